From an optimization exercise on the open Yosys and OpenROAD flow, aimed at small area, a short achievable clock period and few clock cycles per item; shortcuts taken in it are not production practice. At most, simulation tests tie the RTL to the original design; equivalence was not proved. The runs stand in the order in which they began. Some may have run side by side, so a run need not build on the results above it, and the first need not be the original design. Not every run is shown, and edits may drop behaviour that the tests do not exercise. The RTL of runs 2, 3 and 7 was laid out without a check of its function. No activity file was given, so power comes from the tool's default toggle rates.

==> flow/design.v <==
module sum_stationary #(
  parameter int DATA_WIDTH = 8,    
  parameter int N = 4,             
  parameter int C_DATA_WIDTH = (2 * DATA_WIDTH) + $clog2(N),   
  parameter int COUNTER_BITS = 16  
) (
  input                             clk,             
  input                             reset,           
  input                             a_input_valid,     
  input                             b_input_valid,     
  input                             output_ready,    
  output                            input_ready,     
  output logic                      output_valid,    
  input                             output_by_row,   
  input        [COUNTER_BITS-1:0]   len_input,       
  input        [N*DATA_WIDTH-1:0]   a_data,          
  input        [N*DATA_WIDTH-1:0]   b_data,          
  output logic [N*C_DATA_WIDTH-1:0] c_data_streaming  
);
  logic [COUNTER_BITS-1:0] counter;   
  logic is_first_input;   
  logic result_valid;
  assign result_valid = counter == 0;   
  logic enable;
  logic clear;
  assign clear = reset || (result_valid && !output_valid);
  always_ff @(posedge clk) begin
    if (clear) begin
      counter <= 3 * N - 1;   
      is_first_input <= 1;
    end else if (enable && is_first_input) begin   
      counter <= 2*N-1 + len_input-1;   
      is_first_input <= 0;
    end else if (enable) begin   
      counter <= counter - 1;
    end
  end
  assign enable = ((a_input_valid && b_input_valid) || (counter <= 2 * N - 1)) && !result_valid;   
  assign input_ready = (counter > 2 * N - 1) && (a_input_valid && b_input_valid);  
  logic [N*DATA_WIDTH-1:0] north_inputs;   
  logic [N*DATA_WIDTH-1:0] west_inputs;    
  input_delay_register #(
    .DATA_WIDTH(DATA_WIDTH),
    .N(N)
  ) west_delay_register (
    .clk(clk),
    .reset(clear),
    .input_valid(input_ready),   
    .enable(enable),
    .data_i(a_data),
    .data_o(west_inputs)
  );
  input_delay_register #(
    .DATA_WIDTH(DATA_WIDTH),
    .N(N)
  ) north_delay_register(
    .clk(clk),
    .reset(clear),
    .input_valid(input_ready),
    .enable(enable),
    .data_i(b_data),
    .data_o(north_inputs)
  );
  logic [DATA_WIDTH-1:0] horizontal_interconnect[N][N+1];  
  logic [DATA_WIDTH-1:0] vertical_interconnect[N+1][N];  
  logic [N*N*C_DATA_WIDTH-1:0] c_data;  
  generate
    genvar i, j;
    for (i = 0; i < N; i++) begin : row
      assign horizontal_interconnect[i][0] = west_inputs[i*DATA_WIDTH +: DATA_WIDTH];
      for (j = 0; j < N; j++) begin : col
        if (i == 0) begin : top_edge
          assign vertical_interconnect[0][j] = north_inputs[j*DATA_WIDTH +: DATA_WIDTH];
        end
        processing_unit #(
          .DATA_WIDTH(DATA_WIDTH),
          .N(N),
          .C_DATA_WIDTH(C_DATA_WIDTH)
        ) u_processing_unit (
          .clk(clk),
          .enable(enable),
          .reset(clear),
          .west_i(horizontal_interconnect[i][j]),
          .north_i(vertical_interconnect[i][j]),
          .south_o(vertical_interconnect[i+1][j]),
          .east_o(horizontal_interconnect[i][j+1]),
          .result_o(c_data[(i*N+j)*C_DATA_WIDTH +: C_DATA_WIDTH])
        );
      end
    end
  endgenerate
  output_streaming_registers #(
    .C_DATA_WIDTH(C_DATA_WIDTH),
    .N(N)
  ) u_output_streaming_registers (
    .clk(clk),
    .reset(reset),
    .result_valid(result_valid),   
    .output_by_row(output_by_row),  
    .output_ready(output_ready),   
    .output_valid(output_valid),   
    .c_data(c_data),   
    .output_data(c_data_streaming)
  );
endmodule
module processing_unit #(
  parameter int DATA_WIDTH = 8,
  parameter int N = 4,
  parameter int C_DATA_WIDTH = (2 * DATA_WIDTH) + $clog2(N),
  parameter int PRODUCT_WIDTH = (2 * DATA_WIDTH)
) (
  input                           clk,       
  input                           enable,    
  input                           reset,     
  input        [DATA_WIDTH-1:0]   west_i,    
  input        [DATA_WIDTH-1:0]   north_i,   
  output       [DATA_WIDTH-1:0]   south_o,   
  output       [DATA_WIDTH-1:0]   east_o,    
  output logic [C_DATA_WIDTH-1:0] result_o   
);
  logic [C_DATA_WIDTH-1:0] result_calc;
  logic [C_DATA_WIDTH-1:0] result_reg;
  logic [PRODUCT_WIDTH-1:0] product_calc;
  logic [PRODUCT_WIDTH-1:0] product_reg;
  logic product_calculated;
  assign result_calc = product_reg + result_reg;
  assign product_calc = north_i * west_i;
  assign result_o = result_reg;
  logic [DATA_WIDTH-1:0] north_i_reg;
  logic [DATA_WIDTH-1:0] west_i_reg;
  assign south_o = north_i_reg;
  assign east_o = west_i_reg;
  always_ff @(posedge clk) begin
    if (reset) begin
      north_i_reg <= '0;
      west_i_reg <= '0;
      result_reg <= '0;
      product_reg <= '0;
      product_calculated <= '0;
    end else begin
      if (enable) begin
        product_reg <= product_calc;
        product_calculated <= '1;
        north_i_reg <= north_i;
        west_i_reg <= west_i;
      end else begin
        product_calculated <= '0;
      end
      if (product_calculated) begin
        result_reg <= result_calc;
      end
    end
  end
endmodule
module input_delay_register #(
  parameter int DATA_WIDTH = 8,    
  parameter int N = 4              
) (
  input                           clk,             
  input                           reset,           
  input                           input_valid,     
  input                           enable,          
  input        [N*DATA_WIDTH-1:0] data_i,          
  output logic [N*DATA_WIDTH-1:0] data_o           
);
  assign data_o[0 +: DATA_WIDTH] = input_valid ? data_i[0 +: DATA_WIDTH] : '0;
  generate
    genvar i;
    for (i = 1; i < N; i++) begin : shift_reg_gen
      logic [i*DATA_WIDTH-1:0] shift_reg_i;  
      always_ff @(posedge clk) begin
        if (reset) begin
          shift_reg_i <= '0;
        end else if (enable) begin
          for (int j = i-1; j > 0; j--) begin
            shift_reg_i[j*DATA_WIDTH +: DATA_WIDTH] <= shift_reg_i[(j-1)*DATA_WIDTH +: DATA_WIDTH];
          end
          shift_reg_i[0 +: DATA_WIDTH] <= input_valid ? data_i[i*DATA_WIDTH +: DATA_WIDTH] : '0;  
        end
      end
      assign data_o[i*DATA_WIDTH +: DATA_WIDTH] = shift_reg_i[(i-1)*DATA_WIDTH +: DATA_WIDTH];  
    end
  endgenerate
endmodule
module output_streaming_registers #(
  parameter int N = 4,  
  parameter int C_DATA_WIDTH = 18
) (
  input                               clk, 
  input                               reset,
  input                               result_valid,    
  input                               output_by_row,   
  input                               output_ready,    
  output logic                        output_valid,    
  input        [N*N*C_DATA_WIDTH-1:0] c_data,          
  output logic [N*C_DATA_WIDTH-1:0]   output_data      
);
  logic [$clog2(N+1)-1:0] counter;   
  always_ff @(posedge clk) begin
    if (reset) begin
      counter <= 0;   
    end else if (result_valid && !output_valid) begin   
      counter <= N;
    end else if (output_valid && output_ready) begin   
      counter <= counter - 1; 
    end
  end
  assign output_valid = counter != 0;   
  logic output_by_row_register;
  logic output_by_row_wire;
  assign output_by_row_wire = counter == N ? output_by_row : output_by_row_register;   
  always_ff @(posedge clk) begin
    if (reset) begin
      output_by_row_register <= 0;
    end else if (output_valid && output_ready && counter == N) begin   
      output_by_row_register <= output_by_row;
    end
  end
  logic [C_DATA_WIDTH-1:0] output_registers [N][N];  
  generate
    genvar i, j;
    for (i = 0; i < N; i++) begin : output_buffer_i
      for (j = 0; j < N; j++) begin : output_buffer_j
        always_ff @(posedge clk) begin
          if (reset) begin
            output_registers[i][j] <= 0;
          end else if (result_valid && !output_valid) begin
            output_registers[i][j] <= c_data[(i*N+j)*C_DATA_WIDTH +: C_DATA_WIDTH];
          end else if (output_valid && output_ready) begin
            output_registers[i][j] <= output_by_row_wire ? (i < N-1 ? output_registers[(i+1)%N][j] : 0) : (j < N-1 ? output_registers[i][(j+1)%N] : 0);
          end
        end
      end
    end
  endgenerate
  always_comb begin
    if (output_by_row_wire) begin
      for (int j = 0; j < N; j++) begin
        output_data[j*C_DATA_WIDTH +: C_DATA_WIDTH] = output_registers[0][j];
      end
    end else begin
      for (int i = 0; i < N; i++) begin
        output_data[i*C_DATA_WIDTH +: C_DATA_WIDTH] = output_registers[i][0];
      end
    end
  end
endmodule
==> flow/run.sh <==
#!/bin/bash
# synth_recipe.tcl (not shown) runs the flow's synth.tcl, then flattens the netlist and writes it again
# the make line also repeats each setting of config.mk as NAME=value (left out here)
make -C /OpenROAD-flow-scripts/flow DESIGN_CONFIG=/design/flow/config.mk WORK_HOME=/design/flow/orfs CLKGATE_MAP_FILE= SYNTH_SCRIPT=/design/flow/synth_recipe.tcl finish
==> flow/config.mk <==
export PLATFORM = sky130hd
export DESIGN_NAME = sum_stationary
export DESIGN_NICKNAME = sum_stationary
export VERILOG_FILES = /design/flow/design.v
export SDC_FILE = /design/flow/constraint.sdc
export NUM_CORES = 4
export LEC_CHECK = 0
export CAP_MARGIN = 20
export CORE_MARGIN = 2
export CORE_UTILIZATION = 40
export PLACE_DENSITY = 0.6
export SLEW_MARGIN = 20
==> flow/constraint.sdc <==
create_clock -name core_clock -period 6.0 [get_ports {clk}]
set_input_delay 1.2000 -clock core_clock [delete_from_list [all_inputs] [get_ports {clk}]]
set_output_delay 1.2000 -clock core_clock [all_outputs]
set_load 0.01 [all_outputs]
==> flow_metrics.py, run 1 <==
metrics = {
    "power": {
        "internal_power_mw": 13.91,
        "powerDensity_nw_per_um2": 210.6,
        "switching_share_pct": 30.50,
        "combPwrFrac_pct": 14.7,
        "vdd_drop_max_mv": 0.2912,
        "leakage_nw": 40.73,
        "switching_power_mw": 6.101,
        "p_total_mw": 20.01,
        "p_clk_share_pct": 44.2,
        "pwr-share-seq_pct": 41.1,
    },
    "finish": {
        "synthToLayoutAreaGrowth_pct": 10.15,
        "fillers": 21160,
        "final_common_cell": "nand2_1",
        "num-nets-final": 11930,
        "final_util_pct": 44.30,
        "final_cell_mix": "nand2_1, dfxtp_1, a21oi_1",
        "drive_above_1_share_pct": 4.019,
    },
    "route": {
        "via_per_inst": 5.524,
        "met1Wirelength_um": 131300,
        "postRouteWirelength_um": 278800,
        "firstDrtPassIters": 8,
        "route.met3.wl_um": 20920,
        "detail_route.wl_per_cell_um": 20.87,
        "vias": 73820,
        "top_layer_used": "met5",
        "wl_met2_um": 118300,
        "drt_first_iter_violations": 6427,
        "route.detailed.drc": 0,
        "antenna_left": 0,
    },
    "global_routing": {
        "antenna_found_initial": 15,
        "globalRoute.totalOverflow": 0,
        "grt_pass1_wl_um": 426700,
        "grt_pass1_vias": 70010,
        "grtUsageTotal_pct": 25.02,
        "grt_start_max_net_pins": 170,
    },
    "synth": {
        "synth_cell_types": 72,
        "synth_adder_area_share_pct": 25.89,
        "synth_top_cell_by_area": "dfxtp_1",
        "synth_xor_area_share_pct": 3.768,
        "synthCells": 10610,
        "synth_warnings": 9,
        "synth_edf_count": 0,
        "synth_top_family_by_area": "adder cells",
        "muxShareOfSynthArea_pct": 1.210,
        "netlist_top_cells_area": "dfxtp_1, fa_1, ha_1",
        "synth_compound_area_share_pct": 16.67,
        "synth_nets": 12130,
        "async_flop_share_pct": 0,
        "netlist.area_leader.share_pct": 26.51,
        "seq_area_frac_synth_pct": 26.51,
        "ys.flop_type": "dfxtp_1",
        "synth.cell_area_um2": 86240,
        "synth-simple-area-share_pct": 19.21,
        "synth-seq-cells": 1142,
        "synth_area_per_cell_um2": 8.126,
    },
    "die": {
        "die_w_um": 468.3,
        "rows": 170,
        "io_pins": 160,
        "start_util_pct": 40.22,
        "die_height_um": 468.3,
        "coreArea_um2": 214400,
        "die_area_um2": 219300,
    },
    "worst_setup_path": {
        "startpoint_type": "flip-flop",
        "worstSetupPathType": "flip-flop to flip-flop",
        "worstPathRequired_ns": 6.74,
        "cp_max_fo": 19,
        "endpoint_kind": "flip-flop",
        "arrival_ns": 6.47,
        "rr_worst_depth": 22,
    },
    "timing": {
        "skew_ns": 0.02982,
        "slew_viol_final": 0,
        "fin_ws_ns": 0.2638,
        "fin_crit_ns": 5.736,
        "setup_viol": 0,
        "worst_pin_slew_ns": 1.117,
        "rsz0062_at_grt": "false",
        "relSlewSlack_pct": 24.93,
        "hold_viol_final": 0,
        "fin_setup_tns_ns": 0,
        "max_freq_ghz": 0.1743,
        "period_share_pct": 95.60,
    },
    "clock_network": {
        "cts_made_buffers": 139,
        "clkTransAtPathRegs_ns": 0.06,
        "cts_tree": "yes",
        "clk_path_buf_depth": 3,
        "clk_latency_ns": 0.82,
        "cts_sinks": 1142,
        "cts_root_buf": "clkbuf_16",
        "ctsHtreeMaxLevel": 4,
    },
    "hold_path": {
        "worstHoldPathCells": 2,
        "min_path_type": "flip-flop to flip-flop",
    },
    "placed_design": {
        "dp_slack_ns": -0.3465,
        "place.gp.congestion": 0.9336,
        "place_hpwl_um": 210300,
        "port_buffers": 159,
    },
    "run_status": {
        "status": "complete, no violations",
    },
    "job": {
        "drv_cap": 0,
    },
}
-- area by class of cell --
cell class	count	area, um^2	area share (%)
Inverter	846	3178	3.346
Sequential cell	1142	22870	24.07
Multi-Input combinational cell	7981	57690	60.73
Timing Repair Buffer	301	2983	3.140
Antenna cell	1	2.502	0.002634
Clock inverter	53	684.4	0.7205
Tap cell	2838	3551	3.738
Clock buffer	201	4034	4.247
-- cell families after synthesis --
group | after synthesis
mux | 104
fa+ha+maj | 1429
compound gates | 2322
buf+inv | 1490
flops | 1142
xor+xnor | 371
simple gates | 3755
-- power by group through the flow --
stage / registers [mW] / logic [mW] / clock network, mW
floorplan: 8.15 / 1.88 / 0
global placement: 8.38 / 2.89 / 0
detailed placement: 8.38 / 2.91 / 0
CTS: 8.22 / 2.92 / 8.99
global route: 8.25 / 3.17 / 9.29
finish: 8.23 / 2.94 / 8.84
-- worst paths after layout --
path / start / end / slack (ns)
setup reg to reg: counter[7]$_SDFFE_PP0P_ / row[0].col[0].u_processing_unit.product_reg[13]$_SDFFE_PP0P_ / 0.26
setup / recovery: counter[7]$_SDFFE_PP0P_ / row[0].col[0].u_processing_unit.product_reg[13]$_SDFFE_PP0P_ / 0.26
hold reg to reg: flip-flop / flip-flop / 0.45
hold / removal: flip-flop / flip-flop / 0.45
-- cell usage after synthesis (105+ instances only) --
library cell,instances
a21o_1,113
dfxtp_1,1142
fa_1,592
xnor2_1,239
a21oi_1,1074
nor2b_1,105
nand3_1,168
xor2_1,132
a22oi_1,125
ha_1,837
o21a_1,111
a221oi_1,117
clkbuf_1,452
and2_1,532
buf_2,164
nand2_1,2098
o21ai_0,296
inv_1,845
nor2_1,564
-- what timing repair did --
action | 4_1_cts | 5_1_grt
buffers inserted | 0 | 0
hold buffers | 0 | 0
resized for setup | 0 | 1
setup endpoints to repair | 0 | 2
-- critical path: stages, from the launching register on --
cell and delay [ns]:
dfxtp_1 0.31, or4_1 0.59, nor4_4 0.17, buf_4 0.20
a21oi_4 0.10, buf_4 0.22, and3_1 0.21, fa_1 0.50
fa_1 0.52, inv_1 0.06, fa_1 0.44, fa_1 0.52
inv_1 0.04, ha_1 0.28, a21oi_1 0.15, nor2b_1 0.07
a311o_1 0.34, a21o_1 0.23, a41oi_2 0.23, buf_4 0.14
xnor2_1 0.10, nand2_1 0.07, a21oi_1 0.16
-- through the flow --
| stage | instance area [um^2] | hold WS (ns) | std cells |
|---|---|---|---|
| 3_3_place_gp | 90230 | 0.4391 | 13110 |
| 5_1_grt | 94990 | 0.4662 | 13360 |
| 6_report | 94990 | 0.4514 | 13360 |
| 4_1_cts | 94950 | 0.4513 | 13360 |
| 3_5_place_dp | 90230 | 0.4432 | 13110 |
| 2_1_floorplan | 86240 | 0.4291 | 10610 |
-- metal layers --
metal | track usage (%) | vias up
li1 | - | 35010
met1 | 36.91 | 36090
met2 | 37.38 | 2357
met3 | 3.927 | 353
met4 | 7.337 | 8
met5 | 0 | -
Testbench counts, summed over its fixed seeds: cycles 5,747, tiles 128.
==> inputs of run 2 (changes only) <==
==> flow/design.v (replaced) <==
module sum_stationary #(
  parameter int DATA_WIDTH = 8,
  parameter int N = 4,
  parameter int C_DATA_WIDTH = (2 * DATA_WIDTH) + $clog2(N),
  parameter int COUNTER_BITS = 16,
  parameter int LEN_BITS = 12      
) (
  input                             clk,
  input                             reset,
  input                             a_input_valid,
  input                             b_input_valid,
  input                             output_ready,
  output                            input_ready,
  output logic                      output_valid,
  input                             output_by_row,
  input        [COUNTER_BITS-1:0]   len_input,
  input        [N*DATA_WIDTH-1:0]   a_data,
  input        [N*DATA_WIDTH-1:0]   b_data,
  output logic [N*C_DATA_WIDTH-1:0] c_data_streaming
);
  localparam int DW = DATA_WIDTH;
  localparam int CW = C_DATA_WIDTH;
  logic               in_first;    
  logic [LEN_BITS-1:0] rem;        
  logic               rem_is1;     
  logic               v_r, f_r, l_r;    
  logic [N*DW-1:0]    a_r, b_r;
  logic               full;        
  logic [1:0]         beat;        
  logic               by_row_r;
  logic out_xfer;
  assign out_xfer = full && output_ready && !reset;
  assign input_ready = !in_first ||
                       (!(v_r && l_r) && (!full || (beat == 2'd3 && output_ready)));
  logic hs;
  assign hs = a_input_valid && b_input_valid && input_ready && !reset;
  logic len_is1;
  assign len_is1 = len_input[LEN_BITS-1:0] == 1;
  always_ff @(posedge clk) begin
    if (reset) begin
      in_first <= 1'b1;
      rem      <= '0;
      rem_is1  <= 1'b0;
      v_r      <= 1'b0;
      f_r      <= 1'b0;
      l_r      <= 1'b0;
    end else begin
      v_r <= hs;
      f_r <= hs && in_first;
      l_r <= hs && (in_first ? len_is1 : rem_is1);
      if (hs) begin
        if (in_first) begin
          rem      <= len_input[LEN_BITS-1:0] - 1'b1;
          rem_is1  <= len_input[LEN_BITS-1:0] == 2;
          in_first <= len_is1;
        end else begin
          rem      <= rem - 1'b1;
          rem_is1  <= rem == 2;
          in_first <= rem_is1;
        end
      end
    end
  end
  always_ff @(posedge clk) begin
    a_r <= hs ? a_data : '0;
    b_r <= b_data;
  end
  logic [CW-1:0] acc [N][N];
  generate
    genvar i, j;
    for (i = 0; i < N; i++) begin : row
      for (j = 0; j < N; j++) begin : col
        always_ff @(posedge clk) begin
          acc[i][j] <= (f_r ? {CW{1'b0}} : acc[i][j])
                       + a_r[i*DW +: DW] * b_r[j*DW +: DW];
        end
      end
    end
  endgenerate
  always_ff @(posedge clk) begin
    if (reset) begin
      full     <= 1'b0;
      beat     <= 2'd0;
      by_row_r <= 1'b0;
    end else begin
      if (out_xfer) beat <= beat + 1'b1;
      if (out_xfer && beat == 2'd0) by_row_r <= output_by_row;
      if (v_r && l_r) full <= 1'b1;
      else if (out_xfer && beat == 2'd3) full <= 1'b0;
    end
  end
  assign output_valid = full;
  always_comb begin
    for (int e = 0; e < N; e++) begin
      logic [CW-1:0] x_row, x_col, x_sel;
      x_row = acc[beat][e];
      x_col = acc[e][beat];
      x_sel = by_row_r ? x_row : x_col;
      if (beat == 2'd0)
        c_data_streaming[e*CW +: CW] = output_by_row ? acc[0][e] : acc[e][0];
      else
        c_data_streaming[e*CW +: CW] = x_sel;
    end
  end
endmodule
==> flow_metrics.py, run 2 <==
metrics = {
    "power": {
        "leakage_nw": 31.71,
        "p_total_mw": 17.67,
        "powerDensity_nw_per_um2": 286.4,
        "vdd_drop_max_mv": 0.2705,
    },
    "route": {
        "antenna_left": 0,
        "via_per_inst": 5.193,
        "vias": 43450,
        "route.detailed.drc": 0,
        "drt_first_iter_violations": 3218,
        "detail_route.wl_per_cell_um": 20.27,
        "postRouteWirelength_um": 169600,
        "firstDrtPassIters": 8,
    },
    "finish": {
        "num-nets-final": 7977,
        "fillers": 13760,
        "synthToLayoutAreaGrowth_pct": 10.57,
        "regMostFlops": "acc",
        "largest_reg_flops": 288,
        "drive_above_1_share_pct": 4.592,
        "final_common_cell": "inv_1",
        "final_util_pct": 44.37,
        "final_cell_mix": "inv_1, fa_1, and2_1",
    },
    "worst_setup_path": {
        "endpoint_kind": "flip-flop",
        "critPathBufInv": 4,
        "worstPathRequired_ns": 6.54,
        "crit_path_frequent_cell": "fa_1",
        "ff2ff_setup_slack_ns": 0.58,
        "path_cells": "buf_4, nand2_1, fa_1, inv_1, fa_1, inv_1, fa_1, fa_1, inv_1, ha_1, o21ai_0, o21bai_1, o2111ai_1, a21boi_0, o21ai_0, a31oi_1",
        "worstSetupPathType": "flip-flop to flip-flop",
        "cpPeakStageDelay_ns": 0.81,
        "arrival_ns": 5.95,
        "critPathTopFamily": "adder cells",
        "slowest_stage": "dfxtp_1",
        "cp_max_fo": 17,
        "startpoint_type": "flip-flop",
    },
    "global_routing": {
        "globalRoute.totalOverflow": 0,
        "grt_pass1_vias": 44320,
        "grtUsageTotal_pct": 24.33,
        "grt_pass1_wl_um": 264000,
        "antenna_found_initial": 13,
        "grt_start_max_net_pins": 106,
    },
    "hold_path": {
        "min_path_type": "flip-flop to flip-flop",
    },
    "timing": {
        "relSlewSlack_pct": 21.98,
        "slew_viol_final": 0,
        "skew_ns": 0.02257,
        "rsz0062_at_grt": "false",
        "max_freq_ghz": 0.1846,
        "worst_pin_slew_ns": 1.169,
        "setup_viol": 0,
        "fin_crit_ns": 5.416,
        "period_share_pct": 90.26,
        "hold_viol_final": 0,
        "fin_setup_tns_ns": 0,
    },
    "die": {
        "die_w_um": 377.4,
        "die_area_um2": 142500,
        "io_pins": 160,
        "start_util_pct": 40.13,
        "die_height_um": 377.4,
        "rows": 137,
        "coreArea_um2": 139000,
    },
    "synth": {
        "synthCells": 6406,
        "netlist_top_cells_area": "fa_1, ha_1, dfxtp_1",
        "synth_warnings": 2,
        "synth.most_common_cell": "inv_1",
        "ys.flop_type": "dfxtp_1",
        "synth_cell_types": 79,
        "synth-seq-cells": 373,
        "synth_nets": 7939,
        "synth_commonest_cells": "inv_1, fa_1, and2_1",
        "synth_top_cell_by_area": "fa_1",
        "synth_edf_count": 0,
        "netlist.area_leader.share_pct": 28.71,
        "async_flop_share_pct": 0,
        "seq_area_frac_synth_pct": 13.39,
        "synth_area_per_cell_um2": 8.708,
        "synth.cell_area_um2": 55780,
    },
    "job": {
        "drv_cap": 0,
    },
    "placed_design": {
        "place.gp.congestion": 0.9614,
        "port_buffers": 155,
        "place_hpwl_um": 136600,
    },
    "clock_network": {
        "ctsResizeCount": 0,
        "cts_setup_buffers": 0,
        "cts_root_buf": "clkbuf_16",
        "clk_latency_ns": 0.67,
        "cts_tree": "yes",
        "clkTransAtPathRegs_ns": 0.06,
        "cts_sinks": 373,
        "holdBufCountCts": 0,
        "ctsHtreeMaxLevel": 2,
        "clk_path_buf_depth": 3,
        "cts_made_buffers": 56,
    },
    "run_status": {
        "status": "complete, no violations",
    },
}
[run 2: cell types whose count changed after synthesis, moves of 140 or more]
cell      delta
nand2_1   -1616
a21oi_1    -813
dfxtp_1    -769
inv_1      +516
nor2_1     -449
fa_1       +208
ha_1       -190
o21ai_0    -185
buf_2      -160
clkbuf_1   -156
and2_1     +153
nand3_1    -140
[run 2: worst reg2reg max path, stage by stage (launching register included)]
cell,delay [ns]
dfxtp_1,0.81
buf_4,0.44
nand2_1,0.11
fa_1,0.50
inv_1,0.05
fa_1,0.49
inv_1,0.05
fa_1,0.51
fa_1,0.51
inv_1,0.05
ha_1,0.33
o21ai_0,0.23
o21bai_1,0.14
o2111ai_1,0.49
a21boi_0,0.22
o21ai_0,0.22
a31oi_1,0.13
[run 2: final timing paths]
kind,startpoint,endpoint,cells past startpoint
max reg2reg,a_r[29]$_SDFF_PN0_,acc[13][15]$_DFF_P_,16
min reg2reg,rem[6]$_SDFFE_PP0P_,rem[6]$_SDFFE_PP0P_,2
max,a_r[29]$_SDFF_PN0_,acc[13][15]$_DFF_P_,16
min,rem[6]$_SDFFE_PP0P_,rem[6]$_SDFFE_PP0P_,2
[run 2: final cells by class]
class                   instances  area [um^2]  share of cell area, %
diodes                          1        2.502               0.004057
clock buffers                  73         1577                  2.556
clock inverters                31        384.1                 0.6228
inverters                    1361         5109                  8.283
multi-input cells            4354        42070                  68.20
flip-flops and latches        373         7482                  12.13
well taps                    1876         2347                  3.806
repair buffers                298         2710                  4.394
[run 2: metrics by stage]
stage / area [um^2] / worst slack [ns] / instances / hold slack [ns]
after global placement: 59710 / 0.6704 / 8262 / 0.4644
after floorplan: 55780 / 1.065 / 6406 / 0.4568
final: 61680 / 0.5842 / 8367 / 0.4912
after CTS: 61670 / 0.6132 / 8366 / 0.4896
after global routing: 61680 / 0.3019 / 8366 / 0.5089
after detailed placement: 59710 / 0.6846 / 8262 / 0.4834
[run 2: routing by layer]
layer  vias up  global-route usage (%)  wire length, um
met3       240                   3.820            12020
li1      20110                       -                -
met5         -                       0               35
met4         6                   7.864             5679
met1     21780                   33.76            75690
met2      1314                   38.67            76160
[run 2: cells by family after synthesis]
| family | share of synthesized area [%] |
|---|---|
| buffers and inverters | 11.31 |
| AO/OA/AOI/OAI | 10.46 |
| adder cells (fa/ha/maj) | 43.22 |
| XOR/XNOR | 3.172 |
| multiplexers | 1.422 |
| AND/OR/NAND/NOR | 17.03 |
| flip-flops | 13.39 |
[run 2: where the power goes]
| part | switching [mW] | total [mW] | internal [mW] |
|---|---|---|---|
| sequential | 1.42 | 4.85 | 3.43 |
| combinational | 5.24 | 9.19 | 3.95 |
| clock | 1.44 | 3.63 | 2.19 |
==> inputs of run 3 (changes only) <==
--- a/flow/config.mk
+++ b/flow/config.mk
@@ -5,8 +5,10 @@
 export SDC_FILE = /design/flow/constraint.sdc
 export NUM_CORES = 4
 export LEC_CHECK = 0
+export ABC_CLOCK_PERIOD_IN_PS = 3000
 export CAP_MARGIN = 20
 export CORE_MARGIN = 2
 export CORE_UTILIZATION = 40
 export PLACE_DENSITY = 0.6
+export SETUP_SLACK_MARGIN = 2.6
 export SLEW_MARGIN = 20
==> flow_metrics.py, run 3 <==
metrics = {
    "timing": {
        "slew_viol_final": 0,
        "period_share_pct": 78.42,
        "skew_ns": 0.03019,
        "max_freq_ghz": 0.2125,
        "worst_pin_slew_ns": 0.8847,
        "setup_viol": 0,
        "hold_viol_final": 0,
        "relSlewSlack_pct": 40.83,
        "rsz0062_at_grt": "true",
        "fin_setup_tns_ns": 0,
        "fin_crit_ns": 4.705,
    },
    "global_routing": {
        "globalRoute.totalOverflow": 0,
        "grt_pass1_wl_um": 294500,
        "grt_pass1_vias": 48340,
        "grtUsageTotal_pct": 27.46,
        "grt_start_max_net_pins": 51,
        "antenna_found_initial": 17,
    },
    "route": {
        "detail_route.wl_per_cell_um": 23.06,
        "postRouteWirelength_um": 203800,
        "vias": 47610,
        "antenna_left": 0,
        "drt_first_iter_violations": 3794,
        "firstDrtPassIters": 8,
        "route.detailed.drc": 0,
        "via_per_inst": 5.388,
    },
    "synth": {
        "async_flop_share_pct": 0,
        "synth-seq-cells": 373,
        "synth.most_common_cell": "inv_1",
        "synth_compound_area_share_pct": 10.46,
        "synth_area_per_cell_um2": 8.708,
        "synth_nets": 7939,
        "synthCells": 6406,
        "netlist_top_cells_area": "fa_1, ha_1, dfxtp_1",
        "synth-simple-area-share_pct": 17.03,
        "synth_top_family_by_area": "adder cells",
        "synth_top_cell_by_area": "fa_1",
        "synth.cell_area_um2": 55780,
        "seq_area_frac_synth_pct": 13.39,
        "ys.flop_type": "dfxtp_1",
        "synth_xor_area_share_pct": 3.172,
        "synth_cell_types": 79,
        "synth_warnings": 2,
        "muxShareOfSynthArea_pct": 1.422,
        "synth_commonest_cells": "inv_1, fa_1, and2_1",
        "netlist.area_leader.share_pct": 28.71,
        "synth_edf_count": 0,
        "synth_adder_area_share_pct": 43.22,
    },
    "finish": {
        "drive_above_1_share_pct": 26.14,
        "final_cell_mix": "inv_1, fa_1, and2_1",
        "final_util_pct": 53.24,
        "largest_reg_flops": 288,
        "num-nets-final": 8447,
        "synthToLayoutAreaGrowth_pct": 32.67,
        "fillers": 12130,
        "final_common_cell": "inv_1",
        "regMostFlops": "acc",
    },
    "power": {
        "powerDensity_nw_per_um2": 283.4,
        "vdd_drop_max_mv": 0.2648,
        "leakage_nw": 35.77,
    },
    "hold_path": {
        "min_path_type": "flip-flop to flip-flop",
    },
    "worst_setup_path": {
        "slowest_stage": "fa_1",
        "cp_max_fo": 14,
        "critPathTopFamily": "adder cells",
        "critPathBufInv": 7,
        "ff2ff_setup_slack_ns": 1.30,
        "arrival_ns": 5.33,
        "worstSetupPathType": "flip-flop to flip-flop",
        "crit_path_frequent_cell": "fa_1",
        "worstPathRequired_ns": 6.62,
        "path_cells": "buf_12, buf_12, buf_6, nand2b_4, fa_1, inv_1, fa_1, fa_1, inv_1, fa_1, inv_1, ha_4, o21a_1, o31a_1, or2_1, buf_4, nand3_2, nand3b_1, xor2_1",
        "startpoint_type": "flip-flop",
        "cpPeakStageDelay_ns": 0.53,
        "endpoint_kind": "flip-flop",
    },
    "placed_design": {
        "port_buffers": 155,
        "place_hpwl_um": 136700,
        "place.gp.congestion": 0.9139,
    },
    "die": {
        "coreArea_um2": 139000,
        "die_height_um": 377.4,
        "rows": 137,
        "io_pins": 160,
        "die_w_um": 377.4,
        "start_util_pct": 40.13,
        "die_area_um2": 142500,
    },
    "clock_network": {
        "cts_sinks": 373,
        "clkTransAtPathRegs_ns": 0.07,
        "clk_latency_ns": 0.70,
        "cts_tree": "yes",
        "cts_root_buf": "clkbuf_16",
        "ctsHtreeMaxLevel": 2,
        "holdBufCountCts": 0,
        "cts_made_buffers": 53,
        "clk_path_buf_depth": 3,
    },
    "job": {
        "drv_cap": 0,
    },
    "run_status": {
        "status": "complete, no violations",
    },
}
## run 3: cells by family after synthesis
| group | Yosys count |
|---|---|
| adder cells (fa/ha/maj) | 1447 |
| flip-flops | 373 |
| AO/OA/AOI/OAI | 869 |
| XOR/XNOR | 202 |
| AND/OR/NAND/NOR | 1759 |
| multiplexers | 77 |
| buffers and inverters | 1679 |
## run 3: path summary, 6_finish.rpt
kind | from | to | cells past startpoint
setup / recovery | f_r$_SDFF_PP0_ | acc[9][13]$_DFF_P_ | 19
setup reg to reg | f_r$_SDFF_PP0_ | acc[9][13]$_DFF_P_ | 19
hold reg to reg | rem_is1$_SDFFE_PP0P_ | rem_is1$_SDFFE_PP0P_ | 2
hold / removal | rem_is1$_SDFFE_PP0P_ | rem_is1$_SDFFE_PP0P_ | 2
## run 3: per-layer routing
| layer | global-route usage [%] | up-vias | wire, um |
|---|---|---|---|
| li1 | - | 21050 | - |
| met1 | 36.64 | 23970 | 81210 |
| met2 | 42.88 | 2002 | 88650 |
| met3 | 5.249 | 586 | 20340 |
| met4 | 12.82 | 8 | 13530 |
| met5 | 0 | - | 54 |
## run 3: worst reg2reg max path: stages, from the launching register on
cell and delay [ns]:
dfxtp_4 0.36, buf_12 0.17, buf_12 0.18, buf_6 0.16, nand2b_4 0.15, fa_1 0.53, inv_1 0.05, fa_1 0.46
fa_1 0.52, inv_1 0.06, fa_1 0.49, inv_1 0.07, ha_4 0.30, o21a_1 0.14, o31a_1 0.24, or2_1 0.18
buf_4 0.12, nand3_2 0.11, nand3b_1 0.17, xor2_1 0.18
## run 3: stage by stage
stage / power, mW / std cells / instance area (um^2) / worst slack, ns / hold WS [ns]
2_1_floorplan: 11.23 / 6406 / 56970 / 1.457 / 0.4568
3_3_place_gp: 14.18 / 8253 / 60680 / 0.7816 / 0.4800
3_5_place_dp: 14.42 / 8253 / 60680 / 0.7857 / 0.4904
4_1_cts: 19.56 / 8659 / 70120 / 1.359 / 0.4979
5_1_grt: 22.49 / 8836 / 74010 / 1.198 / 0.5296
6_report: 20.97 / 8836 / 74010 / 1.295 / 0.5008
## run 3: timing repair
action,in CTS,in global routing
gates resized for setup,1288,508
pin swaps,429,472
setup endpoints to repair,339,297
gates cloned,25,12
buffers inserted,281,163
endpoints found under the hold margin,0,0
## run 3: cell type report
cell class | instances | area (um^2) | share of cell area, %
Clock inverter | 32 | 467.9 | 0.6323
Clock buffer | 68 | 1483 | 2.003
Inverter | 1361 | 5114 | 6.910
Multi-Input combinational cell | 4354 | 48320 | 65.28
Timing Repair Buffer | 771 | 8625 | 11.65
Tap cell | 1876 | 2347 | 3.172
Sequential cell | 373 | 7655 | 10.34
Antenna cell | 1 | 2.502 | 0.003381
## run 3: where the power goes
group	switching, mW	internal [mW]	leakage, nW
combinational	6.51	5.60	31.7
clock	1.47	2.22	0.972
sequential	1.75	3.42	3.14
==> inputs of run 4 (changes only) <==
--- a/flow/design.v
+++ b/flow/design.v
@@ -20,18 +20,20 @@
 );
   localparam int DW = DATA_WIDTH;
   localparam int CW = C_DATA_WIDTH;
-  logic               in_first;    
+  logic                in_first;   
   logic [LEN_BITS-1:0] rem;        
-  logic               rem_is1;     
-  logic               v_r, f_r, l_r;    
-  logic [N*DW-1:0]    a_r, b_r;
-  logic               full;        
-  logic [1:0]         beat;        
-  logic               by_row_r;
+  logic                rem_is1;    
+  logic                v_r, f_r, l_r;    
+  logic [N*DW-1:0]     a_r, b_r;
+  logic                full;       
+  logic                b0;         
+  logic [N-1:1]        rs, cs;     
+  logic                last_beat;
+  assign last_beat = rs[N-1] || cs[N-1];
   logic out_xfer;
   assign out_xfer = full && output_ready && !reset;
   assign input_ready = !in_first ||
-                       (!(v_r && l_r) && (!full || (beat == 2'd3 && output_ready)));
+                       (!(v_r && l_r) && (!full || (last_beat && output_ready)));
   logic hs;
   assign hs = a_input_valid && b_input_valid && input_ready && !reset;
   logic len_is1;
@@ -70,36 +72,161 @@
     genvar i, j;
     for (i = 0; i < N; i++) begin : row
       for (j = 0; j < N; j++) begin : col
-        always_ff @(posedge clk) begin
-          acc[i][j] <= (f_r ? {CW{1'b0}} : acc[i][j])
-                       + a_r[i*DW +: DW] * b_r[j*DW +: DW];
-        end
+        logic [CW-1:0] acc_in, acc_nx;
+        assign acc_in = f_r ? {CW{1'b0}} : acc[i][j];
+        ss_mac18 u_mac (
+          .a(a_r[i*DW +: DW]),
+          .b(b_r[j*DW +: DW]),
+          .c(acc_in),
+          .y(acc_nx)
+        );
+        always_ff @(posedge clk) acc[i][j] <= acc_nx;
       end
     end
   endgenerate
   always_ff @(posedge clk) begin
     if (reset) begin
-      full     <= 1'b0;
-      beat     <= 2'd0;
-      by_row_r <= 1'b0;
+      full <= 1'b0;
+      b0   <= 1'b1;
+      rs   <= '0;
+      cs   <= '0;
     end else begin
-      if (out_xfer) beat <= beat + 1'b1;
-      if (out_xfer && beat == 2'd0) by_row_r <= output_by_row;
+      if (out_xfer) begin
+        b0 <= last_beat;
+        rs <= {rs[N-2:1], b0 && output_by_row};
+        cs <= {cs[N-2:1], b0 && !output_by_row};
+      end
       if (v_r && l_r) full <= 1'b1;
-      else if (out_xfer && beat == 2'd3) full <= 1'b0;
+      else if (out_xfer && last_beat) full <= 1'b0;
     end
   end
   assign output_valid = full;
   always_comb begin
     for (int e = 0; e < N; e++) begin
-      logic [CW-1:0] x_row, x_col, x_sel;
-      x_row = acc[beat][e];
-      x_col = acc[e][beat];
-      x_sel = by_row_r ? x_row : x_col;
-      if (beat == 2'd0)
-        c_data_streaming[e*CW +: CW] = output_by_row ? acc[0][e] : acc[e][0];
-      else
-        c_data_streaming[e*CW +: CW] = x_sel;
+      c_data_streaming[e*CW +: CW] = b0 ? (output_by_row ? acc[0][e] : acc[e][0]) : '0;
+      for (int r = 1; r < N; r++) begin
+        c_data_streaming[e*CW +: CW] = c_data_streaming[e*CW +: CW]
+                                      | ({CW{rs[r]}} & acc[r][e])
+                                      | ({CW{cs[r]}} & acc[e][r]);
+      end
     end
   end
 endmodule
+module ss_mac18 (input [7:0] a, input [7:0] b, input [17:0] c, output [17:0] y);
+  wire t1, t2, t3, t4, t5, t6, t7, t8, t9, t10, t11, t12, t13, t14, t15, t16, t17, t18, t19, t20, t21, t22, t23, t24, t25, t26, t27, t28, t29, t30, t31, t32, t33, t34, t35, t36, t37, t38, t39, t40, t41, t42, t43, t44, t45, t46, t47, t48, t49, t50, t51, t52, t53, t54, t55, t56, t57, t58, t59, t60, t61, t62, t63, t64, t65, t66, t67, t68, t69, t70, t71, t72, t73, t74, t75, t76, t77, t78, t79, t80, t81, t82, t83, t84, t85, t86, t87, t88, t89, t90, t91, t92, t93, t94, t95, t96, t97, t98, t99, t100, t101, t102, t103, t104, t105, t106, t107, t108, t109, t110, t111, t112;
+  assign t1 = (a[0] & b[5]) ^ (a[1] & b[4]);
+  assign t2 = (a[0] & b[5]) & (a[1] & b[4]);
+  assign t3 = (a[0] & b[6]) ^ (a[1] & b[5]) ^ (a[2] & b[4]);
+  assign t4 = ((a[0] & b[6]) & (a[1] & b[5])) | ((a[0] & b[6]) & (a[2] & b[4])) | ((a[1] & b[5]) & (a[2] & b[4]));
+  assign t5 = (a[3] & b[3]) ^ (a[4] & b[2]);
+  assign t6 = (a[3] & b[3]) & (a[4] & b[2]);
+  assign t7 = (a[0] & b[7]) ^ (a[1] & b[6]) ^ (a[2] & b[5]);
+  assign t8 = ((a[0] & b[7]) & (a[1] & b[6])) | ((a[0] & b[7]) & (a[2] & b[5])) | ((a[1] & b[6]) & (a[2] & b[5]));
+  assign t9 = (a[3] & b[4]) ^ (a[4] & b[3]) ^ (a[5] & b[2]);
+  assign t10 = ((a[3] & b[4]) & (a[4] & b[3])) | ((a[3] & b[4]) & (a[5] & b[2])) | ((a[4] & b[3]) & (a[5] & b[2]));
+  assign t11 = (a[6] & b[1]) ^ (a[7] & b[0]);
+  assign t12 = (a[6] & b[1]) & (a[7] & b[0]);
+  assign t13 = (a[1] & b[7]) ^ (a[2] & b[6]) ^ (a[3] & b[5]);
+  assign t14 = ((a[1] & b[7]) & (a[2] & b[6])) | ((a[1] & b[7]) & (a[3] & b[5])) | ((a[2] & b[6]) & (a[3] & b[5]));
+  assign t15 = (a[4] & b[4]) ^ (a[5] & b[3]) ^ (a[6] & b[2]);
+  assign t16 = ((a[4] & b[4]) & (a[5] & b[3])) | ((a[4] & b[4]) & (a[6] & b[2])) | ((a[5] & b[3]) & (a[6] & b[2]));
+  assign t17 = (a[7] & b[1]) ^ c[8];
+  assign t18 = (a[7] & b[1]) & c[8];
+  assign t19 = (a[2] & b[7]) ^ (a[3] & b[6]) ^ (a[4] & b[5]);
+  assign t20 = ((a[2] & b[7]) & (a[3] & b[6])) | ((a[2] & b[7]) & (a[4] & b[5])) | ((a[3] & b[6]) & (a[4] & b[5]));
+  assign t21 = (a[5] & b[4]) ^ (a[6] & b[3]) ^ (a[7] & b[2]);
+  assign t22 = ((a[5] & b[4]) & (a[6] & b[3])) | ((a[5] & b[4]) & (a[7] & b[2])) | ((a[6] & b[3]) & (a[7] & b[2]));
+  assign t23 = (a[3] & b[7]) ^ (a[4] & b[6]) ^ (a[5] & b[5]);
+  assign t24 = ((a[3] & b[7]) & (a[4] & b[6])) | ((a[3] & b[7]) & (a[5] & b[5])) | ((a[4] & b[6]) & (a[5] & b[5]));
+  assign t25 = (a[0] & b[3]) ^ (a[1] & b[2]);
+  assign t26 = (a[0] & b[3]) & (a[1] & b[2]);
+  assign t27 = (a[0] & b[4]) ^ (a[1] & b[3]) ^ (a[2] & b[2]);
+  assign t28 = ((a[0] & b[4]) & (a[1] & b[3])) | ((a[0] & b[4]) & (a[2] & b[2])) | ((a[1] & b[3]) & (a[2] & b[2]));
+  assign t29 = (a[3] & b[1]) ^ (a[4] & b[0]);
+  assign t30 = (a[3] & b[1]) & (a[4] & b[0]);
+  assign t31 = (a[2] & b[3]) ^ (a[3] & b[2]) ^ (a[4] & b[1]);
+  assign t32 = ((a[2] & b[3]) & (a[3] & b[2])) | ((a[2] & b[3]) & (a[4] & b[1])) | ((a[3] & b[2]) & (a[4] & b[1]));
+  assign t33 = (a[5] & b[0]) ^ c[5] ^ t1;
+  assign t34 = ((a[5] & b[0]) & c[5]) | ((a[5] & b[0]) & t1) | (c[5] & t1);
+  assign t35 = (a[5] & b[1]) ^ (a[6] & b[0]) ^ c[6];
+  assign t36 = ((a[5] & b[1]) & (a[6] & b[0])) | ((a[5] & b[1]) & c[6]) | ((a[6] & b[0]) & c[6]);
+  assign t37 = t3 ^ t5 ^ t2;
+  assign t38 = (t3 & t5) | (t3 & t2) | (t5 & t2);
+  assign t39 = c[7] ^ t7 ^ t9;
+  assign t40 = (c[7] & t7) | (c[7] & t9) | (t7 & t9);
+  assign t41 = t11 ^ t4 ^ t6;
+  assign t42 = (t11 & t4) | (t11 & t6) | (t4 & t6);
+  assign t43 = t13 ^ t15 ^ t17;
+  assign t44 = (t13 & t15) | (t13 & t17) | (t15 & t17);
+  assign t45 = t8 ^ t10 ^ t12;
+  assign t46 = (t8 & t10) | (t8 & t12) | (t10 & t12);
+  assign t47 = c[9] ^ t19 ^ t21;
+  assign t48 = (c[9] & t19) | (c[9] & t21) | (t19 & t21);
+  assign t49 = t14 ^ t16 ^ t18;
+  assign t50 = (t14 & t16) | (t14 & t18) | (t16 & t18);
+  assign t51 = (a[6] & b[4]) ^ (a[7] & b[3]) ^ c[10];
+  assign t52 = ((a[6] & b[4]) & (a[7] & b[3])) | ((a[6] & b[4]) & c[10]) | ((a[7] & b[3]) & c[10]);
+  assign t53 = t23 ^ t20 ^ t22;
+  assign t54 = (t23 & t20) | (t23 & t22) | (t20 & t22);
+  assign t55 = (a[4] & b[7]) ^ (a[5] & b[6]) ^ (a[6] & b[5]);
+  assign t56 = ((a[4] & b[7]) & (a[5] & b[6])) | ((a[4] & b[7]) & (a[6] & b[5])) | ((a[5] & b[6]) & (a[6] & b[5]));
+  assign t57 = (a[7] & b[4]) ^ c[11] ^ t24;
+  assign t58 = ((a[7] & b[4]) & c[11]) | ((a[7] & b[4]) & t24) | (c[11] & t24);
+  assign t59 = (a[5] & b[7]) ^ (a[6] & b[6]) ^ (a[7] & b[5]);
+  assign t60 = ((a[5] & b[7]) & (a[6] & b[6])) | ((a[5] & b[7]) & (a[7] & b[5])) | ((a[6] & b[6]) & (a[7] & b[5]));
+  assign t61 = (a[0] & b[2]) ^ (a[1] & b[1]);
+  assign t62 = (a[0] & b[2]) & (a[1] & b[1]);
+  assign t63 = (a[2] & b[1]) ^ (a[3] & b[0]) ^ c[3];
+  assign t64 = ((a[2] & b[1]) & (a[3] & b[0])) | ((a[2] & b[1]) & c[3]) | ((a[3] & b[0]) & c[3]);
+  assign t65 = c[4] ^ t27 ^ t29;
+  assign t66 = (c[4] & t27) | (c[4] & t29) | (t27 & t29);
+  assign t67 = t31 ^ t33 ^ t28;
+  assign t68 = (t31 & t33) | (t31 & t28) | (t33 & t28);
+  assign t69 = t35 ^ t37 ^ t32;
+  assign t70 = (t35 & t37) | (t35 & t32) | (t37 & t32);
+  assign t71 = t39 ^ t41 ^ t36;
+  assign t72 = (t39 & t41) | (t39 & t36) | (t41 & t36);
+  assign t73 = t43 ^ t45 ^ t40;
+  assign t74 = (t43 & t45) | (t43 & t40) | (t45 & t40);
+  assign t75 = t47 ^ t49 ^ t44;
+  assign t76 = (t47 & t49) | (t47 & t44) | (t49 & t44);
+  assign t77 = t51 ^ t53 ^ t48;
+  assign t78 = (t51 & t53) | (t51 & t48) | (t53 & t48);
+  assign t79 = t55 ^ t57 ^ t52;
+  assign t80 = (t55 & t57) | (t55 & t52) | (t57 & t52);
+  assign t81 = c[12] ^ t59 ^ t56;
+  assign t82 = (c[12] & t59) | (c[12] & t56) | (t59 & t56);
+  assign t83 = (a[6] & b[7]) ^ (a[7] & b[6]) ^ c[13];
+  assign t84 = ((a[6] & b[7]) & (a[7] & b[6])) | ((a[6] & b[7]) & c[13]) | ((a[7] & b[6]) & c[13]);
+  assign t85 = (a[0] & b[1]) ^ (a[1] & b[0]);
+  assign t86 = (a[0] & b[1]) & (a[1] & b[0]);
+  assign t87 = (a[2] & b[0]) ^ c[2] ^ t61;
+  assign t88 = ((a[2] & b[0]) & c[2]) | ((a[2] & b[0]) & t61) | (c[2] & t61);
+  assign t89 = t25 ^ t63 ^ t62;
+  assign t90 = (t25 & t63) | (t25 & t62) | (t63 & t62);
+  assign t91 = t26 ^ t65 ^ t64;
+  assign t92 = (t26 & t65) | (t26 & t64) | (t65 & t64);
+  assign t93 = t30 ^ t67 ^ t66;
+  assign t94 = (t30 & t67) | (t30 & t66) | (t67 & t66);
+  assign t95 = t34 ^ t69 ^ t68;
+  assign t96 = (t34 & t69) | (t34 & t68) | (t69 & t68);
+  assign t97 = t38 ^ t71 ^ t70;
+  assign t98 = (t38 & t71) | (t38 & t70) | (t71 & t70);
+  assign t99 = t42 ^ t73 ^ t72;
+  assign t100 = (t42 & t73) | (t42 & t72) | (t73 & t72);
+  assign t101 = t46 ^ t75 ^ t74;
+  assign t102 = (t46 & t75) | (t46 & t74) | (t75 & t74);
+  assign t103 = t50 ^ t77 ^ t76;
+  assign t104 = (t50 & t77) | (t50 & t76) | (t77 & t76);
+  assign t105 = t54 ^ t79 ^ t78;
+  assign t106 = (t54 & t79) | (t54 & t78) | (t79 & t78);
+  assign t107 = t58 ^ t81 ^ t80;
+  assign t108 = (t58 & t81) | (t58 & t80) | (t81 & t80);
+  assign t109 = t60 ^ t83 ^ t82;
+  assign t110 = (t60 & t83) | (t60 & t82) | (t83 & t82);
+  assign t111 = (a[7] & b[7]) ^ c[14] ^ t84;
+  assign t112 = ((a[7] & b[7]) & c[14]) | ((a[7] & b[7]) & t84) | (c[14] & t84);
+  wire [17:0] r0 = {c[17], c[16], c[15], t111, t109, t107, t105, t103, t101, t99, t97, t95, t93, t91, t89, t87, c[1], (a[0] & b[0])};
+  wire [17:0] r1 = {1'b0, 1'b0, t112, t110, t108, t106, t104, t102, t100, t98, t96, t94, t92, t90, t88, t86, t85, c[0]};
+  assign y = r0 + r1;
+endmodule
--- a/flow/config.mk
+++ b/flow/config.mk
@@ -5,10 +5,9 @@
 export SDC_FILE = /design/flow/constraint.sdc
 export NUM_CORES = 4
 export LEC_CHECK = 0
-export ABC_CLOCK_PERIOD_IN_PS = 3000
 export CAP_MARGIN = 20
 export CORE_MARGIN = 2
 export CORE_UTILIZATION = 40
 export PLACE_DENSITY = 0.6
-export SETUP_SLACK_MARGIN = 2.6
+export SETUP_SLACK_MARGIN = 0.6
 export SLEW_MARGIN = 20
==> flow_metrics.py, run 4 <==
metrics = {
    "die": {
        "die_w_um": 361.9,
        "rows": 131,
        "die_area_um2": 130900,
        "io_pins": 160,
        "coreArea_um2": 127400,
        "die_height_um": 361.9,
        "start_util_pct": 40.22,
    },
    "clock_network": {
        "ctsResizeCount": 0,
        "cts_made_buffers": 55,
        "ctsHtreeMaxLevel": 2,
        "clk_path_buf_depth": 3,
        "holdBufCountCts": 0,
        "cts_sinks": 377,
        "cts_setup_buffers": 0,
        "cts_tree": "yes",
        "clk_latency_ns": 0.70,
        "cts_root_buf": "clkbuf_16",
        "clkTransAtPathRegs_ns": 0.06,
    },
    "worst_setup_path": {
        "ff2ff_setup_slack_ns": 0.82,
        "critPathTopFamily": "adder cells",
        "slowest_stage": "dfxtp_1",
        "reg2reg_to": "acc[14][17]$_DFF_P_",
        "critPathBufInv": 3,
        "endpoint_kind": "flip-flop",
        "arrival_ns": 5.74,
        "rr_worst_depth": 14,
        "cp_max_fo": 14,
        "path_cells": "nand2_1, fa_1, inv_1, fa_1, inv_1, fa_1, fa_1, inv_1, ha_1, and3_1, a221oi_1, o22ai_1, xnor2_1, nor2_1",
        "crit_path_frequent_cell": "fa_1",
        "cpPeakStageDelay_ns": 0.96,
        "worstPathRequired_ns": 6.56,
        "worstSetupPathType": "flip-flop to flip-flop",
        "r2r_start": "a_r[29]$_SDFF_PN0_",
        "startpoint_type": "flip-flop",
    },
    "route": {
        "antenna_left": 0,
        "detail_route.wl_per_cell_um": 23.15,
        "firstDrtPassIters": 6,
        "top_layer_used": "met5",
        "postRouteWirelength_um": 174700,
        "drt_first_iter_violations": 3517,
        "via_per_inst": 5.524,
        "route.detailed.drc": 0,
        "vias": 41670,
        "wl_met2_um": 78440,
        "met1Wirelength_um": 72610,
        "route.met3.wl_um": 13810,
    },
    "synth": {
        "synth_top_cell_by_area": "fa_1",
        "async_flop_share_pct": 0,
        "synth_area_per_cell_um2": 8.857,
        "synth_edf_count": 0,
        "netlist_top_cells_area": "fa_1, dfxtp_1, ha_1",
        "netlist.area_leader.share_pct": 30.64,
        "seq_area_frac_synth_pct": 14.73,
        "synth-seq-cells": 377,
        "synthCells": 5784,
        "synth_nets": 7041,
        "synth.cell_area_um2": 51230,
        "ys.flop_type": "dfxtp_1",
        "synth.most_common_cell": "fa_1",
        "synth_warnings": 2,
        "synth_commonest_cells": "fa_1, inv_1, nand2_1",
        "synth_cell_types": 85,
    },
    "global_routing": {
        "antenna_found_initial": 12,
        "grtUsageTotal_pct": 26.95,
        "grt_start_max_net_pins": 70,
        "grt_pass1_vias": 42760,
        "globalRoute.totalOverflow": 0,
        "grt_pass1_wl_um": 266300,
    },
    "hold_path": {
        "min_to": "rem[10]$_SDFFE_PP0P_",
        "worstHoldPathCells": 2,
        "min_from": "rem[10]$_SDFFE_PP0P_",
        "min_path_type": "flip-flop to flip-flop",
    },
    "timing": {
        "worst_pin_slew_ns": 1.058,
        "period_share_pct": 86.42,
        "fin_ws_ns": 0.8151,
        "slew_viol_final": 0,
        "fin_setup_tns_ns": 0,
        "relSlewSlack_pct": 29.45,
        "fin_crit_ns": 5.185,
        "max_freq_ghz": 0.1929,
        "skew_ns": 0.03711,
        "hold_viol_final": 0,
        "setup_viol": 0,
        "rsz0062_at_grt": "false",
    },
    "finish": {
        "fillers": 12330,
        "multi_input_area_um2": 39670,
        "largest_reg_flops": 288,
        "final_cell_mix": "fa_1, inv_1, nand2_1",
        "final_common_cell": "fa_1",
        "synthToLayoutAreaGrowth_pct": 11.36,
        "regMostFlops": "acc",
        "drive_above_1_share_pct": 5.837,
        "regArea_um2": 7564,
        "num-nets-final": 7088,
    },
    "placed_design": {
        "place_hpwl_um": 133600,
        "port_buffers": 155,
        "place.gp.congestion": 0.9726,
        "dp_slack_ns": 0.8282,
    },
    "power": {
        "leakage_nw": 27.77,
        "powerDensity_nw_per_um2": 320.1,
        "vdd_drop_max_mv": 0.2565,
    },
    "run_status": {
        "status": "complete, no violations",
    },
    "job": {
        "drv_cap": 0,
    },
}
-- run 4: cell count changes after synthesis, moves of 65 or more --
cell / previous run / this run
inv_1: 1361 / 759
ha_1: 647 / 387
nand2_1: 482 / 664
and2_1: 685 / 563
a22oi_1: 58 / 150
a211oi_1: 88 / 23
nor2_1: 115 / 180
-- run 4: worst max-delay path by stage --
stage                                   from                  end  slack (ns)  depth (start not counted)
after floorplan               f_r$_SDFF_PP0_  acc[10][15]$_DFF_P_        1.23                         18
after global placement       b_r[20]$_DFF_P_  acc[14][17]$_DFF_P_        0.81                         15
after detailed placement     b_r[20]$_DFF_P_   acc[6][16]$_DFF_P_        0.83                         17
after CTS                    b_r[20]$_DFF_P_   acc[6][16]$_DFF_P_        0.76                         17
after global routing         b_r[27]$_DFF_P_   acc[7][16]$_DFF_P_        0.62                         16
final                     a_r[29]$_SDFF_PN0_  acc[14][17]$_DFF_P_        0.82                         14
-- run 4: worst register-to-register path, cell delays in order, from the launching register on --
cell and delay, ns:
dfxtp_1 0.96, nand2_1 0.19, fa_1 0.54, inv_1 0.05, fa_1 0.49, inv_1 0.05
fa_1 0.48, fa_1 0.53, inv_1 0.04, ha_1 0.38, and3_1 0.18, a221oi_1 0.59
o22ai_1 0.33, xnor2_1 0.21, nor2_1 0.05
-- run 4: metal layers --
layer / GRT usage [%] / vias up
met2: 42.44 / 1519
met1: 35.01 / 21060
li1: - / 18720
met3: 5.750 / 368
met4: 13.46 / 10
met5: 0 / -
-- run 4: logic make-up after synthesis --
| family | after synthesis | synth area share (%) |
|---|---|---|
| and+or+nand+nor | 1966 | 19.74 |
| buffers and inverters | 1068 | 7.831 |
| muxes | 65 | 1.424 |
| AOI/OAI and AO/OA | 907 | 12.25 |
| xor gates and xnor gates | 230 | 3.932 |
| adders and majority gates | 1171 | 40.09 |
| DFF | 377 | 14.73 |
-- run 4: power by group --
part           internal (mW)  switching (mW)
sequential              3.46            1.37
combinational           4.19            5.45
clock                   2.29            1.50
total                   9.94            8.32
-- run 4: area by class of cell --
class | count | area share [%]
Antenna cell | 6 | 0.02632
Clock buffer | 70 | 2.709
Clock inverter | 32 | 0.8334
Inverter | 759 | 4.994
Multi-Input combinational cell | 4339 | 69.53
Sequential cell | 377 | 13.26
Tap cell | 1662 | 3.645
Timing Repair Buffer | 299 | 5.001
-- run 4: per-stage QoR --
stage	hold slack [ns]	total power [mW]	std cells	util [%]	area, um^2
finish	0.4941	18.26	7544	44.79	57050
global route	0.5210	19.61	7539	44.78	57040
CTS	0.4938	18.25	7538	44.78	57030
detailed placement	0.4802	14.35	7436	43.20	55010
global placement	0.4686	14.22	7436	43.19	55010
floorplan	0.4520	10.93	5784	-	51230
Testbench counts for the RTL of run 4, summed over its fixed seeds: cycles 5,211, tiles 128.
==> inputs of run 5 (changes only) <==
--- a/flow/config.mk
+++ b/flow/config.mk
@@ -9,5 +9,4 @@
 export CORE_MARGIN = 2
 export CORE_UTILIZATION = 40
 export PLACE_DENSITY = 0.6
-export SETUP_SLACK_MARGIN = 0.6
 export SLEW_MARGIN = 20
==> flow_metrics.py, run 5 <==
metrics = {
    "run_status": {
        "status": "complete, no violations",
    },
    "timing": {
        "relSlewSlack_pct": 24.24,
        "fin_crit_ns": 5.256,
        "hold_viol_final": 0,
        "whs_ns": 0.4941,
        "fin_setup_tns_ns": 0,
        "period_share_pct": 87.60,
        "worst_pin_slew_ns": 1.136,
        "setup_viol": 0,
        "rsz0062_at_grt": "false",
        "max_freq_ghz": 0.1903,
        "slew_viol_final": 0,
        "skew_ns": 0.03588,
        "fin_ws_ns": 0.7443,
    },
    "placed_design": {
        "port_buffers": 155,
        "place.gp.congestion": 0.9726,
        "place_hpwl_um": 133600,
        "dp_slack_ns": 0.8282,
    },
    "global_routing": {
        "globalRoute.totalOverflow": 0,
        "grt_pass1_wl_um": 266300,
        "grt_pass1_vias": 42760,
        "grt_start_max_net_pins": 70,
        "antenna_found_initial": 12,
        "grtUsageTotal_pct": 26.95,
    },
    "synth": {
        "synth.cell_area_um2": 51230,
        "async_flop_share_pct": 0,
        "synth_commonest_cells": "fa_1, inv_1, nand2_1",
        "synth-seq-cells": 377,
        "synth_edf_count": 0,
        "ys.flop_type": "dfxtp_1",
        "synth_nets": 7041,
        "synth_top_cell_by_area": "fa_1",
        "synth_warnings": 2,
        "seq_area_frac_synth_pct": 14.73,
        "synthCells": 5784,
        "netlist_top_cells_area": "fa_1, dfxtp_1, ha_1",
        "netlist.area_leader.share_pct": 30.64,
        "synth.most_common_cell": "fa_1",
        "synth_cell_types": 85,
        "synth_area_per_cell_um2": 8.857,
    },
    "worst_setup_path": {
        "crit_path_frequent_cell": "fa_1",
        "endpoint_kind": "flip-flop",
        "startpoint_type": "flip-flop",
        "critPathBufInv": 4,
        "cp_max_fo": 18,
        "worstSetupPathType": "flip-flop to flip-flop",
        "path_cells": "buf_4, nand2_1, fa_1, inv_1, fa_1, inv_1, fa_1, fa_1, inv_1, ha_1, and2_1, a31o_2, o21ai_0, a21oi_1, nor3_2, nor3_1, a311o_1",
        "cpPeakStageDelay_ns": 0.68,
        "worstPathRequired_ns": 6.56,
        "slowest_stage": "dfxtp_1",
        "arrival_ns": 5.82,
        "critPathTopFamily": "adder cells",
    },
    "finish": {
        "num-nets-final": 7088,
        "largest_reg_flops": 288,
        "final_common_cell": "fa_1",
        "synthToLayoutAreaGrowth_pct": 11.37,
        "multi_input_area_um2": 39670,
        "final_cell_mix": "fa_1, inv_1, nand2_1",
        "drive_above_1_share_pct": 5.820,
        "regMostFlops": "acc",
        "fillers": 12330,
        "regArea_um2": 7562,
    },
    "route": {
        "via_per_inst": 5.532,
        "route.detailed.drc": 0,
        "antenna_left": 0,
        "firstDrtPassIters": 6,
        "postRouteWirelength_um": 174800,
        "drt_first_iter_violations": 3580,
        "vias": 41740,
        "detail_route.wl_per_cell_um": 23.17,
    },
    "die": {
        "start_util_pct": 40.22,
        "io_pins": 160,
        "rows": 131,
        "die_area_um2": 130900,
        "coreArea_um2": 127400,
        "die_height_um": 361.9,
        "die_w_um": 361.9,
    },
    "clock_network": {
        "clk_latency_ns": 0.69,
        "cts_root_buf": "clkbuf_16",
        "ctsResizeCount": 0,
        "clkTransAtPathRegs_ns": 0.06,
        "clk_path_buf_depth": 3,
        "cts_made_buffers": 55,
        "cts_setup_buffers": 0,
        "cts_sinks": 377,
        "cts_tree": "yes",
        "holdBufCountCts": 0,
        "ctsHtreeMaxLevel": 2,
    },
    "power": {
        "vdd_drop_max_mv": 0.2569,
        "powerDensity_nw_per_um2": 320.0,
        "switching_share_pct": 45.54,
        "combPwrFrac_pct": 52.8,
        "p_clk_share_pct": 20.8,
        "switching_power_mw": 8.314,
        "leakage_nw": 27.77,
        "pwr-share-seq_pct": 26.4,
        "internal_power_mw": 9.943,
    },
    "hold_path": {
        "min_path_type": "flip-flop to flip-flop",
    },
    "job": {
        "drv_cap": 0,
    },
}
run 5: cell types whose count changed in the layout (fill, tap and decap cells not counted), sizes merged:
cell and change:
diode +1
run 5: per-stage QoR:
stage	total power [mW]	std cells	util, %	area [um^2]
after floorplan	10.93	5784	-	51230
after global placement	14.22	7436	43.19	55010
after detailed placement	14.35	7436	43.20	55010
after CTS	18.25	7538	44.78	57030
after global routing	19.61	7539	44.78	57030
final	18.26	7545	44.80	57050
run 5: worst min-delay path: stages, from the launching register on:
cell and delay, ns:
dfxtp_1 0.33, nand2_1 0.06, a21oi_1 0.05
run 5: power by group through the flow:
stage	Clock (mW)	Sequential, mW	Combinational (mW)
floorplan	0	3.93	7.01
global placement	0	4.81	9.41
detailed placement	0	4.80	9.55
CTS	3.84	4.76	9.65
global route	3.93	4.85	10.8
finish	3.79	4.82	9.64
run 5: cells by family after synthesis:
kind of cell	share of synthesized area, %
fa+ha+maj	40.09
mux	1.424
xor+xnor	3.932
flops	14.73
simple gates	19.74
compound gates	12.25
buf+inv	7.831
run 5: final cells by class:
cell class                 instances  area share (%)
inverter                         759           4.994
timing repair buffer             299           5.000
clock inverter                    32          0.8334
antenna                            7         0.03070
sequential                       377           13.26
tap                             1662           3.645
clock buffer                      70           2.709
multi-input combinational       4339           69.53
run 5: final timing paths:
| check | depth (start not counted) | slack, ns | endpoint | startpoint |
|---|---|---|---|---|
| max reg2reg | 17 | 0.74 | acc[6][16]$_DFF_P_ | b_r[20]$_DFF_P_ |
| min reg2reg | 2 | 0.49 | rem[10]$_SDFFE_PP0P_ | rem[10]$_SDFFE_PP0P_ |
| min | 2 | 0.49 | rem[10]$_SDFFE_PP0P_ | rem[10]$_SDFFE_PP0P_ |
| max | 17 | 0.74 | acc[6][16]$_DFF_P_ | b_r[20]$_DFF_P_ |
run 5: layer usage:
metal	part of all wire [%]	GRT usage (%)
met5	0.029	0
met4	5.5	13.46
met3	8.1	5.750
met2	45	42.44
met1	41	35.01
==> inputs of run 6 (changes only) <==
--- a/flow/config.mk
+++ b/flow/config.mk
@@ -9,4 +9,5 @@
 export CORE_MARGIN = 2
 export CORE_UTILIZATION = 40
 export PLACE_DENSITY = 0.6
+export SETUP_SLACK_MARGIN = 1.2
 export SLEW_MARGIN = 20
==> flow_metrics.py, run 6 <==
metrics = {
    "route": {
        "antenna_left": 0,
        "via_per_inst": 5.621,
        "postRouteWirelength_um": 192000,
        "drt_first_iter_violations": 4006,
        "detail_route.wl_per_cell_um": 25.10,
        "firstDrtPassIters": 6,
        "route.detailed.drc": 0,
        "vias": 42990,
    },
    "synth": {
        "synth_commonest_cells": "fa_1, inv_1, nand2_1",
        "synth_nets": 7041,
        "synth.most_common_cell": "fa_1",
        "netlist.area_leader.share_pct": 30.64,
        "synth_edf_count": 0,
        "seq_area_frac_synth_pct": 14.73,
        "synth.cell_area_um2": 51230,
        "synth_cell_types": 85,
        "async_flop_share_pct": 0,
        "synth_area_per_cell_um2": 8.857,
        "synth-seq-cells": 377,
        "netlist_top_cells_area": "fa_1, dfxtp_1, ha_1",
        "synthCells": 5784,
        "synth_warnings": 2,
        "synth_top_cell_by_area": "fa_1",
        "ys.flop_type": "dfxtp_1",
    },
    "worst_setup_path": {
        "endpoint_kind": "flip-flop",
        "worstSetupPathType": "flip-flop to flip-flop",
        "cp_max_fo": 8,
        "startpoint_type": "flip-flop",
        "worstPathRequired_ns": 6.59,
        "crit_start": "b_r[21]$_DFF_P_",
        "r2r_start": "b_r[21]$_DFF_P_",
        "arrival_ns": 5.33,
    },
    "finish": {
        "fin_area_um2": 59360,
        "drive_above_1_share_pct": 9.176,
        "final_cell_mix": "fa_1, inv_1, nand2_1",
        "stdcell_count": 7648,
        "synthToLayoutAreaGrowth_pct": 15.88,
        "final_common_cell": "fa_1",
        "largest_reg_flops": 288,
        "num-nets-final": 7184,
        "regMostFlops": "acc",
    },
    "clock_network": {
        "cts_root_buf": "clkbuf_16",
        "holdBufCountCts": 0,
        "cts_tree": "yes",
        "clk_path_buf_depth": 3,
        "cts_sinks": 377,
        "clkTransAtPathRegs_ns": 0.06,
        "ctsHtreeMaxLevel": 2,
        "clk_latency_ns": 0.70,
        "cts_made_buffers": 55,
    },
    "die": {
        "die_area_um2": 130900,
        "coreArea_um2": 127400,
        "rows": 131,
        "die_w_um": 361.9,
        "start_util_pct": 40.22,
        "io_pins": 160,
        "die_height_um": 361.9,
    },
    "placed_design": {
        "placed_area_um2": 55010,
        "place_hpwl_um": 133600,
        "place.gp.congestion": 0.9726,
        "place_inst": 7436,
        "port_buffers": 155,
    },
    "global_routing": {
        "grt_pass1_vias": 42860,
        "grt_start_max_net_pins": 70,
        "grt_util_met2_pct": 42.41,
        "use_met1_pct": 35.20,
        "antenna_found_initial": 16,
        "grtUsageTotal_pct": 27.15,
        "grt_pass1_wl_um": 267800,
        "met3_usage_pct": 5.878,
        "grt_busiest_layer": "met2",
        "globalRoute.totalOverflow": 0,
    },
    "power": {
        "vdd_drop_max_mv": 0.2580,
        "powerDensity_nw_per_um2": 317.1,
        "leakage_nw": 28.64,
    },
    "timing": {
        "setup_viol": 0,
        "relSlewSlack_pct": 28.69,
        "slew_viol_final": 0,
        "fin_crit_ns": 4.747,
        "hold_viol_final": 0,
        "worst_pin_slew_ns": 1.070,
        "fin_setup_tns_ns": 0,
        "skew_ns": 0.03160,
        "rsz0062_at_grt": "true",
        "max_freq_ghz": 0.2107,
        "period_share_pct": 79.12,
        "whs_ns": 0.4964,
    },
    "hold_path": {
        "min_path_type": "flip-flop to flip-flop",
        "min_from": "rem[11]$_SDFFE_PP0P_",
    },
    "run_status": {
        "status": "complete, no violations",
    },
    "job": {
        "drv_cap": 0,
    },
}
==> run 6: cell types whose count changed in the layout (fill, tap and decap cells not counted), sizes merged <==
| cell | change |
|---|---|
| bufbuf | +1 |
| clkbuf | +21 |
| buf | +74 |
| diode | +7 |
==> run 6: path summary, 6_finish.rpt <==
kind | endpoint | depth (start not counted) | slack, ns
worst max register to register | acc[2][17]$_DFF_P_ | 14 | 1.25
worst min register to register | rem[11]$_SDFFE_PP0P_ | 2 | 0.50
worst max-delay path | acc[2][17]$_DFF_P_ | 14 | 1.25
worst min-delay path | rem[11]$_SDFFE_PP0P_ | 2 | 0.50
==> run 6: timing repair <==
action / 4_1_cts / 5_1_grt
resized for setup: 65 / 190
gates cloned: 2 / 21
setup buffers: 6 / 67
pin swaps: 3 / 26
setup endpoints to repair: 89 / 70
==> run 6: cell families (layout without fill, tap and decap cells) <==
family | count (synthesis) | after routing | synth area share [%]
fa+ha+maj | 1171 | 1171 | 40.09
flops | 377 | 377 | 14.73
xor+xnor | 230 | 230 | 3.932
buf+inv | 1068 | 1256 | 7.831
compound gates | 907 | 907 | 12.25
other cells | 0 | 14 | 0
simple gates | 1966 | 1966 | 19.74
mux | 65 | 65 | 1.424
==> run 6: critical path, cell delays in order, from the launching register on <==
cell and delay, ns:
dfxtp_4 0.42, buf_12 0.21, and2_4 0.17, fa_1 0.44, fa_1 0.53, fa_1 0.60, fa_1 0.48, ha_4 0.31
nand3_2 0.08, or4b_1 0.47, o211ai_1 0.19, o31ai_4 0.13, nor3b_2 0.17, o31a_1 0.15, mux2_4 0.29
==> run 6: metal layers <==
layer  up-vias  part of all wire, %
li1      18950                    -
met2      1787                   44
met1     21800                   40
met3       447                  9.4
met5         -                0.022
met4         6                  6.6
==> run 6: stage by stage <==
stage	worst slack, ns	utilization, %	power [mW]
floorplan	1.231	-	10.93
global placement	0.8110	43.19	14.22
detailed placement	0.8282	43.20	14.35
CTS	1.151	45.02	18.30
global route	1.128	46.59	20.08
finish	1.253	46.61	18.82
==> run 6: final cells by class <==
class                      instances  area (um^2)
multi-input combinational       4339        40090
sequential                       377         7714
tap                             1662         2079
clock inverter                    32        475.5
fill                           12110        67990
antenna                           14        35.03
inverter                         759         2849
clock buffer                      70         1545
timing repair buffer             395         4573
==> run 6: power by group <==
| part | switching, mW | internal, mW | total [mW] |
|---|---|---|---|
| clock network | 1.51 | 2.29 | 3.80 |
| registers | 1.40 | 3.45 | 4.85 |
| logic | 5.72 | 4.45 | 10.2 |
==> inputs of run 7 (changes only) <==
==> flow/design.v (replaced) <==
module sum_stationary #(
  parameter int DATA_WIDTH = 8,
  parameter int N = 4,
  parameter int C_DATA_WIDTH = (2 * DATA_WIDTH) + $clog2(N),
  parameter int COUNTER_BITS = 16,
  parameter int LEN_BITS = 12      
) (
  input                             clk,
  input                             reset,
  input                             a_input_valid,
  input                             b_input_valid,
  input                             output_ready,
  output                            input_ready,
  output logic                      output_valid,
  input                             output_by_row,
  input        [COUNTER_BITS-1:0]   len_input,
  input        [N*DATA_WIDTH-1:0]   a_data,
  input        [N*DATA_WIDTH-1:0]   b_data,
  output logic [N*C_DATA_WIDTH-1:0] c_data_streaming
);
  localparam int DW = DATA_WIDTH;
  localparam int CW = C_DATA_WIDTH;
  logic                in_first;   
  logic [LEN_BITS-1:0] rem;        
  logic                rem_is1;    
  logic                v_r, f_r, l_r;    
  logic [N*DW-1:0]     a_r;              
  logic [N*10-1:0]     t_r;              
  logic [N*4-1:0]      s1_r, s2_r, s3_r;  
  logic                full;       
  logic                b0;         
  logic [N-1:1]        rs, cs;     
  logic                last_beat;
  assign last_beat = rs[N-1] || cs[N-1];
  logic out_xfer;
  assign out_xfer = full && output_ready && !reset;
  assign input_ready = !in_first ||
                       (!(v_r && l_r) && (!full || (last_beat && output_ready)));
  logic hs;
  assign hs = a_input_valid && b_input_valid && input_ready && !reset;
  logic len_is1;
  assign len_is1 = len_input[LEN_BITS-1:0] == 1;
  always_ff @(posedge clk) begin
    if (reset) begin
      in_first <= 1'b1;
      rem      <= '0;
      rem_is1  <= 1'b0;
      v_r      <= 1'b0;
      f_r      <= 1'b0;
      l_r      <= 1'b0;
    end else begin
      v_r <= hs;
      f_r <= hs && in_first;
      l_r <= hs && (in_first ? len_is1 : rem_is1);
      if (hs) begin
        if (in_first) begin
          rem      <= len_input[LEN_BITS-1:0] - 1'b1;
          rem_is1  <= len_input[LEN_BITS-1:0] == 2;
          in_first <= len_is1;
        end else begin
          rem      <= rem - 1'b1;
          rem_is1  <= rem == 2;
          in_first <= rem_is1;
        end
      end
    end
  end
  always_ff @(posedge clk) begin
    a_r <= a_data;
    for (int r = 0; r < N; r++)
      t_r[r*10 +: 10] <= {2'b00, a_data[r*DW +: DW]} + {1'b0, a_data[r*DW +: DW], 1'b0};
    for (int c = 0; c < N; c++)
      for (int k = 0; k < 4; k++) begin
        s1_r[4*c+k] <= hs && b_data[c*DW + 2*k +: 2] == 2'd1;
        s2_r[4*c+k] <= hs && b_data[c*DW + 2*k +: 2] == 2'd2;
        s3_r[4*c+k] <= hs && b_data[c*DW + 2*k +: 2] == 2'd3;
      end
  end
  logic [CW-1:0] acc [N][N];
  generate
    genvar i, j;
    for (i = 0; i < N; i++) begin : row
      for (j = 0; j < N; j++) begin : col
        logic [CW-1:0] acc_in, acc_nx;
        assign acc_in = f_r ? {CW{1'b0}} : acc[i][j];
        ss_mac18 u_mac (
          .a(a_r[i*DW +: DW]),
          .t(t_r[i*10 +: 10]),
          .s1(s1_r[4*j +: 4]),
          .s2(s2_r[4*j +: 4]),
          .s3(s3_r[4*j +: 4]),
          .c(acc_in),
          .y(acc_nx)
        );
        always_ff @(posedge clk) acc[i][j] <= acc_nx;
      end
    end
  endgenerate
  always_ff @(posedge clk) begin
    if (reset) begin
      full <= 1'b0;
      b0   <= 1'b1;
      rs   <= '0;
      cs   <= '0;
    end else begin
      if (out_xfer) begin
        b0 <= last_beat;
        rs <= {rs[N-2:1], b0 && output_by_row};
        cs <= {cs[N-2:1], b0 && !output_by_row};
      end
      if (v_r && l_r) full <= 1'b1;
      else if (out_xfer && last_beat) full <= 1'b0;
    end
  end
  assign output_valid = full;
  always_comb begin
    for (int e = 0; e < N; e++) begin
      c_data_streaming[e*CW +: CW] = b0 ? (output_by_row ? acc[0][e] : acc[e][0]) : '0;
      for (int r = 1; r < N; r++) begin
        c_data_streaming[e*CW +: CW] = c_data_streaming[e*CW +: CW]
                                      | ({CW{rs[r]}} & acc[r][e])
                                      | ({CW{cs[r]}} & acc[e][r]);
      end
    end
  end
endmodule
module ss_mac18 (input [7:0] a, input [9:0] t, input [3:0] s1, input [3:0] s2, input [3:0] s3, input [17:0] c, output [17:0] y);
  wire t1, t2, t3, t4, t5, t6, t7, t8, t9, t10, t11, t12, t13, t14, t15, t16, t17, t18, t19, t20, t21, t22, t23, t24, t25, t26, t27, t28, t29, t30, t31, t32, t33, t34, t35, t36, t37, t38, t39, t40, t41, t42, t43, t44, t45, t46, t47, t48, t49, t50, t51, t52, t53, t54, t55, t56, t57, t58, t59, t60;
  assign t1 = ((s1[0] & a[6]) | (s2[0] & a[5]) | (s3[0] & t[6])) ^ ((s1[1] & a[4]) | (s2[1] & a[3]) | (s3[1] & t[4]));
  assign t2 = ((s1[0] & a[6]) | (s2[0] & a[5]) | (s3[0] & t[6])) & ((s1[1] & a[4]) | (s2[1] & a[3]) | (s3[1] & t[4]));
  assign t3 = ((s1[0] & a[7]) | (s2[0] & a[6]) | (s3[0] & t[7])) ^ ((s1[1] & a[5]) | (s2[1] & a[4]) | (s3[1] & t[5])) ^ ((s1[2] & a[3]) | (s2[2] & a[2]) | (s3[2] & t[3]));
  assign t4 = (((s1[0] & a[7]) | (s2[0] & a[6]) | (s3[0] & t[7])) & ((s1[1] & a[5]) | (s2[1] & a[4]) | (s3[1] & t[5]))) | (((s1[0] & a[7]) | (s2[0] & a[6]) | (s3[0] & t[7])) & ((s1[2] & a[3]) | (s2[2] & a[2]) | (s3[2] & t[3]))) | (((s1[1] & a[5]) | (s2[1] & a[4]) | (s3[1] & t[5])) & ((s1[2] & a[3]) | (s2[2] & a[2]) | (s3[2] & t[3])));
  assign t5 = ((s2[0] & a[7]) | (s3[0] & t[8])) ^ ((s1[1] & a[6]) | (s2[1] & a[5]) | (s3[1] & t[6])) ^ ((s1[2] & a[4]) | (s2[2] & a[3]) | (s3[2] & t[4]));
  assign t6 = (((s2[0] & a[7]) | (s3[0] & t[8])) & ((s1[1] & a[6]) | (s2[1] & a[5]) | (s3[1] & t[6]))) | (((s2[0] & a[7]) | (s3[0] & t[8])) & ((s1[2] & a[4]) | (s2[2] & a[3]) | (s3[2] & t[4]))) | (((s1[1] & a[6]) | (s2[1] & a[5]) | (s3[1] & t[6])) & ((s1[2] & a[4]) | (s2[2] & a[3]) | (s3[2] & t[4])));
  assign t7 = ((s3[0] & t[9])) ^ ((s1[1] & a[7]) | (s2[1] & a[6]) | (s3[1] & t[7])) ^ ((s1[2] & a[5]) | (s2[2] & a[4]) | (s3[2] & t[5]));
  assign t8 = (((s3[0] & t[9])) & ((s1[1] & a[7]) | (s2[1] & a[6]) | (s3[1] & t[7]))) | (((s3[0] & t[9])) & ((s1[2] & a[5]) | (s2[2] & a[4]) | (s3[2] & t[5]))) | (((s1[1] & a[7]) | (s2[1] & a[6]) | (s3[1] & t[7])) & ((s1[2] & a[5]) | (s2[2] & a[4]) | (s3[2] & t[5])));
  assign t9 = ((s2[1] & a[7]) | (s3[1] & t[8])) ^ ((s1[2] & a[6]) | (s2[2] & a[5]) | (s3[2] & t[6]));
  assign t10 = ((s2[1] & a[7]) | (s3[1] & t[8])) & ((s1[2] & a[6]) | (s2[2] & a[5]) | (s3[2] & t[6]));
  assign t11 = ((s3[1] & t[9])) ^ ((s1[2] & a[7]) | (s2[2] & a[6]) | (s3[2] & t[7]));
  assign t12 = ((s3[1] & t[9])) & ((s1[2] & a[7]) | (s2[2] & a[6]) | (s3[2] & t[7]));
  assign t13 = ((s1[0] & a[4]) | (s2[0] & a[3]) | (s3[0] & t[4])) ^ ((s1[1] & a[2]) | (s2[1] & a[1]) | (s3[1] & t[2]));
  assign t14 = ((s1[0] & a[4]) | (s2[0] & a[3]) | (s3[0] & t[4])) & ((s1[1] & a[2]) | (s2[1] & a[1]) | (s3[1] & t[2]));
  assign t15 = ((s1[0] & a[5]) | (s2[0] & a[4]) | (s3[0] & t[5])) ^ ((s1[1] & a[3]) | (s2[1] & a[2]) | (s3[1] & t[3])) ^ ((s1[2] & a[1]) | (s2[2] & a[0]) | (s3[2] & t[1]));
  assign t16 = (((s1[0] & a[5]) | (s2[0] & a[4]) | (s3[0] & t[5])) & ((s1[1] & a[3]) | (s2[1] & a[2]) | (s3[1] & t[3]))) | (((s1[0] & a[5]) | (s2[0] & a[4]) | (s3[0] & t[5])) & ((s1[2] & a[1]) | (s2[2] & a[0]) | (s3[2] & t[1]))) | (((s1[1] & a[3]) | (s2[1] & a[2]) | (s3[1] & t[3])) & ((s1[2] & a[1]) | (s2[2] & a[0]) | (s3[2] & t[1])));
  assign t17 = ((s1[2] & a[2]) | (s2[2] & a[1]) | (s3[2] & t[2])) ^ ((s1[3] & a[0]) | (s3[3] & t[0])) ^ c[6];
  assign t18 = (((s1[2] & a[2]) | (s2[2] & a[1]) | (s3[2] & t[2])) & ((s1[3] & a[0]) | (s3[3] & t[0]))) | (((s1[2] & a[2]) | (s2[2] & a[1]) | (s3[2] & t[2])) & c[6]) | (((s1[3] & a[0]) | (s3[3] & t[0])) & c[6]);
  assign t19 = ((s1[3] & a[1]) | (s2[3] & a[0]) | (s3[3] & t[1])) ^ c[7] ^ t3;
  assign t20 = (((s1[3] & a[1]) | (s2[3] & a[0]) | (s3[3] & t[1])) & c[7]) | (((s1[3] & a[1]) | (s2[3] & a[0]) | (s3[3] & t[1])) & t3) | (c[7] & t3);
  assign t21 = ((s1[3] & a[2]) | (s2[3] & a[1]) | (s3[3] & t[2])) ^ c[8] ^ t5;
  assign t22 = (((s1[3] & a[2]) | (s2[3] & a[1]) | (s3[3] & t[2])) & c[8]) | (((s1[3] & a[2]) | (s2[3] & a[1]) | (s3[3] & t[2])) & t5) | (c[8] & t5);
  assign t23 = ((s1[3] & a[3]) | (s2[3] & a[2]) | (s3[3] & t[3])) ^ c[9] ^ t7;
  assign t24 = (((s1[3] & a[3]) | (s2[3] & a[2]) | (s3[3] & t[3])) & c[9]) | (((s1[3] & a[3]) | (s2[3] & a[2]) | (s3[3] & t[3])) & t7) | (c[9] & t7);
  assign t25 = ((s1[3] & a[4]) | (s2[3] & a[3]) | (s3[3] & t[4])) ^ c[10] ^ t9;
  assign t26 = (((s1[3] & a[4]) | (s2[3] & a[3]) | (s3[3] & t[4])) & c[10]) | (((s1[3] & a[4]) | (s2[3] & a[3]) | (s3[3] & t[4])) & t9) | (c[10] & t9);
  assign t27 = ((s1[3] & a[5]) | (s2[3] & a[4]) | (s3[3] & t[5])) ^ c[11] ^ t11;
  assign t28 = (((s1[3] & a[5]) | (s2[3] & a[4]) | (s3[3] & t[5])) & c[11]) | (((s1[3] & a[5]) | (s2[3] & a[4]) | (s3[3] & t[5])) & t11) | (c[11] & t11);
  assign t29 = ((s2[2] & a[7]) | (s3[2] & t[8])) ^ ((s1[3] & a[6]) | (s2[3] & a[5]) | (s3[3] & t[6])) ^ c[12];
  assign t30 = (((s2[2] & a[7]) | (s3[2] & t[8])) & ((s1[3] & a[6]) | (s2[3] & a[5]) | (s3[3] & t[6]))) | (((s2[2] & a[7]) | (s3[2] & t[8])) & c[12]) | (((s1[3] & a[6]) | (s2[3] & a[5]) | (s3[3] & t[6])) & c[12]);
  assign t31 = ((s3[2] & t[9])) ^ ((s1[3] & a[7]) | (s2[3] & a[6]) | (s3[3] & t[7]));
  assign t32 = ((s3[2] & t[9])) & ((s1[3] & a[7]) | (s2[3] & a[6]) | (s3[3] & t[7]));
  assign t33 = ((s1[0] & a[2]) | (s2[0] & a[1]) | (s3[0] & t[2])) ^ ((s1[1] & a[0]) | (s3[1] & t[0]));
  assign t34 = ((s1[0] & a[2]) | (s2[0] & a[1]) | (s3[0] & t[2])) & ((s1[1] & a[0]) | (s3[1] & t[0]));
  assign t35 = ((s1[0] & a[3]) | (s2[0] & a[2]) | (s3[0] & t[3])) ^ ((s1[1] & a[1]) | (s2[1] & a[0]) | (s3[1] & t[1])) ^ c[3];
  assign t36 = (((s1[0] & a[3]) | (s2[0] & a[2]) | (s3[0] & t[3])) & ((s1[1] & a[1]) | (s2[1] & a[0]) | (s3[1] & t[1]))) | (((s1[0] & a[3]) | (s2[0] & a[2]) | (s3[0] & t[3])) & c[3]) | (((s1[1] & a[1]) | (s2[1] & a[0]) | (s3[1] & t[1])) & c[3]);
  assign t37 = ((s1[2] & a[0]) | (s3[2] & t[0])) ^ c[4] ^ t13;
  assign t38 = (((s1[2] & a[0]) | (s3[2] & t[0])) & c[4]) | (((s1[2] & a[0]) | (s3[2] & t[0])) & t13) | (c[4] & t13);
  assign t39 = c[5] ^ t15 ^ t14;
  assign t40 = (c[5] & t15) | (c[5] & t14) | (t15 & t14);
  assign t41 = t1 ^ t17 ^ t16;
  assign t42 = (t1 & t17) | (t1 & t16) | (t17 & t16);
  assign t43 = t2 ^ t19 ^ t18;
  assign t44 = (t2 & t19) | (t2 & t18) | (t19 & t18);
  assign t45 = t4 ^ t21 ^ t20;
  assign t46 = (t4 & t21) | (t4 & t20) | (t21 & t20);
  assign t47 = t6 ^ t23 ^ t22;
  assign t48 = (t6 & t23) | (t6 & t22) | (t23 & t22);
  assign t49 = t8 ^ t25 ^ t24;
  assign t50 = (t8 & t25) | (t8 & t24) | (t25 & t24);
  assign t51 = t10 ^ t27 ^ t26;
  assign t52 = (t10 & t27) | (t10 & t26) | (t27 & t26);
  assign t53 = t12 ^ t29 ^ t28;
  assign t54 = (t12 & t29) | (t12 & t28) | (t29 & t28);
  assign t55 = c[13] ^ t31 ^ t30;
  assign t56 = (c[13] & t31) | (c[13] & t30) | (t31 & t30);
  assign t57 = ((s2[3] & a[7]) | (s3[3] & t[8])) ^ c[14] ^ t32;
  assign t58 = (((s2[3] & a[7]) | (s3[3] & t[8])) & c[14]) | (((s2[3] & a[7]) | (s3[3] & t[8])) & t32) | (c[14] & t32);
  assign t59 = ((s3[3] & t[9])) ^ c[15];
  assign t60 = ((s3[3] & t[9])) & c[15];
  wire [17:0] r0 = {c[17], c[16], t59, t57, t55, t53, t51, t49, t47, t45, t43, t41, t39, t37, t35, c[2], ((s1[0] & a[1]) | (s2[0] & a[0]) | (s3[0] & t[1])), ((s1[0] & a[0]) | (s3[0] & t[0]))};
  wire [17:0] r1 = {1'b0, t60, t58, t56, t54, t52, t50, t48, t46, t44, t42, t40, t38, t36, t34, t33, c[1], c[0]};
  assign y = r0 + r1;
endmodule
--- a/flow/config.mk
+++ b/flow/config.mk
@@ -9,5 +9,4 @@
 export CORE_MARGIN = 2
 export CORE_UTILIZATION = 40
 export PLACE_DENSITY = 0.6
-export SETUP_SLACK_MARGIN = 1.2
 export SLEW_MARGIN = 20
==> flow_metrics.py, run 7 <==
metrics = {
    "timing": {
        "max_freq_ghz": 0.1942,
        "setup_viol": 0,
        "fin_crit_ns": 5.149,
        "skew_ns": 0.03640,
        "worst_pin_slew_ns": 1.193,
        "period_share_pct": 85.82,
        "slew_viol_final": 0,
        "hold_viol_final": 0,
        "relSlewSlack_pct": 20.38,
        "rsz0062_at_grt": "false",
        "fin_setup_tns_ns": 0,
    },
    "synth": {
        "synthCells": 5253,
        "ys.flop_type": "dfxtp_1",
        "seq_area_frac_synth_pct": 18.54,
        "async_flop_share_pct": 0,
        "netlist.area_leader.share_pct": 18.54,
        "synth_commonest_cells": "inv_1, a222oi_1, dfxtp_1",
        "synth_cell_types": 83,
        "synth.cell_area_um2": 46320,
        "synth_area_per_cell_um2": 8.817,
        "netlist_top_cells_area": "dfxtp_1, fa_1, ha_1",
        "synth_nets": 6150,
        "synth_top_cell_by_area": "dfxtp_1",
        "synth.most_common_cell": "inv_1",
        "synth_edf_count": 0,
        "synth_warnings": 2,
        "synth-seq-cells": 429,
    },
    "route": {
        "vias": 43590,
        "route.met3.wl_um": 26580,
        "met1Wirelength_um": 71700,
        "postRouteWirelength_um": 190000,
        "wl_met2_um": 75630,
        "via_per_inst": 6.413,
        "antenna_left": 0,
        "route.detailed.drc": 0,
        "drt_first_iter_violations": 9039,
        "top_layer_used": "met5",
        "firstDrtPassIters": 22,
        "detail_route.wl_per_cell_um": 27.95,
    },
    "worst_setup_path": {
        "critPathTopFamily": "adder cells",
        "slowest_stage": "dfxtp_1",
        "path_cells": "buf_4, a222oi_1, fa_1, inv_1, fa_1, inv_1, fa_1, inv_1, ha_1, a21o_1, a21oi_1, nor2b_1, o311ai_0, a21oi_1, nor3_1, xnor2_1",
        "crit_cells": 16,
        "endpoint_kind": "flip-flop",
        "worstPathRequired_ns": 6.62,
        "startpoint_type": "flip-flop",
        "arrival_ns": 5.77,
        "cp_max_fo": 17,
        "cpPeakStageDelay_ns": 1.10,
        "crit_start": "a_r[14]$_DFF_P_",
        "worstSetupPathType": "flip-flop to flip-flop",
        "rr_worst_depth": 16,
        "critPathBufInv": 4,
        "r2r_start": "a_r[14]$_DFF_P_",
    },
    "die": {
        "die_height_um": 344.3,
        "start_util_pct": 40.40,
        "io_pins": 160,
        "coreArea_um2": 114700,
        "die_w_um": 344.3,
        "die_area_um2": 118500,
        "rows": 124,
    },
    "run_status": {
        "status": "complete, no violations",
    },
    "finish": {
        "final_util_pct": 45.20,
        "largest_reg_flops": 288,
        "regMostFlops": "acc",
        "synthToLayoutAreaGrowth_pct": 11.89,
        "n_antenna_cell": 0,
        "num-nets-final": 6136,
        "drive_above_1_share_pct": 7.550,
        "final_cell_mix": "inv_1, a222oi_1, ha_1",
        "final_common_cell": "inv_1",
    },
    "clock_network": {
        "cts_made_buffers": 57,
        "clk_path_buf_depth": 3,
        "clk_latency_ns": 0.71,
        "holdBufCountCts": 0,
        "cts_setup_buffers": 0,
        "ctsHtreeMaxLevel": 2,
        "cts_sinks": 429,
        "cts_tree": "yes",
        "cts_root_buf": "clkbuf_16",
        "clkTransAtPathRegs_ns": 0.06,
        "ctsResizeCount": 0,
    },
    "power": {
        "p_clk_share_pct": 21.5,
        "combPwrFrac_pct": 48.6,
        "internal_power_mw": 9.788,
        "pwr-share-seq_pct": 29.9,
        "vdd_drop_max_mv": 0.2108,
        "switching_share_pct": 44.60,
        "switching_power_mw": 7.881,
        "powerDensity_nw_per_um2": 340.9,
        "leakage_nw": 25.04,
    },
    "placed_design": {
        "port_buffers": 155,
        "place_hpwl_um": 143400,
        "place.gp.congestion": 1.003,
    },
    "global_routing": {
        "grt_pass1_wl_um": 279100,
        "grt_start_max_net_pins": 57,
        "antenna_found_initial": 9,
        "grt_pass1_vias": 42100,
        "grtUsageTotal_pct": 31.56,
        "globalRoute.totalOverflow": 0,
    },
    "job": {
        "drv_cap": 0,
    },
    "hold_path": {
        "min_path_type": "flip-flop to flip-flop",
        "worstHoldPathCells": 2,
        "min_from": "rem[9]$_SDFFE_PP0P_",
    },
}
-- run 7: final timing paths --
kind | endpoint | slack [ns]
worst max-delay path | acc[4][16]$_DFF_P_ | 0.85
worst min-delay path | rem[9]$_SDFFE_PP0P_ | 0.48
worst max register to register | acc[4][16]$_DFF_P_ | 0.85
worst min register to register | rem[9]$_SDFFE_PP0P_ | 0.48
-- run 7: routing by layer --
layer	vias up	GRT usage (%)
met5	-	0
li1	19000	-
met2	3007	44.86
met3	625	10.81
met4	14	21.14
met1	20940	40.30
-- run 7: area by class of cell --
cell class              instances  area, um^2
flip-flops and latches        429        8613
clock buffers                  71        1549
well taps                    1512        1892
inverters                     715        2684
clock inverters                34       460.4
fillers                     11120       62830
multi-input cells            3686       33450
repair buffers                350        3173
-- run 7: kinds of logic (layout without fill, tap and decap cells) --
family          after synthesis  count (layout)  share of synthesized area [%]
compound gates             1458            1458                          25.03
xor+xnor                    253             253                          4.784
fa+ha+maj                   811             811                          28.20
buf+inv                    1138            1170                          9.234
flops                       429             429                          18.54
mux                          63              63                          1.510
simple gates               1101            1101                          12.70
-- run 7: metrics by stage --
| stage | area, um^2 | power (mW) | hold slack (ns) | cells | setup WS [ns] |
|---|---|---|---|---|---|
| global placement | 49810 | 13.56 | 0.4597 | 6692 | 1.111 |
| CTS | 51820 | 17.54 | 0.4778 | 6797 | 1.073 |
| detailed placement | 49810 | 13.70 | 0.4667 | 6692 | 1.104 |
| floorplan | 46320 | 10.51 | 0.4436 | 5253 | 1.614 |
| finish | 51820 | 17.67 | 0.4818 | 6797 | 0.8508 |
| global route | 51820 | 18.77 | 0.5087 | 6797 | 0.7169 |
-- run 7: power groups by stage --
stage	Clock [mW]	Combinational (mW)	Sequential, mW
6_report	3.79	8.59	5.29
4_1_cts	3.83	8.50	5.21
5_1_grt	3.93	9.54	5.30
3_3_place_gp	0	8.30	5.27
3_5_place_dp	0	8.44	5.25
2_1_floorplan	0	6.18	4.33
-- run 7: tightest hold or removal path, stage by stage, from the launching register on --
cell     delay, ns
dfxtp_1       0.31
o21ai_0       0.07
a21oi_1       0.06
==> inputs of run 8 (changes only) <==
--- a/flow/design.v
+++ b/flow/design.v
@@ -3,7 +3,8 @@
   parameter int N = 4,
   parameter int C_DATA_WIDTH = (2 * DATA_WIDTH) + $clog2(N),
   parameter int COUNTER_BITS = 16,
-  parameter int LEN_BITS = 12      
+  parameter int LEN_BITS = 12,     
+  parameter int SPLIT = 13         
 ) (
   input                             clk,
   input                             reset,
@@ -77,13 +78,19 @@
       end
   end
   logic [CW-1:0] acc [N][N];
+  logic          cp [N][N];
+  logic [CW-1:0] res [N][N];      
   generate
     genvar i, j;
     for (i = 0; i < N; i++) begin : row
       for (j = 0; j < N; j++) begin : col
         logic [CW-1:0] acc_in, acc_nx;
+        logic cp_nx;
         assign acc_in = f_r ? {CW{1'b0}} : acc[i][j];
+        assign res[i][j] = {acc[i][j][CW-1:SPLIT] + cp[i][j], acc[i][j][SPLIT-1:0]};
         ss_mac18 u_mac (
+          .cp(!f_r && cp[i][j]),
+          .co(cp_nx),
           .a(a_r[i*DW +: DW]),
           .t(t_r[i*10 +: 10]),
           .s1(s1_r[4*j +: 4]),
@@ -92,7 +99,10 @@
           .c(acc_in),
           .y(acc_nx)
         );
-        always_ff @(posedge clk) acc[i][j] <= acc_nx;
+        always_ff @(posedge clk) begin
+          acc[i][j] <= acc_nx;
+          cp[i][j]  <= cp_nx;
+        end
       end
     end
   endgenerate
@@ -115,7 +125,7 @@
   assign output_valid = full;
   always_comb begin
     for (int e = 0; e < N; e++) begin
-      c_data_streaming[e*CW +: CW] = b0 ? (output_by_row ? acc[0][e] : acc[e][0]) : '0;
+      c_data_streaming[e*CW +: CW] = b0 ? (output_by_row ? res[0][e] : res[e][0]) : '0;
       for (int r = 1; r < N; r++) begin
         c_data_streaming[e*CW +: CW] = c_data_streaming[e*CW +: CW]
                                       | ({CW{rs[r]}} & acc[r][e])
@@ -124,7 +134,7 @@
     end
   end
 endmodule
-module ss_mac18 (input [7:0] a, input [9:0] t, input [3:0] s1, input [3:0] s2, input [3:0] s3, input [17:0] c, output [17:0] y);
+module ss_mac18 (input [7:0] a, input [9:0] t, input [3:0] s1, input [3:0] s2, input [3:0] s3, input [17:0] c, input cp, output co, output [17:0] y);
   wire t1, t2, t3, t4, t5, t6, t7, t8, t9, t10, t11, t12, t13, t14, t15, t16, t17, t18, t19, t20, t21, t22, t23, t24, t25, t26, t27, t28, t29, t30, t31, t32, t33, t34, t35, t36, t37, t38, t39, t40, t41, t42, t43, t44, t45, t46, t47, t48, t49, t50, t51, t52, t53, t54, t55, t56, t57, t58, t59, t60;
   assign t1 = ((s1[0] & a[6]) | (s2[0] & a[5]) | (s3[0] & t[6])) ^ ((s1[1] & a[4]) | (s2[1] & a[3]) | (s3[1] & t[4]));
   assign t2 = ((s1[0] & a[6]) | (s2[0] & a[5]) | (s3[0] & t[6])) & ((s1[1] & a[4]) | (s2[1] & a[3]) | (s3[1] & t[4]));
@@ -156,8 +166,8 @@
   assign t28 = (((s1[3] & a[5]) | (s2[3] & a[4]) | (s3[3] & t[5])) & c[11]) | (((s1[3] & a[5]) | (s2[3] & a[4]) | (s3[3] & t[5])) & t11) | (c[11] & t11);
   assign t29 = ((s2[2] & a[7]) | (s3[2] & t[8])) ^ ((s1[3] & a[6]) | (s2[3] & a[5]) | (s3[3] & t[6])) ^ c[12];
   assign t30 = (((s2[2] & a[7]) | (s3[2] & t[8])) & ((s1[3] & a[6]) | (s2[3] & a[5]) | (s3[3] & t[6]))) | (((s2[2] & a[7]) | (s3[2] & t[8])) & c[12]) | (((s1[3] & a[6]) | (s2[3] & a[5]) | (s3[3] & t[6])) & c[12]);
-  assign t31 = ((s3[2] & t[9])) ^ ((s1[3] & a[7]) | (s2[3] & a[6]) | (s3[3] & t[7]));
-  assign t32 = ((s3[2] & t[9])) & ((s1[3] & a[7]) | (s2[3] & a[6]) | (s3[3] & t[7]));
+  assign t31 = ((s3[2] & t[9])) ^ ((s1[3] & a[7]) | (s2[3] & a[6]) | (s3[3] & t[7])) ^ c[13];
+  assign t32 = (((s3[2] & t[9])) & ((s1[3] & a[7]) | (s2[3] & a[6]) | (s3[3] & t[7]))) | (((s3[2] & t[9])) & c[13]) | (((s1[3] & a[7]) | (s2[3] & a[6]) | (s3[3] & t[7])) & c[13]);
   assign t33 = ((s1[0] & a[2]) | (s2[0] & a[1]) | (s3[0] & t[2])) ^ ((s1[1] & a[0]) | (s3[1] & t[0]));
   assign t34 = ((s1[0] & a[2]) | (s2[0] & a[1]) | (s3[0] & t[2])) & ((s1[1] & a[0]) | (s3[1] & t[0]));
   assign t35 = ((s1[0] & a[3]) | (s2[0] & a[2]) | (s3[0] & t[3])) ^ ((s1[1] & a[1]) | (s2[1] & a[0]) | (s3[1] & t[1])) ^ c[3];
@@ -180,13 +190,16 @@
   assign t52 = (t10 & t27) | (t10 & t26) | (t27 & t26);
   assign t53 = t12 ^ t29 ^ t28;
   assign t54 = (t12 & t29) | (t12 & t28) | (t29 & t28);
-  assign t55 = c[13] ^ t31 ^ t30;
-  assign t56 = (c[13] & t31) | (c[13] & t30) | (t31 & t30);
+  assign t55 = cp ^ t31 ^ t30;
+  assign t56 = (cp & t31) | (cp & t30) | (t31 & t30);
   assign t57 = ((s2[3] & a[7]) | (s3[3] & t[8])) ^ c[14] ^ t32;
   assign t58 = (((s2[3] & a[7]) | (s3[3] & t[8])) & c[14]) | (((s2[3] & a[7]) | (s3[3] & t[8])) & t32) | (c[14] & t32);
   assign t59 = ((s3[3] & t[9])) ^ c[15];
   assign t60 = ((s3[3] & t[9])) & c[15];
   wire [17:0] r0 = {c[17], c[16], t59, t57, t55, t53, t51, t49, t47, t45, t43, t41, t39, t37, t35, c[2], ((s1[0] & a[1]) | (s2[0] & a[0]) | (s3[0] & t[1])), ((s1[0] & a[0]) | (s3[0] & t[0]))};
   wire [17:0] r1 = {1'b0, t60, t58, t56, t54, t52, t50, t48, t46, t44, t42, t40, t38, t36, t34, t33, c[1], c[0]};
-  assign y = r0 + r1;
+  wire [13:0] ylo = r0[12:0] + r1[12:0];
+  assign y[12:0] = ylo[12:0];
+  assign co = ylo[13];
+  assign y[17:13] = r0[17:13] + r1[17:13];
 endmodule
--- a/flow/config.mk
+++ b/flow/config.mk
@@ -5,6 +5,7 @@
 export SDC_FILE = /design/flow/constraint.sdc
 export NUM_CORES = 4
 export LEC_CHECK = 0
+export ABC_AREA = 1
 export CAP_MARGIN = 20
 export CORE_MARGIN = 2
 export CORE_UTILIZATION = 40
==> flow_metrics.py, run 8 <==
metrics = {
    "timing": {
        "relSlewSlack_pct": 12.87,
        "rsz0062_at_grt": "false",
        "hold_viol_final": 0,
        "fin_setup_tns_ns": 0,
        "fin_ws_ns": 0.8933,
        "max_freq_ghz": 0.1958,
        "period_share_pct": 85.11,
        "fin_crit_ns": 5.107,
        "slew_viol_final": 0,
        "setup_viol": 0,
        "skew_ns": 0.05880,
        "worst_pin_slew_ns": 1.305,
        "whs_ns": 0.4770,
    },
    "global_routing": {
        "grt_pass1_vias": 47730,
        "antenna_found_initial": 11,
        "grt_pass1_wl_um": 341700,
        "grtUsageTotal_pct": 38.77,
        "globalRoute.totalOverflow": 0,
        "grt_start_max_net_pins": 79,
    },
    "finish": {
        "num-nets-final": 7555,
        "final_cell_mix": "nand2_1, inv_1, nand3_1",
        "drive_above_1_share_pct": 5.078,
        "fillers": 12240,
        "final_common_cell": "nand2_1",
        "multi_input_area_um2": 33970,
        "synthToLayoutAreaGrowth_pct": 11.69,
        "regMostFlops": "acc",
        "fin_area_um2": 53520,
        "largest_reg_flops": 288,
        "regArea_um2": 8945,
    },
    "power": {
        "leakage_nw": 26.95,
        "vdd_drop_max_mv": 0.2592,
        "p_total_mw": 18.58,
        "combPwrFrac_pct": 48.5,
        "internal_power_mw": 9.498,
        "p_clk_share_pct": 21.5,
        "switching_power_mw": 9.084,
        "pwr-share-seq_pct": 30.0,
        "powerDensity_nw_per_um2": 347.2,
        "switching_share_pct": 48.89,
    },
    "synth": {
        "synth_adder_area_share_pct": 28.54,
        "synth_compound_area_share_pct": 15.80,
        "seq_area_frac_synth_pct": 18.59,
        "netlist.area_leader.share_pct": 18.59,
        "synth-seq-cells": 445,
        "synth_top_cell_by_area": "dfxtp_1",
        "synth_nets": 7567,
        "ys.flop_type": "dfxtp_1",
        "synthCells": 6640,
        "synth_area_per_cell_um2": 7.217,
        "synth_xor_area_share_pct": 4.423,
        "synth_warnings": 4,
        "muxShareOfSynthArea_pct": 0.02089,
        "netlist_top_cells_area": "dfxtp_1, fa_1, nand2_1",
        "synth_top_family_by_area": "adder cells",
        "async_flop_share_pct": 0,
        "synth_edf_count": 0,
        "synth_commonest_cells": "nand2_1, inv_1, nand3_1",
        "synth-simple-area-share_pct": 22.09,
        "synth.cell_area_um2": 47920,
        "synth.most_common_cell": "nand2_1",
        "synth_cell_types": 44,
    },
    "clock_network": {
        "clk_path_buf_depth": 3,
        "clk_latency_ns": 0.75,
        "cts_setup_buffers": 0,
        "ctsResizeCount": 0,
        "cts_root_buf": "clkbuf_16",
        "clkTransAtPathRegs_ns": 0.06,
        "ctsHtreeMaxLevel": 2,
        "cts_made_buffers": 59,
        "holdBufCountCts": 0,
        "cts_sinks": 445,
        "cts_tree": "yes",
    },
    "route": {
        "detail_route.wl_per_cell_um": 29.00,
        "route.detailed.drc": 0,
        "vias": 49590,
        "postRouteWirelength_um": 240400,
        "drt_first_iter_violations": 6547,
        "via_per_inst": 5.982,
        "antenna_left": 0,
        "firstDrtPassIters": 8,
    },
    "die": {
        "rows": 126,
        "io_pins": 160,
        "die_height_um": 350.1,
        "coreArea_um2": 118400,
        "die_w_um": 350.1,
        "start_util_pct": 40.47,
        "die_area_um2": 122600,
    },
    "worst_setup_path": {
        "reg2reg_to": "acc[11][8]$_DFF_P_",
        "worstSetupPathType": "flip-flop to output pin",
        "ff2ff_setup_slack_ns": 1.38,
        "cp_max_fo": 15,
        "rr_worst_depth": 14,
        "endpoint_kind": "output pin",
        "startpoint_type": "flip-flop",
        "r2r_start": "a_r[18]$_DFF_P_",
        "worstPathRequired_ns": 4.80,
        "arrival_ns": 3.91,
    },
    "run_status": {
        "status": "complete, no violations",
    },
    "placed_design": {
        "place_hpwl_um": 179400,
        "dp_slack_ns": 1.031,
        "placed_area_um2": 51350,
        "port_buffers": 155,
        "place.gp.congestion": 1.060,
    },
    "hold_path": {
        "min_to": "rem_is1$_SDFFE_PP0P_",
        "worstHoldPathCells": 2,
        "min_from": "rem_is1$_SDFFE_PP0P_",
        "min_path_type": "flip-flop to flip-flop",
    },
    "job": {
        "drv_cap": 0,
    },
}
## run 8: changes by cell type in the layout (fill, tap and decap cells not counted), moves of 102 or more
cell	delta
nand2b_1	-132
nor2_1	+291
a22oi_1	-175
nand3_1	+430
a22o_1	+175
o22ai_1	+102
nand2_1	+1291
a21oi_1	+277
a222oi_1	-466
inv_1	+189
nor2b_1	-262
## run 8: area by class of cell
type                    instances  area share (%)
flip-flops and latches        445           16.71
well taps                    1600           3.740
repair buffers                346           5.695
diodes                         14         0.06546
clock buffers                  79           3.048
clock inverters                30          0.9047
multi-input cells            4867           63.46
inverters                     909           6.375
## run 8: stage by stage
stage / util [%] / std cells
after floorplan: - / 6640
after global placement: 43.37 / 8165
after detailed placement: 43.37 / 8165
after CTS: 45.16 / 8274
after global routing: 45.18 / 8276
final: 45.21 / 8290
## run 8: logic make-up after synthesis
kind of cell    Yosys count
mux                       1
simple gates           2579
fa+ha+maj               841
compound gates         1204
buf+inv                1328
flops                   445
xor+xnor                242
## run 8: how the worst max path moves through the flow
stage | start | to
3_5_place_dp | output_by_row | c_data_streaming[29]
2_1_floorplan | a_r[21]$_DFF_P_ | acc[9][12]$_DFF_P_
3_3_place_gp | output_by_row | c_data_streaming[29]
4_1_cts | output_by_row | c_data_streaming[29]
6_report | cs[3]$_SDFFE_PP0P_ | c_data_streaming[45]
5_1_grt | output_by_row | c_data_streaming[64]
## run 8: power groups by stage
stage / logic, mW / registers, mW / clock network, mW
2_1_floorplan: 5.89 / 4.42 / 0
3_3_place_gp: 8.67 / 5.49 / 0
3_5_place_dp: 8.74 / 5.47 / 0
4_1_cts: 8.81 / 5.42 / 4.03
5_1_grt: 9.91 / 5.52 / 4.14
6_report: 9.01 / 5.58 / 3.99
## run 8: metal layers
metal / GRT usage [%] / vias up / wire (um)
met5: 1.217 / - / 250
met4: 26.42 / 10 / 19290
met3: 15.23 / 814 / 34030
met2: 53.80 / 3563 / 94420
met1: 49.00 / 23580 / 92450
li1: - / 21620 / -
## run 8: critical path, stage by stage (launching register included)
cell and delay, ns:
dfxtp_2 0.32, inv_1 0.68, o22ai_1 0.43, a221oi_1 0.92, nand3_1 0.24, clkdlybuf4s50_1 0.56
Testbench counts for the RTL of run 8, summed over its fixed seeds: cycles 5,211, tiles 128.
==> inputs of run 9 (changes only) <==
--- a/flow/config.mk
+++ b/flow/config.mk
@@ -10,4 +10,5 @@
 export CORE_MARGIN = 2
 export CORE_UTILIZATION = 40
 export PLACE_DENSITY = 0.6
+export SETUP_SLACK_MARGIN = 1.5
 export SLEW_MARGIN = 20
==> flow_metrics.py, run 9 <==
metrics = {
    "global_routing": {
        "grt_busiest_layer": "met2",
        "grtUsageTotal_pct": 38.86,
        "use_met1_pct": 49.53,
        "globalRoute.totalOverflow": 0,
        "met3_usage_pct": 14.69,
        "grt_pass1_wl_um": 342600,
        "antenna_found_initial": 16,
        "grt_start_max_net_pins": 79,
        "grt_pass1_vias": 47840,
        "grt_util_met2_pct": 54.09,
    },
    "placed_design": {
        "place.gp.congestion": 1.060,
        "place_hpwl_um": 179400,
        "place_inst": 8165,
        "dp_slack_ns": 1.031,
        "port_buffers": 155,
        "placed_area_um2": 51350,
    },
    "run_status": {
        "status": "complete, no violations",
    },
    "worst_setup_path": {
        "critPathBufInv": 3,
        "arrival_ns": 3.36,
        "endpoint_kind": "output pin",
        "startpoint_type": "flip-flop",
        "path_cells": "inv_1, buf_6, o22ai_1, a21oi_1, o2111ai_1, clkdlybuf4s50_1",
        "cp_max_fo": 21,
        "worstSetupPathType": "flip-flop to output pin",
        "slowest_stage": "clkdlybuf4s50_1",
        "worstPathRequired_ns": 4.80,
        "cpPeakStageDelay_ns": 0.57,
        "critPathTopFamily": "buffers and inverters",
    },
    "route": {
        "vias": 49480,
        "via_per_inst": 5.962,
        "route.detailed.drc": 0,
        "detail_route.wl_per_cell_um": 29.00,
        "antenna_left": 0,
        "postRouteWirelength_um": 240700,
        "drt_first_iter_violations": 6456,
        "firstDrtPassIters": 9,
    },
    "die": {
        "start_util_pct": 40.47,
        "coreArea_um2": 118400,
        "rows": 126,
        "die_area_um2": 122600,
        "io_pins": 160,
        "die_height_um": 350.1,
        "die_w_um": 350.1,
    },
    "finish": {
        "final_common_cell": "nand2_1",
        "fin_area_um2": 53820,
        "fillers": 12230,
        "synthToLayoutAreaGrowth_pct": 12.32,
        "drive_above_1_share_pct": 5.976,
        "largest_reg_flops": 288,
        "regMostFlops": "acc",
        "num-nets-final": 7572,
        "final_cell_mix": "nand2_1, inv_1, nand3_1",
        "final_util_pct": 45.46,
        "stdcell_count": 8299,
    },
    "synth": {
        "synth_nets": 7567,
        "netlist_top_cells_area": "dfxtp_1, fa_1, nand2_1",
        "netlist.area_leader.share_pct": 18.59,
        "synth-seq-cells": 445,
        "synth_top_cell_by_area": "dfxtp_1",
        "synth_warnings": 4,
        "synth_commonest_cells": "nand2_1, inv_1, nand3_1",
        "synth.most_common_cell": "nand2_1",
        "seq_area_frac_synth_pct": 18.59,
        "synth_edf_count": 0,
        "synthCells": 6640,
        "synth_cell_types": 44,
        "ys.flop_type": "dfxtp_1",
        "synth.cell_area_um2": 47920,
        "async_flop_share_pct": 0,
        "synth_area_per_cell_um2": 7.217,
    },
    "timing": {
        "hold_viol_final": 0,
        "worst_pin_slew_ns": 1.188,
        "fin_crit_ns": 4.556,
        "relSlewSlack_pct": 20.54,
        "fin_ws_ns": 1.444,
        "whs_ns": 0.4763,
        "skew_ns": 0.05038,
        "rsz0062_at_grt": "true",
        "fin_setup_tns_ns": 0,
        "max_freq_ghz": 0.2195,
        "setup_viol": 0,
        "period_share_pct": 75.93,
        "slew_viol_final": 0,
    },
    "clock_network": {
        "clk_latency_ns": 0.74,
        "cts_sinks": 445,
        "cts_tree": "yes",
        "holdBufCountCts": 0,
        "clkTransAtPathRegs_ns": 0.06,
        "ctsHtreeMaxLevel": 2,
        "cts_made_buffers": 59,
        "clk_path_buf_depth": 3,
        "cts_root_buf": "clkbuf_16",
    },
    "power": {
        "p_total_mw": 18.58,
        "leakage_nw": 27.05,
        "vdd_drop_max_mv": 0.2538,
        "powerDensity_nw_per_um2": 345.2,
    },
    "hold_path": {
        "min_path_type": "flip-flop to flip-flop",
    },
    "job": {
        "drv_cap": 0,
    },
}
-- run 9: cell types whose count changed in the layout (fill, tap and decap cells not counted), moves of 8 or more --
cell and delta:
dfxtp_2 +12, inv_1 -9, clkinvlp_4 +9, a221oi_2 +13, diode_2 -8, buf_4 +13, a221oi_1 -13, dfxtp_1 -13
-- run 9: final timing paths --
path	from	endpoint	slack, ns	depth (start not counted)
worst max register to register	s2_r[9]$_DFF_P_	acc[6][9]$_DFF_P_	1.56	12
worst max-delay path	cs[2]$_SDFFE_PP0P_	c_data_streaming[55]	1.44	6
worst min-delay path	rem_is1$_SDFFE_PP0P_	rem_is1$_SDFFE_PP0P_	0.48	2
worst min register to register	rem_is1$_SDFFE_PP0P_	rem_is1$_SDFFE_PP0P_	0.48	2
-- run 9: what timing repair did --
item | CTS | global route
resized for setup | 31 | 24
setup endpoints to repair | 58 | 43
buffers inserted | 10 | 9
pin swaps | 2 | 1
cloned | 0 | 0
-- run 9: cell families after synthesis --
group                      synth area share, %
muxes                                  0.02089
AOI/OAI and AO/OA                        15.80
and+or+nand+nor                          22.09
DFF                                      18.59
adders and majority gates                28.54
xor gates and xnor gates                 4.423
buffers and inverters                    10.53
-- run 9: report_power, final --
group | switching [mW] | leakage (nW) | total, mW | internal [mW]
sequential | 1.61 | 3.71 | 5.58 | 3.96
combinational | 5.79 | 22.3 | 9.01 | 3.22
clock | 1.67 | 1.02 | 3.99 | 2.32
total | 9.08 | 27.1 | 18.6 | 9.50
-- run 9: area by class of cell --
cell class	instances	area (um^2)	area share [%]
tap	1600	2002	3.719
sequential	445	8964	16.65
multi-input combinational	4867	34070	63.30
inverter	909	3451	6.411
antenna	6	15.01	0.02790
clock inverter	30	484.2	0.8996
clock buffer	79	1632	3.031
timing repair buffer	363	3204	5.953
-- run 9: worst min-delay path, cell delays in order (launching register included) --
cell	delay (ns)
dfxtp_1	0.31
nand2_1	0.06
a21oi_1	0.05
-- run 9: per-layer routing --
layer | vias to the layer above | routed length (um)
li1 | 21640 | -
met1 | 23510 | 91960
met2 | 3474 | 94540
met3 | 838 | 34710
met4 | 18 | 19080
met5 | - | 378
==> inputs of run 10 (changes only) <==
--- a/flow/config.mk
+++ b/flow/config.mk
@@ -5,10 +5,9 @@
 export SDC_FILE = /design/flow/constraint.sdc
 export NUM_CORES = 4
 export LEC_CHECK = 0
-export ABC_AREA = 1
 export CAP_MARGIN = 20
 export CORE_MARGIN = 2
 export CORE_UTILIZATION = 40
 export PLACE_DENSITY = 0.6
-export SETUP_SLACK_MARGIN = 1.5
+export SETUP_SLACK_MARGIN = 2.0
 export SLEW_MARGIN = 20
==> flow_metrics.py, run 10 <==
metrics = {
    "worst_setup_path": {
        "cp_max_fo": 22,
        "crit_cells": 14,
        "startpoint_type": "flip-flop",
        "slowest_stage": "fa_1",
        "ff2ff_setup_slack_ns": 1.95,
        "r2r_start": "a_r[22]$_DFF_P_",
        "critPathBufInv": 3,
        "cpPeakStageDelay_ns": 0.58,
        "path_cells": "a222oi_1, fa_1, inv_1, fa_1, inv_1, fa_1, inv_1, ha_2, nand3_1, nor3_1, a211o_1, a31o_4, a21oi_2, xnor2_1",
        "endpoint_kind": "flip-flop",
        "worstPathRequired_ns": 6.60,
        "arrival_ns": 4.65,
        "worstSetupPathType": "flip-flop to flip-flop",
        "setup.worst_path.end": "acc[9][12]$_DFF_P_",
        "rr_worst_depth": 14,
        "critPathTopFamily": "adder cells",
        "reg2reg_to": "acc[9][12]$_DFF_P_",
        "crit_start": "a_r[22]$_DFF_P_",
    },
    "clock_network": {
        "cts_made_buffers": 56,
        "cts_tree": "yes",
        "cts_root_buf": "clkbuf_16",
        "clk_path_buf_depth": 3,
        "clk_latency_ns": 0.71,
        "ctsHtreeMaxLevel": 2,
        "holdBufCountCts": 0,
        "cts_sinks": 445,
        "clkTransAtPathRegs_ns": 0.07,
    },
    "synth": {
        "netlist.area_leader.share_pct": 19.68,
        "async_flop_share_pct": 0,
        "seq_area_frac_synth_pct": 19.68,
        "synth_nets": 5896,
        "netlist_top_cells_area": "dfxtp_1, fa_1, ha_1",
        "ys.flop_type": "dfxtp_1",
        "synth_commonest_cells": "inv_1, a222oi_1, dfxtp_1",
        "synth_warnings": 4,
        "synthCells": 4969,
        "synth.cell_area_um2": 45260,
        "synth-seq-cells": 445,
        "synth_edf_count": 0,
        "synth_cell_types": 68,
        "synth_area_per_cell_um2": 9.109,
        "synth_top_cell_by_area": "dfxtp_1",
        "synth.most_common_cell": "inv_1",
    },
    "route": {
        "vias": 43020,
        "postRouteWirelength_um": 196400,
        "drt_first_iter_violations": 8522,
        "route.detailed.drc": 0,
        "firstDrtPassIters": 13,
        "antenna_left": 0,
        "detail_route.wl_per_cell_um": 29.39,
        "via_per_inst": 6.437,
    },
    "finish": {
        "final_cell_mix": "inv_1, a222oi_1, fa_1",
        "final_common_cell": "inv_1",
        "fillers": 10590,
        "final_util_pct": 48.35,
        "drive_above_1_share_pct": 15.50,
        "stdcell_count": 6682,
        "regMostFlops": "acc",
        "largest_reg_flops": 288,
        "num-nets-final": 6061,
        "synthToLayoutAreaGrowth_pct": 20.01,
    },
    "die": {
        "die_w_um": 340.4,
        "die_area_um2": 115900,
        "rows": 123,
        "die_height_um": 340.4,
        "coreArea_um2": 112300,
        "io_pins": 160,
        "start_util_pct": 40.29,
    },
    "global_routing": {
        "grt_start_max_net_pins": 76,
        "grt_pass1_wl_um": 277400,
        "grtUsageTotal_pct": 32.13,
        "antenna_found_initial": 3,
        "globalRoute.totalOverflow": 0,
        "grt_pass1_vias": 42660,
    },
    "power": {
        "leakage_nw": 26.92,
        "p_total_mw": 17.80,
        "powerDensity_nw_per_um2": 327.7,
        "vdd_drop_max_mv": 0.2630,
    },
    "timing": {
        "hold_viol_final": 0,
        "relSlewSlack_pct": 20.40,
        "fin_setup_tns_ns": 0,
        "max_freq_ghz": 0.2470,
        "setup_viol": 0,
        "worst_pin_slew_ns": 1.190,
        "fin_crit_ns": 4.048,
        "slew_viol_final": 0,
        "skew_ns": 0.03732,
        "period_share_pct": 67.47,
        "rsz0062_at_grt": "true",
    },
    "placed_design": {
        "place_hpwl_um": 137500,
        "place_inst": 6400,
        "port_buffers": 155,
        "place.gp.congestion": 1.006,
    },
    "hold_path": {
        "min_path_type": "flip-flop to flip-flop",
    },
    "job": {
        "drv_cap": 0,
    },
    "run_status": {
        "status": "complete, no violations",
    },
}
-- run 10: changes by cell type after synthesis, sizes merged, moves of 99 or more --
cell    delta
nand3    -414
a22oi    +161
a222oi   +463
nor2     -336
a21o      +99
nand2   -1267
a22o     -158
nor2b    +321
o22ai    -103
o21ai    -101
a21oi    -293
xnor2    +100
inv      -261
-- run 10: worst min-delay path by stage --
stage	startpoint	endpoint	slack (ns)	depth (start not counted)
2_1_floorplan	rem[11]$_SDFFE_PP0P_	rem[11]$_SDFFE_PP0P_	0.44	2
3_3_place_gp	rem[11]$_SDFFE_PP0P_	rem[11]$_SDFFE_PP0P_	0.45	2
3_5_place_dp	rem[11]$_SDFFE_PP0P_	rem[11]$_SDFFE_PP0P_	0.46	2
4_1_cts	rem[11]$_SDFFE_PP0P_	rem[11]$_SDFFE_PP0P_	0.47	2
5_1_grt	rem[11]$_SDFFE_PP0P_	rem[11]$_SDFFE_PP0P_	0.48	2
6_report	rem[11]$_SDFFE_PP0P_	rem[11]$_SDFFE_PP0P_	0.46	2
-- run 10: worst register-to-register path: stages (launching register included) --
cell	delay [ns]
dfxtp_4	0.56
a222oi_1	0.18
fa_1	0.58
inv_1	0.06
fa_1	0.56
inv_1	0.06
fa_1	0.51
inv_1	0.04
ha_2	0.39
nand3_1	0.10
nor3_1	0.30
a211o_1	0.20
a31o_4	0.20
a21oi_2	0.07
xnor2_1	0.12
-- run 10: cells by family after synthesis --
kind of cell,share of synthesized area (%)
buffers and inverters,8.812
adder cells (fa/ha/maj),30.21
AND/OR/NAND/NOR,12.05
AO/OA/AOI/OAI,23.07
XOR/XNOR,4.992
flip-flops,19.68
multiplexers,1.186
-- run 10: through the flow --
step	area, um^2	setup slack [ns]	hold slack [ns]
after floorplan	45290	2.002	0.4406
after global placement	48590	1.242	0.4526
after detailed placement	48600	1.259	0.4574
after CTS	52030	1.864	0.4679
after global routing	54320	1.818	0.4839
final	54320	1.952	0.4650
-- run 10: metal layers --
layer  vias up  wire (um)  global-route usage, %  share of wire (%)
met1     20840      70430                  39.72                 36
met2      3128      82530                  48.63                 42
met4         0      16620                  21.81                8.5
met3       791      26810                  9.015                 14
li1      18260          -                      -                  -
met5         -          0                      0                  0
-- run 10: final cells by class --
cell class / instances / area, um^2 / share of cell area, %
clock buffers: 64 / 1491 / 2.746
flip-flops and latches: 445 / 9228 / 16.99
clock inverters: 41 / 594.3 / 1.094
diodes: 1 / 2.502 / 0.004607
inverters: 645 / 2421 / 4.457
multi-input cells: 3471 / 33140 / 61.02
repair buffers: 515 / 5562 / 10.24
well taps: 1500 / 1877 / 3.455
-- run 10: repair_timing --
item                                    4_1_cts  5_1_grt
setup buffers                                45      120
endpoints found under the setup margin      169       76
gates resized for setup                     304      268
pin swaps                                    40      211
gates cloned                                  2        9
-- run 10: power breakdown --
part           switching, mW  internal (mW)
logic                   4.66           3.81
clock network           1.60           2.35
registers               1.46           3.91
==> inputs of run 11 (changes only) <==
--- a/flow/config.mk
+++ b/flow/config.mk
@@ -5,6 +5,7 @@
 export SDC_FILE = /design/flow/constraint.sdc
 export NUM_CORES = 4
 export LEC_CHECK = 0
+export ABC_AREA = 1
 export CAP_MARGIN = 20
 export CORE_MARGIN = 2
 export CORE_UTILIZATION = 40
==> flow_metrics.py, run 11 <==
metrics = {
    "run_status": {
        "status": "complete, no violations",
    },
    "synth": {
        "synth_cell_types": 44,
        "synth_warnings": 4,
        "synth_compound_area_share_pct": 15.80,
        "netlist.area_leader.share_pct": 18.59,
        "synth_xor_area_share_pct": 4.423,
        "synth_top_cell_by_area": "dfxtp_1",
        "muxShareOfSynthArea_pct": 0.02089,
        "async_flop_share_pct": 0,
        "synth_area_per_cell_um2": 7.217,
        "synth_edf_count": 0,
        "synth_commonest_cells": "nand2_1, inv_1, nand3_1",
        "netlist_top_cells_area": "dfxtp_1, fa_1, nand2_1",
        "synth_top_family_by_area": "adder cells",
        "synth-seq-cells": 445,
        "ys.flop_type": "dfxtp_1",
        "synthCells": 6640,
        "synth_adder_area_share_pct": 28.54,
        "seq_area_frac_synth_pct": 18.59,
        "synth-simple-area-share_pct": 22.09,
        "synth.most_common_cell": "nand2_1",
        "synth_nets": 7567,
        "synth.cell_area_um2": 47920,
    },
    "job": {
        "drv_cap": 0,
    },
    "route": {
        "vias": 50870,
        "firstDrtPassIters": 10,
        "drt_first_iter_violations": 6987,
        "postRouteWirelength_um": 252300,
        "via_per_inst": 6.044,
        "route.detailed.drc": 0,
        "antenna_left": 0,
        "detail_route.wl_per_cell_um": 29.98,
    },
    "global_routing": {
        "globalRoute.totalOverflow": 0,
        "grtUsageTotal_pct": 39.28,
        "grt_pass1_wl_um": 345800,
        "antenna_found_initial": 18,
        "grt_pass1_vias": 48210,
        "grt_start_max_net_pins": 79,
    },
    "clock_network": {
        "ctsHtreeMaxLevel": 2,
        "cts_tree": "yes",
        "holdBufCountCts": 0,
        "clk_path_buf_depth": 3,
        "clk_latency_ns": 0.75,
        "cts_made_buffers": 59,
        "clkTransAtPathRegs_ns": 0.06,
        "cts_root_buf": "clkbuf_16",
        "cts_sinks": 445,
    },
    "placed_design": {
        "place.gp.congestion": 1.060,
        "port_buffers": 155,
        "place_hpwl_um": 179400,
        "dp_slack_ns": 1.031,
    },
    "worst_setup_path": {
        "crit_path_frequent_cell": "buf_4",
        "arrival_ns": 2.91,
        "ff2ff_setup_slack_ns": 2.08,
        "setup.worst_path.end": "c_data_streaming[65]",
        "crit_start": "b0$_SDFFE_PP1P_",
        "cpPeakStageDelay_ns": 0.52,
        "worstSetupPathType": "flip-flop to output pin",
        "path_cells": "buf_12, buf_4, nand2_4, clkinv_8, buf_4, a22oi_1, o211ai_1, clkdlybuf4s50_1",
        "endpoint_kind": "output pin",
        "cp_max_fo": 11,
        "reg2reg_to": "acc[8][9]$_DFF_P_",
        "r2r_start": "t_r[26]$_DFF_P_",
        "slowest_stage": "clkdlybuf4s50_1",
        "startpoint_type": "flip-flop",
        "worstPathRequired_ns": 4.80,
        "rr_worst_depth": 12,
    },
    "hold_path": {
        "min_from": "rem_is1$_SDFFE_PP0P_",
        "min_path_type": "flip-flop to flip-flop",
    },
    "finish": {
        "regMostFlops": "acc",
        "synthToLayoutAreaGrowth_pct": 17.71,
        "final_cell_mix": "nand2_1, inv_1, nand3_1",
        "largest_reg_flops": 288,
        "fillers": 12000,
        "final_util_pct": 47.64,
        "final_common_cell": "nand2_1",
        "drive_above_1_share_pct": 9.410,
        "num-nets-final": 7680,
    },
    "die": {
        "start_util_pct": 40.47,
        "die_height_um": 350.1,
        "rows": 126,
        "coreArea_um2": 118400,
        "io_pins": 160,
        "die_area_um2": 122600,
        "die_w_um": 350.1,
    },
    "timing": {
        "slew_viol_final": 0,
        "worst_pin_slew_ns": 1.151,
        "period_share_pct": 68.54,
        "fin_setup_tns_ns": 0,
        "fin_crit_ns": 4.112,
        "hold_viol_final": 0,
        "relSlewSlack_pct": 22.99,
        "fin_ws_ns": 1.888,
        "setup_viol": 0,
        "rsz0062_at_grt": "true",
        "skew_ns": 0.05316,
        "max_freq_ghz": 0.2432,
    },
    "power": {
        "powerDensity_nw_per_um2": 336.2,
        "leakage_nw": 28.27,
        "vdd_drop_max_mv": 0.2582,
    },
}
## run 11: cell types whose count changed after synthesis, moves of 103 or more
| cell | change |
|---|---|
| o22ai_1 | +103 |
| inv_1 | +260 |
| nor2_1 | +332 |
| a22o_1 | +158 |
| nor2b_1 | -321 |
| a21oi_1 | +293 |
| nand3_1 | +414 |
| a22oi_1 | -161 |
| nand2_1 | +1264 |
| a222oi_1 | -463 |
## run 11: worst min-delay path by stage
stage / end / slack (ns) / cells after the start
after floorplan: rem_is1$_SDFFE_PP0P_ / 0.44 / 2
after global placement: rem_is1$_SDFFE_PP0P_ / 0.46 / 2
after detailed placement: rem_is1$_SDFFE_PP0P_ / 0.47 / 2
after CTS: rem_is1$_SDFFE_PP0P_ / 0.48 / 2
after global routing: rem_is1$_SDFFE_PP0P_ / 0.50 / 2
final: rem_is1$_SDFFE_PP0P_ / 0.48 / 2
## run 11: worst max-delay path: cells and delay by family, from the launching register on
kind / cells / cell delay, ns
buffers and inverters: 5 / 1.23
flip-flops: 1 / 0.32
AND/OR/NAND/NOR: 1 / 0.20
AO/OA/AOI/OAI: 2 / 0.40
## run 11: area by class of cell
| type | instances | area [um^2] | area share, % |
|---|---|---|---|
| diodes | 16 | 40.04 | 0.07098 |
| repair buffers | 471 | 4888 | 8.667 |
| inverters | 909 | 3510 | 6.222 |
| clock inverters | 30 | 484.2 | 0.8585 |
| well taps | 1600 | 2002 | 3.549 |
| flip-flops and latches | 445 | 9130 | 16.19 |
| clock buffers | 79 | 1632 | 2.893 |
| multi-input cells | 4867 | 34720 | 61.55 |
## run 11: power breakdown
group          switching [mW]  total (mW)  internal [mW]
registers                1.68        5.64           3.96
logic                    5.99        9.32           3.32
clock network            1.69        4.01           2.32
## run 11: what timing repair did
item                       4_1_cts  5_1_grt
pin swaps                       11       13
buffers inserted                44       76
gates resized for setup        215      213
setup endpoints to repair      171      136
cloned                           1        6
## run 11: routing by layer
layer / global-route usage [%] / part of all wire [%] / vias up
met5: 1.570 / 0.23 / -
met4: 25.56 / 8.6 / 24
met3: 15.75 / 15 / 1051
met2: 54.94 / 39 / 3846
met1: 49.54 / 37 / 24070
li1: - / - / 21880
## run 11: metrics by stage
step	instance area [um^2]	hold WS, ns	instances	total power, mW
after floorplan	47920	0.4437	6640	10.31
after global placement	51350	0.4574	8165	14.16
after detailed placement	51350	0.4662	8165	14.21
after CTS	54640	0.4759	8319	18.35
after global routing	56360	0.4973	8401	19.89
final	56400	0.4758	8417	18.96
## run 11: logic make-up after synthesis
| group | count (synthesis) |
|---|---|
| AND/OR/NAND/NOR | 2579 |
| multiplexers | 1 |
| flip-flops | 445 |
| buffers and inverters | 1328 |
| AO/OA/AOI/OAI | 1204 |
| adder cells (fa/ha/maj) | 841 |
| XOR/XNOR | 242 |
==> inputs of run 12 (changes only) <==
==> flow/flow/run.sh (new file) <==
#!/bin/bash
# The standard layout (standard synthesis, floorplan, placement, CTS,
# routing), with one change: the input and output port buffers that
# global placement inserts are plain buf_2 cells, which the resizer may
# upsize, instead of the clkdlybuf4s50 delay cells buffer_ports picks on
# its own. Every port still gets its buffer.
set -euo pipefail
export BUFFER_PORTS_ARGS="-buffer_cell sky130_fd_sc_hd__buf_2"
bash standard.sh finish > run_standard.log 2>&1
==> flow/standard.sh (new file) <==
#!/bin/bash
# synth_recipe.tcl (not shown) runs the flow's synth.tcl, then flattens the netlist and writes it again
# the make line also repeats each setting of config.mk as NAME=value (left out here)
make -C /OpenROAD-flow-scripts/flow DESIGN_CONFIG=/design/flow/config.mk WORK_HOME=/design/flow/orfs CLKGATE_MAP_FILE= SYNTH_SCRIPT=/design/flow/synth_recipe.tcl "${@:-finish}"
removed: flow/run.sh
==> flow_metrics.py, run 12 <==
metrics = {
    "run_status": {
        "status": "complete, no violations",
    },
    "die": {
        "die_area_um2": 122600,
        "coreArea_um2": 118400,
        "die_w_um": 350.1,
        "start_util_pct": 40.47,
        "rows": 126,
        "die_height_um": 350.1,
        "io_pins": 160,
    },
    "power": {
        "p_total_mw": 18.40,
        "switching_power_mw": 9.200,
        "vdd_drop_max_mv": 0.2753,
        "p_clk_share_pct": 20.9,
        "leakage_nw": 27.48,
        "internal_power_mw": 9.199,
        "powerDensity_nw_per_um2": 339.0,
        "pwr-share-seq_pct": 30.0,
        "switching_share_pct": 50.00,
        "combPwrFrac_pct": 49.0,
    },
    "route": {
        "firstDrtPassIters": 7,
        "drt_first_iter_violations": 6746,
        "vias": 50190,
        "route.detailed.drc": 0,
        "postRouteWirelength_um": 238900,
        "antenna_left": 0,
        "detail_route.wl_per_cell_um": 28.57,
        "via_per_inst": 6.003,
    },
    "timing": {
        "skew_ns": 0.06640,
        "fin_setup_tns_ns": 0,
        "worst_pin_slew_ns": 1.368,
        "period_share_pct": 68.49,
        "slew_viol_final": 0,
        "setup_viol": 0,
        "rsz0062_at_grt": "true",
        "fin_ws_ns": 1.891,
        "relSlewSlack_pct": 8.473,
        "fin_crit_ns": 4.109,
        "hold_viol_final": 0,
        "max_freq_ghz": 0.2434,
    },
    "job": {
        "drv_cap": 0,
    },
    "clock_network": {
        "cts_sinks": 445,
        "ctsHtreeMaxLevel": 2,
        "cts_root_buf": "clkbuf_16",
        "cts_tree": "yes",
        "clkTransAtPathRegs_ns": 0.06,
        "cts_made_buffers": 60,
        "clk_path_buf_depth": 3,
        "clk_latency_ns": 0.75,
    },
    "synth": {
        "synth_top_cell_by_area": "dfxtp_1",
        "synth_cell_types": 44,
        "synth-seq-cells": 445,
        "synth_area_per_cell_um2": 7.217,
        "seq_area_frac_synth_pct": 18.59,
        "synth_nets": 7567,
        "synth.most_common_cell": "nand2_1",
        "synthCells": 6640,
        "synth_commonest_cells": "nand2_1, inv_1, nand3_1",
        "synth_edf_count": 0,
        "netlist.area_leader.share_pct": 18.59,
        "async_flop_share_pct": 0,
        "netlist_top_cells_area": "dfxtp_1, fa_1, nand2_1",
        "synth_warnings": 4,
        "ys.flop_type": "dfxtp_1",
        "synth.cell_area_um2": 47920,
    },
    "global_routing": {
        "antenna_found_initial": 21,
        "grt_start_max_net_pins": 160,
        "globalRoute.totalOverflow": 0,
        "grt_pass1_wl_um": 335300,
        "grt_pass1_vias": 47960,
        "grtUsageTotal_pct": 37.98,
    },
    "worst_setup_path": {
        "endpoint_kind": "output pin",
        "startpoint_type": "flip-flop",
        "arrival_ns": 2.91,
        "critPathTopFamily": "compound AO/OA/AOI/OAI gates",
        "worstPathRequired_ns": 4.80,
        "cp_max_fo": 18,
        "critPathBufInv": 3,
        "path_cells": "clkinvlp_4, buf_12, o21ai_0, a221oi_2, o211ai_1, buf_2",
        "cpPeakStageDelay_ns": 0.64,
        "slowest_stage": "a221oi_2",
        "worstSetupPathType": "flip-flop to output pin",
    },
    "finish": {
        "regMostFlops": "acc",
        "final_common_cell": "nand2_1",
        "drive_above_1_share_pct": 10.31,
        "num-nets-final": 7628,
        "stdcell_count": 8361,
        "final_cell_mix": "nand2_1, inv_1, nand3_1",
        "synthToLayoutAreaGrowth_pct": 13.26,
        "largest_reg_flops": 288,
    },
    "placed_design": {
        "place_inst": 8175,
        "dp_slack_ns": 1.661,
        "port_buffers": 155,
        "place_hpwl_um": 174900,
        "place.gp.congestion": 1.075,
    },
    "hold_path": {
        "min_path_type": "flip-flop to flip-flop",
    },
}
run 12: cells by family (layout without fill, tap and decap cells):
logic type                 Yosys count  in the layout  share of synthesized area, %
muxes                                1              1                       0.02089
AOI/OAI and AO/OA                 1204           1204                         15.80
adders and majority gates          841            841                         28.54
xor gates and xnor gates           242            242                         4.423
DFF                                445            445                         18.59
buffers and inverters             1328           1436                         10.53
other                                0             13                             0
and+or+nand+nor                   2579           2579                         22.09
run 12: worst register-to-register path: cells and delay by family (launching register included):
family / cells / cell delay (ns)
adder cells (fa/ha/maj): 3 / 1.41
buffers and inverters: 1 / 0.31
XOR/XNOR: 1 / 0.19
AND/OR/NAND/NOR: 5 / 1.42
AO/OA/AOI/OAI: 1 / 0.26
flip-flops: 1 / 0.30
run 12: final timing paths:
path                              from                   end  slack, ns  cells after the start
hold reg to reg   rem_is1$_SDFFE_PP0P_  rem_is1$_SDFFE_PP0P_       0.47                      2
setup / recovery    rs[1]$_SDFFE_PP0P_  c_data_streaming[56]       1.89                      6
setup reg to reg       s3_r[7]$_DFF_P_    acc[1][11]$_DFF_P_       1.99                     11
hold / removal    rem_is1$_SDFFE_PP0P_  rem_is1$_SDFFE_PP0P_       0.47                      2
run 12: per-layer routing:
layer	wire length (um)	global-route usage, %
met1	89380	47.31
met2	91840	52.04
met3	36880	16.93
met4	20560	26.21
met5	211	0
run 12: power by group through the flow:
stage	registers [mW]	clock network (mW)	logic (mW)
2_1_floorplan	4.42	0	5.89
3_3_place_gp	5.42	0	8.44
3_5_place_dp	5.41	0	8.53
4_1_cts	5.38	3.89	8.63
5_1_grt	5.47	4.00	9.87
6_report	5.52	3.85	9.02
run 12: final cells by class:
cell class	instances	area (um^2)
Fill cell	12050	64120
Antenna cell	13	32.53
Sequential cell	445	9120
Multi-Input combinational cell	4867	34330
Tap cell	1600	2002
Clock inverter	31	404.1
Timing Repair inverter	1	5.005
Clock buffer	78	1629
Inverter	909	3491
Timing Repair Buffer	417	3257
run 12: timing repair:
action,CTS,global route
hold buffers,0,0
gates cloned,0,3
setup buffers,35,26
resized for setup,120,175
endpoints found under the setup margin,159,128
pin swaps,3,7
run 12: stage by stage:
| step | hold slack (ns) | util, % | cell area, um^2 |
|---|---|---|---|
| after floorplan | 0.4437 | - | 47920 |
| after global placement | 0.4610 | 42.75 | 50620 |
| after detailed placement | 0.4574 | 42.75 | 50620 |
| after CTS | 0.4665 | 45.03 | 53310 |
| after global routing | 0.4826 | 45.82 | 54240 |
| final | 0.4657 | 45.84 | 54270 |
==> inputs of run 13 (changes only) <==
--- a/flow/config.mk
+++ b/flow/config.mk
@@ -5,7 +5,6 @@
 export SDC_FILE = /design/flow/constraint.sdc
 export NUM_CORES = 4
 export LEC_CHECK = 0
-export ABC_AREA = 1
 export CAP_MARGIN = 20
 export CORE_MARGIN = 2
 export CORE_UTILIZATION = 40
==> flow_metrics.py, run 13 <==
metrics = {
    "run_status": {
        "status": "complete, no violations",
    },
    "synth": {
        "synth_warnings": 4,
        "synth_area_per_cell_um2": 9.109,
        "netlist.area_leader.share_pct": 19.68,
        "synth_top_family_by_area": "adder cells",
        "synthCells": 4969,
        "synth_top_cell_by_area": "dfxtp_1",
        "synth_commonest_cells": "inv_1, a222oi_1, dfxtp_1",
        "synth_xor_area_share_pct": 4.992,
        "muxShareOfSynthArea_pct": 1.186,
        "synth_adder_area_share_pct": 30.21,
        "synth-simple-area-share_pct": 12.05,
        "synth.most_common_cell": "inv_1",
        "synth_compound_area_share_pct": 23.07,
        "netlist_top_cells_area": "dfxtp_1, fa_1, ha_1",
        "synth_nets": 5896,
        "synth_edf_count": 0,
        "synth_cell_types": 68,
        "synth-seq-cells": 445,
        "ys.flop_type": "dfxtp_1",
        "seq_area_frac_synth_pct": 19.68,
        "async_flop_share_pct": 0,
        "synth.cell_area_um2": 45260,
    },
    "route": {
        "vias": 42870,
        "detail_route.wl_per_cell_um": 29.55,
        "via_per_inst": 6.451,
        "route.detailed.drc": 0,
        "firstDrtPassIters": 15,
        "postRouteWirelength_um": 196400,
        "drt_first_iter_violations": 8525,
        "antenna_left": 0,
    },
    "placed_design": {
        "place_inst": 6399,
        "place.gp.congestion": 1.010,
        "dp_slack_ns": 1.312,
        "place_hpwl_um": 136500,
        "port_buffers": 155,
    },
    "worst_setup_path": {
        "rr_worst_depth": 13,
        "arrival_ns": 4.64,
        "slowest_stage": "fa_1",
        "endpoint_kind": "flip-flop",
        "worstSetupPathType": "flip-flop to flip-flop",
        "startpoint_type": "flip-flop",
        "ff2ff_setup_slack_ns": 1.96,
        "cp_max_fo": 11,
        "worstPathRequired_ns": 6.60,
        "path_cells": "buf_12, buf_12, a222oi_1, fa_1, inv_1, fa_1, fa_1, ha_2, or3_1, a211o_1, a31o_2, a21oi_2, xnor2_1",
        "crit_path_frequent_cell": "fa_1",
        "cpPeakStageDelay_ns": 0.49,
        "critPathBufInv": 3,
        "reg2reg_to": "acc[4][12]$_DFF_P_",
        "critPathTopFamily": "adder cells",
        "r2r_start": "s1_r[1]$_DFF_P_",
    },
    "timing": {
        "skew_ns": 0.03332,
        "worst_pin_slew_ns": 1.219,
        "hold_viol_final": 0,
        "fin_setup_tns_ns": 0,
        "slew_viol_final": 0,
        "rsz0062_at_grt": "true",
        "fin_ws_ns": 1.957,
        "fin_crit_ns": 4.043,
        "max_freq_ghz": 0.2473,
        "period_share_pct": 67.38,
        "relSlewSlack_pct": 18.45,
        "setup_viol": 0,
    },
    "clock_network": {
        "cts_sinks": 445,
        "holdBufCountCts": 0,
        "clk_path_buf_depth": 3,
        "clkTransAtPathRegs_ns": 0.06,
        "cts_made_buffers": 57,
        "cts_tree": "yes",
        "cts_root_buf": "clkbuf_16",
        "ctsHtreeMaxLevel": 2,
        "clk_latency_ns": 0.68,
    },
    "job": {
        "drv_cap": 0,
    },
    "finish": {
        "drive_above_1_share_pct": 17.03,
        "final_cell_mix": "inv_1, a222oi_1, fa_1",
        "num-nets-final": 6017,
        "largest_reg_flops": 288,
        "stdcell_count": 6645,
        "final_common_cell": "inv_1",
        "regMostFlops": "acc",
        "synthToLayoutAreaGrowth_pct": 16.78,
    },
    "die": {
        "start_util_pct": 40.29,
        "coreArea_um2": 112300,
        "io_pins": 160,
        "rows": 123,
        "die_height_um": 340.4,
        "die_area_um2": 115900,
        "die_w_um": 340.4,
    },
    "global_routing": {
        "grt_pass1_wl_um": 277000,
        "grt_pass1_vias": 42060,
        "grt_start_max_net_pins": 57,
        "antenna_found_initial": 11,
        "globalRoute.totalOverflow": 0,
        "grtUsageTotal_pct": 32.17,
    },
    "hold_path": {
        "worstHoldPathCells": 2,
        "min_from": "rem[11]$_SDFFE_PP0P_",
        "min_to": "rem[11]$_SDFFE_PP0P_",
        "min_path_type": "flip-flop to flip-flop",
    },
    "power": {
        "leakage_nw": 26.43,
        "powerDensity_nw_per_um2": 328.5,
        "p_total_mw": 17.36,
        "vdd_drop_max_mv": 0.2320,
    },
}
[run 13: cell count changes after synthesis, moves of 103 or more]
cell | previous run | this run
nand3_1 | 488 | 74
nor2b_1 | 0 | 321
nor2_1 | 482 | 150
a22oi_1 | 21 | 182
nand2_1 | 1479 | 215
a222oi_1 | 0 | 463
inv_1 | 904 | 644
a22o_1 | 192 | 34
a21oi_1 | 485 | 192
o22ai_1 | 105 | 2
[run 13: cells by family (layout without fill, tap and decap cells)]
family / count (synthesis) / after routing
flops: 445 / 445
xor+xnor: 258 / 258
other cells: 0 / 7
compound gates: 1293 / 1293
mux: 48 / 48
buf+inv: 1053 / 1222
simple gates: 1031 / 1031
fa+ha+maj: 841 / 841
[run 13: power by group]
group	internal (mW)	total [mW]	switching [mW]
clock network	2.22	3.79	1.57
logic	3.56	8.19	4.63
registers	3.91	5.38	1.47
[run 13: what timing repair did]
item	CTS	global route
buffers inserted	39	78
pin swaps	19	194
cloned	5	10
setup endpoints to repair	145	76
resized for setup	200	236
[run 13: metal layers]
layer	track usage [%]	up-vias	part of all wire [%]
met5	0	-	0.023
met4	21.26	8	8.4
met3	10.27	854	15
met2	47.96	3158	41
met1	39.82	20680	36
li1	-	18170	-
[run 13: metrics by stage]
| step | hold WS [ns] | instance area (um^2) | util, % |
|---|---|---|---|
| 6_report | 0.4760 | 52860 | 47.05 |
| 5_1_grt | 0.5021 | 52850 | 47.04 |
| 4_1_cts | 0.4757 | 51050 | 45.44 |
| 3_5_place_dp | 0.4671 | 47880 | 42.62 |
| 3_3_place_gp | 0.4499 | 47870 | 42.61 |
| 2_1_floorplan | 0.4406 | 45290 | - |
[run 13: how the worst max path moves through the flow]
stage                          from                  to  slack [ns]  depth (start not counted)
finish              s1_r[1]$_DFF_P_  acc[4][12]$_DFF_P_        1.96                         13
global placement    s3_r[6]$_DFF_P_       cp[9]$_DFF_P_        1.31                         13
CTS                 a_r[12]$_DFF_P_  acc[4][12]$_DFF_P_        1.90                         12
floorplan           s1_r[6]$_DFF_P_  acc[9][12]$_DFF_P_        2.00                         17
detailed placement  s3_r[6]$_DFF_P_       cp[9]$_DFF_P_        1.31                         13
global route        s1_r[1]$_DFF_P_  acc[4][12]$_DFF_P_        1.84                         13
[run 13: final cells by class]
class | count | area (um^2)
antenna | 7 | 17.52
clock buffer | 79 | 1643
clock inverter | 28 | 360.3
fill | 10630 | 59490
inverter | 645 | 2421
multi-input combinational | 3471 | 33030
sequential | 445 | 9199
tap | 1500 | 1877
timing repair buffer | 470 | 4308
[run 13: tightest hold or removal path: stages, from the launching register on]
cell     delay (ns)
dfxtp_1        0.31
nand2_1        0.07
a21oi_2        0.05

## afterwards: timing with drivers on the ports
How much do the figures lean on ideal ports? The routed layouts below were timed once more, with nothing changed but the port constraints.
Step 1, drivers: a clkbuf_16 drives clk and a buf_2 each remaining input, both assumed.
Step 2 adds t to the input delays and takes it off the output delays; t is the mean of the earliest and latest rising clock arrival at the registers after step 1. Input paths then give back, and output paths get back, about the clock's delay inside the block.
a / b / c = ideal / step 1 / step 2; a / b = the first two.
| run | t, ns | setup slack, ns | hold WS [ns] | clock arrival spread, ns | slew at the worst register clock pin (ns) |
|---|---|---|---|---|---|
| run 1 | 0.891 | 0.264 / 0.264 / -0.364 | 0.451 / 0.451 / 0.451 | 0.031 / 0.031 | 0.07 / 0.07 |
| run 2 | 0.741 | 0.584 / 0.584 / 0.584 | 0.491 / 0.491 / 0.491 | 0.025 / 0.024 | 0.07 / 0.07 |
| run 3 | 0.759 | 1.295 / 1.295 / 1.295 | 0.501 / 0.501 / 0.501 | 0.030 / 0.030 | 0.07 / 0.07 |
| run 4 | 0.751 | 0.815 / 0.815 / 0.815 | 0.494 / 0.494 / 0.494 | 0.039 / 0.040 | 0.07 / 0.07 |
| run 5 | 0.750 | 0.744 / 0.744 / 0.744 | 0.494 / 0.494 / 0.494 | 0.036 / 0.037 | 0.07 / 0.07 |
| run 6 | 0.756 | 1.253 / 1.214 / 1.214 | 0.496 / 0.496 / 0.496 | 0.032 / 0.032 | 0.07 / 0.07 |
| run 7 | 0.766 | 0.851 / 0.851 / 0.851 | 0.482 / 0.482 / 0.482 | 0.039 / 0.039 | 0.07 / 0.07 |
| run 8 | 0.806 | 0.893 / 0.810 / 0.945 | 0.477 / 0.477 / 0.477 | 0.063 / 0.063 | 0.07 / 0.07 |
| run 9 | 0.802 | 1.444 / 1.362 / 1.447 | 0.476 / 0.476 / 0.476 | 0.053 / 0.053 | 0.07 / 0.07 |
| run 10 | 0.770 | 1.952 / 1.787 / 1.787 | 0.465 / 0.465 / 0.465 | 0.039 / 0.039 | 0.07 / 0.07 |
| run 11 | 0.817 | 1.888 / 1.804 / 1.870 | 0.476 / 0.476 / 0.476 | 0.061 / 0.061 | 0.08 / 0.08 |
| run 12 | 0.797 | 1.891 / 1.814 / 1.936 | 0.466 / 0.466 / 0.466 | 0.066 / 0.066 | 0.07 / 0.07 |
| run 13 | 0.740 | 1.957 / 1.898 / 1.957 | 0.476 / 0.476 / 0.476 | 0.035 / 0.035 | 0.07 / 0.07 |
Met with ideal ports but missed after step 2: setup timing in run 1. For run 1, which loses most, drivers alone change the setup slack by 0.000 ns; drivers and shift together by -0.628 ns.
